From an optimization exercise on the open Yosys and OpenROAD flow, aimed at small area and a short achievable clock period; shortcuts taken in it are not production practice.
Function was checked by simulation only, so behaviour that the tests miss may differ from the original.
Order is by start time. A run may have started before the one above it ended, and the first run may already hold edits.
The series may have gaps, and a smaller design here may also do less where the tests do not look.

## flow/run.sh

```bash
#!/bin/bash
# synth_recipe.tcl (not shown) runs the flow's synth.tcl, then flattens the netlist and writes it again
# the make line also repeats each setting of config.mk as NAME=value (left out here)
make -C /OpenROAD-flow-scripts/flow DESIGN_CONFIG=/design/flow/config.mk WORK_HOME=/design/flow/orfs CLKGATE_MAP_FILE= SYNTH_SCRIPT=/design/flow/synth_recipe.tcl finish
```

## flow/config.mk

```make
export PLATFORM = sky130hd
export DESIGN_NAME = conv_filter
export DESIGN_NICKNAME = conv_filter
export VERILOG_FILES = /design/flow/design.v
export SDC_FILE = /design/flow/constraint.sdc
export NUM_CORES = 4
export LEC_CHECK = 0
export CAP_MARGIN = 20
export CORE_MARGIN = 2
export CORE_UTILIZATION = 40
export SLEW_MARGIN = 20
```

## flow/constraint.sdc

```tcl
create_clock -name core_clock -period 85.0 [get_ports {clk}]
set_input_delay 17.0000 -clock core_clock [delete_from_list [all_inputs] [get_ports {clk}]]
set_output_delay 17.0000 -clock core_clock [all_outputs]
set_load 0.01 [all_outputs]
```

## flow/design.v

```verilog
module kernel_lut(kernel, divisor, select);
	output reg [49 * 8 - 1:0] kernel;	 
	output reg [7:0] divisor;			 
	input [3:0] select;				 
	always @(*) begin
		case (select)
			0: begin   
					kernel = {	{8'h00, 8'h00, 8'h00, 8'h00, 8'h00, 8'h00, 8'h00},
								{8'h00, 8'h00, 8'h00, 8'h00, 8'h00, 8'h00, 8'h00},
								{8'h00, 8'h00, 8'h00, 8'h00, 8'h00, 8'h00, 8'h00},
								{8'h00, 8'h00, 8'h00, 8'h01, 8'h00, 8'h00, 8'h00},
								{8'h00, 8'h00, 8'h00, 8'h00, 8'h00, 8'h00, 8'h00},
								{8'h00, 8'h00, 8'h00, 8'h00, 8'h00, 8'h00, 8'h00},
								{8'h00, 8'h00, 8'h00, 8'h00, 8'h00, 8'h00, 8'h00}};
					divisor = 1;
				end
			1: begin   
					kernel = {	{8'h00, 8'h00, 8'h00, 8'h00, 8'h00, 8'h00, 8'h00},
								{8'h00, 8'h00, 8'h00, 8'h00, 8'h00, 8'h00, 8'h00},
								{8'h00, 8'h00, 8'h01, 8'h01, 8'h01, 8'h00, 8'h00},
								{8'h00, 8'h00, 8'h01, 8'h01, 8'h01, 8'h00, 8'h00},
								{8'h00, 8'h00, 8'h01, 8'h01, 8'h01, 8'h00, 8'h00},
								{8'h00, 8'h00, 8'h00, 8'h00, 8'h00, 8'h00, 8'h00},
								{8'h00, 8'h00, 8'h00, 8'h00, 8'h00, 8'h00, 8'h00}};
					divisor = 9;
				end
			2: begin   
					kernel = {{8'h00, 8'h00, 8'h00, 8'h00, 8'h00, 8'h00, 8'h00},
								{8'h00, 8'h01, 8'h01, 8'h01, 8'h01, 8'h01, 8'h00},
								{8'h00, 8'h01, 8'h01, 8'h01, 8'h01, 8'h01, 8'h00},
								{8'h00, 8'h01, 8'h01, 8'h01, 8'h01, 8'h01, 8'h00},
								{8'h00, 8'h01, 8'h01, 8'h01, 8'h01, 8'h01, 8'h00},
								{8'h00, 8'h01, 8'h01, 8'h01, 8'h01, 8'h01, 8'h00},
								{8'h00, 8'h00, 8'h00, 8'h00, 8'h00, 8'h00, 8'h00}};
					divisor = 25;
				end
			3: begin   
					kernel = {	{8'h01, 8'h01, 8'h01, 8'h01, 8'h01, 8'h01, 8'h01},
								{8'h01, 8'h01, 8'h01, 8'h01, 8'h01, 8'h01, 8'h01},
								{8'h01, 8'h01, 8'h01, 8'h01, 8'h01, 8'h01, 8'h01},
								{8'h01, 8'h01, 8'h01, 8'h01, 8'h01, 8'h01, 8'h01},
								{8'h01, 8'h01, 8'h01, 8'h01, 8'h01, 8'h01, 8'h01},
								{8'h01, 8'h01, 8'h01, 8'h01, 8'h01, 8'h01, 8'h01},
								{8'h01, 8'h01, 8'h01, 8'h01, 8'h01, 8'h01, 8'h01}};
					divisor = 49;
				end
			4: begin   
					kernel = {	{8'h00, 8'h00, 8'h00, 8'h00, 8'h00, 8'h00, 8'h00},
								{8'h00, 8'h00, 8'h00, 8'h00, 8'h00, 8'h00, 8'h00},
								{8'h00, 8'h00, 8'h01, 8'h02, 8'h01, 8'h00, 8'h00},
								{8'h00, 8'h00, 8'h02, 8'h04, 8'h02, 8'h00, 8'h00},
								{8'h00, 8'h00, 8'h01, 8'h02, 8'h01, 8'h00, 8'h00},
								{8'h00, 8'h00, 8'h00, 8'h00, 8'h00, 8'h00, 8'h00},
								{8'h00, 8'h00, 8'h00, 8'h00, 8'h00, 8'h00, 8'h00}};
					divisor = 16;
				end
			5: begin   
					kernel = {	{8'h00, 8'h00, 8'h00, 8'h00, 8'h00, 8'h00, 8'h00},
								{8'h00, 8'h01, 8'h04, 8'h06, 8'h04, 8'h01, 8'h00},
								{8'h00, 8'h04, 8'h10, 8'h18, 8'h10, 8'h04, 8'h00},
								{8'h00, 8'h06, 8'h18, 8'h23, 8'h18, 8'h06, 8'h00},
								{8'h00, 8'h04, 8'h10, 8'h18, 8'h10, 8'h04, 8'h00},
								{8'h00, 8'h01, 8'h04, 8'h06, 8'h04, 8'h01, 8'h00},
								{8'h00, 8'h00, 8'h00, 8'h00, 8'h00, 8'h00, 8'h00}};
					divisor = 255;
				end
			6: begin   
					kernel = {	{8'h01, 8'h01, 8'h02, 8'h02, 8'h02, 8'h01, 8'h01},
								{8'h01, 8'h03, 8'h04, 8'h05, 8'h04, 8'h03, 8'h01},
								{8'h02, 8'h04, 8'h07, 8'h08, 8'h07, 8'h04, 8'h02},
								{8'h02, 8'h05, 8'h08, 8'h0A, 8'h08, 8'h05, 8'h02},
								{8'h02, 8'h04, 8'h07, 8'h08, 8'h07, 8'h04, 8'h02},
								{8'h01, 8'h03, 8'h04, 8'h05, 8'h04, 8'h03, 8'h01},
								{8'h01, 8'h01, 8'h02, 8'h02, 8'h02, 8'h01, 8'h01}};
					divisor = 176;
				end
			7: begin   
					kernel = {	{8'h00, 8'h00, 8'h00, 8'h00, 8'h00, 8'h00, 8'h00},
								{8'h00, 8'h00, 8'h00, 8'h00, 8'h00, 8'h00, 8'h00},
								{8'h00, 8'h00, 8'hFF, 8'h00, 8'h01, 8'h00, 8'h00},
								{8'h00, 8'h00, 8'hFE, 8'h00, 8'h02, 8'h00, 8'h00},
								{8'h00, 8'h00, 8'hFF, 8'h00, 8'h01, 8'h00, 8'h00},
								{8'h00, 8'h00, 8'h00, 8'h00, 8'h00, 8'h00, 8'h00},
								{8'h00, 8'h00, 8'h00, 8'h00, 8'h00, 8'h00, 8'h00}};
					divisor = 1;
				end
			8: begin   
					kernel = {	{8'h00, 8'h00, 8'h00, 8'h00, 8'h00, 8'h00, 8'h00},
								{8'h00, 8'h00, 8'h00, 8'h00, 8'h00, 8'h00, 8'h00},
								{8'h00, 8'h00, 8'h01, 8'h02, 8'h01, 8'h00, 8'h00},
								{8'h00, 8'h00, 8'h00, 8'h00, 8'h00, 8'h00, 8'h00},
								{8'h00, 8'h00, 8'hFF, 8'hFE, 8'hFF, 8'h00, 8'h00},
								{8'h00, 8'h00, 8'h00, 8'h00, 8'h00, 8'h00, 8'h00},
								{8'h00, 8'h00, 8'h00, 8'h00, 8'h00, 8'h00, 8'h00}};
					divisor = 1;
				end
			9: begin   
					kernel = {	{8'h00, 8'h00, 8'h00, 8'h00, 8'h00, 8'h00, 8'h00},
								{8'h00, 8'h00, 8'h00, 8'h00, 8'h00, 8'h00, 8'h00},
								{8'h00, 8'h00, 8'hFF, 8'hFF, 8'hFF, 8'h00, 8'h00},
								{8'h00, 8'h00, 8'hFF, 8'h09, 8'hFF, 8'h00, 8'h00},
								{8'h00, 8'h00, 8'hFF, 8'hFF, 8'hFF, 8'h00, 8'h00},
								{8'h00, 8'h00, 8'h00, 8'h00, 8'h00, 8'h00, 8'h00},
								{8'h00, 8'h00, 8'h00, 8'h00, 8'h00, 8'h00, 8'h00}};
					divisor = 1;
				end
			default: begin
					kernel = 0;
					divisor = 1;
				end
		endcase
	end
endmodule
module conv(red_out, green_out, blue_out, reset_n, enable, red_in, green_in, blue_in, kernel, divisor);
    input reset_n, enable;
    input [391:0] red_in, green_in, blue_in;   
    input [391:0] kernel;                      
    input [7:0] divisor;
    output reg [7:0] red_out, green_out, blue_out;
    reg signed [17:0] result_red, result_green, result_blue;
    reg signed [17:0] quot_red, quot_green, quot_blue;
    wire signed [17:0] div_s = {10'b0, divisor};
    wire signed [16:0] prod_red [0:48];
    wire signed [16:0] prod_green [0:48];
    wire signed [16:0] prod_blue [0:48];
    genvar g;
    generate
      for (g = 0; g < 49; g = g + 1) begin : tap
        assign prod_red[g]   = $signed(kernel[8 * g +: 8]) * $signed({1'b0, red_in[8 * g +: 8]});
        assign prod_green[g] = $signed(kernel[8 * g +: 8]) * $signed({1'b0, green_in[8 * g +: 8]});
        assign prod_blue[g]  = $signed(kernel[8 * g +: 8]) * $signed({1'b0, blue_in[8 * g +: 8]});
      end
    endgenerate
    integer i;
    always @(*) begin
      result_red = 0;
      result_green = 0;
      result_blue = 0;
      if (reset_n == 1 && enable == 1) begin
        for (i = 0; i < 49; i = i + 1) begin
          result_red = result_red + prod_red[i];
          result_green = result_green + prod_green[i];
          result_blue = result_blue + prod_blue[i];
        end
      end
    end
    always @(*) begin
      quot_red = result_red / div_s;
      quot_green = result_green / div_s;
      quot_blue = result_blue / div_s;
      red_out = quot_red < 0 ? 8'd0 : (quot_red > 255 ? 8'd255 : quot_red[7:0]);
      green_out = quot_green < 0 ? 8'd0 : (quot_green > 255 ? 8'd255 : quot_green[7:0]);
      blue_out = quot_blue < 0 ? 8'd0 : (quot_blue > 255 ? 8'd255 : quot_blue[7:0]);
    end
endmodule
module conv_filter(
    input clk,
    input reset_n,
    input in_valid,
    input [3:0] select,
    input [391:0] red_in,
    input [391:0] green_in,
    input [391:0] blue_in,
    output reg out_valid,
    output reg [7:0] red_out,
    output reg [7:0] green_out,
    output reg [7:0] blue_out
    );
    wire [391:0] kernel;
    wire [7:0] divisor;
    wire [7:0] red_c, green_c, blue_c;
    kernel_lut lut(
        .kernel(kernel),
        .divisor(divisor),
        .select(select)
    );
    conv c0(
        .red_out(red_c),
        .green_out(green_c),
        .blue_out(blue_c),
        .reset_n(reset_n),
        .enable(in_valid),
        .red_in(red_in),
        .green_in(green_in),
        .blue_in(blue_in),
        .kernel(kernel),
        .divisor(divisor)
    );
    always @(posedge clk) begin
        if (!reset_n)
            out_valid <= 1'b0;
        else
            out_valid <= in_valid;
        red_out <= red_c;
        green_out <= green_c;
        blue_out <= blue_c;
    end
endmodule
```

==> impl_metrics.ini, run 1 <==
[logic_synthesis]
synthXorXnorAreaFrac = 0.0142
yosys.area.top_type = fa_1
synthAdderAreaFrac = 0.655
async_flop_share = 0
yosysTopAreaCellShare = 0.400
syn_nets = 25979
yosysWarnings = 3
synth.area.top_cells = fa_1 40%, ha_1 25%, inv_1 11%
muxShareOfSynthArea = 0.00760
synth-simple-area-share = 0.143
yosysSeqAreaShare = 0.00302
synthFlopType = dfxtp_1
synth_edf_count = 0
netlist_instances = 18120
synth_commonest_cells = 4,882 x inv_1, 3,370 x ha_1, 3,306 x fa_1
ys_ff_latch = 25
syn_area_per_cell_um2 = 9.14
synthDistinctLibCells = 130
yosysMostFrequentCell = inv_1
synth_top_family_by_area = adder cells
syn-cell-area_um2 = 166000
synth_compound_area_frac = 0.0540

[run_status]
outcome = finished clean

[placed_design]
post_dp_cell_area_um2 = 184000
dp_hpwl_mm = 594
io_buffer_count = 1207
gp_congestion = 1.03

[global_route]
grt_max_degree = 102
antenna_found_initial = 298
grt_pass1_wl_mm = 957
track_usage = 0.319
gr-total-overflow = 0
grt_pass1_vias = 132625

[detailed_routing]
via_count = 127549
routed_wl_mm = 667
antenna_left = 0
drt-wirelength-per-cell_um = 27.1
avgViaCountPerCell = 5.19
drt-initial-drc-count = 11009
drc = 0
drt_pass1_iterations = 5

[cts]
ctsHoldBuffers = 0
htreeDepth = 1
clock_tree.buffer_depth = 2
cts_root_buf = clkbuf_16
clkTransAtPathRegs_ns = 0.07
cts_sinks = 25
cts_resized = 0
cts_setup_buffers = 0
cts_tree = yes
cts_made_buffers = 3

[worst_setup_path]
cp_slowest_cell = clkdlybuf4s50_1
max_stage_delay_ns = 0.95
required_ns = 85.14
path_common_cell = o21a_1
cp-start-kind = input port
path_class = in2reg
cp-end-kind = flip-flop
arrival_ns = 79.24
worstPathMaxFanout = 48

[hold_path]
hold_path_depth = 1
hp-class = reg2out

[floorplan]
core_area_um2 = 413000
floorplan.initialDensity = 0.401
die_area_um2 = 419000
core.rowCount = 236
dieWidth_um = 647
fp.dieH_um = 647
ios = 1208

[timing]
fin_tns_setup_ns = 0
slew-limit-headroom = 0.201
setup_viol = 0
period_minus_slack_ns = 79.10
worst_pin_slew_ns = 1.20
timing.final.crit_share = 0.931
final_max_slew_viol_count = 0
max_freq_mhz = 12.6
rsz0062_at_grt = false
hold_violations = 0

[finish]
final_area_um2 = 184000
num-fill-cells = 40556
syn_to_final_growth_pct = 11.4
regArea_um2 = 500
multi_input_area_um2 = 145000
layout-drive-gt1-share = 0.0220
final_nets = 26790

[job]
cap_violations = 0
[area by class of cell]
| class | count | area share |
|---|---|---|
| repair buffers | 1356 | 0.0717 |
| flip-flops and latches | 25 | 0.00271 |
| diodes | 185 | 0.00251 |
| well taps | 5474 | 0.0371 |
| multi-input cells | 12655 | 0.786 |
| inverters | 4890 | 0.0996 |
| clock buffers | 3 | 0.000407 |
| clock inverters | 1 | 0.0000407 |
[critical path, delay by kind of cell]
| kind | cells | cell delay [ns] |
|---|---|---|
| AO/OA/AOI/OAI | 126 | 28.36 |
| AND/OR/NAND/NOR | 63 | 13.27 |
| buffers and inverters | 27 | 6.10 |
| XOR/XNOR | 1 | 0.65 |
| adder cells (fa/ha/maj) | 34 | 13.04 |
| multiplexers | 2 | 0.52 |
[final timing paths]
| check | startpoint | endpoint | slack (ns) |
|---|---|---|---|
| worst min-delay path | red_out[1] | red_out[1] | 18.07 |
| worst max-delay path | select[3] | green_out[3] | 5.90 |
[registers in the layout (all words and copies together), names as in the netlist]
signal / count
red_out: 8
blue_out: 8
out_valid: 1
green_out: 8
[through the flow]
stage          hold slack, ns  std cells  worst slack, ns   util
6_report                18.07      24589             5.90  0.447
5_1_grt                 18.09      24545            0.865  0.447
4_1_cts                 18.08      24404             6.28  0.446
3_5_place_dp            17.74      24400             5.98  0.446
3_3_place_gp            17.75      24400             6.15  0.446
2_1_floorplan           17.30      18120            12.61      -
[cell families after synthesis]
kind of cell	Yosys count
compound gates	1269
buf+inv	5440
xor+xnor	260
flops	25
simple gates	4333
fa+ha+maj	6679
mux	114
[placed cells by master, fill, tap and decap left out, drive strengths merged, types with 33 or more instances in the layout]
cell | synthesis | routed
a211oi | 46 | 46
a21o | 84 | 84
a21oi | 228 | 228
a31oi | 38 | 38
and2 | 992 | 992
and3 | 1278 | 1278
buf | 40 | 150
clkdlybuf4s50 | 0 | 1206
diode | 0 | 185
fa | 3306 | 3306
ha | 3370 | 3370
inv | 4888 | 4889
mux2 | 65 | 65
mux2i | 49 | 49
nand2 | 803 | 803
nand2b | 109 | 109
nand3 | 71 | 71
nand4 | 33 | 33
nor2 | 533 | 533
nor2b | 73 | 73
nor3 | 254 | 254
o211ai | 35 | 35
o21a | 260 | 260
o21ai | 235 | 235
o31ai | 109 | 109
or2 | 55 | 55
or3 | 46 | 46
xnor2 | 183 | 183
xor2 | 74 | 74
[routing by layer]
metal | vias up | wire, µm | GRT usage
li1 | 58125 | - | -
met1 | 63800 | 291000 | 0.442
met2 | 4714 | 277000 | 0.463
met3 | 812 | 60600 | 0.0784
met4 | 98 | 37000 | 0.154
met5 | - | 625 | 0
Power of run 1 is not shown: default switching activity piles up to over one toggle a cycle in this logic, so the estimate is an artifact.
## Run 2: large edit since run 1, in outline
flow/design.v: 198 -> 3551 lines; modules unchanged: 0
  FA: new, 4 lines
  HA: new, 4 lines
  conv_filter: edited, 43 -> 3543 lines, shown in part
  removed: kernel_lut, conv
==> module FA as of run 2 <==
module FA(input a, input b, input c, output s, output co);
  assign s = a ^ b ^ c;
  assign co = (a & b) | (a & c) | (b & c);
endmodule
==> module HA as of run 2 <==
module HA(input a, input b, output s, output co);
  assign s = a ^ b;
  assign co = a & b;
endmodule
==> module conv_filter, changes in run 2, first 51 of 3586 lines <==
@@ -1,43 +1,3543 @@
-module conv_filter(
-    input clk,
-    input reset_n,
-    input in_valid,
-    input [3:0] select,
-    input [391:0] red_in,
-    input [391:0] green_in,
-    input [391:0] blue_in,
-    output reg out_valid,
-    output reg [7:0] red_out,
-    output reg [7:0] green_out,
-    output reg [7:0] blue_out
-    );
-    wire [391:0] kernel;
-    wire [7:0] divisor;
-    wire [7:0] red_c, green_c, blue_c;
-    kernel_lut lut(
-        .kernel(kernel),
-        .divisor(divisor),
-        .select(select)
-    );
-    conv c0(
-        .red_out(red_c),
-        .green_out(green_c),
-        .blue_out(blue_c),
-        .reset_n(reset_n),
-        .enable(in_valid),
-        .red_in(red_in),
-        .green_in(green_in),
-        .blue_in(blue_in),
-        .kernel(kernel),
-        .divisor(divisor)
-    );
-    always @(posedge clk) begin
-        if (!reset_n)
-            out_valid <= 1'b0;
-        else
-            out_valid <= in_valid;
-        red_out <= red_c;
-        green_out <= green_c;
-        blue_out <= blue_c;
-    end
+module conv_filter(input clk, input reset_n, input in_valid, input [3:0] select,
+  input [391:0] red_in, input [391:0] green_in, input [391:0] blue_in,
+  output reg out_valid, output reg [7:0] red_out, output reg [7:0] green_out, output reg [7:0] blue_out);
+wire w0,w1,w2,w3,w4,w5,w6,w7,w8,w9,w10,w11,w12,w13,w14,w15,w16,w17,w18,w19;
+wire w20,w21,w22,w23,w24,w25,w26,w27,w28,w29,w30,w31,w32,w33,w34,w35,w36,w37,w38,w39;
+wire w40,w41,w42,w43,w44,w45,w46,w47,w48,w49,w50,w51,w52,w53,w54,w55,w56,w57,w58,w59;
+wire w60,w61,w62,w63,w64,w65,w66,w67,w68,w69,w70,w71,w72,w73,w74,w75,w76,w77,w78,w79;
+wire w80,w81,w82,w83,w84,w85,w86,w87,w88,w89,w90,w91,w92,w93,w94,w95,w96,w97,w98,w99;
==> impl_metrics.ini, run 2 <==
[run_status]
outcome = finished clean

[timing]
setup_viol = 0
worst_pin_slew_ns = 1.00
period_minus_slack_ns = 23.41
rsz0062_at_grt = false
fin_tns_setup_ns = 0
timing.final.crit_share = 0.275
max_freq_mhz = 42.7
finClkSkew_ns = 0.0442
slew-limit-headroom = 0.315
hold_violations = 0
final_max_slew_viol_count = 0

[placed_design]
dp_hpwl_mm = 222
gp_congestion = 1.01
io_buffer_count = 1207
placedCellCount = 9004
post_dp_cell_area_um2 = 75000

[logic_synthesis]
synthFlopType = dfxtp_1
syn_nets = 9018
netlist_instances = 5954
yosysWarnings = 1
synthDistinctLibCells = 73
async_flop_share = 0
yosysMostFrequentCell = inv_1
syn-cell-area_um2 = 60800
syn_area_per_cell_um2 = 10.2
synth.area.top_cells = fa_1 58%, inv_1 11%, dfxtp_1 10%
ys_ff_latch = 312
synth_edf_count = 0
yosys.area.top_type = fa_1
yosysTopAreaCellShare = 0.579
yosysSeqAreaShare = 0.103
synth_commonest_cells = 1,816 x inv_1, 1,758 x fa_1, 349 x nand2_1

[detailed_routing]
via_count = 46439
drc = 0
avgViaCountPerCell = 5.10
drt-wirelength-per-cell_um = 27.4
routed_wl_mm = 250
drt_pass1_iterations = 10
drt-initial-drc-count = 3751
antenna_left = 0

[worst_setup_path]
arrival_ns = 23.96
cp_slowest_cell = or4b_2
cp-start-kind = input port
max_stage_delay_ns = 0.69
crit_cells = 20
endpoint = w2453
path_class = in2reg
reg2reg_from = w2643
worstPathMaxFanout = 76
critPathLaunch = select[1]
cp_num_buf_inv = 8
required_ns = 85.55
r2r-end = green_out[7]
path_delay_family = adder cells
path_common_cell = fa_1
reg2reg_depth = 54
crit_chain = clkdlybuf4s50_1, or4b_2, buf_4, nand2_1, inv_1, fa_1, fa_1, fa_1, inv_1, fa_1, inv_1, fa_1, inv_1, fa_1, fa_1, fa_1, fa_1, inv_1, fa_1, inv_1
r2r_slack_ns = 67.11
cp-end-kind = flip-flop

[floorplan]
die_area_um2 = 155000
ios = 1208
fp.dieH_um = 394
dieWidth_um = 394
core.rowCount = 143
floorplan.initialDensity = 0.402
core_area_um2 = 151000

[finish]
final_area_um2 = 76400
final_nets = 10079
final_common_cell = inv_1
final_cells = 9108
layout_common_cells = 1,814 x inv_1, 1,758 x fa_1, 1,207 x clkdlybuf4s50_1, 347 x nand2_1, 311 x dfxtp_1
fin_util = 0.505
syn_to_final_growth_pct = 25.6
reg.largest.list = blue_out (8), green_out (8), red_out (8)
layout-drive-gt1-share = 0.0223

[cts]
cts_root_buf = clkbuf_16
cts_made_buffers = 39
ctsHoldBuffers = 0
htreeDepth = 2
cts_tree = yes
cts_setup_buffers = 0
clock_tree.buffer_depth = 3
clkTransAtPathRegs_ns = 0.06
clock_latency_ns = 0.63
cts_resized = 0
cts_sinks = 312

[job]
cap_violations = 0

[global_route]
grt_pass1_vias = 52005
antenna_found_initial = 73
track_usage = 0.328
grt_pass1_wl_mm = 364
grt_max_degree = 108
gr-total-overflow = 0

[hold_path]
hp-class = reg2reg
[run 2: per-stage QoR]
| step | setup slack [ns] | hold WS, ns |
|---|---|---|
| 3_5_place_dp | 61.02 | 0.427 |
| 4_1_cts | 61.65 | 0.440 |
| 6_report | 61.59 | 0.439 |
| 5_1_grt | 61.30 | 0.458 |
| 2_1_floorplan | 61.86 | 0.412 |
| 3_3_place_gp | 61.06 | 0.419 |
[run 2: worst min-delay path by stage]
stage                           end  startpoint  cells past startpoint
after floorplan           out_valid          v1                      1
after detailed placement  out_valid          v1                      1
after global routing      out_valid          v1                      1
after CTS                 out_valid          v1                      1
after global placement    out_valid          v1                      1
final                     out_valid          v1                      1
[run 2: area by class of cell]
type,instances,area [µm²]
well taps,2030,2540
clock inverters,16,236
multi-input cells,3571,46700
flip-flops and latches,312,6250
clock buffers,55,1110
diodes,33,82.6
inverters,1821,6840
repair buffers,1270,12600
fillers,14062,75000
[run 2: cell families (layout without fill, tap and decap cells)]
group                    count (synthesis)  count (layout)  share of synthesized area
multiplexers                            11              11                    0.00183
AND/OR/NAND/NOR                        862             862                     0.0647
buffers and inverters                 2071            3162                      0.129
flip-flops                             312             312                      0.103
XOR/XNOR                                34              34                    0.00490
adder cells (fa/ha/maj)               1888            1888                      0.605
AO/OA/AOI/OAI                          776             776                     0.0911
other                                    0              33                          0
[run 2: per-layer routing]
metal / GRT usage / wire (µm) / share of wire
met5: 0 / 159 / 0.00064
met4: 0.118 / 11100 / 0.044
met3: 0.0580 / 19900 / 0.080
met2: 0.567 / 125000 / 0.50
met1: 0.413 / 93800 / 0.38
Power of run 2 is left out for the same reason.
--- run 3: outline of the changes from run 2 ---
flow/design.v: 3551 -> 3557 lines; modules unchanged: 2
  conv_filter: edited, 3543 -> 3549 lines, shown in part
==> module conv_filter as of run 3, first 16 of 3549 lines <==
module conv_filter(input clk, input reset_n, input in_valid, input [3:0] select,
  input [391:0] red_in, input [391:0] green_in, input [391:0] blue_in,
  output reg out_valid, output reg [7:0] red_out, output reg [7:0] green_out, output reg [7:0] blue_out);
wire w0,w1,w2,w3,w4,w5,w6,w7,w8,w9,w10,w11,w12,w13,w14,w15,w16,w17,w18,w19,w20,w21,w22,w23;
wire w24,w25,w26,w27,w28,w29,w30,w31,w32,w33,w34,w35,w36,w37,w38,w39,w40,w41,w42,w43,w44,w45,w46,w47;
wire w48,w49,w50,w51,w52,w53,w54,w55,w56,w57,w58,w59,w60,w61,w62,w63,w64,w65,w66,w67,w68,w69,w70,w71;
wire w72,w73,w74,w75,w76,w77,w78,w79,w80,w81,w82,w83,w84,w85,w86,w87,w88,w89,w90,w91,w92,w93,w94,w95;
wire w96,w97,w98,w99,w100,w101,w102,w103,w104,w105,w106,w107,w108,w109,w110,w111,w112,w113,w114,w115,w116,w117,w118,w119;
wire w120,w121,w122,w123,w124,w125,w126,w127,w128,w129,w130,w131,w132,w133,w134,w135,w136,w137,w138,w139,w140,w141,w142,w143;
wire w144,w145,w146,w147,w148,w149,w150,w151,w152,w153,w154,w155,w156,w157,w158,w159,w160,w161,w162,w163,w164,w165,w166,w167;
wire w168,w169,w170,w171,w172,w173,w174,w175,w176,w177,w178,w179,w180,w181,w182,w183,w184,w185,w186,w187,w188,w189,w190,w191;
wire w192,w193,w194,w195,w196,w197,w198,w199,w200,w201,w202,w203,w204,w205,w206,w207,w208,w209,w210,w211,w212,w213,w214,w215;
wire w216,w217,w218,w219,w220,w221,w222,w223,w224,w225,w226,w227,w228,w229,w230,w231,w232,w233,w234,w235,w236,w237,w238,w239;
wire w240,w241,w242,w243,w244,w245,w246,w247,w248,w249,w250,w251,w252,w253,w254,w255,w256,w257,w258,w259,w260,w261,w262,w263;
wire w264,w265,w266,w267,w268,w269,w270,w271,w272,w273,w274,w275,w276,w277,w278,w279,w280,w281,w282,w283,w284,w285,w286,w287;
wire w288,w289,w290,w291,w292,w293,w294,w295,w296,w297,w298,w299,w300,w301,w302,w303,w304,w305,w306,w307,w308,w309,w310,w311;
--- a/flow/config.mk
+++ b/flow/config.mk
@@ -10,2 +10,4 @@
 export CORE_UTILIZATION = 40
 export SLEW_MARGIN = 20
+export SYNTH_HIERARCHICAL = 1
+export SYNTH_MINIMUM_KEEP_SIZE = 0
==> impl_metrics.ini, run 3 <==
[run_status]
outcome = finished clean

[timing]
period_minus_slack_ns = 20.92
timing.final.crit_share = 0.246
finClkSkew_ns = 0.0325
fin_tns_setup_ns = 0
hold_violations = 0
slew-limit-headroom = 0.229
max_freq_mhz = 47.8
worst_pin_slew_ns = 1.15
setup_viol = 0
rsz0062_at_grt = false
final_max_slew_viol_count = 0

[cts]
clock_latency_ns = 0.69
clkTransAtPathRegs_ns = 0.07
clock_tree.buffer_depth = 3
cts_setup_buffers = 0
cts_root_buf = clkbuf_16
cts_sinks = 483
htreeDepth = 2
ctsHoldBuffers = 0
cts_made_buffers = 60
cts_resized = 0
cts_tree = yes

[worst_setup_path]
required_ns = 85.54
reg2reg_from = sel2[2]
arrival_ns = 21.46
r2r_slack_ns = 71.01
r2r-end = green_out[7]
path_class = in2reg
worstPathMaxFanout = 36
reg2reg_depth = 35
cp-start-kind = input port
cp-end-kind = flip-flop

[logic_synthesis]
synth-simple-area-share = 0.0602
synthAdderAreaFrac = 0.637
synthXorXnorAreaFrac = 0.000629
yosysWarnings = 7
syn_area_per_cell_um2 = 13.8
yosysMostFrequentCell = fa_1
syn-cell-area_um2 = 55700
async_flop_share = 0
ys_ff_latch = 483
netlist_instances = 4033
synth_edf_count = 0
synth.area.top_cells = fa_1 61%, dfxtp_1 17%, ha_1 3.0%
yosysSeqAreaShare = 0.174
yosys.area.top_type = fa_1
yosysTopAreaCellShare = 0.606
synth_top_family_by_area = adder cells
synthFlopType = dfxtp_1
synth_compound_area_frac = 0.0916
synth_commonest_cells = 1,686 x fa_1, 483 x dfxtp_1, 233 x and2_1
muxShareOfSynthArea = 0.0150
synthDistinctLibCells = 66
syn_nets = 7037

[finish]
reg.largest.list = blue_out (8), green_out (8), red_out (8)
layout_common_cells = 1,686 x fa_1, 1,207 x clkdlybuf4s50_1, 478 x dfxtp_1, 233 x and2_1, 191 x a22o_1
num-fill-cells = 11794
regArea_um2 = 9680
final_nets = 8132
multi_input_area_um2 = 44900
syn_to_final_growth_pct = 28.7
layout-drive-gt1-share = 0.0431
final_common_cell = fa_1

[global_route]
grt_max_degree = 67
grt_pass1_wl_mm = 315
antenna_found_initial = 41
track_usage = 0.315
grt_pass1_vias = 43402
gr-total-overflow = 0

[floorplan]
dieWidth_um = 377
floorplan.initialDensity = 0.404
core.rowCount = 136
core_area_um2 = 138000
ios = 1208
fp.dieH_um = 377
die_area_um2 = 142000

[job]
cap_violations = 0

[detailed_routing]
drt-wirelength-per-cell_um = 31.8
drt-initial-drc-count = 3349
antenna_left = 0
via_count = 38729
routed_wl_mm = 222
avgViaCountPerCell = 5.54
drt_pass1_iterations = 8
drc = 0

[hold_path]
hp-class = reg2reg
hold_path_depth = 1
holdCritStartpoint = v
min_to = out_valid

[placed_design]
io_buffer_count = 1207
dp_hpwl_mm = 194
gp_congestion = 0.996
-- run 3: cell type report --
cell class                 count  share of cell area
multi-input combinational   3268               0.626
timing repair buffer        1258               0.174
sequential                   483               0.135
tap                         1794              0.0313
clock buffer                  81              0.0235
clock inverter                32             0.00656
inverter                      57             0.00298
antenna                       15            0.000524
-- run 3: worst max path at each step --
stage / end / start / cells after the start
global route: r2_w2600 / select[3] / 10
floorplan: r2_w1254 / green_in[360] / 8
detailed placement: r2_w2600 / select[3] / 10
global placement: r2_w3343 / select[3] / 10
CTS: r2_w2600 / select[3] / 10
finish: r2_w2600 / select[3] / 10
-- run 3: cells by family after synthesis --
kind of cell / count (synthesis)
buffers and inverters: 282
AND/OR/NAND/NOR: 660
multiplexers: 77
AO/OA/AOI/OAI: 705
flip-flops: 483
XOR/XNOR: 4
adder cells (fa/ha/maj): 1822
-- run 3: routing by layer --
layer,vias up,wire (µm),track usage,part of all wire
met3,317,18500,0.0621,0.083
met5,-,253,0,0.0011
met1,20626,88600,0.430,0.40
li1,15713,-,-,-
met2,2045,108000,0.517,0.49
met4,28,6320,0.0813,0.028
-- run 3: per-module statistics from Yosys (local to each module, per instance) --
module       cell area (µm²)  flip-flops and latches  copies in the design
HA                      12.5                       0                   126
FA                      20.0                       0                  1686
conv_filter            20400                     483                     1
-- run 3: critical path, stage by stage --
cell and delay [ns]:
clkdlybuf4s50_1 0.82, nand2b_1 0.53, or2_1 0.35, inv_2 0.44
buf_4 0.56, a222oi_1 0.21, inv_1 0.12, fa_1 0.42
fa_1 0.56, fa_1 0.42
-- run 3: stage by stage --
step                      utilization  setup slack [ns]  hold slack, ns  std cells  cell area [µm²]
after floorplan                     -             64.86           0.412       4033            55700
after global placement          0.504             63.53           0.527       6860            69500
after detailed placement        0.504             63.45           0.525       6860            69500
after CTS                       0.520             64.15           0.543       6973            71700
after global routing            0.520             63.93           0.561       6978            71700
final                           0.520             64.08           0.530       6988            71700
Power of run 3 is left out for the same reason.
==> inputs of run 4 (changes only) <==
==> flow/flow/run.sh (new file) <==
#!/bin/bash
# The standard layout (standard.sh: standard synthesis, floorplan, place, CTS, route),
# with one change: the buffers that buffer_ports puts on every input and output port are
# sky130_fd_sc_hd__buf_1 instead of the flow's default delay-buffer cell.
set -uo pipefail
export BUFFER_PORTS_ARGS="-buffer_cell sky130_fd_sc_hd__buf_1"
bash standard.sh > standard_flow.log 2>&1
status=$?
# each ORFS step's own log is under orfs/logs; copy them next to this flow's log
mkdir -p step_logs
cp -r orfs/logs/. step_logs/ 2>/dev/null || true
exit $status
==> flow/standard.sh (new file) <==
#!/bin/bash
# synth_recipe.tcl (not shown) runs the flow's synth.tcl, then flattens the netlist and writes it again
# the make line also repeats each setting of config.mk as NAME=value (left out here)
make -C /OpenROAD-flow-scripts/flow DESIGN_CONFIG=/design/flow/config.mk WORK_HOME=/design/flow/orfs CLKGATE_MAP_FILE= SYNTH_SCRIPT=/design/flow/synth_recipe.tcl "${@:-finish}"
removed: flow/run.sh
==> impl_metrics.ini, run 4 <==
[run_status]
outcome = finished clean

[detailed_routing]
via_count = 38798
wl_met2_mm = 106
avgViaCountPerCell = 5.55
drc = 0
drt_pass1_iterations = 8
wl_met1_mm = 88.3
dr.max_layer_used = met5
drt-wirelength-per-cell_um = 31.4
antenna_left = 0
wl_met3_mm = 18.1
routed_wl_mm = 220
drt-initial-drc-count = 3335

[floorplan]
fp.dieH_um = 377
ios = 1208
die_area_um2 = 142000
floorplan.initialDensity = 0.404
core_area_um2 = 138000
dieWidth_um = 377
core.rowCount = 136

[finish]
syn_to_final_growth_pct = 15.2
final_nets = 8127
num-fill-cells = 12638
final_common_cell = fa_1
layout_common_cells = 1,686 x fa_1, 1,206 x buf_1, 478 x dfxtp_1, 233 x and2_1, 191 x a22o_1
layout-drive-gt1-share = 0.0437
reg.largest.list = blue_out (8), green_out (8), red_out (8)
regArea_um2 = 9680
multi_input_area_um2 = 44900

[worst_setup_path]
worstPathMaxFanout = 25
cp-end-kind = flip-flop
path_class = in2reg
required_ns = 85.54
critPathLaunch = select[3]
cp-start-kind = input port
reg2reg_from = sel2[2]
arrival_ns = 21.11

[placed_design]
dp_hpwl_mm = 192
io_buffer_count = 1207
gp_congestion = 1.01

[timing]
timing.final.crit_share = 0.242
rsz0062_at_grt = false
period_minus_slack_ns = 20.57
finClkSkew_ns = 0.0348
worst_pin_slew_ns = 1.17
setup_viol = 0
slew-limit-headroom = 0.218
final_max_slew_viol_count = 0
max_freq_mhz = 48.6
hold_violations = 0
fin_tns_setup_ns = 0

[logic_synthesis]
syn_nets = 7037
synthDistinctLibCells = 66
synth.area.top_cells = fa_1 61%, dfxtp_1 17%, ha_1 3.0%
yosysTopAreaCellShare = 0.606
yosysWarnings = 7
syn_area_per_cell_um2 = 13.8
yosys.area.top_type = fa_1
synth_commonest_cells = 1,686 x fa_1, 483 x dfxtp_1, 233 x and2_1
async_flop_share = 0
synthFlopType = dfxtp_1
ys_ff_latch = 483
syn-cell-area_um2 = 55700
synth_edf_count = 0
yosysMostFrequentCell = fa_1
yosysSeqAreaShare = 0.174
netlist_instances = 4033

[hold_path]
hp-class = reg2reg
holdCritStartpoint = v

[global_route]
grt_max_degree = 74
track_usage = 0.310
grt_pass1_vias = 43493
antenna_found_initial = 50
grt_pass1_wl_mm = 310
gr-total-overflow = 0

[cts]
cts_made_buffers = 59
cts_tree = yes
clock_latency_ns = 0.70
cts_sinks = 483
htreeDepth = 2
cts_resized = 0
cts_root_buf = clkbuf_16
ctsHoldBuffers = 0
clkTransAtPathRegs_ns = 0.06
cts_setup_buffers = 0
clock_tree.buffer_depth = 3

[job]
cap_violations = 0
-- run 4: cell types whose count changed in the layout (fill, tap and decap cells not counted), moves of 2 or more --
| cell | change |
|---|---|
| clkbuf_16 | -2 |
| buf_4 | -4 |
| diode_2 | +7 |
| clkinvlp_4 | +3 |
| clkinv_4 | -4 |
| buf_1 | +1206 |
| clkbuf_1 | -9 |
| clkdlybuf4s50_1 | -1207 |
| inv_6 | +2 |
-- run 4: critical path, stage by stage --
cell and delay [ns]:
buf_1 0.70, nand2b_1 0.48, or2_1 0.20, buf_4 0.28, nand2_2 0.41, and2_1 0.34
fa_1 0.40, fa_1 0.41, fa_1 0.40, fa_1 0.47
-- run 4: final timing paths --
kind	slack, ns	endpoint	depth (start not counted)
setup reg to reg	71.17	green_out[7]	33
hold / removal	0.45	out_valid	1
setup / recovery	64.43	r2_w3543	10
hold reg to reg	0.45	out_valid	1
-- run 4: cells by family (layout without fill, tap and decap cells) --
| family | count (synthesis) | in the layout | synth area share |
|---|---|---|---|
| simple gates | 660 | 660 | 0.0602 |
| xor+xnor | 4 | 4 | 0.000629 |
| mux | 77 | 77 | 0.0150 |
| fa+ha+maj | 1822 | 1822 | 0.637 |
| flops | 483 | 483 | 0.174 |
| other cells | 0 | 22 | 0 |
| compound gates | 705 | 705 | 0.0916 |
| buf+inv | 282 | 1420 | 0.0224 |
-- run 4: cell type report --
cell class	count	share of cell area
clock inverter	38	0.00870
inverter	57	0.00333
sequential	483	0.151
antenna	22	0.000858
tap	1794	0.0350
timing repair buffer	1254	0.0761
clock buffer	71	0.0251
multi-input combinational	3268	0.700
-- run 4: metrics by stage --
stage | cell area [µm²] | setup WS, ns | utilization | std cells | hold WS (ns)
6_report | 64200 | 64.43 | 0.465 | 6987 | 0.449
5_1_grt | 64100 | 64.32 | 0.465 | 6973 | 0.460
4_1_cts | 64100 | 64.55 | 0.465 | 6965 | 0.452
3_5_place_dp | 61900 | 63.86 | 0.449 | 6856 | 0.431
3_3_place_gp | 61900 | 63.99 | 0.449 | 6856 | 0.424
2_1_floorplan | 55700 | 64.86 | - | 4033 | 0.412
-- run 4: routing by layer --
layer	up-vias	GRT usage
met5	-	0
met4	32	0.0939
met3	328	0.0680
li1	15710	-
met2	1916	0.501
met1	20812	0.420
-- run 4: modules after synthesis, one instance, submodules excluded --
module       flip-flops and latches  cell area (µm²)  cells  times used
HA                                0             12.5      1         126
conv_filter                     483            20400   2221           1
FA                                0             20.0      1        1686
Power of run 4 is left out for the same reason.
==> inputs of run 5 (changes only) <==
--- a/flow/config.mk
+++ b/flow/config.mk
@@ -8,5 +8,6 @@
 export CAP_MARGIN = 20
 export CORE_MARGIN = 2
-export CORE_UTILIZATION = 40
+export CORE_UTILIZATION = 60
+export PLACE_DENSITY = 0.68
 export SLEW_MARGIN = 20
 export SYNTH_HIERARCHICAL = 1
==> impl_metrics.ini, run 5 <==
[run_status]
outcome = did not finish
haltStage = I/O pin placement (3_2_place_iop)
error_line = [ERROR PPL-0024] Number of IO pins (1208) exceeds maximum number of available positions (1114). Increase the die perimeter from 1234.66um to 1642.88um.

[logic_synthesis]
yosysTopAreaCellShare = 0.606
synth_commonest_cells = 1,686 x fa_1, 483 x dfxtp_1, 233 x and2_1
synthDistinctLibCells = 66
ys_ff_latch = 483
synth_edf_count = 0
muxShareOfSynthArea = 0.0150
synth.area.top_cells = fa_1 61%, dfxtp_1 17%, ha_1 3.0%
yosys.area.top_type = fa_1
yosysWarnings = 7
synth_compound_area_frac = 0.0916
synthAdderAreaFrac = 0.637
synth-simple-area-share = 0.0602
synthXorXnorAreaFrac = 0.000629
synthFlopType = dfxtp_1
yosysMostFrequentCell = fa_1
async_flop_share = 0
synth_top_family_by_area = adder cells
yosysSeqAreaShare = 0.174
syn_nets = 7037
syn-cell-area_um2 = 55700
netlist_instances = 4033
syn_area_per_cell_um2 = 13.8

[floorplan]
fp.dieH_um = 309
core.rowCount = 111
floorplan.initialDensity = 0.607
dieWidth_um = 309
## run 5: cells by family after synthesis
group	count (synthesis)
and+or+nand+nor	660
DFF	483
AOI/OAI and AO/OA	705
xor gates and xnor gates	4
adders and majority gates	1822
muxes	77
buffers and inverters	282
## run 5: per-module statistics from Yosys (local to each module, per instance)
module	copies in the design	area, µm²	flops+latches
conv_filter	1	20400	483
FA	1686	20.0	0
HA	126	12.5	0
## Run 6: large edit since run 5, in outline
flow/design.v: 3557 -> 3660 lines; modules unchanged: 2
  conv_filter: edited, 3549 -> 3652 lines, shown in part
==> module conv_filter as of run 6, first 16 of 3652 lines <==
module conv_filter(input clk, input reset_n, input in_valid, input [3:0] select,
  input [391:0] red_in, input [391:0] green_in, input [391:0] blue_in,
  output reg out_valid, output reg [7:0] red_out, output reg [7:0] green_out, output reg [7:0] blue_out);
wire w0,w1,w2,w3,w4,w5,w6,w7,w8,w9,w10,w11,w12,w13,w14,w15,w16,w17,w18,w19,w20,w21,w22,w23;
wire w24,w25,w26,w27,w28,w29,w30,w31,w32,w33,w34,w35,w36,w37,w38,w39,w40,w41,w42,w43,w44,w45,w46,w47;
wire w48,w49,w50,w51,w52,w53,w54,w55,w56,w57,w58,w59,w60,w61,w62,w63,w64,w65,w66,w67,w68,w69,w70,w71;
wire w72,w73,w74,w75,w76,w77,w78,w79,w80,w81,w82,w83,w84,w85,w86,w87,w88,w89,w90,w91,w92,w93,w94,w95;
wire w96,w97,w98,w99,w100,w101,w102,w103,w104,w105,w106,w107,w108,w109,w110,w111,w112,w113,w114,w115,w116,w117,w118,w119;
wire w120,w121,w122,w123,w124,w125,w126,w127,w128,w129,w130,w131,w132,w133,w134,w135,w136,w137,w138,w139,w140,w141,w142,w143;
wire w144,w145,w146,w147,w148,w149,w150,w151,w152,w153,w154,w155,w156,w157,w158,w159,w160,w161,w162,w163,w164,w165,w166,w167;
wire w168,w169,w170,w171,w172,w173,w174,w175,w176,w177,w178,w179,w180,w181,w182,w183,w184,w185,w186,w187,w188,w189,w190,w191;
wire w192,w193,w194,w195,w196,w197,w198,w199,w200,w201,w202,w203,w204,w205,w206,w207,w208,w209,w210,w211,w212,w213,w214,w215;
wire w216,w217,w218,w219,w220,w221,w222,w223,w224,w225,w226,w227,w228,w229,w230,w231,w232,w233,w234,w235,w236,w237,w238,w239;
wire w240,w241,w242,w243,w244,w245,w246,w247,w248,w249,w250,w251,w252,w253,w254,w255,w256,w257,w258,w259,w260,w261,w262,w263;
wire w264,w265,w266,w267,w268,w269,w270,w271,w272,w273,w274,w275,w276,w277,w278,w279,w280,w281,w282,w283,w284,w285,w286,w287;
wire w288,w289,w290,w291,w292,w293,w294,w295,w296,w297,w298,w299,w300,w301,w302,w303,w304,w305,w306,w307,w308,w309,w310,w311;
--- a/flow/config.mk
+++ b/flow/config.mk
@@ -8,6 +8,5 @@
 export CAP_MARGIN = 20
 export CORE_MARGIN = 2
-export CORE_UTILIZATION = 60
-export PLACE_DENSITY = 0.68
+export CORE_UTILIZATION = 40
 export SLEW_MARGIN = 20
 export SYNTH_HIERARCHICAL = 1
==> impl_metrics.ini, run 6 <==
[detailed_routing]
avgViaCountPerCell = 5.61
routed_wl_mm = 255
drt_pass1_iterations = 10
antenna_left = 0
drt-wirelength-per-cell_um = 35.3
drt-initial-drc-count = 5072
via_count = 40525
drc = 0

[cts]
cts_setup_buffers = 0
clkTransAtPathRegs_ns = 0.07
clock_tree.buffer_depth = 3
cts_sinks = 477
clock_latency_ns = 0.72
ctsHoldBuffers = 0
cts_made_buffers = 57
htreeDepth = 2
cts_tree = yes
cts_root_buf = clkbuf_16
cts_resized = 0

[timing]
rsz0062_at_grt = false
period_minus_slack_ns = 19.69
worst_pin_slew_ns = 1.16
max_freq_mhz = 50.8
setup_viol = 0
hold_violations = 0
holdWs_ns = 0.438
timing.final.crit_share = 0.232
fin_tns_setup_ns = 0
final.setup.worst_slack_ns = 65.31
slew-limit-headroom = 0.228
final_max_slew_viol_count = 0
finClkSkew_ns = 0.0579

[floorplan]
dieWidth_um = 381
core.rowCount = 138
ios = 1208
floorplan.initialDensity = 0.402
fp.dieH_um = 381
die_area_um2 = 145000
core_area_um2 = 141000

[run_status]
outcome = finished clean

[logic_synthesis]
netlist_instances = 4125
syn_area_per_cell_um2 = 13.8
syn_nets = 7258
synthDistinctLibCells = 71
async_flop_share = 0
synth_commonest_cells = 1,794 x fa_1, 477 x dfxtp_1, 379 x nand2_1
syn-cell-area_um2 = 56900
yosysTopAreaCellShare = 0.631
synthFlopType = dfxtp_1
yosysMostFrequentCell = fa_1
synth.area.top_cells = fa_1 63%, dfxtp_1 17%, ha_1 3.4%
ys_ff_latch = 477
yosys.area.top_type = fa_1
yosysSeqAreaShare = 0.168
synth_edf_count = 0
yosysWarnings = 7

[placed_design]
gp_congestion = 1.06
io_buffer_count = 1207
place_worst_setup_slack_ns = 64.66
dp_hpwl_mm = 226

[global_route]
grt_pass1_vias = 45082
gr-total-overflow = 0
grt_pass1_wl_mm = 354
grt_max_degree = 88
antenna_found_initial = 93
track_usage = 0.355

[job]
cap_violations = 0

[worst_setup_path]
r2r_slack_ns = 70.01
path_class = in2reg
arrival_ns = 20.23
required_ns = 85.54
worstPathMaxFanout = 1
cp-end-kind = flip-flop
cp-start-kind = input port

[finish]
final_common_cell = fa_1
syn_to_final_growth_pct = 15.1
reg.largest.list = blue_out (8), green_out (8), red_out (8)
final_nets = 8382
layout-drive-gt1-share = 0.0451
layout_common_cells = 1,794 x fa_1, 1,207 x buf_1, 473 x dfxtp_1, 379 x nand2_1, 224 x inv_1

[hold_path]
hp-class = reg2reg
run 6: changes by cell type after synthesis, moves of 44 or more:
cell | previous run | this run
nor2_1 | 143 | 83
a22oi_1 | 70 | 169
a22o_1 | 191 | 20
o22ai_1 | 86 | 34
inv_1 | 53 | 225
nand2_1 | 166 | 379
clkbuf_1 | 118 | 74
fa_1 | 1686 | 1794
o21ai_1 | 1 | 46
and2_1 | 233 | 8
o21ai_0 | 123 | 67
run 6: kinds of logic (layout without fill, tap and decap cells):
logic type,after synthesis,after routing,share of synthesized area
adder cells (fa/ha/maj),1950,1950,0.665
AO/OA/AOI/OAI,615,615,0.0778
AND/OR/NAND/NOR,603,603,0.0475
flip-flops,477,477,0.168
buffers and inverters,433,1605,0.0328
multiplexers,42,42,0.00813
XOR/XNOR,5,5,0.000769
other,0,42,0
run 6: final cells by class:
class                      instances  area, µm²
clock inverter                    40        524
clock buffer                      67       1500
timing repair buffer            1267       4990
multi-input combinational       3215      45600
fill                           12962      75900
sequential                       477       9560
inverter                         231        870
antenna                           42        105
tap                             1890       2360
run 6: worst paths after layout:
check | endpoint | depth (start not counted) | from
min | out_valid | 1 | v
max reg2reg | green_out[7] | 44 | sel2[1]
min reg2reg | out_valid | 1 | v
max | r2_w630 | 6 | red_in[63]
run 6: per-stage QoR:
step | instance area [µm²] | instances | utilization
3_5_place_dp | 63400 | 7080 | 0.448
2_1_floorplan | 56900 | 4125 | -
5_1_grt | 65400 | 7204 | 0.463
3_3_place_gp | 63400 | 7080 | 0.448
4_1_cts | 65400 | 7187 | 0.463
6_report | 65500 | 7229 | 0.463
run 6: modules after synthesis (local to each module, per instance):
module | copies in the design | cells inside | cell area (µm²)
HA | 120 | 1 | 12.5
FA | 1794 | 1 | 20.0
conv_filter | 1 | 2211 | 19500
run 6: worst max-delay path, stage by stage:
cell	delay, ns
buf_1	0.62
fa_1	0.73
fa_1	0.47
fa_1	0.46
fa_1	0.51
fa_1	0.42
run 6: layer usage:
layer | wire length, µm | up-vias | global-route usage | part of all wire
met5 | 287 | - | 0 | 0.0011
met4 | 14000 | 48 | 0.153 | 0.055
met3 | 27000 | 449 | 0.101 | 0.11
met2 | 118000 | 2594 | 0.554 | 0.46
met1 | 96200 | 21614 | 0.463 | 0.38
li1 | - | 15820 | - | -
Power of run 6 is left out for the same reason.
==> inputs of run 7 (changes only) <==
--- a/flow/config.mk
+++ b/flow/config.mk
@@ -7,6 +7,7 @@
 export LEC_CHECK = 0
 export CAP_MARGIN = 20
-export CORE_MARGIN = 2
-export CORE_UTILIZATION = 40
+export CORE_AREA = 2 2.72 458 222.72
+export DIE_AREA = 0 0 460 225
+export PLACE_DENSITY = 0.7
 export SLEW_MARGIN = 20
 export SYNTH_HIERARCHICAL = 1
==> impl_metrics.ini, run 7 <==
[run_status]
outcome = finished clean

[worst_setup_path]
path_class = in2reg
cp_slowest_cell = buf_1
max_stage_delay_ns = 0.69
required_ns = 85.52
r2r-end = red_out[7]
reg2reg_depth = 44
cp-end-kind = flip-flop
r2r_slack_ns = 69.52
worstPathMaxFanout = 1
critPathLaunch = red_in[329]
crit_chain = buf_1, fa_1, fa_1, fa_1, fa_1, fa_1
path_common_cell = fa_1
arrival_ns = 20.18
reg2reg_from = sel2[3]
cp-start-kind = input port

[cts]
htreeDepth = 2
clock_latency_ns = 0.64
cts_made_buffers = 45
clkTransAtPathRegs_ns = 0.07
cts_tree = yes
cts_setup_buffers = 0
ctsHoldBuffers = 0
cts_root_buf = clkbuf_16
clock_tree.buffer_depth = 3
cts_resized = 0
cts_sinks = 477

[detailed_routing]
via_count = 42139
routed_wl_mm = 250
drt_pass1_iterations = 12
drt-initial-drc-count = 6330
antenna_left = 0
drc = 0
drt-wirelength-per-cell_um = 37.3
avgViaCountPerCell = 6.29

[finish]
final_common_cell = fa_1
syn_to_final_growth_pct = 13.1
reg.largest.list = blue_out (8), green_out (8), red_out (8)
layout_common_cells = 1,794 x fa_1, 1,207 x buf_1, 473 x dfxtp_1, 379 x nand2_1, 224 x inv_1
layout-drive-gt1-share = 0.0378
num-fill-cells = 7507
fin_util = 0.650
final_nets = 8360

[logic_synthesis]
async_flop_share = 0
synthFlopType = dfxtp_1
yosysMostFrequentCell = fa_1
synthDistinctLibCells = 71
yosysWarnings = 7
yosysTopAreaCellShare = 0.631
yosysSeqAreaShare = 0.168
ys_ff_latch = 477
syn_nets = 7258
syn_area_per_cell_um2 = 13.8
yosys.area.top_type = fa_1
synth_commonest_cells = 1,794 x fa_1, 477 x dfxtp_1, 379 x nand2_1
synth_edf_count = 0
netlist_instances = 4125
synth.area.top_cells = fa_1 63%, dfxtp_1 17%, ha_1 3.4%
syn-cell-area_um2 = 56900

[timing]
timing.final.crit_share = 0.231
max_freq_mhz = 50.9
setup_viol = 0
finClkSkew_ns = 0.0264
period_minus_slack_ns = 19.66
fin_tns_setup_ns = 0
hold_violations = 0
slew-limit-headroom = 0.298
holdWs_ns = 0.440
final_max_slew_viol_count = 0
final.setup.worst_slack_ns = 65.34
worst_pin_slew_ns = 1.05
rsz0062_at_grt = false

[job]
cap_violations = 0

[hold_path]
hp-class = reg2reg
holdCritStartpoint = v
hold_path_depth = 1
min_to = out_valid

[floorplan]
die_area_um2 = 104000
floorplan.initialDensity = 0.574
core.rowCount = 80
fp.dieH_um = 225
core_area_um2 = 99100
ios = 1208
dieWidth_um = 460

[global_route]
grt_max_degree = 145
antenna_found_initial = 100
grt_pass1_vias = 46572
track_usage = 0.497
grt_pass1_wl_mm = 346
gr-total-overflow = 0

[placed_design]
dp_hpwl_mm = 216
place_worst_setup_slack_ns = 64.82
gp_congestion = 1.17
io_buffer_count = 1207
==> run 7: cell counts after synthesis <==
No cell type changed its count.
==> run 7: worst max-delay path by stage <==
stage                    end  slack (ns)  cells past startpoint
floorplan           r2_w1614       65.32                      6
global placement     r2_w462       64.85                      7
detailed placement   r2_w462       64.82                      7
CTS                  r2_w462       65.47                      7
global route         r2_w462       65.27                      6
finish               r2_w638       65.34                      6
==> run 7: per-module statistics from Yosys (local to each module, per instance) <==
| module | flip-flops and latches | copies in the design | cell area (µm²) |
|---|---|---|---|
| HA | 0 | 120 | 12.5 |
| conv_filter | 477 | 1 | 19500 |
| FA | 0 | 1794 | 20.0 |
==> run 7: metal layers <==
layer | part of all wire | track usage
met5 | 0.0011 | 0.0709
met3 | 0.16 | 0.270
met1 | 0.33 | 0.591
met4 | 0.085 | 0.328
met2 | 0.42 | 0.692
==> run 7: worst max-delay path: cells and delay by family <==
kind | cells | cell delay, ns
adders and majority gates | 5 | 2.47
buffers and inverters | 1 | 0.69
==> run 7: cell type report <==
cell class	count	area, µm²	share of cell area
Clock inverter	28	340	0.00528
Inverter	231	868	0.0135
Multi-Input combinational cell	3215	45600	0.708
Tap cell	1312	1640	0.0255
Timing Repair Buffer	1257	4920	0.0764
Antenna cell	121	303	0.00470
Sequential cell	477	9560	0.148
Clock buffer	56	1210	0.0187
==> run 7: cells by family after synthesis <==
| family | share of synthesized area |
|---|---|
| muxes | 0.00813 |
| buffers and inverters | 0.0328 |
| AOI/OAI and AO/OA | 0.0778 |
| DFF | 0.168 |
| adders and majority gates | 0.665 |
| and+or+nand+nor | 0.0475 |
| xor gates and xnor gates | 0.000769 |
==> run 7: metrics by stage <==
step,instances,instance area (µm²)
after floorplan,4125,56900
after global placement,6492,62600
after detailed placement,6492,62600
after CTS,6576,64100
after global routing,6675,64300
final,6697,64400
Power of run 7 is left out for the same reason.
--- run 8: outline of the changes from run 7 ---
flow/design.v: 3660 -> 3509 lines; modules unchanged: 2
  conv_filter: edited, 3652 -> 3501 lines, shown in part
==> module conv_filter as of run 8, first 16 of 3501 lines <==
module conv_filter(input clk, input reset_n, input in_valid, input [3:0] select,
  input [391:0] red_in, input [391:0] green_in, input [391:0] blue_in,
  output reg out_valid, output reg [7:0] red_out, output reg [7:0] green_out, output reg [7:0] blue_out);
wire w0,w1,w2,w3,w4,w5,w6,w7,w8,w9,w10,w11,w12,w13,w14,w15,w16,w17,w18,w19,w20,w21,w22,w23;
wire w24,w25,w26,w27,w28,w29,w30,w31,w32,w33,w34,w35,w36,w37,w38,w39,w40,w41,w42,w43,w44,w45,w46,w47;
wire w48,w49,w50,w51,w52,w53,w54,w55,w56,w57,w58,w59,w60,w61,w62,w63,w64,w65,w66,w67,w68,w69,w70,w71;
wire w72,w73,w74,w75,w76,w77,w78,w79,w80,w81,w82,w83,w84,w85,w86,w87,w88,w89,w90,w91,w92,w93,w94,w95;
wire w96,w97,w98,w99,w100,w101,w102,w103,w104,w105,w106,w107,w108,w109,w110,w111,w112,w113,w114,w115,w116,w117,w118,w119;
wire w120,w121,w122,w123,w124,w125,w126,w127,w128,w129,w130,w131,w132,w133,w134,w135,w136,w137,w138,w139,w140,w141,w142,w143;
wire w144,w145,w146,w147,w148,w149,w150,w151,w152,w153,w154,w155,w156,w157,w158,w159,w160,w161,w162,w163,w164,w165,w166,w167;
wire w168,w169,w170,w171,w172,w173,w174,w175,w176,w177,w178,w179,w180,w181,w182,w183,w184,w185,w186,w187,w188,w189,w190,w191;
wire w192,w193,w194,w195,w196,w197,w198,w199,w200,w201,w202,w203,w204,w205,w206,w207,w208,w209,w210,w211,w212,w213,w214,w215;
wire w216,w217,w218,w219,w220,w221,w222,w223,w224,w225,w226,w227,w228,w229,w230,w231,w232,w233,w234,w235,w236,w237,w238,w239;
wire w240,w241,w242,w243,w244,w245,w246,w247,w248,w249,w250,w251,w252,w253,w254,w255,w256,w257,w258,w259,w260,w261,w262,w263;
wire w264,w265,w266,w267,w268,w269,w270,w271,w272,w273,w274,w275,w276,w277,w278,w279,w280,w281,w282,w283,w284,w285,w286,w287;
wire w288,w289,w290,w291,w292,w293,w294,w295,w296,w297,w298,w299,w300,w301,w302,w303,w304,w305,w306,w307,w308,w309,w310,w311;
--- a/flow/config.mk
+++ b/flow/config.mk
@@ -7,7 +7,6 @@
 export LEC_CHECK = 0
 export CAP_MARGIN = 20
-export CORE_AREA = 2 2.72 458 222.72
-export DIE_AREA = 0 0 460 225
-export PLACE_DENSITY = 0.7
+export CORE_MARGIN = 2
+export CORE_UTILIZATION = 40
 export SLEW_MARGIN = 20
 export SYNTH_HIERARCHICAL = 1
==> impl_metrics.ini, run 8 <==
[detailed_routing]
antenna_left = 0
drc = 0
avgViaCountPerCell = 5.64
routed_wl_mm = 222
drt-initial-drc-count = 4374
via_count = 39407
drt-wirelength-per-cell_um = 31.8
drt_pass1_iterations = 9

[global_route]
track_usage = 0.317
antenna_found_initial = 90
grt_pass1_wl_mm = 314
grt_max_degree = 77
grt_pass1_vias = 43058
gr-total-overflow = 0

[timing]
max_freq_mhz = 51.7
slew-limit-headroom = 0.237
fin_tns_setup_ns = 0
hold_violations = 0
final_max_slew_viol_count = 0
finClkSkew_ns = 0.0612
timing.final.crit_share = 0.228
setup_viol = 0
worst_pin_slew_ns = 1.14
rsz0062_at_grt = false
period_minus_slack_ns = 19.35

[finish]
layout-drive-gt1-share = 0.0434
syn_to_final_growth_pct = 15.0
reg.largest.list = blue_out (8), green_out (8), red_out (8)
final_nets = 8125
final_area_um2 = 63600
final_common_cell = fa_1
num-fill-cells = 12604
layout_common_cells = 1,686 x fa_1, 1,207 x buf_1, 479 x dfxtp_1, 362 x nand2_1, 205 x a22oi_1

[logic_synthesis]
synthXorXnorAreaFrac = 0.00158
syn_nets = 7030
synth_edf_count = 0
yosysWarnings = 7
yosysTopAreaCellShare = 0.611
synth_commonest_cells = 1,686 x fa_1, 483 x dfxtp_1, 362 x nand2_1
synthAdderAreaFrac = 0.643
netlist_instances = 4020
synthFlopType = dfxtp_1
synth_compound_area_frac = 0.0986
synth_top_family_by_area = adder cells
syn-cell-area_um2 = 55300
yosys.area.top_type = fa_1
synth.area.top_cells = fa_1 61%, dfxtp_1 17%, ha_1 3.2%
synth-simple-area-share = 0.0479
yosysSeqAreaShare = 0.175
synthDistinctLibCells = 69
syn_area_per_cell_um2 = 13.7
async_flop_share = 0
muxShareOfSynthArea = 0.00709
ys_ff_latch = 483
yosysMostFrequentCell = fa_1

[floorplan]
fp.dieH_um = 376
ios = 1208
dieWidth_um = 376
core_area_um2 = 137000
core.rowCount = 136
floorplan.initialDensity = 0.402
die_area_um2 = 141000

[worst_setup_path]
path_class = in2reg
arrival_ns = 19.90
required_ns = 85.55
worstPathMaxFanout = 1
cp-end-kind = flip-flop
cp-start-kind = input port

[placed_design]
io_buffer_count = 1207
dp_hpwl_mm = 194
post_dp_cell_area_um2 = 61500
gp_congestion = 1.03

[run_status]
outcome = finished clean

[cts]
clkTransAtPathRegs_ns = 0.06
clock_tree.buffer_depth = 3
cts_root_buf = clkbuf_16
ctsHoldBuffers = 0
clock_latency_ns = 0.69
cts_made_buffers = 59
htreeDepth = 2
cts_tree = yes
cts_setup_buffers = 0
cts_resized = 0
cts_sinks = 483

[job]
cap_violations = 0

[hold_path]
hp-class = reg2reg
run 8: cell types whose count changed after synthesis, moves of 10 or more:
| cell | previous run | this run |
|---|---|---|
| nand2_1 | 379 | 362 |
| clkbuf_1 | 74 | 102 |
| o22a_1 | 3 | 92 |
| ha_1 | 156 | 141 |
| o21ai_0 | 67 | 81 |
| fa_1 | 1794 | 1686 |
| a22oi_1 | 169 | 205 |
| a21boi_1 | 13 | 3 |
| inv_1 | 225 | 100 |
| a21boi_0 | 6 | 17 |
| a21oi_1 | 61 | 78 |
| a221o_1 | 9 | 21 |
| o21ai_1 | 46 | 5 |
| nor3b_1 | 10 | 20 |
run 8: per-stage QoR:
stage | hold WS, ns | setup WS, ns | utilization | std cells
floorplan | 0.412 | 65.39 | - | 4020
global placement | 0.435 | 64.93 | 0.448 | 6848
detailed placement | 0.423 | 64.96 | 0.448 | 6848
CTS | 0.446 | 65.71 | 0.462 | 6956
global route | 0.477 | 65.62 | 0.462 | 6964
finish | 0.444 | 65.65 | 0.463 | 6989
run 8: worst max-delay path, stage by stage:
cell	delay [ns]
buf_1	0.26
fa_1	0.51
fa_1	0.52
fa_1	0.54
fa_1	0.41
ha_1	0.23
fa_1	0.42
run 8: cell type report:
cell class              count  area (µm²)  share of cell area
multi-input cells        3196       44200               0.695
flip-flops and latches    483        9670               0.152
repair buffers           1267        4980              0.0784
well taps                1794        2240              0.0353
clock buffers              82        1700              0.0268
inverters                 108         408             0.00642
clock inverters            26         283             0.00445
diodes                     33        82.6             0.00130
run 8: kinds of logic (layout without fill, tap and decap cells):
family / after synthesis / after routing
flops: 483 / 483
simple gates: 590 / 590
fa+ha+maj: 1827 / 1827
buf+inv: 341 / 1483
xor+xnor: 10 / 10
other cells: 0 / 33
mux: 36 / 36
compound gates: 733 / 733
run 8: modules after synthesis (local to each module, per instance):
module       copies in the design  cells  cell area, µm²  flip-flops and latches
FA                           1686      1            20.0                       0
HA                            108      1            12.5                       0
conv_filter                     1   2226           20200                     483
run 8: worst paths after layout:
kind	from	to	slack (ns)	depth (start not counted)
max	green_in[24]	r2_w1250	65.65	7
min	v	out_valid	0.44	1
max reg2reg	sel2[1]	green_out[7]	69.58	41
min reg2reg	v	out_valid	0.44	1
run 8: per-layer routing:
metal  vias to the layer above  wire [µm]  part of all wire  track usage
met5                         -        504            0.0023      0.00995
met3                       356      24900              0.11       0.0958
met1                     20876      91200              0.41        0.450
li1                      15757          -                 -            -
met4                        54       5380             0.024       0.0666
met2                      2364     100000              0.45        0.482
Power of run 8 is left out for the same reason.
==> inputs of run 9 (changes only) <==
--- a/flow/config.mk
+++ b/flow/config.mk
@@ -7,6 +7,8 @@
 export LEC_CHECK = 0
 export CAP_MARGIN = 20
-export CORE_MARGIN = 2
-export CORE_UTILIZATION = 40
+export CORE_AREA = 2 2.72 458 222.72
+export CTS_BUF_LIST = sky130_fd_sc_hd__clkbuf_4 sky130_fd_sc_hd__clkbuf_8
+export DIE_AREA = 0 0 460 225
+export PLACE_DENSITY = 0.7
 export SLEW_MARGIN = 20
 export SYNTH_HIERARCHICAL = 1
==> impl_metrics.ini, run 9 <==
[worst_setup_path]
cp-end-kind = flip-flop
cp-start-kind = input port
worstPathMaxFanout = 1
reg2reg_depth = 48
required_ns = 85.63
arrival_ns = 20.08
path_class = in2reg

[logic_synthesis]
yosysSeqAreaShare = 0.175
yosysTopAreaCellShare = 0.611
async_flop_share = 0
syn_nets = 7030
syn_area_per_cell_um2 = 13.7
synth_top_family_by_area = adder cells
muxShareOfSynthArea = 0.00709
synthXorXnorAreaFrac = 0.00158
synth-simple-area-share = 0.0479
yosysWarnings = 7
synth_commonest_cells = 1,686 x fa_1, 483 x dfxtp_1, 362 x nand2_1
synthAdderAreaFrac = 0.643
synth_edf_count = 0
yosysMostFrequentCell = fa_1
synth_compound_area_frac = 0.0986
netlist_instances = 4020
synth.area.top_cells = fa_1 61%, dfxtp_1 17%, ha_1 3.2%
ys_ff_latch = 483
syn-cell-area_um2 = 55300
synthFlopType = dfxtp_1
yosys.area.top_type = fa_1
synthDistinctLibCells = 69

[placed_design]
io_buffer_count = 1207
dp_hpwl_mm = 213
gp_congestion = 1.16

[cts]
clock_latency_ns = 0.80
htreeDepth = 3
cts_setup_buffers = 0
clkTransAtPathRegs_ns = 0.07
ctsHoldBuffers = 0
cts_resized = 0
clock_tree.buffer_depth = 3
cts_sinks = 483
cts_tree = yes
cts_root_buf = clkbuf_8
cts_made_buffers = 75

[detailed_routing]
drc = 0
avgViaCountPerCell = 6.45
antenna_left = 0
drt_pass1_iterations = 17
routed_wl_mm = 244
via_count = 42312
drt-wirelength-per-cell_um = 37.2
drt-initial-drc-count = 6691

[timing]
final_max_slew_viol_count = 0
slew-limit-headroom = 0.257
hold_violations = 0
finClkSkew_ns = 0.0365
worst_pin_slew_ns = 1.11
fin_tns_setup_ns = 0
max_freq_mhz = 51.4
setup_viol = 0
rsz0062_at_grt = false
timing.final.crit_share = 0.229
period_minus_slack_ns = 19.44

[floorplan]
ios = 1208
die_area_um2 = 104000
fp.dieH_um = 225
core.rowCount = 80
dieWidth_um = 460
core_area_um2 = 99100
floorplan.initialDensity = 0.558

[global_route]
grt_max_degree = 94
track_usage = 0.480
gr-total-overflow = 0
grt_pass1_vias = 45878
grt_pass1_wl_mm = 337
antenna_found_initial = 82

[finish]
syn_to_final_growth_pct = 13.5
layout_common_cells = 1,686 x fa_1, 1,207 x buf_1, 479 x dfxtp_1, 362 x nand2_1, 205 x a22oi_1
layout-drive-gt1-share = 0.0506
num-fill-cells = 7529
final_nets = 8144
reg.largest.list = blue_out (8), green_out (8), red_out (8)
final_common_cell = fa_1

[run_status]
outcome = finished clean

[hold_path]
hold_path_depth = 1
hp-class = reg2reg

[job]
cap_violations = 0
==> run 9: cell types whose count changed in the layout (fill, tap and decap cells not counted), moves of 2 or more <==
| cell | previous run | this run |
|---|---|---|
| inv_6 | 6 | 2 |
| clkinv_8 | 0 | 2 |
| buf_4 | 60 | 62 |
| clkbuf_1 | 9 | 0 |
| clkbuf_4 | 0 | 17 |
| inv_8 | 0 | 3 |
| clkbuf_16 | 59 | 0 |
| clkbuf_8 | 14 | 90 |
| diode_2 | 33 | 53 |
==> run 9: modules after synthesis, one instance, submodules excluded <==
module / area, µm² / cells inside
HA: 12.5 / 1
conv_filter: 20200 / 2226
FA: 20.0 / 1
==> run 9: per-layer routing <==
metal / routed length [µm] / global-route usage / vias up
met3: 43400 / 0.287 / 761
met5: 1010 / 0.0490 / -
li1: - / - / 15821
met4: 10600 / 0.170 / 40
met2: 102000 / 0.657 / 3735
met1: 87200 / 0.622 / 21955
==> run 9: cells by family after synthesis <==
kind of cell    after synthesis
fa+ha+maj                  1827
simple gates                590
mux                          36
compound gates              733
xor+xnor                     10
flops                       483
buf+inv                     341
==> run 9: final timing paths <==
kind                            slack (ns)            to        start
worst max-delay path                 65.56       r2_w446  red_in[221]
worst min-delay path                  0.54     out_valid            v
worst max register to register       68.53  green_out[7]      sel2[0]
worst min register to register        0.54     out_valid            v
==> run 9: worst max-delay path, stage by stage <==
cell   delay (ns)
buf_1        0.63
fa_1         0.58
fa_1         0.45
fa_1         0.46
fa_1         0.53
fa_1         0.42
==> run 9: final cells by class <==
type                    instances  area [µm²]  area share
inverters                     108         408     0.00650
multi-input cells            3196       44200       0.704
well taps                    1312        1640      0.0262
diodes                         53         133     0.00211
flip-flops and latches        483        9680       0.154
clock inverters                30         332     0.00528
clock buffers                 107        1370      0.0218
repair buffers               1270        5020      0.0799
==> run 9: per-stage QoR <==
stage                     std cells  hold slack [ns]  cell area (µm²)  worst slack (ns)  utilization
after floorplan                4020            0.412            55300             65.39            -
after global placement         6369            0.423            60900             64.88        0.615
after detailed placement       6369            0.466            60900             64.82        0.615
after CTS                      6506            0.533            62600             65.61        0.632
after global routing           6539            0.522            62700             65.60        0.633
final                          6559            0.540            62700             65.56        0.633
Power of run 9 is left out for the same reason.
==> inputs of run 10 (changes only) <==
--- a/flow/design.v
+++ b/flow/design.v
@@ -240,7 +240,9 @@
 wire g2_3=(sel2[0]&sel2[1]&~sel2[2]&~sel2[3]);
 wire g2_3_6=(sel2[0]&sel2[1]&~sel2[2]&~sel2[3])|(~sel2[0]&sel2[1]&sel2[2]&~sel2[3]);
+wire g2_3_5=(sel2[0]&sel2[1]&~sel2[2]&~sel2[3])|(sel2[0]&~sel2[1]&sel2[2]&~sel2[3]);
 wire g2_2=(~sel2[0]&sel2[1]&~sel2[2]&~sel2[3]);
+wire g2_1_6=(sel2[0]&~sel2[1]&~sel2[2]&~sel2[3])|(~sel2[0]&sel2[1]&sel2[2]&~sel2[3]);
 wire g2_1=(sel2[0]&~sel2[1]&~sel2[2]&~sel2[3]);
-wire g2_3_5=(sel2[0]&sel2[1]&~sel2[2]&~sel2[3])|(sel2[0]&~sel2[1]&sel2[2]&~sel2[3]);
+wire g2_2_6=(~sel2[0]&sel2[1]&~sel2[2]&~sel2[3])|(~sel2[0]&sel2[1]&sel2[2]&~sel2[3]);
 wire g2_1_2=(sel2[0]&~sel2[1]&~sel2[2]&~sel2[3])|(~sel2[0]&sel2[1]&~sel2[2]&~sel2[3]);
 wire g2_1_2_3_6=(sel2[0]&~sel2[1]&~sel2[2]&~sel2[3])|(~sel2[0]&sel2[1]&~sel2[2]&~sel2[3])|(sel2[0]&sel2[1]&~sel2[2]&~sel2[3])|(~sel2[0]&sel2[1]&sel2[2]&~sel2[3]);
@@ -1859,64 +1861,64 @@
 assign w2869=w2836|w2867;
 FA f1196(w2837,w2838,w2869,w2870,w2871);
-assign w2872=(g2_3&w2856)|(g2_5&~w2854);
-assign w2873=(g2_3&~w2852)|(g2_5&~w2536);
-assign w2874=(g2_3&w2848);
-assign w2875=(g2_3&~w2842);
-assign w2876=(g2_3&~w2536);
+assign w2872=(g2_3_5&~w2536);
+assign w2873=(g2_3&w2856)|(g2_5&~w2854);
+assign w2874=(g2_3&~w2852);
+assign w2875=(g2_3&w2848);
+assign w2876=(g2_3&~w2842);
 assign w2877=(g2_2_3&w2858)|(g2_5&~w2856);
-assign w2878=(g2_2&w2854)|(g2_3&~w2854)|(g2_5&~w2840);
-assign w2879=(g2_2&~w2844)|(g2_3&w2850);
-assign w2880=(g2_2&~w2536)|(g2_3&~w2844);
-assign w2881=(g2_3&~w2840);
+assign w2878=(g2_2_3&~w2844);
+assign w2879=(g2_3_5&~w2840)|(g2_2&w2854);
+assign w2880=(g2_2&~w2536)|(g2_3&~w2854);
+assign w2881=(g2_3&w2850);
 assign w2882=(g2_2_3&w2860)|(g2_5&~w2858);
-assign w2883=(g2_2&w2856)|(g2_3&~w2856)|(g2_5&~w2842);
-assign w2884=(g2_2&~w2846)|(g2_3&w2852);
-assign w2885=(g2_2&~w2840)|(g2_3&~w2846);
-assign w2886=(g2_3&~w2842);
+assign w2883=(g2_2_3&~w2846);
+assign w2884=(g2_3_5&~w2842)|(g2_2&w2856);
+assign w2885=(g2_2&~w2840)|(g2_3&~w2856);
+assign w2886=(g2_3&w2852);
 assign w2887=(g2_3&~w2536);
-assign w2888=(g2_1&w2852)|(g2_2_3&w2862)|(g2_5&~w2860)|(g2_6&w2866);
-assign w2889=(g2_1&~w2846)|(g2_2&w2858)|(g2_3&~w2858)|(g2_5&~w2844)|(g2_6&~w2862);
-assign w2890=(g2_1&w2840)|(g2_2&~w2848)|(g2_3&w2854)|(g2_6&~w2856);
-assign w2891=(g2_2&~w2842)|(g2_3&~w2848)|(g2_6&w2852);
-assign w2892=(g2_2&~w2536)|(g2_3&~w2844)|(g2_6&w2846);
+assign w2888=(g2_1_6&w2852)|(g2_2_3&w2862)|(g2_5&~w2860);
+assign w2889=(g2_2_3&~w2848)|(g2_1&~w2846)|(g2_6&w2866);
+assign w2890=(g2_3_5&~w2844)|(g2_1&w2840)|(g2_2&w2858)|(g2_6&~w2862);
+assign w2891=(g2_2&~w2842)|(g2_3&~w2858)|(g2_6&~w2856);
+assign w2892=(g2_2&~w2536)|(g2_3&w2854)|(g2_6&w2846);
 assign w2893=(g2_3&~w2840);
-assign w2894=(g2_1&w2854)|(g2_2&w2860)|(g2_3&w2864)|(g2_5&~w2862)|(g2_6&w2868);
-assign w2895=(g2_1&~w2848)|(g2_2&~w2850)|(g2_3&~w2860)|(g2_5&~w2846)|(g2_6&~w2864);
-assign w2896=(g2_1&w2842)|(g2_2&~w2844)|(g2_3&w2856)|(g2_6&~w2858);
-assign w2897=(g2_2&~w2840)|(g2_3&~w2850)|(g2_6&w2854);
-assign w2898=(g2_3&~w2846)|(g2_6&w2848);
+assign w2894=(g2_1_6&w2854)|(g2_2_3&~w2850)|(g2_5&~w2862);
+assign w2895=(g2_3_5&~w2846)|(g2_1&~w2848)|(g2_2&w2860)|(g2_6&w2868);
+assign w2896=(g2_1&w2842)|(g2_2&~w2844)|(g2_3&w2864)|(g2_6&~w2864);
+assign w2897=(g2_2&~w2840)|(g2_3&~w2860)|(g2_6&~w2858);
+assign w2898=(g2_3&w2856)|(g2_6&w2848);
 assign w2899=(g2_3&~w2842);
-assign w2900=(g2_1&w2856)|(g2_2&w2862)|(g2_3&~w2862)|(g2_5&~w2864)|(g2_6&~w2866);
-assign w2901=(g2_1&~w2850)|(g2_2&~w2852)|(g2_3&w2858)|(g2_5&~w2848)|(g2_6&~w2860);
-assign w2902=(g2_1&w2844)|(g2_2&~w2846)|(g2_3&~w2852)|(g2_6&w2856);
-assign w2903=(g2_1&~w2536)|(g2_2&~w2842)|(g2_3&~w2848)|(g2_6&w2850);
-assign w2904=(g2_3&~w2844)|(g2_6&~w2846);
-assign w2905=(g2_1&w2858)|(g2_2&~w2854)|(g2_3&~w2864)|(g2_5&~w2866)|(g2_6&~w2868);
-assign w2906=(g2_1&~w2852)|(g2_2&~w2848)|(g2_3&w2860)|(g2_5&~w2850)|(g2_6&~w2862);
-assign w2907=(g2_1&w2846)|(g2_2&~w2844)|(g2_3&~w2854)|(g2_6&w2858);
-assign w2908=(g2_1&~w2840)|(g2_3&~w2850)|(g2_6&w2852);
-assign w2909=(g2_3&~w2846)|(g2_6&~w2848);
-assign w2910=(g2_1&w2860)|(g2_2&~w2856)|(g2_3&w2862)|(g2_5&~w2868)|(g2_6&~w2864);
-assign w2911=(g2_1&~w2854)|(g2_2&~w2850)|(g2_3&~w2856)|(g2_5&~w2852)|(g2_6&w2860);
-assign w2912=(g2_1&w2848)|(g2_2&~w2846)|(g2_3&~w2852)|(g2_6&w2854);
-assign w2913=(g2_1&~w2842)|(g2_3&~w2848)|(g2_6&~w2850);
-assign w2914=(g2_1&~w2856)|(g2_2&~w2858)|(g2_3&w2864)|(g2_5&~w2854)|(g2_6&~w2866)|(g2_4&~w2846);
-assign w2915=(g2_1&w2850)|(g2_2&~w2852)|(g2_3&~w2858)|(g2_6&w2862);
-assign w2916=(g2_1&~w2844)|(g2_2&~w2848)|(g2_3&~w2854)|(g2_6&w2856);
-assign w2917=(g2_3&~w2850)|(g2_6&~w2852);
-assign w2918=(g2_1&~w2858)|(g2_2_3&~w2860)|(g2_5&~w2856)|(g2_6&~w2868)|(g2_4&~w2848);
-assign w2919=(g2_1&w2852)|(g2_2&~w2854)|(g2_3&~w2856)|(g2_6&w2864);
-assign w2920=(g2_1&~w2846)|(g2_2&~w2850)|(g2_3&~w2852)|(g2_6&w2858);
-assign w2921=(g2_6&~w2854);
-assign w2922=(g2_1&~w2860)|(g2_2_3&~w2862)|(g2_5&~w2858)|(g2_6&w2866)|(g2_4&~w2850);
-assign w2923=(g2_1&w2854)|(g2_2&~w2856)|(g2_3&~w2858)|(g2_6&w2860);
-assign w2924=(g2_1&~w2848)|(g2_2&~w2852)|(g2_3&~w2854)|(g2_6&~w2856);
-assign w2925=(g2_1&w2856)|(g2_2&~w2858)|(g2_3&~w2864)|(g2_5&~w2860)|(g2_6&w2868)|(g2_4&~w2852);
-assign w2926=(g2_1&~w2850)|(g2_2&~w2854)|(g2_3&~w2860)|(g2_6&w2862);
-assign w2927=(g2_3&~w2856)|(g2_6&~w2858);
-assign w2928=(g2_1&w2858)|(g2_2&~w2860)|(g2_3_5&~w2862)|(g2_6&w2864)|(g2_4&~w2854);
-assign w2929=(g2_1&~w2852)|(g2_2&~w2856)|(g2_3&~w2858)|(g2_6&~w2860);
-assign w2930=(g2_1&w2860)|(g2_2&~w2862)|(g2_3_5&~w2864)|(g2_6&w2866)|(g2_4&~w2856);
-assign w2931=(g2_1&~w2854)|(g2_2&~w2858)|(g2_3&~w2860)|(g2_6&~w2862);
+assign w2900=(g2_1_6&w2856)|(g2_2_3&~w2852)|(g2_5&~w2864);
+assign w2901=(g2_2_6&~w2846)|(g2_3_5&~w2848)|(g2_1&~w2850);
+assign w2902=(g2_1&w2844)|(g2_2&w2862)|(g2_3&~w2862)|(g2_6&~w2866);
+assign w2903=(g2_1&~w2536)|(g2_2&~w2842)|(g2_3&w2858)|(g2_6&~w2860);
+assign w2904=(g2_3&~w2844)|(g2_6&w2850);
+assign w2905=(g2_1_6&w2858)|(g2_2_3&~w2854)|(g2_5&~w2866);
+assign w2906=(g2_2_6&~w2848)|(g2_3_5&~w2850)|(g2_1&~w2852);
+assign w2907=(g2_1&w2846)|(g2_2&~w2844)|(g2_3&~w2864)|(g2_6&~w2868);
+assign w2908=(g2_1&~w2840)|(g2_3&w2860)|(g2_6&~w2862);
+assign w2909=(g2_3&~w2846)|(g2_6&w2852);
+assign w2910=(g2_1_6&w2860)|(g2_2_3&~w2856)|(g2_5&~w2868);
+assign w2911=(g2_2_6&~w2850)|(g2_3_5&~w2852)|(g2_1&~w2854);
+assign w2912=(g2_1&w2848)|(g2_2&~w2846)|(g2_3&w2862)|(g2_6&~w2864);
+assign w2913=(g2_1&~w2842)|(g2_3&~w2848)|(g2_6&w2854);
+assign w2914=(g2_2_3&~w2858)|(g2_1&~w2856)|(g2_6&~w2866)|(g2_4&~w2846);
+assign w2915=(g2_2_6&~w2852)|(g2_3_5&~w2854)|(g2_1&w2850);
+assign w2916=(g2_1&~w2844)|(g2_2&~w2848)|(g2_3&w2864)|(g2_6&w2862);
+assign w2917=(g2_3&~w2850)|(g2_6&w2856);
+assign w2918=(g2_2_3&~w2860)|(g2_1&~w2858)|(g2_6&~w2868)|(g2_4&~w2848);
+assign w2919=(g2_2_6&~w2854)|(g2_3_5&~w2856)|(g2_1&w2852);
+assign w2920=(g2_1&~w2846)|(g2_2&~w2850)|(g2_3&~w2852)|(g2_6&w2864);
+assign w2921=(g2_6&w2858);
+assign w2922=(g2_2_3&~w2862)|(g2_1&~w2860)|(g2_6&w2866)|(g2_4&~w2850);
+assign w2923=(g2_2_6&~w2856)|(g2_3_5&~w2858)|(g2_1&w2854);
+assign w2924=(g2_1&~w2848)|(g2_2&~w2852)|(g2_3&~w2854)|(g2_6&w2860);
+assign w2925=(g2_2_6&~w2858)|(g2_3_5&~w2860)|(g2_1&w2856)|(g2_4&~w2852);
+assign w2926=(g2_1&~w2850)|(g2_2&~w2854)|(g2_3&~w2864)|(g2_6&w2868);
+assign w2927=(g2_3&~w2856)|(g2_6&w2862);
+assign w2928=(g2_2_6&~w2860)|(g2_3_5&~w2862)|(g2_1&w2858)|(g2_4&~w2854);
+assign w2929=(g2_1&~w2852)|(g2_2&~w2856)|(g2_3&~w2858)|(g2_6&w2864);
+assign w2930=(g2_2_6&~w2862)|(g2_3_5&~w2864)|(g2_1&w2860)|(g2_4&~w2856);
+assign w2931=(g2_1&~w2854)|(g2_2&~w2858)|(g2_3&~w2860)|(g2_6&w2866);
 assign w2932=(g2_1&~w2856)|(g2_2&~w2860)|(g2_3&~w2862)|(g2_5&~w2866)|(g2_6&w2868)|(g2_4&~w2858);
 assign w2933=(g2_6&~w2864);
@@ -1937,59 +1939,59 @@
 assign w2948=(g2_2_3_6&1'b1);
 assign w2949=(g2_1_2_3&1'b1);
-FA f1197(w2935,w2876,w2875,w2950,w2951);
-FA f1198(w2950,w2874,w2873,w2952,w2953);
-FA f1199(w2881,w2951,w2880,w2954,w2955);
-FA f1200(w2954,w2879,w2878,w2956,w2957);
+FA f1197(w2935,w2872,w2876,w2950,w2951);
+FA f1198(w2950,w2875,w2874,w2952,w2953);
+FA f1199(w2951,w2878,w2881,w2954,w2955);
+FA f1200(w2954,w2879,w2880,w2956,w2957);
 FA f1201(w2953,w2956,w2877,w2958,w2959);
-FA f1202(w2936,w2887,w2886,w2960,w2961);
-FA f1203(w2960,w2885,w2955,w2962,w2963);
-FA f1204(w2962,w2884,w2883,w2964,w2965);
+FA f1202(w2936,w2887,w2883,w2960,w2961);
+FA f1203(w2960,w2886,w2955,w2962,w2963);
+FA f1204(w2962,w2884,w2885,w2964,w2965);
 FA f1205(w2957,w2882,w2964,w2966,w2967);
 FA f1206(w2937,w2893,w2961,w2968,w2969);
-FA f1207(w2892,w2968,w2963,w2970,w2971);
-FA f1208(w2970,w2891,w2890,w2972,w2973);
-FA f1209(w2965,w2972,w2889,w2974,w2975);
-FA f1210(w2967,w2974,w2888,w2976,w2977);
+FA f1207(w2968,w2892,w2963,w2970,w2971);
+FA f1208(w2970,w2891,w2965,w2972,w2973);
+FA f1209(w2888,w2890,w2967,w2974,w2975);
+FA f1210(w2972,w2889,w2974,w2976,w2977);
 FA f1211(w2938,w2899,w2969,w2978,w2979);
-FA f1212(w2898,w2978,w2971,w2980,w2981);
-FA f1213(w2980,w2897,w2896,w2982,w2983);
-FA f1214(w2973,w2982,w2895,w2984,w2985);
-FA f1215(w2975,w2984,w2894,w2986,w2987);
-FA f1216(w2939,w2904,w2979,w2988,w2989);
-FA f1217(w2903,w2988,w2981,w2990,w2991);
-FA f1218(w2990,w2902,w2901,w2992,w2993);
-FA f1219(w2983,w2992,w2900,w2994,w2995);
+FA f1212(w2978,w2898,w2971,w2980,w2981);
+FA f1213(w2897,w2980,w2894,w2982,w2983);
+FA f1214(w2973,w2896,w2982,w2984,w2985);
+FA f1215(w2975,w2895,w2984,w2986,w2987);
+FA f1216(w2939,w2901,w2904,w2988,w2989);
+FA f1217(w2979,w2988,w2981,w2990,w2991);
+FA f1218(w2903,w2990,w2900,w2992,w2993);
+FA f1219(w2983,w2902,w2992,w2994,w2995);
 FA f1220(w2985,w2994,w2987,w2996,w2997);
-FA f1221(w2940,w2909,w2989,w2998,w2999);
-FA f1222(w2908,w2998,w2991,w3000,w3001);
-FA f1223(w3000,w2907,w2906,w3002,w3003);
-FA f1224(w2993,w3002,w2905,w3004,w3005);
-FA f1225(w2995,w3004,w2997,w3006,w3007);
-FA f1226(w2941,w2913,w2999,w3008,w3009);
-FA f1227(w2912,w3008,w3001,w3010,w3011);
-FA f1228(w2911,w3010,w3003,w3012,w3013);
-FA f1229(w2910,w3012,w3005,w3014,w3015);
-FA f1230(w2942,w2917,w3009,w3016,w3017);
-FA f1231(w2916,w3016,w3011,w3018,w3019);
-FA f1232(w2915,w3018,w2914,w3020,w3021);
-FA f1233(w3013,w3020,w3015,w3022,w3023);
-FA f1234(w2943,w2921,w3017,w3024,w3025);
-FA f1235(w2920,w3024,w3019,w3026,w3027);
-FA f1236(w2919,w3026,w2918,w3028,w3029);
+FA f1221(w2940,w2906,w2909,w2998,w2999);
+FA f1222(w2989,w2998,w2908,w3000,w3001);
+FA f1223(w2991,w3000,w2905,w3002,w3003);
+FA f1224(w2993,w2907,w2995,w3004,w3005);
+FA f1225(w3002,w3004,w2997,w3006,w3007);
+FA f1226(w2941,w2911,w2913,w3008,w3009);
+FA f1227(w2999,w3008,w2912,w3010,w3011);
+FA f1228(w3001,w3010,w2910,w3012,w3013);
+FA f1229(w3003,w3012,w3005,w3014,w3015);
+FA f1230(w2942,w2915,w2917,w3016,w3017);
+FA f1231(w3009,w3016,w2916,w3018,w3019);
+FA f1232(w2914,w3011,w3018,w3020,w3021);
+FA f1233(w3020,w3013,w3015,w3022,w3023);
+FA f1234(w2943,w2919,w2921,w3024,w3025);
+FA f1235(w3017,w3024,w2920,w3026,w3027);
+FA f1236(w3019,w3026,w2918,w3028,w3029);
 FA f1237(w3021,w3028,w3023,w3030,w3031);
-FA f1238(w2944,w2924,w3025,w3032,w3033);
-FA f1239(w2923,w3032,w3027,w3034,w3035);
-FA f1240(w2922,w3034,w3029,w3036,w3037);
-FA f1241(w2945,w2927,w2926,w3038,w3039);
-FA f1242(w3033,w3038,w2925,w3040,w3041);
+FA f1238(w2944,w2923,w2924,w3032,w3033);
+FA f1239(w3025,w3032,w2922,w3034,w3035);
+FA f1240(w3027,w3034,w3029,w3036,w3037);
+FA f1241(w2945,w2925,w2927,w3038,w3039);
+FA f1242(w3033,w3038,w2926,w3040,w3041);
 FA f1243(w3035,w3040,w3037,w3042,w3043);
-FA f1244(w2946,w2929,w2928,w3044,w3045);
+FA f1244(w2946,w2928,w2929,w3044,w3045);
 FA f1245(w3039,w3044,w3041,w3046,w3047);
-FA f1246(w2947,w2931,w2930,w3048,w3049);
+FA f1246(w2947,w2930,w2931,w3048,w3049);
 FA f1247(w3045,w3048,w3047,w3050,w3051);
 FA f1248(w2948,w2933,w2932,w3052,w3053);
 FA f1249(w3049,w3052,w3051,w3054,w3055);
 FA f1250(w2949,w2934,w3053,w3056,w3057);
-HA h65(w2872,w2952,w3058,w3059);
+HA h65(w2873,w2952,w3058,w3059);
 HA h66(w2958,w3059,w3060,w3061);
 FA f1251(w2959,w2966,w3061,w3062,w3063);
@@ -2370,64 +2372,64 @@
 assign w3612=w3579|w3610;
 FA f1411(w3580,w3581,w3612,w3613,w3614);
-assign w3615=(g2_3&w3599)|(g2_5&~w3597);
-assign w3616=(g2_3&~w3595)|(g2_5&~w3279);
-assign w3617=(g2_3&w3591);
-assign w3618=(g2_3&~w3585);
-assign w3619=(g2_3&~w3279);
+assign w3615=(g2_3_5&~w3279);
+assign w3616=(g2_3&w3599)|(g2_5&~w3597);
+assign w3617=(g2_3&~w3595);
+assign w3618=(g2_3&w3591);
+assign w3619=(g2_3&~w3585);
 assign w3620=(g2_2_3&w3601)|(g2_5&~w3599);
-assign w3621=(g2_2&w3597)|(g2_3&~w3597)|(g2_5&~w3583);
-assign w3622=(g2_2&~w3587)|(g2_3&w3593);
-assign w3623=(g2_2&~w3279)|(g2_3&~w3587);
-assign w3624=(g2_3&~w3583);
+assign w3621=(g2_2_3&~w3587);
+assign w3622=(g2_3_5&~w3583)|(g2_2&w3597);
+assign w3623=(g2_2&~w3279)|(g2_3&~w3597);
+assign w3624=(g2_3&w3593);
 assign w3625=(g2_2_3&w3603)|(g2_5&~w3601);
-assign w3626=(g2_2&w3599)|(g2_3&~w3599)|(g2_5&~w3585);
-assign w3627=(g2_2&~w3589)|(g2_3&w3595);
-assign w3628=(g2_2&~w3583)|(g2_3&~w3589);
-assign w3629=(g2_3&~w3585);
+assign w3626=(g2_2_3&~w3589);
+assign w3627=(g2_3_5&~w3585)|(g2_2&w3599);
+assign w3628=(g2_2&~w3583)|(g2_3&~w3599);
+assign w3629=(g2_3&w3595);
 assign w3630=(g2_3&~w3279);
-assign w3631=(g2_1&w3595)|(g2_2_3&w3605)|(g2_5&~w3603)|(g2_6&w3609);
-assign w3632=(g2_1&~w3589)|(g2_2&w3601)|(g2_3&~w3601)|(g2_5&~w3587)|(g2_6&~w3605);
-assign w3633=(g2_1&w3583)|(g2_2&~w3591)|(g2_3&w3597)|(g2_6&~w3599);
-assign w3634=(g2_2&~w3585)|(g2_3&~w3591)|(g2_6&w3595);
-assign w3635=(g2_2&~w3279)|(g2_3&~w3587)|(g2_6&w3589);
+assign w3631=(g2_1_6&w3595)|(g2_2_3&w3605)|(g2_5&~w3603);
+assign w3632=(g2_2_3&~w3591)|(g2_1&~w3589)|(g2_6&w3609);
+assign w3633=(g2_3_5&~w3587)|(g2_1&w3583)|(g2_2&w3601)|(g2_6&~w3605);
+assign w3634=(g2_2&~w3585)|(g2_3&~w3601)|(g2_6&~w3599);
+assign w3635=(g2_2&~w3279)|(g2_3&w3597)|(g2_6&w3589);
 assign w3636=(g2_3&~w3583);
-assign w3637=(g2_1&w3597)|(g2_2&w3603)|(g2_3&w3607)|(g2_5&~w3605)|(g2_6&w3611);
-assign w3638=(g2_1&~w3591)|(g2_2&~w3593)|(g2_3&~w3603)|(g2_5&~w3589)|(g2_6&~w3607);
-assign w3639=(g2_1&w3585)|(g2_2&~w3587)|(g2_3&w3599)|(g2_6&~w3601);
-assign w3640=(g2_2&~w3583)|(g2_3&~w3593)|(g2_6&w3597);
-assign w3641=(g2_3&~w3589)|(g2_6&w3591);
+assign w3637=(g2_1_6&w3597)|(g2_2_3&~w3593)|(g2_5&~w3605);
+assign w3638=(g2_3_5&~w3589)|(g2_1&~w3591)|(g2_2&w3603)|(g2_6&w3611);
+assign w3639=(g2_1&w3585)|(g2_2&~w3587)|(g2_3&w3607)|(g2_6&~w3607);
+assign w3640=(g2_2&~w3583)|(g2_3&~w3603)|(g2_6&~w3601);
+assign w3641=(g2_3&w3599)|(g2_6&w3591);
 assign w3642=(g2_3&~w3585);
-assign w3643=(g2_1&w3599)|(g2_2&w3605)|(g2_3&~w3605)|(g2_5&~w3607)|(g2_6&~w3609);
-assign w3644=(g2_1&~w3593)|(g2_2&~w3595)|(g2_3&w3601)|(g2_5&~w3591)|(g2_6&~w3603);
-assign w3645=(g2_1&w3587)|(g2_2&~w3589)|(g2_3&~w3595)|(g2_6&w3599);
-assign w3646=(g2_1&~w3279)|(g2_2&~w3585)|(g2_3&~w3591)|(g2_6&w3593);
-assign w3647=(g2_3&~w3587)|(g2_6&~w3589);
-assign w3648=(g2_1&w3601)|(g2_2&~w3597)|(g2_3&~w3607)|(g2_5&~w3609)|(g2_6&~w3611);
-assign w3649=(g2_1&~w3595)|(g2_2&~w3591)|(g2_3&w3603)|(g2_5&~w3593)|(g2_6&~w3605);
-assign w3650=(g2_1&w3589)|(g2_2&~w3587)|(g2_3&~w3597)|(g2_6&w3601);
-assign w3651=(g2_1&~w3583)|(g2_3&~w3593)|(g2_6&w3595);
-assign w3652=(g2_3&~w3589)|(g2_6&~w3591);
-assign w3653=(g2_1&w3603)|(g2_2&~w3599)|(g2_3&w3605)|(g2_5&~w3611)|(g2_6&~w3607);
-assign w3654=(g2_1&~w3597)|(g2_2&~w3593)|(g2_3&~w3599)|(g2_5&~w3595)|(g2_6&w3603);
-assign w3655=(g2_1&w3591)|(g2_2&~w3589)|(g2_3&~w3595)|(g2_6&w3597);
-assign w3656=(g2_1&~w3585)|(g2_3&~w3591)|(g2_6&~w3593);
-assign w3657=(g2_1&~w3599)|(g2_2&~w3601)|(g2_3&w3607)|(g2_5&~w3597)|(g2_6&~w3609)|(g2_4&~w3589);
-assign w3658=(g2_1&w3593)|(g2_2&~w3595)|(g2_3&~w3601)|(g2_6&w3605);
-assign w3659=(g2_1&~w3587)|(g2_2&~w3591)|(g2_3&~w3597)|(g2_6&w3599);
-assign w3660=(g2_3&~w3593)|(g2_6&~w3595);
-assign w3661=(g2_1&~w3601)|(g2_2_3&~w3603)|(g2_5&~w3599)|(g2_6&~w3611)|(g2_4&~w3591);
-assign w3662=(g2_1&w3595)|(g2_2&~w3597)|(g2_3&~w3599)|(g2_6&w3607);
-assign w3663=(g2_1&~w3589)|(g2_2&~w3593)|(g2_3&~w3595)|(g2_6&w3601);
-assign w3664=(g2_6&~w3597);
-assign w3665=(g2_1&~w3603)|(g2_2_3&~w3605)|(g2_5&~w3601)|(g2_6&w3609)|(g2_4&~w3593);
-assign w3666=(g2_1&w3597)|(g2_2&~w3599)|(g2_3&~w3601)|(g2_6&w3603);
-assign w3667=(g2_1&~w3591)|(g2_2&~w3595)|(g2_3&~w3597)|(g2_6&~w3599);
-assign w3668=(g2_1&w3599)|(g2_2&~w3601)|(g2_3&~w3607)|(g2_5&~w3603)|(g2_6&w3611)|(g2_4&~w3595);
-assign w3669=(g2_1&~w3593)|(g2_2&~w3597)|(g2_3&~w3603)|(g2_6&w3605);
-assign w3670=(g2_3&~w3599)|(g2_6&~w3601);
-assign w3671=(g2_1&w3601)|(g2_2&~w3603)|(g2_3_5&~w3605)|(g2_6&w3607)|(g2_4&~w3597);
-assign w3672=(g2_1&~w3595)|(g2_2&~w3599)|(g2_3&~w3601)|(g2_6&~w3603);
-assign w3673=(g2_1&w3603)|(g2_2&~w3605)|(g2_3_5&~w3607)|(g2_6&w3609)|(g2_4&~w3599);
-assign w3674=(g2_1&~w3597)|(g2_2&~w3601)|(g2_3&~w3603)|(g2_6&~w3605);
+assign w3643=(g2_1_6&w3599)|(g2_2_3&~w3595)|(g2_5&~w3607);
+assign w3644=(g2_2_6&~w3589)|(g2_3_5&~w3591)|(g2_1&~w3593);
+assign w3645=(g2_1&w3587)|(g2_2&w3605)|(g2_3&~w3605)|(g2_6&~w3609);
+assign w3646=(g2_1&~w3279)|(g2_2&~w3585)|(g2_3&w3601)|(g2_6&~w3603);
+assign w3647=(g2_3&~w3587)|(g2_6&w3593);
+assign w3648=(g2_1_6&w3601)|(g2_2_3&~w3597)|(g2_5&~w3609);
+assign w3649=(g2_2_6&~w3591)|(g2_3_5&~w3593)|(g2_1&~w3595);
+assign w3650=(g2_1&w3589)|(g2_2&~w3587)|(g2_3&~w3607)|(g2_6&~w3611);
+assign w3651=(g2_1&~w3583)|(g2_3&w3603)|(g2_6&~w3605);
+assign w3652=(g2_3&~w3589)|(g2_6&w3595);
+assign w3653=(g2_1_6&w3603)|(g2_2_3&~w3599)|(g2_5&~w3611);
+assign w3654=(g2_2_6&~w3593)|(g2_3_5&~w3595)|(g2_1&~w3597);
+assign w3655=(g2_1&w3591)|(g2_2&~w3589)|(g2_3&w3605)|(g2_6&~w3607);
+assign w3656=(g2_1&~w3585)|(g2_3&~w3591)|(g2_6&w3597);
+assign w3657=(g2_2_3&~w3601)|(g2_1&~w3599)|(g2_6&~w3609)|(g2_4&~w3589);
+assign w3658=(g2_2_6&~w3595)|(g2_3_5&~w3597)|(g2_1&w3593);
+assign w3659=(g2_1&~w3587)|(g2_2&~w3591)|(g2_3&w3607)|(g2_6&w3605);
+assign w3660=(g2_3&~w3593)|(g2_6&w3599);
+assign w3661=(g2_2_3&~w3603)|(g2_1&~w3601)|(g2_6&~w3611)|(g2_4&~w3591);
+assign w3662=(g2_2_6&~w3597)|(g2_3_5&~w3599)|(g2_1&w3595);
+assign w3663=(g2_1&~w3589)|(g2_2&~w3593)|(g2_3&~w3595)|(g2_6&w3607);
+assign w3664=(g2_6&w3601);
+assign w3665=(g2_2_3&~w3605)|(g2_1&~w3603)|(g2_6&w3609)|(g2_4&~w3593);
+assign w3666=(g2_2_6&~w3599)|(g2_3_5&~w3601)|(g2_1&w3597);
+assign w3667=(g2_1&~w3591)|(g2_2&~w3595)|(g2_3&~w3597)|(g2_6&w3603);
+assign w3668=(g2_2_6&~w3601)|(g2_3_5&~w3603)|(g2_1&w3599)|(g2_4&~w3595);
+assign w3669=(g2_1&~w3593)|(g2_2&~w3597)|(g2_3&~w3607)|(g2_6&w3611);
+assign w3670=(g2_3&~w3599)|(g2_6&w3605);
+assign w3671=(g2_2_6&~w3603)|(g2_3_5&~w3605)|(g2_1&w3601)|(g2_4&~w3597);
+assign w3672=(g2_1&~w3595)|(g2_2&~w3599)|(g2_3&~w3601)|(g2_6&w3607);
+assign w3673=(g2_2_6&~w3605)|(g2_3_5&~w3607)|(g2_1&w3603)|(g2_4&~w3599);
+assign w3674=(g2_1&~w3597)|(g2_2&~w3601)|(g2_3&~w3603)|(g2_6&w3609);
 assign w3675=(g2_1&~w3599)|(g2_2&~w3603)|(g2_3&~w3605)|(g2_5&~w3609)|(g2_6&w3611)|(g2_4&~w3601);
 assign w3676=(g2_6&~w3607);
@@ -2448,59 +2450,59 @@
 assign w3691=(g2_2_3_6&1'b1);
 assign w3692=(g2_1_2_3&1'b1);
-FA f1412(w3678,w3619,w3618,w3693,w3694);
-FA f1413(w3693,w3617,w3616,w3695,w3696);
-FA f1414(w3624,w3694,w3623,w3697,w3698);
-FA f1415(w3697,w3622,w3621,w3699,w3700);
+FA f1412(w3678,w3615,w3619,w3693,w3694);
+FA f1413(w3693,w3618,w3617,w3695,w3696);
+FA f1414(w3694,w3621,w3624,w3697,w3698);
+FA f1415(w3697,w3622,w3623,w3699,w3700);
 FA f1416(w3696,w3699,w3620,w3701,w3702);
-FA f1417(w3679,w3630,w3629,w3703,w3704);
-FA f1418(w3703,w3628,w3698,w3705,w3706);
-FA f1419(w3705,w3627,w3626,w3707,w3708);
+FA f1417(w3679,w3630,w3626,w3703,w3704);
+FA f1418(w3703,w3629,w3698,w3705,w3706);
+FA f1419(w3705,w3627,w3628,w3707,w3708);
 FA f1420(w3700,w3625,w3707,w3709,w3710);
 FA f1421(w3680,w3636,w3704,w3711,w3712);
-FA f1422(w3635,w3711,w3706,w3713,w3714);
-FA f1423(w3713,w3634,w3633,w3715,w3716);
-FA f1424(w3708,w3715,w3632,w3717,w3718);
-FA f1425(w3710,w3717,w3631,w3719,w3720);
+FA f1422(w3711,w3635,w3706,w3713,w3714);
+FA f1423(w3713,w3634,w3708,w3715,w3716);
+FA f1424(w3631,w3633,w3710,w3717,w3718);
+FA f1425(w3715,w3632,w3717,w3719,w3720);
 FA f1426(w3681,w3642,w3712,w3721,w3722);
-FA f1427(w3641,w3721,w3714,w3723,w3724);
-FA f1428(w3723,w3640,w3639,w3725,w3726);
-FA f1429(w3716,w3725,w3638,w3727,w3728);
-FA f1430(w3718,w3727,w3637,w3729,w3730);
-FA f1431(w3682,w3647,w3722,w3731,w3732);
-FA f1432(w3646,w3731,w3724,w3733,w3734);
-FA f1433(w3733,w3645,w3644,w3735,w3736);
-FA f1434(w3726,w3735,w3643,w3737,w3738);
+FA f1427(w3721,w3641,w3714,w3723,w3724);
+FA f1428(w3640,w3723,w3637,w3725,w3726);
+FA f1429(w3716,w3639,w3725,w3727,w3728);
+FA f1430(w3718,w3638,w3727,w3729,w3730);
+FA f1431(w3682,w3644,w3647,w3731,w3732);
+FA f1432(w3722,w3731,w3724,w3733,w3734);
+FA f1433(w3646,w3733,w3643,w3735,w3736);
+FA f1434(w3726,w3645,w3735,w3737,w3738);
 FA f1435(w3728,w3737,w3730,w3739,w3740);
-FA f1436(w3683,w3652,w3732,w3741,w3742);
-FA f1437(w3651,w3741,w3734,w3743,w3744);
-FA f1438(w3743,w3650,w3649,w3745,w3746);
-FA f1439(w3736,w3745,w3648,w3747,w3748);
-FA f1440(w3738,w3747,w3740,w3749,w3750);
-FA f1441(w3684,w3656,w3742,w3751,w3752);
-FA f1442(w3655,w3751,w3744,w3753,w3754);
-FA f1443(w3654,w3753,w3746,w3755,w3756);
-FA f1444(w3653,w3755,w3748,w3757,w3758);
-FA f1445(w3685,w3660,w3752,w3759,w3760);
-FA f1446(w3659,w3759,w3754,w3761,w3762);
-FA f1447(w3658,w3761,w3657,w3763,w3764);
-FA f1448(w3756,w3763,w3758,w3765,w3766);
-FA f1449(w3686,w3664,w3760,w3767,w3768);
-FA f1450(w3663,w3767,w3762,w3769,w3770);
-FA f1451(w3662,w3769,w3661,w3771,w3772);
+FA f1436(w3683,w3649,w3652,w3741,w3742);
+FA f1437(w3732,w3741,w3651,w3743,w3744);
+FA f1438(w3734,w3743,w3648,w3745,w3746);
+FA f1439(w3736,w3650,w3738,w3747,w3748);
+FA f1440(w3745,w3747,w3740,w3749,w3750);
+FA f1441(w3684,w3654,w3656,w3751,w3752);
+FA f1442(w3742,w3751,w3655,w3753,w3754);
+FA f1443(w3744,w3753,w3653,w3755,w3756);
+FA f1444(w3746,w3755,w3748,w3757,w3758);
+FA f1445(w3685,w3658,w3660,w3759,w3760);
+FA f1446(w3752,w3759,w3659,w3761,w3762);
+FA f1447(w3657,w3754,w3761,w3763,w3764);
+FA f1448(w3763,w3756,w3758,w3765,w3766);
+FA f1449(w3686,w3662,w3664,w3767,w3768);
+FA f1450(w3760,w3767,w3663,w3769,w3770);
+FA f1451(w3762,w3769,w3661,w3771,w3772);
 FA f1452(w3764,w3771,w3766,w3773,w3774);
-FA f1453(w3687,w3667,w3768,w3775,w3776);
-FA f1454(w3666,w3775,w3770,w3777,w3778);
-FA f1455(w3665,w3777,w3772,w3779,w3780);
-FA f1456(w3688,w3670,w3669,w3781,w3782);
-FA f1457(w3776,w3781,w3668,w3783,w3784);
+FA f1453(w3687,w3666,w3667,w3775,w3776);
+FA f1454(w3768,w3775,w3665,w3777,w3778);
+FA f1455(w3770,w3777,w3772,w3779,w3780);
+FA f1456(w3688,w3668,w3670,w3781,w3782);
+FA f1457(w3776,w3781,w3669,w3783,w3784);
 FA f1458(w3778,w3783,w3780,w3785,w3786);
-FA f1459(w3689,w3672,w3671,w3787,w3788);
+FA f1459(w3689,w3671,w3672,w3787,w3788);
 FA f1460(w3782,w3787,w3784,w3789,w3790);
-FA f1461(w3690,w3674,w3673,w3791,w3792);
+FA f1461(w3690,w3673,w3674,w3791,w3792);
 FA f1462(w3788,w3791,w3790,w3793,w3794);
 FA f1463(w3691,w3676,w3675,w3795,w3796);
 FA f1464(w3792,w3795,w3794,w3797,w3798);
 FA f1465(w3692,w3677,w3796,w3799,w3800);
-HA h82(w3615,w3695,w3801,w3802);
+HA h82(w3616,w3695,w3801,w3802);
 HA h83(w3701,w3802,w3803,w3804);
 FA f1466(w3702,w3709,w3804,w3805,w3806);
@@ -2881,64 +2883,64 @@
 assign w4355=w4322|w4353;
 FA f1626(w4323,w4324,w4355,w4356,w4357);
-assign w4358=(g2_3&w4342)|(g2_5&~w4340);
-assign w4359=(g2_3&~w4338)|(g2_5&~w4022);
-assign w4360=(g2_3&w4334);
-assign w4361=(g2_3&~w4328);
-assign w4362=(g2_3&~w4022);
+assign w4358=(g2_3_5&~w4022);
+assign w4359=(g2_3&w4342)|(g2_5&~w4340);
+assign w4360=(g2_3&~w4338);
+assign w4361=(g2_3&w4334);
+assign w4362=(g2_3&~w4328);
 assign w4363=(g2_2_3&w4344)|(g2_5&~w4342);
-assign w4364=(g2_2&w4340)|(g2_3&~w4340)|(g2_5&~w4326);
-assign w4365=(g2_2&~w4330)|(g2_3&w4336);
-assign w4366=(g2_2&~w4022)|(g2_3&~w4330);
-assign w4367=(g2_3&~w4326);
+assign w4364=(g2_2_3&~w4330);
+assign w4365=(g2_3_5&~w4326)|(g2_2&w4340);
+assign w4366=(g2_2&~w4022)|(g2_3&~w4340);
+assign w4367=(g2_3&w4336);
 assign w4368=(g2_2_3&w4346)|(g2_5&~w4344);
-assign w4369=(g2_2&w4342)|(g2_3&~w4342)|(g2_5&~w4328);
-assign w4370=(g2_2&~w4332)|(g2_3&w4338);
-assign w4371=(g2_2&~w4326)|(g2_3&~w4332);
-assign w4372=(g2_3&~w4328);
+assign w4369=(g2_2_3&~w4332);
+assign w4370=(g2_3_5&~w4328)|(g2_2&w4342);
+assign w4371=(g2_2&~w4326)|(g2_3&~w4342);
+assign w4372=(g2_3&w4338);
 assign w4373=(g2_3&~w4022);
-assign w4374=(g2_1&w4338)|(g2_2_3&w4348)|(g2_5&~w4346)|(g2_6&w4352);
-assign w4375=(g2_1&~w4332)|(g2_2&w4344)|(g2_3&~w4344)|(g2_5&~w4330)|(g2_6&~w4348);
-assign w4376=(g2_1&w4326)|(g2_2&~w4334)|(g2_3&w4340)|(g2_6&~w4342);
-assign w4377=(g2_2&~w4328)|(g2_3&~w4334)|(g2_6&w4338);
-assign w4378=(g2_2&~w4022)|(g2_3&~w4330)|(g2_6&w4332);
+assign w4374=(g2_1_6&w4338)|(g2_2_3&w4348)|(g2_5&~w4346);
+assign w4375=(g2_2_3&~w4334)|(g2_1&~w4332)|(g2_6&w4352);
+assign w4376=(g2_3_5&~w4330)|(g2_1&w4326)|(g2_2&w4344)|(g2_6&~w4348);
+assign w4377=(g2_2&~w4328)|(g2_3&~w4344)|(g2_6&~w4342);
+assign w4378=(g2_2&~w4022)|(g2_3&w4340)|(g2_6&w4332);
 assign w4379=(g2_3&~w4326);
-assign w4380=(g2_1&w4340)|(g2_2&w4346)|(g2_3&w4350)|(g2_5&~w4348)|(g2_6&w4354);
-assign w4381=(g2_1&~w4334)|(g2_2&~w4336)|(g2_3&~w4346)|(g2_5&~w4332)|(g2_6&~w4350);
-assign w4382=(g2_1&w4328)|(g2_2&~w4330)|(g2_3&w4342)|(g2_6&~w4344);
-assign w4383=(g2_2&~w4326)|(g2_3&~w4336)|(g2_6&w4340);
-assign w4384=(g2_3&~w4332)|(g2_6&w4334);
+assign w4380=(g2_1_6&w4340)|(g2_2_3&~w4336)|(g2_5&~w4348);
+assign w4381=(g2_3_5&~w4332)|(g2_1&~w4334)|(g2_2&w4346)|(g2_6&w4354);
+assign w4382=(g2_1&w4328)|(g2_2&~w4330)|(g2_3&w4350)|(g2_6&~w4350);
+assign w4383=(g2_2&~w4326)|(g2_3&~w4346)|(g2_6&~w4344);
+assign w4384=(g2_3&w4342)|(g2_6&w4334);
 assign w4385=(g2_3&~w4328);
-assign w4386=(g2_1&w4342)|(g2_2&w4348)|(g2_3&~w4348)|(g2_5&~w4350)|(g2_6&~w4352);
-assign w4387=(g2_1&~w4336)|(g2_2&~w4338)|(g2_3&w4344)|(g2_5&~w4334)|(g2_6&~w4346);
-assign w4388=(g2_1&w4330)|(g2_2&~w4332)|(g2_3&~w4338)|(g2_6&w4342);
-assign w4389=(g2_1&~w4022)|(g2_2&~w4328)|(g2_3&~w4334)|(g2_6&w4336);
-assign w4390=(g2_3&~w4330)|(g2_6&~w4332);
-assign w4391=(g2_1&w4344)|(g2_2&~w4340)|(g2_3&~w4350)|(g2_5&~w4352)|(g2_6&~w4354);
-assign w4392=(g2_1&~w4338)|(g2_2&~w4334)|(g2_3&w4346)|(g2_5&~w4336)|(g2_6&~w4348);
-assign w4393=(g2_1&w4332)|(g2_2&~w4330)|(g2_3&~w4340)|(g2_6&w4344);
-assign w4394=(g2_1&~w4326)|(g2_3&~w4336)|(g2_6&w4338);
-assign w4395=(g2_3&~w4332)|(g2_6&~w4334);
-assign w4396=(g2_1&w4346)|(g2_2&~w4342)|(g2_3&w4348)|(g2_5&~w4354)|(g2_6&~w4350);
-assign w4397=(g2_1&~w4340)|(g2_2&~w4336)|(g2_3&~w4342)|(g2_5&~w4338)|(g2_6&w4346);
-assign w4398=(g2_1&w4334)|(g2_2&~w4332)|(g2_3&~w4338)|(g2_6&w4340);
-assign w4399=(g2_1&~w4328)|(g2_3&~w4334)|(g2_6&~w4336);
-assign w4400=(g2_1&~w4342)|(g2_2&~w4344)|(g2_3&w4350)|(g2_5&~w4340)|(g2_6&~w4352)|(g2_4&~w4332);
-assign w4401=(g2_1&w4336)|(g2_2&~w4338)|(g2_3&~w4344)|(g2_6&w4348);
-assign w4402=(g2_1&~w4330)|(g2_2&~w4334)|(g2_3&~w4340)|(g2_6&w4342);
-assign w4403=(g2_3&~w4336)|(g2_6&~w4338);
-assign w4404=(g2_1&~w4344)|(g2_2_3&~w4346)|(g2_5&~w4342)|(g2_6&~w4354)|(g2_4&~w4334);
-assign w4405=(g2_1&w4338)|(g2_2&~w4340)|(g2_3&~w4342)|(g2_6&w4350);
-assign w4406=(g2_1&~w4332)|(g2_2&~w4336)|(g2_3&~w4338)|(g2_6&w4344);
-assign w4407=(g2_6&~w4340);
-assign w4408=(g2_1&~w4346)|(g2_2_3&~w4348)|(g2_5&~w4344)|(g2_6&w4352)|(g2_4&~w4336);
-assign w4409=(g2_1&w4340)|(g2_2&~w4342)|(g2_3&~w4344)|(g2_6&w4346);
-assign w4410=(g2_1&~w4334)|(g2_2&~w4338)|(g2_3&~w4340)|(g2_6&~w4342);
-assign w4411=(g2_1&w4342)|(g2_2&~w4344)|(g2_3&~w4350)|(g2_5&~w4346)|(g2_6&w4354)|(g2_4&~w4338);
-assign w4412=(g2_1&~w4336)|(g2_2&~w4340)|(g2_3&~w4346)|(g2_6&w4348);
-assign w4413=(g2_3&~w4342)|(g2_6&~w4344);
-assign w4414=(g2_1&w4344)|(g2_2&~w4346)|(g2_3_5&~w4348)|(g2_6&w4350)|(g2_4&~w4340);
-assign w4415=(g2_1&~w4338)|(g2_2&~w4342)|(g2_3&~w4344)|(g2_6&~w4346);
-assign w4416=(g2_1&w4346)|(g2_2&~w4348)|(g2_3_5&~w4350)|(g2_6&w4352)|(g2_4&~w4342);
-assign w4417=(g2_1&~w4340)|(g2_2&~w4344)|(g2_3&~w4346)|(g2_6&~w4348);
+assign w4386=(g2_1_6&w4342)|(g2_2_3&~w4338)|(g2_5&~w4350);
+assign w4387=(g2_2_6&~w4332)|(g2_3_5&~w4334)|(g2_1&~w4336);
+assign w4388=(g2_1&w4330)|(g2_2&w4348)|(g2_3&~w4348)|(g2_6&~w4352);
+assign w4389=(g2_1&~w4022)|(g2_2&~w4328)|(g2_3&w4344)|(g2_6&~w4346);
+assign w4390=(g2_3&~w4330)|(g2_6&w4336);
+assign w4391=(g2_1_6&w4344)|(g2_2_3&~w4340)|(g2_5&~w4352);
+assign w4392=(g2_2_6&~w4334)|(g2_3_5&~w4336)|(g2_1&~w4338);
+assign w4393=(g2_1&w4332)|(g2_2&~w4330)|(g2_3&~w4350)|(g2_6&~w4354);
+assign w4394=(g2_1&~w4326)|(g2_3&w4346)|(g2_6&~w4348);
+assign w4395=(g2_3&~w4332)|(g2_6&w4338);
+assign w4396=(g2_1_6&w4346)|(g2_2_3&~w4342)|(g2_5&~w4354);
+assign w4397=(g2_2_6&~w4336)|(g2_3_5&~w4338)|(g2_1&~w4340);
+assign w4398=(g2_1&w4334)|(g2_2&~w4332)|(g2_3&w4348)|(g2_6&~w4350);
+assign w4399=(g2_1&~w4328)|(g2_3&~w4334)|(g2_6&w4340);
+assign w4400=(g2_2_3&~w4344)|(g2_1&~w4342)|(g2_6&~w4352)|(g2_4&~w4332);
+assign w4401=(g2_2_6&~w4338)|(g2_3_5&~w4340)|(g2_1&w4336);
+assign w4402=(g2_1&~w4330)|(g2_2&~w4334)|(g2_3&w4350)|(g2_6&w4348);
+assign w4403=(g2_3&~w4336)|(g2_6&w4342);
+assign w4404=(g2_2_3&~w4346)|(g2_1&~w4344)|(g2_6&~w4354)|(g2_4&~w4334);
+assign w4405=(g2_2_6&~w4340)|(g2_3_5&~w4342)|(g2_1&w4338);
+assign w4406=(g2_1&~w4332)|(g2_2&~w4336)|(g2_3&~w4338)|(g2_6&w4350);
+assign w4407=(g2_6&w4344);
+assign w4408=(g2_2_3&~w4348)|(g2_1&~w4346)|(g2_6&w4352)|(g2_4&~w4336);
+assign w4409=(g2_2_6&~w4342)|(g2_3_5&~w4344)|(g2_1&w4340);
+assign w4410=(g2_1&~w4334)|(g2_2&~w4338)|(g2_3&~w4340)|(g2_6&w4346);
+assign w4411=(g2_2_6&~w4344)|(g2_3_5&~w4346)|(g2_1&w4342)|(g2_4&~w4338);
+assign w4412=(g2_1&~w4336)|(g2_2&~w4340)|(g2_3&~w4350)|(g2_6&w4354);
+assign w4413=(g2_3&~w4342)|(g2_6&w4348);
+assign w4414=(g2_2_6&~w4346)|(g2_3_5&~w4348)|(g2_1&w4344)|(g2_4&~w4340);
+assign w4415=(g2_1&~w4338)|(g2_2&~w4342)|(g2_3&~w4344)|(g2_6&w4350);
+assign w4416=(g2_2_6&~w4348)|(g2_3_5&~w4350)|(g2_1&w4346)|(g2_4&~w4342);
+assign w4417=(g2_1&~w4340)|(g2_2&~w4344)|(g2_3&~w4346)|(g2_6&w4352);
 assign w4418=(g2_1&~w4342)|(g2_2&~w4346)|(g2_3&~w4348)|(g2_5&~w4352)|(g2_6&w4354)|(g2_4&~w4344);
 assign w4419=(g2_6&~w4350);
@@ -2959,59 +2961,59 @@
 assign w4434=(g2_2_3_6&1'b1);
 assign w4435=(g2_1_2_3&1'b1);
-FA f1627(w4421,w4362,w4361,w4436,w4437);
-FA f1628(w4436,w4360,w4359,w4438,w4439);
-FA f1629(w4367,w4437,w4366,w4440,w4441);
-FA f1630(w4440,w4365,w4364,w4442,w4443);
+FA f1627(w4421,w4358,w4362,w4436,w4437);
+FA f1628(w4436,w4361,w4360,w4438,w4439);
+FA f1629(w4437,w4364,w4367,w4440,w4441);
+FA f1630(w4440,w4365,w4366,w4442,w4443);
 FA f1631(w4439,w4442,w4363,w4444,w4445);
-FA f1632(w4422,w4373,w4372,w4446,w4447);
-FA f1633(w4446,w4371,w4441,w4448,w4449);
-FA f1634(w4448,w4370,w4369,w4450,w4451);
+FA f1632(w4422,w4373,w4369,w4446,w4447);
+FA f1633(w4446,w4372,w4441,w4448,w4449);
+FA f1634(w4448,w4370,w4371,w4450,w4451);
 FA f1635(w4443,w4368,w4450,w4452,w4453);
 FA f1636(w4423,w4379,w4447,w4454,w4455);
-FA f1637(w4378,w4454,w4449,w4456,w4457);
-FA f1638(w4456,w4377,w4376,w4458,w4459);
-FA f1639(w4451,w4458,w4375,w4460,w4461);
-FA f1640(w4453,w4460,w4374,w4462,w4463);
+FA f1637(w4454,w4378,w4449,w4456,w4457);
+FA f1638(w4456,w4377,w4451,w4458,w4459);
+FA f1639(w4374,w4376,w4453,w4460,w4461);
+FA f1640(w4458,w4375,w4460,w4462,w4463);
 FA f1641(w4424,w4385,w4455,w4464,w4465);
-FA f1642(w4384,w4464,w4457,w4466,w4467);
-FA f1643(w4466,w4383,w4382,w4468,w4469);
-FA f1644(w4459,w4468,w4381,w4470,w4471);
-FA f1645(w4461,w4470,w4380,w4472,w4473);
-FA f1646(w4425,w4390,w4465,w4474,w4475);
-FA f1647(w4389,w4474,w4467,w4476,w4477);
-FA f1648(w4476,w4388,w4387,w4478,w4479);
-FA f1649(w4469,w4478,w4386,w4480,w4481);
+FA f1642(w4464,w4384,w4457,w4466,w4467);
+FA f1643(w4383,w4466,w4380,w4468,w4469);
+FA f1644(w4459,w4382,w4468,w4470,w4471);
+FA f1645(w4461,w4381,w4470,w4472,w4473);
+FA f1646(w4425,w4387,w4390,w4474,w4475);
+FA f1647(w4465,w4474,w4467,w4476,w4477);
+FA f1648(w4389,w4476,w4386,w4478,w4479);
+FA f1649(w4469,w4388,w4478,w4480,w4481);
 FA f1650(w4471,w4480,w4473,w4482,w4483);
-FA f1651(w4426,w4395,w4475,w4484,w4485);
-FA f1652(w4394,w4484,w4477,w4486,w4487);
-FA f1653(w4486,w4393,w4392,w4488,w4489);
-FA f1654(w4479,w4488,w4391,w4490,w4491);
-FA f1655(w4481,w4490,w4483,w4492,w4493);
-FA f1656(w4427,w4399,w4485,w4494,w4495);
-FA f1657(w4398,w4494,w4487,w4496,w4497);
-FA f1658(w4397,w4496,w4489,w4498,w4499);
-FA f1659(w4396,w4498,w4491,w4500,w4501);
-FA f1660(w4428,w4403,w4495,w4502,w4503);
-FA f1661(w4402,w4502,w4497,w4504,w4505);
-FA f1662(w4401,w4504,w4400,w4506,w4507);
-FA f1663(w4499,w4506,w4501,w4508,w4509);
-FA f1664(w4429,w4407,w4503,w4510,w4511);
-FA f1665(w4406,w4510,w4505,w4512,w4513);
-FA f1666(w4405,w4512,w4404,w4514,w4515);
+FA f1651(w4426,w4392,w4395,w4484,w4485);
+FA f1652(w4475,w4484,w4394,w4486,w4487);
+FA f1653(w4477,w4486,w4391,w4488,w4489);
+FA f1654(w4479,w4393,w4481,w4490,w4491);
+FA f1655(w4488,w4490,w4483,w4492,w4493);
+FA f1656(w4427,w4397,w4399,w4494,w4495);
+FA f1657(w4485,w4494,w4398,w4496,w4497);
+FA f1658(w4487,w4496,w4396,w4498,w4499);
+FA f1659(w4489,w4498,w4491,w4500,w4501);
+FA f1660(w4428,w4401,w4403,w4502,w4503);
+FA f1661(w4495,w4502,w4402,w4504,w4505);
+FA f1662(w4400,w4497,w4504,w4506,w4507);
+FA f1663(w4506,w4499,w4501,w4508,w4509);
+FA f1664(w4429,w4405,w4407,w4510,w4511);
+FA f1665(w4503,w4510,w4406,w4512,w4513);
+FA f1666(w4505,w4512,w4404,w4514,w4515);
 FA f1667(w4507,w4514,w4509,w4516,w4517);
-FA f1668(w4430,w4410,w4511,w4518,w4519);
-FA f1669(w4409,w4518,w4513,w4520,w4521);
-FA f1670(w4408,w4520,w4515,w4522,w4523);
-FA f1671(w4431,w4413,w4412,w4524,w4525);
-FA f1672(w4519,w4524,w4411,w4526,w4527);
+FA f1668(w4430,w4409,w4410,w4518,w4519);
+FA f1669(w4511,w4518,w4408,w4520,w4521);
+FA f1670(w4513,w4520,w4515,w4522,w4523);
+FA f1671(w4431,w4411,w4413,w4524,w4525);
+FA f1672(w4519,w4524,w4412,w4526,w4527);
 FA f1673(w4521,w4526,w4523,w4528,w4529);
-FA f1674(w4432,w4415,w4414,w4530,w4531);
+FA f1674(w4432,w4414,w4415,w4530,w4531);
 FA f1675(w4525,w4530,w4527,w4532,w4533);
-FA f1676(w4433,w4417,w4416,w4534,w4535);
+FA f1676(w4433,w4416,w4417,w4534,w4535);
 FA f1677(w4531,w4534,w4533,w4536,w4537);
 FA f1678(w4434,w4419,w4418,w4538,w4539);
 FA f1679(w4535,w4538,w4537,w4540,w4541);
 FA f1680(w4435,w4420,w4539,w4542,w4543);
-HA h99(w4358,w4438,w4544,w4545);
+HA h99(w4359,w4438,w4544,w4545);
 HA h100(w4444,w4545,w4546,w4547);
 FA f1681(w4445,w4452,w4547,w4548,w4549);
==> impl_metrics.ini, run 10 <==
[logic_synthesis]
synth_commonest_cells = 1,686 x fa_1, 483 x dfxtp_1, 306 x nand2_1
synthFlopType = dfxtp_1
ys_ff_latch = 483
netlist_instances = 3957
yosysTopAreaCellShare = 0.613
yosys.area.top_type = fa_1
yosysSeqAreaShare = 0.176
synth.area.top_cells = fa_1 61%, dfxtp_1 18%, ha_1 3.2%
yosysMostFrequentCell = fa_1
synth_edf_count = 0
synthDistinctLibCells = 73
async_flop_share = 0
yosysWarnings = 7
syn_area_per_cell_um2 = 13.9
syn_nets = 6967
syn-cell-area_um2 = 55000

[global_route]
gr-total-overflow = 0
antenna_found_initial = 80
top_usage_layer = met2
grt_pass1_wl_mm = 310
grt_max_degree = 73
grtUsageMet1 = 0.553
grt_pass1_vias = 44432
track_usage = 0.434
grtUsageMet3 = 0.176
met2_usage = 0.643

[placed_design]
dp_hpwl_mm = 190
io_buffer_count = 1207
gp_congestion = 1.03

[timing]
finClkSkew_ns = 0.0534
period_minus_slack_ns = 19.59
worst_pin_slew_ns = 1.05
rsz0062_at_grt = false
final_max_slew_viol_count = 0
timing.final.crit_share = 0.230
fin_tns_setup_ns = 0
max_freq_mhz = 51.0
setup_viol = 0
slew-limit-headroom = 0.301
hold_violations = 0

[finish]
final_nets = 8086
reg.largest.list = blue_out (8), green_out (8), red_out (8)
final_common_cell = fa_1
layout_common_cells = 1,686 x fa_1, 1,207 x buf_1, 479 x dfxtp_1, 306 x nand2_1, 218 x a22oi_1
layout-drive-gt1-share = 0.0540
syn_to_final_growth_pct = 13.3

[detailed_routing]
antenna_left = 0
via_count = 40234
drt-wirelength-per-cell_um = 33.9
drt-initial-drc-count = 5349
drt_pass1_iterations = 11
avgViaCountPerCell = 6.20
drc = 0
routed_wl_mm = 220

[floorplan]
core_area_um2 = 99100
dieWidth_um = 460
fp.dieH_um = 225
ios = 1208
core.rowCount = 80
floorplan.initialDensity = 0.555
die_area_um2 = 104000

[cts]
htreeDepth = 3
cts_setup_buffers = 0
clock_latency_ns = 0.80
clock_tree.buffer_depth = 3
cts_resized = 0
cts_made_buffers = 73
cts_root_buf = clkbuf_8
clkTransAtPathRegs_ns = 0.06
cts_tree = yes
ctsHoldBuffers = 0
cts_sinks = 483

[worst_setup_path]
required_ns = 85.66
worstPathMaxFanout = 2
arrival_ns = 20.25
cp-start-kind = input port
path_class = in2reg
cp-end-kind = flip-flop

[run_status]
outcome = finished clean

[job]
cap_violations = 0

[hold_path]
hp-class = reg2reg
run 10: changes by cell type after synthesis, moves of 12 or more:
| cell | previous run | this run |
|---|---|---|
| a22oi_1 | 205 | 218 |
| and3_1 | 6 | 18 |
| clkbuf_1 | 102 | 85 |
| nand2_1 | 362 | 306 |
| nor2_1 | 82 | 121 |
| o211ai_1 | 56 | 28 |
| or2_2 | 1 | 21 |
| or3_1 | 30 | 1 |
run 10: Yosys stat by module (local to each module, per instance):
module,flip-flops and latches,times used
conv_filter,483,1
HA,0,108
FA,0,1686
run 10: logic make-up (layout without fill, tap and decap cells):
group           after synthesis  in the layout  share of synthesized area
simple gates                566            566                     0.0468
fa+ha+maj                  1827           1827                      0.645
other cells                   0             52                          0
mux                          43             43                    0.00837
xor+xnor                      7              7                    0.00111
compound gates              704            704                     0.0952
buf+inv                     327           1500                     0.0275
flops                       483            483                      0.176
run 10: worst max-delay path, stage by stage:
cell,delay [ns]
buf_1,0.10
fa_1,0.70
fa_1,0.81
fa_1,0.51
fa_1,0.47
ha_1,0.22
fa_1,0.43
run 10: layout make-up:
cell class / instances / area, µm²
Inverter: 105 / 398
Clock inverter: 29 / 350
Antenna cell: 52 / 130
Clock buffer: 100 / 1290
Multi-Input combinational cell: 3147 / 43900
Sequential cell: 483 / 9670
Timing Repair Buffer: 1266 / 4970
Tap cell: 1312 / 1640
Fill cell: 7780 / 36700
run 10: layer usage:
| metal | vias to the layer above | part of all wire |
|---|---|---|
| met3 | 696 | 0.14 |
| li1 | 15532 | - |
| met4 | 34 | 0.061 |
| met1 | 20989 | 0.36 |
| met2 | 2983 | 0.44 |
| met5 | - | 0.0010 |
run 10: through the flow:
stage | worst slack (ns) | std cells | instance area [µm²] | util | hold WS [ns]
4_1_cts | 65.46 | 6442 | 62200 | 0.628 | 0.468
3_3_place_gp | 64.62 | 6313 | 60600 | 0.612 | 0.421
3_5_place_dp | 64.61 | 6313 | 60600 | 0.612 | 0.444
2_1_floorplan | 65.39 | 3957 | 55000 | - | 0.412
5_1_grt | 65.35 | 6484 | 62300 | 0.629 | 0.492
6_report | 65.41 | 6494 | 62400 | 0.629 | 0.470
run 10: worst paths after layout:
kind / from / cells after the start / slack, ns / end
worst min register to register: v / 1 / 0.47 / out_valid
worst min-delay path: v / 1 / 0.47 / out_valid
worst max register to register: sel2[0] / 40 / 68.74 / green_out[7]
worst max-delay path: green_in[313] / 7 / 65.41 / r2_w1030
Power of run 10 is left out for the same reason.
==> inputs of run 11 (changes only) <==
--- a/flow/design.v
+++ b/flow/design.v
@@ -202,23 +202,24 @@
 wire w4560,w4561,w4562,w4563,w4564,w4565,w4566,w4567,w4568,w4569,w4570,w4571,w4572,w4573,w4574,w4575,w4576,w4577,w4578,w4579,w4580,w4581,w4582,w4583;
 wire w4584,w4585,w4586,w4587,w4588,w4589,w4590,w4591,w4592;
-reg r2_w17,r2_w20,r2_w39,r2_w21,r2_w24,r2_w25,r2_w28,r2_w27,r2_w29,r2_w65,r2_w68,r2_w87,r2_w69,r2_w72,r2_w73,r2_w76,r2_w75,r2_w77,r2_w113,r2_w116,r2_w135,r2_w117,r2_w120,r2_w121;
-reg r2_w124,r2_w123,r2_w125,r2_w183,r2_w194,r2_w243,r2_w195,r2_w206,r2_w207,r2_w218,r2_w219,r2_w230,r2_w231,r2_w234,r2_w233,r2_w235,r2_w273,r2_w276,r2_w295,r2_w277,r2_w280,r2_w281,r2_w284,r2_w283;
-reg r2_w285,r2_w366,r2_w463,r2_w367,r2_w386,r2_w387,r2_w406,r2_w407,r2_w426,r2_w427,r2_w446,r2_w447,r2_w454,r2_w455,r2_w456,r2_w457,r2_w542,r2_w639,r2_w543,r2_w562,r2_w563,r2_w582,r2_w583,r2_w602;
-reg r2_w603,r2_w622,r2_w623,r2_w630,r2_w631,r2_w632,r2_w633,r2_w707,r2_w708,r2_w710,r2_w709,r2_w711,r2_w714,r2_w716,r2_w715,r2_w717,r2_w722,r2_w724,r2_w723,r2_w725,r2_w730,r2_w732,r2_w731,r2_w733;
-reg r2_w738,r2_w740,r2_w739,r2_w741,r2_w746,r2_w748,r2_w747,r2_w749,r2_w754,r2_w756,r2_w671,r2_w695,r2_w755,r2_w757,r2_w696,r2_w706,r2_w767,r2_w805,r2_w808,r2_w827,r2_w809,r2_w812,r2_w813,r2_w816;
-reg r2_w815,r2_w817,r2_w853,r2_w856,r2_w875,r2_w857,r2_w860,r2_w861,r2_w864,r2_w863,r2_w865,r2_w901,r2_w904,r2_w923,r2_w905,r2_w908,r2_w909,r2_w912,r2_w911,r2_w913,r2_w971,r2_w982,r2_w1031,r2_w983;
-reg r2_w994,r2_w995,r2_w1006,r2_w1007,r2_w1018,r2_w1019,r2_w1022,r2_w1021,r2_w1023,r2_w1061,r2_w1064,r2_w1083,r2_w1065,r2_w1068,r2_w1069,r2_w1072,r2_w1071,r2_w1073,r2_w1154,r2_w1251,r2_w1155,r2_w1174,r2_w1175,r2_w1194;
-reg r2_w1195,r2_w1214,r2_w1215,r2_w1234,r2_w1235,r2_w1242,r2_w1243,r2_w1244,r2_w1245,r2_w1330,r2_w1427,r2_w1331,r2_w1350,r2_w1351,r2_w1370,r2_w1371,r2_w1390,r2_w1391,r2_w1410,r2_w1411,r2_w1418,r2_w1419,r2_w1420,r2_w1421;
-reg r2_w1495,r2_w1496,r2_w1498,r2_w1497,r2_w1499,r2_w1502,r2_w1504,r2_w1503,r2_w1505,r2_w1510,r2_w1512,r2_w1511,r2_w1513,r2_w1518,r2_w1520,r2_w1519,r2_w1521,r2_w1526,r2_w1528,r2_w1527,r2_w1529,r2_w1534,r2_w1536,r2_w1535;
-reg r2_w1537,r2_w1542,r2_w1544,r2_w1459,r2_w1483,r2_w1543,r2_w1545,r2_w1484,r2_w1494,r2_w1555,r2_w1593,r2_w1596,r2_w1615,r2_w1597,r2_w1600,r2_w1601,r2_w1604,r2_w1603,r2_w1605,r2_w1641,r2_w1644,r2_w1663,r2_w1645,r2_w1648;
-reg r2_w1649,r2_w1652,r2_w1651,r2_w1653,r2_w1689,r2_w1692,r2_w1711,r2_w1693,r2_w1696,r2_w1697,r2_w1700,r2_w1699,r2_w1701,r2_w1759,r2_w1770,r2_w1819,r2_w1771,r2_w1782,r2_w1783,r2_w1794,r2_w1795,r2_w1806,r2_w1807,r2_w1810;
-reg r2_w1809,r2_w1811,r2_w1849,r2_w1852,r2_w1871,r2_w1853,r2_w1856,r2_w1857,r2_w1860,r2_w1859,r2_w1861,r2_w1942,r2_w2039,r2_w1943,r2_w1962,r2_w1963,r2_w1982,r2_w1983,r2_w2002,r2_w2003,r2_w2022,r2_w2023,r2_w2030,r2_w2031;
-reg r2_w2032,r2_w2033,r2_w2118,r2_w2215,r2_w2119,r2_w2138,r2_w2139,r2_w2158,r2_w2159,r2_w2178,r2_w2179,r2_w2198,r2_w2199,r2_w2206,r2_w2207,r2_w2208,r2_w2209,r2_w2283,r2_w2284,r2_w2286,r2_w2285,r2_w2287,r2_w2290,r2_w2292;
-reg r2_w2291,r2_w2293,r2_w2298,r2_w2300,r2_w2299,r2_w2301,r2_w2306,r2_w2308,r2_w2307,r2_w2309,r2_w2314,r2_w2316,r2_w2315,r2_w2317,r2_w2322,r2_w2324,r2_w2323,r2_w2325,r2_w2330,r2_w2332,r2_w2247,r2_w2271,r2_w2331,r2_w2333;
-reg r2_w2272,r2_w2282,r2_w2343,r2_red_in_192,r2_red_in_193,r2_red_in_194,r2_red_in_195,r2_red_in_196,r2_red_in_197,r2_red_in_198,r2_red_in_199,r2_w30,r2_w32,r2_w34,r2_w36,r2_w38,r2_w78,r2_w80,r2_w82,r2_w84,r2_w86,r2_w126,r2_w128,r2_w130;
-reg r2_w132,r2_w134,r2_w236,r2_w238,r2_w240,r2_w242,r2_w286,r2_w288,r2_w290,r2_w292,r2_w294,r2_w458,r2_w460,r2_w462,r2_w634,r2_w636,r2_w638,r2_green_in_192,r2_green_in_193,r2_green_in_194,r2_green_in_195,r2_green_in_196,r2_green_in_197,r2_green_in_198;
-reg r2_green_in_199,r2_w818,r2_w820,r2_w822,r2_w824,r2_w826,r2_w866,r2_w868,r2_w870,r2_w872,r2_w874,r2_w914,r2_w916,r2_w918,r2_w920,r2_w922,r2_w1024,r2_w1026,r2_w1028,r2_w1030,r2_w1074,r2_w1076,r2_w1078,r2_w1080;
-reg r2_w1082,r2_w1246,r2_w1248,r2_w1250,r2_w1422,r2_w1424,r2_w1426,r2_blue_in_192,r2_blue_in_193,r2_blue_in_194,r2_blue_in_195,r2_blue_in_196,r2_blue_in_197,r2_blue_in_198,r2_blue_in_199,r2_w1606,r2_w1608,r2_w1610,r2_w1612,r2_w1614,r2_w1654,r2_w1656,r2_w1658,r2_w1660;
-reg r2_w1662,r2_w1702,r2_w1704,r2_w1706,r2_w1708,r2_w1710,r2_w1812,r2_w1814,r2_w1816,r2_w1818,r2_w1862,r2_w1864,r2_w1866,r2_w1868,r2_w1870,r2_w2034,r2_w2036,r2_w2038,r2_w2210,r2_w2212,r2_w2214;
+reg r2_w13,r2_w16,r2_w37,r2_w17,r2_w20,r2_w21,r2_w24,r2_w25,r2_w28,r2_w27,r2_w29,r2_w61,r2_w64,r2_w85,r2_w65,r2_w68,r2_w69,r2_w72,r2_w73,r2_w76,r2_w75,r2_w77,r2_w109,r2_w112;
+reg r2_w133,r2_w113,r2_w116,r2_w117,r2_w120,r2_w121,r2_w124,r2_w123,r2_w125,r2_w171,r2_w182,r2_w241,r2_w183,r2_w194,r2_w195,r2_w206,r2_w207,r2_w218,r2_w219,r2_w230,r2_w231,r2_w234,r2_w233,r2_w235;
+reg r2_w269,r2_w272,r2_w293,r2_w273,r2_w276,r2_w277,r2_w280,r2_w281,r2_w284,r2_w283,r2_w285,r2_w329,r2_w346,r2_w461,r2_w366,r2_w367,r2_w386,r2_w387,r2_w406,r2_w407,r2_w426,r2_w427,r2_w446,r2_w447;
+reg r2_w454,r2_w455,r2_w456,r2_w457,r2_w505,r2_w522,r2_w637,r2_w542,r2_w543,r2_w562,r2_w563,r2_w582,r2_w583,r2_w602,r2_w603,r2_w622,r2_w623,r2_w630,r2_w631,r2_w632,r2_w633,r2_w707,r2_w708,r2_w710;
+reg r2_w709,r2_w711,r2_w714,r2_w716,r2_w715,r2_w717,r2_w722,r2_w724,r2_w723,r2_w725,r2_w730,r2_w732,r2_w731,r2_w733,r2_w738,r2_w740,r2_w739,r2_w741,r2_w746,r2_w748,r2_w747,r2_w749,r2_w754,r2_w756;
+reg r2_w671,r2_w695,r2_w755,r2_w757,r2_w696,r2_w706,r2_w801,r2_w804,r2_w825,r2_w805,r2_w808,r2_w809,r2_w812,r2_w813,r2_w816,r2_w815,r2_w817,r2_w849,r2_w852,r2_w873,r2_w853,r2_w856,r2_w857,r2_w860;
+reg r2_w861,r2_w864,r2_w863,r2_w865,r2_w897,r2_w900,r2_w921,r2_w901,r2_w904,r2_w905,r2_w908,r2_w909,r2_w912,r2_w911,r2_w913,r2_w959,r2_w970,r2_w1029,r2_w971,r2_w982,r2_w983,r2_w994,r2_w995,r2_w1006;
+reg r2_w1007,r2_w1018,r2_w1019,r2_w1022,r2_w1021,r2_w1023,r2_w1057,r2_w1060,r2_w1081,r2_w1061,r2_w1064,r2_w1065,r2_w1068,r2_w1069,r2_w1072,r2_w1071,r2_w1073,r2_w1117,r2_w1134,r2_w1249,r2_w1154,r2_w1155,r2_w1174,r2_w1175;
+reg r2_w1194,r2_w1195,r2_w1214,r2_w1215,r2_w1234,r2_w1235,r2_w1242,r2_w1243,r2_w1244,r2_w1245,r2_w1293,r2_w1310,r2_w1425,r2_w1330,r2_w1331,r2_w1350,r2_w1351,r2_w1370,r2_w1371,r2_w1390,r2_w1391,r2_w1410,r2_w1411,r2_w1418;
+reg r2_w1419,r2_w1420,r2_w1421,r2_w1495,r2_w1496,r2_w1498,r2_w1497,r2_w1499,r2_w1502,r2_w1504,r2_w1503,r2_w1505,r2_w1510,r2_w1512,r2_w1511,r2_w1513,r2_w1518,r2_w1520,r2_w1519,r2_w1521,r2_w1526,r2_w1528,r2_w1527,r2_w1529;
+reg r2_w1534,r2_w1536,r2_w1535,r2_w1537,r2_w1542,r2_w1544,r2_w1459,r2_w1483,r2_w1543,r2_w1545,r2_w1484,r2_w1494,r2_w1589,r2_w1592,r2_w1613,r2_w1593,r2_w1596,r2_w1597,r2_w1600,r2_w1601,r2_w1604,r2_w1603,r2_w1605,r2_w1637;
+reg r2_w1640,r2_w1661,r2_w1641,r2_w1644,r2_w1645,r2_w1648,r2_w1649,r2_w1652,r2_w1651,r2_w1653,r2_w1685,r2_w1688,r2_w1709,r2_w1689,r2_w1692,r2_w1693,r2_w1696,r2_w1697,r2_w1700,r2_w1699,r2_w1701,r2_w1747,r2_w1758,r2_w1817;
+reg r2_w1759,r2_w1770,r2_w1771,r2_w1782,r2_w1783,r2_w1794,r2_w1795,r2_w1806,r2_w1807,r2_w1810,r2_w1809,r2_w1811,r2_w1845,r2_w1848,r2_w1869,r2_w1849,r2_w1852,r2_w1853,r2_w1856,r2_w1857,r2_w1860,r2_w1859,r2_w1861,r2_w1905;
+reg r2_w1922,r2_w2037,r2_w1942,r2_w1943,r2_w1962,r2_w1963,r2_w1982,r2_w1983,r2_w2002,r2_w2003,r2_w2022,r2_w2023,r2_w2030,r2_w2031,r2_w2032,r2_w2033,r2_w2081,r2_w2098,r2_w2213,r2_w2118,r2_w2119,r2_w2138,r2_w2139,r2_w2158;
+reg r2_w2159,r2_w2178,r2_w2179,r2_w2198,r2_w2199,r2_w2206,r2_w2207,r2_w2208,r2_w2209,r2_w2283,r2_w2284,r2_w2286,r2_w2285,r2_w2287,r2_w2290,r2_w2292,r2_w2291,r2_w2293,r2_w2298,r2_w2300,r2_w2299,r2_w2301,r2_w2306,r2_w2308;
+reg r2_w2307,r2_w2309,r2_w2314,r2_w2316,r2_w2315,r2_w2317,r2_w2322,r2_w2324,r2_w2323,r2_w2325,r2_w2330,r2_w2332,r2_w2247,r2_w2271,r2_w2331,r2_w2333,r2_w2272,r2_w2282,r2_red_in_192,r2_red_in_193,r2_red_in_194,r2_red_in_195,r2_red_in_196,r2_red_in_197;
+reg r2_red_in_198,r2_red_in_199,r2_w30,r2_w32,r2_w34,r2_w36,r2_w78,r2_w80,r2_w82,r2_w84,r2_w126,r2_w128,r2_w130,r2_w132,r2_w236,r2_w238,r2_w240,r2_w286,r2_w288,r2_w290,r2_w292,r2_w458,r2_w460,r2_w634;
+reg r2_w636,r2_green_in_192,r2_green_in_193,r2_green_in_194,r2_green_in_195,r2_green_in_196,r2_green_in_197,r2_green_in_198,r2_green_in_199,r2_w818,r2_w820,r2_w822,r2_w824,r2_w866,r2_w868,r2_w870,r2_w872,r2_w914,r2_w916,r2_w918,r2_w920,r2_w1024,r2_w1026,r2_w1028;
+reg r2_w1074,r2_w1076,r2_w1078,r2_w1080,r2_w1246,r2_w1248,r2_w1422,r2_w1424,r2_blue_in_192,r2_blue_in_193,r2_blue_in_194,r2_blue_in_195,r2_blue_in_196,r2_blue_in_197,r2_blue_in_198,r2_blue_in_199,r2_w1606,r2_w1608,r2_w1610,r2_w1612,r2_w1654,r2_w1656,r2_w1658,r2_w1660;
+reg r2_w1702,r2_w1704,r2_w1706,r2_w1708,r2_w1812,r2_w1814,r2_w1816,r2_w1862,r2_w1864,r2_w1866,r2_w1868,r2_w2034,r2_w2036,r2_w2210,r2_w2212;
 reg [3:0] sel2;
 reg [1:1] v;
@@ -268,6 +269,6 @@
 FA f16(w5,w8,w33,w34,w35);
 FA f17(w9,w12,w35,w36,w37);
-FA f18(w13,w16,w37,w38,w39);
-FA f19(r2_w17,r2_w20,r2_w39,w40,w41);
+FA f18(r2_w13,r2_w16,r2_w37,w38,w39);
+FA f19(r2_w17,r2_w20,w39,w40,w41);
 FA f20(r2_w21,r2_w24,w41,w42,w43);
 FA f21(r2_w25,r2_w28,w43,w44,w45);
@@ -292,6 +293,6 @@
 FA f38(w53,w56,w81,w82,w83);
 FA f39(w57,w60,w83,w84,w85);
-FA f40(w61,w64,w85,w86,w87);
-FA f41(r2_w65,r2_w68,r2_w87,w88,w89);
+FA f40(r2_w61,r2_w64,r2_w85,w86,w87);
+FA f41(r2_w65,r2_w68,w87,w88,w89);
 FA f42(r2_w69,r2_w72,w89,w90,w91);
 FA f43(r2_w73,r2_w76,w91,w92,w93);
@@ -316,6 +317,6 @@
 FA f60(w101,w104,w129,w130,w131);
 FA f61(w105,w108,w131,w132,w133);
-FA f62(w109,w112,w133,w134,w135);
-FA f63(r2_w113,r2_w116,r2_w135,w136,w137);
+FA f62(r2_w109,r2_w112,r2_w133,w134,w135);
+FA f63(r2_w113,r2_w116,w135,w136,w137);
 FA f64(r2_w117,r2_w120,w137,w138,w139);
 FA f65(r2_w121,r2_w124,w139,w140,w141);
@@ -370,6 +371,6 @@
 HA h8(w158,w237,w238,w239);
 HA h9(w170,w239,w240,w241);
-FA f113(w171,w182,w241,w242,w243);
-FA f114(r2_w183,r2_w194,r2_w243,w244,w245);
+FA f113(r2_w171,r2_w182,r2_w241,w242,w243);
+FA f114(r2_w183,r2_w194,w243,w244,w245);
 FA f115(r2_w195,r2_w206,w245,w246,w247);
 FA f116(r2_w207,r2_w218,w247,w248,w249);
@@ -396,6 +397,6 @@
 FA f135(w261,w264,w289,w290,w291);
 FA f136(w265,w268,w291,w292,w293);
-FA f137(w269,w272,w293,w294,w295);
-FA f138(r2_w273,r2_w276,r2_w295,w296,w297);
+FA f137(r2_w269,r2_w272,r2_w293,w294,w295);
+FA f138(r2_w273,r2_w276,w295,w296,w297);
 FA f139(r2_w277,r2_w280,w297,w298,w299);
 FA f140(r2_w281,r2_w284,w299,w300,w301);
@@ -480,6 +481,6 @@
 HA h12(w310,w312,w458,w459);
 HA h13(w328,w459,w460,w461);
-FA f219(w329,w346,w461,w462,w463);
-HA h14(r2_w366,r2_w463,w464,w465);
+FA f219(r2_w329,r2_w346,r2_w461,w462,w463);
+HA h14(r2_w366,w463,w464,w465);
 FA f220(r2_w367,r2_w386,w465,w466,w467);
 FA f221(r2_w387,r2_w406,w467,w468,w469);
@@ -568,6 +569,6 @@
 HA h16(w486,w488,w634,w635);
 HA h17(w504,w635,w636,w637);
-FA f303(w505,w522,w637,w638,w639);
-HA h18(r2_w542,r2_w639,w640,w641);
+FA f303(r2_w505,r2_w522,r2_w637,w638,w639);
+HA h18(r2_w542,w639,w640,w641);
 FA f304(r2_w543,r2_w562,w641,w642,w643);
 FA f305(r2_w563,r2_w582,w643,w644,w645);
@@ -658,7 +659,7 @@
 FA f339(r2_w757,w759,w762,w764,w765);
 assign w766=~(r2_w696^r2_w706);
-assign w767=w696|w706;
-assign w768=~(w712^r2_w767);
-assign w769=w712|r2_w767;
+assign w767=r2_w696|r2_w706;
+assign w768=~(w712^w767);
+assign w769=w712|w767;
 FA f340(w704,w720,w769,w770,w771);
 FA f341(w721,w728,w771,w772,w773);
@@ -690,6 +691,6 @@
 FA f363(w793,w796,w821,w822,w823);
 FA f364(w797,w800,w823,w824,w825);
-FA f365(w801,w804,w825,w826,w827);
-FA f366(r2_w805,r2_w808,r2_w827,w828,w829);
+FA f365(r2_w801,r2_w804,r2_w825,w826,w827);
+FA f366(r2_w805,r2_w808,w827,w828,w829);
 FA f367(r2_w809,r2_w812,w829,w830,w831);
 FA f368(r2_w813,r2_w816,w831,w832,w833);
@@ -714,6 +715,6 @@
 FA f385(w841,w844,w869,w870,w871);
 FA f386(w845,w848,w871,w872,w873);
-FA f387(w849,w852,w873,w874,w875);
-FA f388(r2_w853,r2_w856,r2_w875,w876,w877);
+FA f387(r2_w849,r2_w852,r2_w873,w874,w875);
+FA f388(r2_w853,r2_w856,w875,w876,w877);
 FA f389(r2_w857,r2_w860,w877,w878,w879);
 FA f390(r2_w861,r2_w864,w879,w880,w881);
@@ -738,6 +739,6 @@
 FA f407(w889,w892,w917,w918,w919);
 FA f408(w893,w896,w919,w920,w921);
-FA f409(w897,w900,w921,w922,w923);
-FA f410(r2_w901,r2_w904,r2_w923,w924,w925);
+FA f409(r2_w897,r2_w900,r2_w921,w922,w923);
+FA f410(r2_w901,r2_w904,w923,w924,w925);
 FA f411(r2_w905,r2_w908,w925,w926,w927);
 FA f412(r2_w909,r2_w912,w927,w928,w929);
@@ -792,6 +793,6 @@
 HA h27(w946,w1025,w1026,w1027);
 HA h28(w958,w1027,w1028,w1029);
-FA f460(w959,w970,w1029,w1030,w1031);
-FA f461(r2_w971,r2_w982,r2_w1031,w1032,w1033);
+FA f460(r2_w959,r2_w970,r2_w1029,w1030,w1031);
+FA f461(r2_w971,r2_w982,w1031,w1032,w1033);
 FA f462(r2_w983,r2_w994,w1033,w1034,w1035);
 FA f463(r2_w995,r2_w1006,w1035,w1036,w1037);
@@ -818,6 +819,6 @@
 FA f482(w1049,w1052,w1077,w1078,w1079);
 FA f483(w1053,w1056,w1079,w1080,w1081);
-FA f484(w1057,w1060,w1081,w1082,w1083);
-FA f485(r2_w1061,r2_w1064,r2_w1083,w1084,w1085);
+FA f484(r2_w1057,r2_w1060,r2_w1081,w1082,w1083);
+FA f485(r2_w1061,r2_w1064,w1083,w1084,w1085);
 FA f486(r2_w1065,r2_w1068,w1085,w1086,w1087);
 FA f487(r2_w1069,r2_w1072,w1087,w1088,w1089);
@@ -902,6 +903,6 @@
 HA h31(w1098,w1100,w1246,w1247);
 HA h32(w1116,w1247,w1248,w1249);
-FA f566(w1117,w1134,w1249,w1250,w1251);
-HA h33(r2_w1154,r2_w1251,w1252,w1253);
+FA f566(r2_w1117,r2_w1134,r2_w1249,w1250,w1251);
+HA h33(r2_w1154,w1251,w1252,w1253);
 FA f567(r2_w1155,r2_w1174,w1253,w1254,w1255);
 FA f568(r2_w1175,r2_w1194,w1255,w1256,w1257);
@@ -990,6 +991,6 @@
 HA h35(w1274,w1276,w1422,w1423);
 HA h36(w1292,w1423,w1424,w1425);
-FA f650(w1293,w1310,w1425,w1426,w1427);
-HA h37(r2_w1330,r2_w1427,w1428,w1429);
+FA f650(r2_w1293,r2_w1310,r2_w1425,w1426,w1427);
+HA h37(r2_w1330,w1427,w1428,w1429);
 FA f651(r2_w1331,r2_w1350,w1429,w1430,w1431);
 FA f652(r2_w1351,r2_w1370,w1431,w1432,w1433);
@@ -1080,7 +1081,7 @@
 FA f686(r2_w1545,w1547,w1550,w1552,w1553);
 assign w1554=~(r2_w1484^r2_w1494);
-assign w1555=w1484|w1494;
-assign w1556=~(w1500^r2_w1555);
-assign w1557=w1500|r2_w1555;
+assign w1555=r2_w1484|r2_w1494;
+assign w1556=~(w1500^w1555);
+assign w1557=w1500|w1555;
 FA f687(w1492,w1508,w1557,w1558,w1559);
 FA f688(w1509,w1516,w1559,w1560,w1561);
@@ -1112,6 +1113,6 @@
 FA f710(w1581,w1584,w1609,w1610,w1611);
 FA f711(w1585,w1588,w1611,w1612,w1613);
-FA f712(w1589,w1592,w1613,w1614,w1615);
-FA f713(r2_w1593,r2_w1596,r2_w1615,w1616,w1617);
+FA f712(r2_w1589,r2_w1592,r2_w1613,w1614,w1615);
+FA f713(r2_w1593,r2_w1596,w1615,w1616,w1617);
 FA f714(r2_w1597,r2_w1600,w1617,w1618,w1619);
 FA f715(r2_w1601,r2_w1604,w1619,w1620,w1621);
@@ -1136,6 +1137,6 @@
 FA f732(w1629,w1632,w1657,w1658,w1659);
 FA f733(w1633,w1636,w1659,w1660,w1661);
-FA f734(w1637,w1640,w1661,w1662,w1663);
-FA f735(r2_w1641,r2_w1644,r2_w1663,w1664,w1665);
+FA f734(r2_w1637,r2_w1640,r2_w1661,w1662,w1663);
+FA f735(r2_w1641,r2_w1644,w1663,w1664,w1665);
 FA f736(r2_w1645,r2_w1648,w1665,w1666,w1667);
 FA f737(r2_w1649,r2_w1652,w1667,w1668,w1669);
@@ -1160,6 +1161,6 @@
 FA f754(w1677,w1680,w1705,w1706,w1707);
 FA f755(w1681,w1684,w1707,w1708,w1709);
-FA f756(w1685,w1688,w1709,w1710,w1711);
-FA f757(r2_w1689,r2_w1692,r2_w1711,w1712,w1713);
+FA f756(r2_w1685,r2_w1688,r2_w1709,w1710,w1711);
+FA f757(r2_w1689,r2_w1692,w1711,w1712,w1713);
 FA f758(r2_w1693,r2_w1696,w1713,w1714,w1715);
 FA f759(r2_w1697,r2_w1700,w1715,w1716,w1717);
@@ -1214,6 +1215,6 @@
 HA h46(w1734,w1813,w1814,w1815);
 HA h47(w1746,w1815,w1816,w1817);
-FA f807(w1747,w1758,w1817,w1818,w1819);
-FA f808(r2_w1759,r2_w1770,r2_w1819,w1820,w1821);
+FA f807(r2_w1747,r2_w1758,r2_w1817,w1818,w1819);
+FA f808(r2_w1759,r2_w1770,w1819,w1820,w1821);
 FA f809(r2_w1771,r2_w1782,w1821,w1822,w1823);
 FA f810(r2_w1783,r2_w1794,w1823,w1824,w1825);
@@ -1240,6 +1241,6 @@
 FA f829(w1837,w1840,w1865,w1866,w1867);
 FA f830(w1841,w1844,w1867,w1868,w1869);
-FA f831(w1845,w1848,w1869,w1870,w1871);
-FA f832(r2_w1849,r2_w1852,r2_w1871,w1872,w1873);
+FA f831(r2_w1845,r2_w1848,r2_w1869,w1870,w1871);
+FA f832(r2_w1849,r2_w1852,w1871,w1872,w1873);
 FA f833(r2_w1853,r2_w1856,w1873,w1874,w1875);
 FA f834(r2_w1857,r2_w1860,w1875,w1876,w1877);
@@ -1324,6 +1325,6 @@
 HA h50(w1886,w1888,w2034,w2035);
 HA h51(w1904,w2035,w2036,w2037);
-FA f913(w1905,w1922,w2037,w2038,w2039);
-HA h52(r2_w1942,r2_w2039,w2040,w2041);
+FA f913(r2_w1905,r2_w1922,r2_w2037,w2038,w2039);
+HA h52(r2_w1942,w2039,w2040,w2041);
 FA f914(r2_w1943,r2_w1962,w2041,w2042,w2043);
 FA f915(r2_w1963,r2_w1982,w2043,w2044,w2045);
@@ -1412,6 +1413,6 @@
 HA h54(w2062,w2064,w2210,w2211);
 HA h55(w2080,w2211,w2212,w2213);
-FA f997(w2081,w2098,w2213,w2214,w2215);
-HA h56(r2_w2118,r2_w2215,w2216,w2217);
+FA f997(r2_w2081,r2_w2098,r2_w2213,w2214,w2215);
+HA h56(r2_w2118,w2215,w2216,w2217);
 FA f998(r2_w2119,r2_w2138,w2217,w2218,w2219);
 FA f999(r2_w2139,r2_w2158,w2219,w2220,w2221);
@@ -1502,7 +1503,7 @@
 FA f1033(r2_w2333,w2335,w2338,w2340,w2341);
 assign w2342=~(r2_w2272^r2_w2282);
-assign w2343=w2272|w2282;
-assign w2344=~(w2288^r2_w2343);
-assign w2345=w2288|r2_w2343;
+assign w2343=r2_w2272|r2_w2282;
+assign w2344=~(w2288^w2343);
+assign w2345=w2288|w2343;
 FA f1034(w2280,w2296,w2345,w2346,w2347);
 FA f1035(w2297,w2304,w2347,w2348,w2349);
@@ -1547,8 +1548,8 @@
 assign w2394=~((g2_1_2_3&r2_w34)|(g2_4&r2_w32)|(g2_9&~r2_w34));
 assign w2395=~((g2_1_2_3&r2_w36)|(g2_4&r2_w34)|(g2_5_6&r2_w30)|(g2_9&~r2_w36));
-assign w2396=~((g2_1_2_3&r2_w38)|(g2_4&r2_w36)|(g2_5_6&r2_w32)|(g2_9&~r2_w38));
-assign w2397=~((g2_1_2_3&w40)|(g2_4&r2_w38)|(g2_5_6&r2_w34)|(g2_9&~w40));
+assign w2396=~((g2_1_2_3&w38)|(g2_4&r2_w36)|(g2_5_6&r2_w32)|(g2_9&~w38));
+assign w2397=~((g2_1_2_3&w40)|(g2_4&w38)|(g2_5_6&r2_w34)|(g2_9&~w40));
 assign w2398=~((g2_1_2_3&w42)|(g2_4&w40)|(g2_5_6&r2_w36)|(g2_9&~w42));
-assign w2399=~((g2_1_2_3&w44)|(g2_4&w42)|(g2_5_6&r2_w38)|(g2_9&~w44));
+assign w2399=~((g2_1_2_3&w44)|(g2_4&w42)|(g2_5_6&w38)|(g2_9&~w44));
 assign w2400=~((g2_1_2_3&w46)|(g2_4&w44)|(g2_5_6&w40)|(g2_9&~w46));
 assign w2401=~((g2_1_2_3&w47)|(g2_4&w46)|(g2_5_6&w42)|(g2_9&~w47));
@@ -1560,5 +1561,5 @@
 assign w2407=~((g2_5&r2_w34));
 assign w2408=~((g2_5&r2_w36));
-assign w2409=~((g2_5&r2_w38));
+assign w2409=~((g2_5&w38));
 assign w2410=~((g2_5&w40));
 assign w2411=~((g2_5&w42));
@@ -1570,9 +1571,9 @@
 assign w2417=~((g2_1_2_3_4&r2_w82)|(g2_9&~r2_w82));
 assign w2418=~((g2_1_2_3_4&r2_w84)|(g2_6&r2_w78)|(g2_9&~r2_w84));
-assign w2419=~((g2_1_2_3_4&r2_w86)|(g2_5&r2_w78)|(g2_6&r2_w80)|(g2_9&~r2_w86));
+assign w2419=~((g2_1_2_3_4&w86)|(g2_5&r2_w78)|(g2_6&r2_w80)|(g2_9&~w86));
 assign w2420=~((g2_1_2_3_4&w88)|(g2_5&r2_w80)|(g2_6&r2_w82)|(g2_9&~w88));
 assign w2421=~((g2_1_2_3_4&w90)|(g2_5&r2_w82)|(g2_6&r2_w84)|(g2_9&~w90));
-assign w2422=~((g2_1_2_3_4&w92)|(g2_5&r2_w84)|(g2_6&r2_w86)|(g2_9&~w92));
-assign w2423=~((g2_1_2_3_4&w94)|(g2_5&r2_w86)|(g2_6&w88)|(g2_9&~w94));
+assign w2422=~((g2_1_2_3_4&w92)|(g2_5&r2_w84)|(g2_6&w86)|(g2_9&~w92));
+assign w2423=~((g2_1_2_3_4&w94)|(g2_5&w86)|(g2_6&w88)|(g2_9&~w94));
 assign w2424=~((g2_1_2_3_4&w95)|(g2_5&w88)|(g2_6&w90)|(g2_9&~w95));
 assign w2425=~((g2_5&w90)|(g2_6&w92));
@@ -1584,5 +1585,5 @@
 assign w2431=~((g2_6&~r2_w82));
 assign w2432=~((g2_6&~r2_w84));
-assign w2433=~((g2_6&~r2_w86));
+assign w2433=~((g2_6&~w86));
 assign w2434=~((g2_6&~w88));
 assign w2435=~((g2_6&~w90));
@@ -1594,6 +1595,6 @@
 assign w2441=~((g2_2_3_6&r2_w130)|(g2_5&r2_w128));
 assign w2442=~((g2_2_3_6&r2_w132)|(g2_5&r2_w130));
-assign w2443=~((g2_2_3_6&r2_w134)|(g2_5&r2_w132));
-assign w2444=~((g2_2_3_6&w136)|(g2_5&r2_w134));
+assign w2443=~((g2_2_3_6&w134)|(g2_5&r2_w132));
+assign w2444=~((g2_2_3_6&w136)|(g2_5&w134));
 assign w2445=~((g2_2_3_6&w138)|(g2_5&w136));
 assign w2446=~((g2_2_3_6&w140)|(g2_5&w138));
@@ -1605,5 +1606,5 @@
 assign w2452=~((g2_5_6&r2_w130));
 assign w2453=~((g2_5_6&r2_w132));
-assign w2454=~((g2_5_6&r2_w134));
+assign w2454=~((g2_5_6&w134));
 assign w2455=~((g2_5_6&w136));
 assign w2456=~((g2_5_6&w138));
@@ -1614,7 +1615,7 @@
 assign w2461=~((g2_2_3&r2_w238));
 assign w2462=~((g2_2_3&r2_w240)|(g2_5_6&r2_w236));
-assign w2463=~((g2_2_3&r2_w242)|(g2_5_6&r2_w238));
+assign w2463=~((g2_2_3&w242)|(g2_5_6&r2_w238));
 assign w2464=~((g2_2_3&w244)|(g2_5_6&r2_w240));
-assign w2465=~((g2_2_3&w246)|(g2_5_6&r2_w242));
+assign w2465=~((g2_2_3&w246)|(g2_5_6&w242));
 assign w2466=~((g2_2_3&w248)|(g2_5_6&w244));
 assign w2467=~((g2_2_3&w250)|(g2_5_6&w246));
@@ -1628,5 +1629,5 @@
 assign w2475=~((g2_2_3_5_6&r2_w290));
 assign w2476=~((g2_2_3_5_6&r2_w292));
-assign w2477=~((g2_2_3_5_6&r2_w294));
+assign w2477=~((g2_2_3_5_6&w294));
 assign w2478=~((g2_2_3_5_6&w296));
 assign w2479=~((g2_2_3_5_6&w298));
@@ -1638,5 +1639,5 @@
 assign w2485=~((g2_6&r2_w290));
 assign w2486=~((g2_6&r2_w292));
-assign w2487=~((g2_6&r2_w294));
+assign w2487=~((g2_6&w294));
 assign w2488=~((g2_6&w296));
 assign w2489=~((g2_6&w298));
@@ -1646,6 +1647,6 @@
 assign w2493=~((g2_3&r2_w458));
 assign w2494=~((g2_3&r2_w460)|(g2_6&r2_w458));
-assign w2495=~((g2_3&r2_w462)|(g2_6&r2_w460));
-assign w2496=~((g2_3&w464)|(g2_6&r2_w462));
+assign w2495=~((g2_3&w462)|(g2_6&r2_w460));
+assign w2496=~((g2_3&w464)|(g2_6&w462));
 assign w2497=~((g2_3&w466)|(g2_6&w464));
 assign w2498=~((g2_3&w468)|(g2_6&w466));
@@ -1659,5 +1660,5 @@
 assign w2506=~((g2_3_6&r2_w634));
 assign w2507=~((g2_3_6&r2_w636));
-assign w2508=~((g2_3_6&r2_w638));
+assign w2508=~((g2_3_6&w638));
 assign w2509=~((g2_3_6&w640));
 assign w2510=~((g2_3_6&w642));
@@ -1755,7 +1756,7 @@
 FA f1116(w2436,w2446,w2455,w2676,w2677);
 FA f1117(w2480,w2489,w2467,w2678,w2679);
-FA f1118(w2500,w2513,w2647,w2680,w2681);
-FA f1119(w2649,w2651,w2653,w2682,w2683);
-FA f1120(w2672,w2674,w2676,w2684,w2685);
+FA f1118(w2647,w2649,w2651,w2680,w2681);
+FA f1119(w2653,w2672,w2674,w2682,w2683);
+FA f1120(w2676,w2500,w2513,w2684,w2685);
 FA f1121(w2678,w2655,w2657,w2686,w2687);
 FA f1122(w2659,w2680,w2682,w2688,w2689);
@@ -1770,32 +1771,32 @@
 FA f1131(w2675,w2677,w2698,w2706,w2707);
 FA f1132(w2700,w2468,w2679,w2708,w2709);
-FA f1133(w2702,w2501,w2514,w2710,w2711);
-FA f1134(w2681,w2683,w2685,w2712,w2713);
-FA f1135(w2704,w2706,w2708,w2714,w2715);
-FA f1136(w2710,w2687,w2689,w2716,w2717);
+FA f1133(w2702,w2681,w2683,w2710,w2711);
+FA f1134(w2704,w2706,w2501,w2712,w2713);
+FA f1135(w2514,w2685,w2708,w2714,w2715);
+FA f1136(w2687,w2689,w2710,w2716,w2717);
 FA f1137(w2712,w2714,w2691,w2718,w2719);
 FA f1138(w2716,w2693,w2718,w2720,w2721);
 FA f1139(w2695,w2720,w782,w2722,w2723);
 FA f1140(w2373,w2382,w2388,w2724,w2725);
-FA f1141(w2410,w2424,w2438,w2726,w2727);
-FA f1142(w2457,w2482,w2401,w2728,w2729);
+FA f1141(w2410,w2457,w2424,w2726,w2727);
+FA f1142(w2438,w2482,w2401,w2728,w2729);
 FA f1143(w2448,w2491,w2699,w2730,w2731);
-FA f1144(w2701,w2703,w2724,w2732,w2733);
+FA f1144(w2701,w2724,w2703,w2732,w2733);
 FA f1145(w2726,w2728,w2705,w2734,w2735);
 FA f1146(w2707,w2730,w2469,w2736,w2737);
-FA f1147(w2709,w2732,w2502,w2738,w2739);
-FA f1148(w2515,w2711,w2713,w2740,w2741);
-FA f1149(w2734,w2715,w2736,w2742,w2743);
-FA f1150(w2738,w2717,w2740,w2744,w2745);
+FA f1147(w2709,w2732,w2711,w2738,w2739);
+FA f1148(w2734,w2502,w2515,w2740,w2741);
+FA f1149(w2713,w2715,w2736,w2742,w2743);
+FA f1150(w2717,w2738,w2740,w2744,w2745);
 FA f1151(w2742,w2719,w2744,w2746,w2747);
 FA f1152(w2721,w2746,w784,w2748,w2749);
 HA h58(w2383,w2389,w2750,w2751);
-FA f1153(w2402,w2411,w2425,w2752,w2753);
-FA f1154(w2449,w2492,w2521,w2754,w2755);
+FA f1153(w2411,w2425,w2521,w2752,w2753);
+FA f1154(w2402,w2449,w2492,w2754,w2755);
 FA f1155(w2458,w2750,w2725,w2756,w2757);
-FA f1156(w2727,w2729,w2752,w2758,w2759);
-FA f1157(w2754,w2731,w2470,w2760,w2761);
-FA f1158(w2733,w2756,w2758,w2762,w2763);
-FA f1159(w2735,w2737,w2760,w2764,w2765);
+FA f1156(w2752,w2727,w2729,w2758,w2759);
+FA f1157(w2754,w2731,w2756,w2760,w2761);
+FA f1158(w2470,w2733,w2758,w2762,w2763);
+FA f1159(w2735,w2760,w2737,w2764,w2765);
 FA f1160(w2503,w2516,w2762,w2766,w2767);
 FA f1161(w2739,w2741,w2743,w2768,w2769);
@@ -1804,29 +1805,29 @@
 FA f1164(w2772,w2518,w2749,w2774,w2775);
 HA h59(w2390,w2412,w2776,w2777);
-FA f1165(w2459,w2522,w2403,w2778,w2779);
-FA f1166(w2426,w2751,w2776,w2780,w2781);
+FA f1165(w2522,w2459,w2751,w2778,w2779);
+FA f1166(w2403,w2426,w2776,w2780,w2781);
 FA f1167(w2753,w2755,w2778,w2782,w2783);
 FA f1168(w2780,w2757,w2759,w2784,w2785);
 FA f1169(w2471,w2782,w2761,w2786,w2787);
 FA f1170(w2517,w2763,w2784,w2788,w2789);
-FA f1171(w2504,w2765,w2786,w2790,w2791);
+FA f1171(w2504,w2786,w2765,w2790,w2791);
 FA f1172(w2767,w2788,w2769,w2792,w2793);
 FA f1173(w2790,w2771,w2792,w2794,w2795);
 FA f1174(w2773,w2794,w2775,w2796,w2797);
-HA h60(w2391,w2404,w2798,w2799);
-FA f1175(w2523,w2413,w2427,w2800,w2801);
-FA f1176(w2777,w2798,w2779,w2802,w2803);
-FA f1177(w2800,w2781,w2472,w2804,w2805);
+HA h60(w2391,w2523,w2798,w2799);
+FA f1175(w2404,w2777,w2413,w2800,w2801);
+FA f1176(w2427,w2798,w2779,w2802,w2803);
+FA f1177(w2781,w2800,w2472,w2804,w2805);
 FA f1178(w2783,w2802,w2785,w2806,w2807);
 FA f1179(w2505,w2804,w2787,w2808,w2809);
-FA f1180(w2789,w2806,w2791,w2810,w2811);
-FA f1181(w2808,w2793,w2810,w2812,w2813);
+FA f1180(w2789,w2806,w2808,w2810,w2811);
+FA f1181(w2791,w2810,w2793,w2812,w2813);
 FA f1182(w2795,w2812,w2797,w2814,w2815);
-HA h61(w2414,w2428,w2816,w2817);
-FA f1183(w2524,w2799,w2816,w2818,w2819);
+HA h61(w2524,w2414,w2816,w2817);
+FA f1183(w2428,w2799,w2816,w2818,w2819);
 FA f1184(w2801,w2818,w2803,w2820,w2821);
 FA f1185(w2805,w2820,w2807,w2822,w2823);
 FA f1186(w2809,w2822,w2811,w2824,w2825);
-FA f1187(w2813,w2824,w2815,w2826,w2827);
+FA f1187(w2824,w2813,w2815,w2826,w2827);
 HA h62(w2525,w2817,w2828,w2829);
 FA f1188(w2828,w2819,w2821,w2830,w2831);
@@ -2058,8 +2059,8 @@
 assign w3137=~((g2_1_2_3&r2_w822)|(g2_4&r2_w820)|(g2_9&~r2_w822));
 assign w3138=~((g2_1_2_3&r2_w824)|(g2_4&r2_w822)|(g2_5_6&r2_w818)|(g2_9&~r2_w824));
-assign w3139=~((g2_1_2_3&r2_w826)|(g2_4&r2_w824)|(g2_5_6&r2_w820)|(g2_9&~r2_w826));
-assign w3140=~((g2_1_2_3&w828)|(g2_4&r2_w826)|(g2_5_6&r2_w822)|(g2_9&~w828));
+assign w3139=~((g2_1_2_3&w826)|(g2_4&r2_w824)|(g2_5_6&r2_w820)|(g2_9&~w826));
+assign w3140=~((g2_1_2_3&w828)|(g2_4&w826)|(g2_5_6&r2_w822)|(g2_9&~w828));
 assign w3141=~((g2_1_2_3&w830)|(g2_4&w828)|(g2_5_6&r2_w824)|(g2_9&~w830));
-assign w3142=~((g2_1_2_3&w832)|(g2_4&w830)|(g2_5_6&r2_w826)|(g2_9&~w832));
+assign w3142=~((g2_1_2_3&w832)|(g2_4&w830)|(g2_5_6&w826)|(g2_9&~w832));
 assign w3143=~((g2_1_2_3&w834)|(g2_4&w832)|(g2_5_6&w828)|(g2_9&~w834));
 assign w3144=~((g2_1_2_3&w835)|(g2_4&w834)|(g2_5_6&w830)|(g2_9&~w835));
@@ -2071,5 +2072,5 @@
 assign w3150=~((g2_5&r2_w822));
 assign w3151=~((g2_5&r2_w824));
-assign w3152=~((g2_5&r2_w826));
+assign w3152=~((g2_5&w826));
 assign w3153=~((g2_5&w828));
 assign w3154=~((g2_5&w830));
@@ -2081,9 +2082,9 @@
 assign w3160=~((g2_1_2_3_4&r2_w870)|(g2_9&~r2_w870));
 assign w3161=~((g2_1_2_3_4&r2_w872)|(g2_6&r2_w866)|(g2_9&~r2_w872));
-assign w3162=~((g2_1_2_3_4&r2_w874)|(g2_5&r2_w866)|(g2_6&r2_w868)|(g2_9&~r2_w874));
+assign w3162=~((g2_1_2_3_4&w874)|(g2_5&r2_w866)|(g2_6&r2_w868)|(g2_9&~w874));
 assign w3163=~((g2_1_2_3_4&w876)|(g2_5&r2_w868)|(g2_6&r2_w870)|(g2_9&~w876));
 assign w3164=~((g2_1_2_3_4&w878)|(g2_5&r2_w870)|(g2_6&r2_w872)|(g2_9&~w878));
-assign w3165=~((g2_1_2_3_4&w880)|(g2_5&r2_w872)|(g2_6&r2_w874)|(g2_9&~w880));
-assign w3166=~((g2_1_2_3_4&w882)|(g2_5&r2_w874)|(g2_6&w876)|(g2_9&~w882));
+assign w3165=~((g2_1_2_3_4&w880)|(g2_5&r2_w872)|(g2_6&w874)|(g2_9&~w880));
+assign w3166=~((g2_1_2_3_4&w882)|(g2_5&w874)|(g2_6&w876)|(g2_9&~w882));
 assign w3167=~((g2_1_2_3_4&w883)|(g2_5&w876)|(g2_6&w878)|(g2_9&~w883));
 assign w3168=~((g2_5&w878)|(g2_6&w880));
@@ -2095,5 +2096,5 @@
 assign w3174=~((g2_6&~r2_w870));
 assign w3175=~((g2_6&~r2_w872));
-assign w3176=~((g2_6&~r2_w874));
+assign w3176=~((g2_6&~w874));
 assign w3177=~((g2_6&~w876));
 assign w3178=~((g2_6&~w878));
@@ -2105,6 +2106,6 @@
 assign w3184=~((g2_2_3_6&r2_w918)|(g2_5&r2_w916));
 assign w3185=~((g2_2_3_6&r2_w920)|(g2_5&r2_w918));
-assign w3186=~((g2_2_3_6&r2_w922)|(g2_5&r2_w920));
-assign w3187=~((g2_2_3_6&w924)|(g2_5&r2_w922));
+assign w3186=~((g2_2_3_6&w922)|(g2_5&r2_w920));
+assign w3187=~((g2_2_3_6&w924)|(g2_5&w922));
 assign w3188=~((g2_2_3_6&w926)|(g2_5&w924));
 assign w3189=~((g2_2_3_6&w928)|(g2_5&w926));
@@ -2116,5 +2117,5 @@
 assign w3195=~((g2_5_6&r2_w918));
 assign w3196=~((g2_5_6&r2_w920));
-assign w3197=~((g2_5_6&r2_w922));
+assign w3197=~((g2_5_6&w922));
 assign w3198=~((g2_5_6&w924));
 assign w3199=~((g2_5_6&w926));
@@ -2125,7 +2126,7 @@
 assign w3204=~((g2_2_3&r2_w1026));
 assign w3205=~((g2_2_3&r2_w1028)|(g2_5_6&r2_w1024));
-assign w3206=~((g2_2_3&r2_w1030)|(g2_5_6&r2_w1026));
+assign w3206=~((g2_2_3&w1030)|(g2_5_6&r2_w1026));
 assign w3207=~((g2_2_3&w1032)|(g2_5_6&r2_w1028));
-assign w3208=~((g2_2_3&w1034)|(g2_5_6&r2_w1030));
+assign w3208=~((g2_2_3&w1034)|(g2_5_6&w1030));
 assign w3209=~((g2_2_3&w1036)|(g2_5_6&w1032));
 assign w3210=~((g2_2_3&w1038)|(g2_5_6&w1034));
@@ -2139,5 +2140,5 @@
 assign w3218=~((g2_2_3_5_6&r2_w1078));
 assign w3219=~((g2_2_3_5_6&r2_w1080));
-assign w3220=~((g2_2_3_5_6&r2_w1082));
+assign w3220=~((g2_2_3_5_6&w1082));
 assign w3221=~((g2_2_3_5_6&w1084));
 assign w3222=~((g2_2_3_5_6&w1086));
@@ -2149,5 +2150,5 @@
 assign w3228=~((g2_6&r2_w1078));
 assign w3229=~((g2_6&r2_w1080));
-assign w3230=~((g2_6&r2_w1082));
+assign w3230=~((g2_6&w1082));
 assign w3231=~((g2_6&w1084));
 assign w3232=~((g2_6&w1086));
@@ -2157,6 +2158,6 @@
 assign w3236=~((g2_3&r2_w1246));
 assign w3237=~((g2_3&r2_w1248)|(g2_6&r2_w1246));
-assign w3238=~((g2_3&r2_w1250)|(g2_6&r2_w1248));
-assign w3239=~((g2_3&w1252)|(g2_6&r2_w1250));
+assign w3238=~((g2_3&w1250)|(g2_6&r2_w1248));
+assign w3239=~((g2_3&w1252)|(g2_6&w1250));
 assign w3240=~((g2_3&w1254)|(g2_6&w1252));
 assign w3241=~((g2_3&w1256)|(g2_6&w1254));
@@ -2170,5 +2171,5 @@
 assign w3249=~((g2_3_6&r2_w1422));
 assign w3250=~((g2_3_6&r2_w1424));
-assign w3251=~((g2_3_6&r2_w1426));
+assign w3251=~((g2_3_6&w1426));
 assign w3252=~((g2_3_6&w1428));
 assign w3253=~((g2_3_6&w1430));
@@ -2266,7 +2267,7 @@
 FA f1331(w3179,w3189,w3198,w3419,w3420);
 FA f1332(w3223,w3232,w3210,w3421,w3422);
-FA f1333(w3243,w3256,w3390,w3423,w3424);
-FA f1334(w3392,w3394,w3396,w3425,w3426);
-FA f1335(w3415,w3417,w3419,w3427,w3428);
+FA f1333(w3390,w3392,w3394,w3423,w3424);
+FA f1334(w3396,w3415,w3417,w3425,w3426);
+FA f1335(w3419,w3243,w3256,w3427,w3428);
 FA f1336(w3421,w3398,w3400,w3429,w3430);
 FA f1337(w3402,w3423,w3425,w3431,w3432);
@@ -2281,32 +2282,32 @@
 FA f1346(w3418,w3420,w3441,w3449,w3450);
 FA f1347(w3443,w3211,w3422,w3451,w3452);
-FA f1348(w3445,w3244,w3257,w3453,w3454);
-FA f1349(w3424,w3426,w3428,w3455,w3456);
-FA f1350(w3447,w3449,w3451,w3457,w3458);
-FA f1351(w3453,w3430,w3432,w3459,w3460);
+FA f1348(w3445,w3424,w3426,w3453,w3454);
+FA f1349(w3447,w3449,w3244,w3455,w3456);
+FA f1350(w3257,w3428,w3451,w3457,w3458);
+FA f1351(w3430,w3432,w3453,w3459,w3460);
 FA f1352(w3455,w3457,w3434,w3461,w3462);
 FA f1353(w3459,w3436,w3461,w3463,w3464);
 FA f1354(w3438,w3463,w1570,w3465,w3466);
 FA f1355(w3116,w3125,w3131,w3467,w3468);
-FA f1356(w3153,w3167,w3181,w3469,w3470);
-FA f1357(w3200,w3225,w3144,w3471,w3472);
+FA f1356(w3153,w3200,w3167,w3469,w3470);
+FA f1357(w3181,w3225,w3144,w3471,w3472);
 FA f1358(w3191,w3234,w3442,w3473,w3474);
-FA f1359(w3444,w3446,w3467,w3475,w3476);
+FA f1359(w3444,w3467,w3446,w3475,w3476);
 FA f1360(w3469,w3471,w3448,w3477,w3478);
 FA f1361(w3450,w3473,w3212,w3479,w3480);
-FA f1362(w3452,w3475,w3245,w3481,w3482);
-FA f1363(w3258,w3454,w3456,w3483,w3484);
-FA f1364(w3477,w3458,w3479,w3485,w3486);
-FA f1365(w3481,w3460,w3483,w3487,w3488);
+FA f1362(w3452,w3475,w3454,w3481,w3482);
+FA f1363(w3477,w3245,w3258,w3483,w3484);
+FA f1364(w3456,w3458,w3479,w3485,w3486);
+FA f1365(w3460,w3481,w3483,w3487,w3488);
 FA f1366(w3485,w3462,w3487,w3489,w3490);
 FA f1367(w3464,w3489,w1572,w3491,w3492);
 HA h75(w3126,w3132,w3493,w3494);
-FA f1368(w3145,w3154,w3168,w3495,w3496);
-FA f1369(w3192,w3235,w3264,w3497,w3498);
+FA f1368(w3154,w3168,w3264,w3495,w3496);
+FA f1369(w3145,w3192,w3235,w3497,w3498);
 FA f1370(w3201,w3493,w3468,w3499,w3500);
-FA f1371(w3470,w3472,w3495,w3501,w3502);
-FA f1372(w3497,w3474,w3213,w3503,w3504);
-FA f1373(w3476,w3499,w3501,w3505,w3506);
-FA f1374(w3478,w3480,w3503,w3507,w3508);
+FA f1371(w3495,w3470,w3472,w3501,w3502);
+FA f1372(w3497,w3474,w3499,w3503,w3504);
+FA f1373(w3213,w3476,w3501,w3505,w3506);
+FA f1374(w3478,w3503,w3480,w3507,w3508);
 FA f1375(w3246,w3259,w3505,w3509,w3510);
 FA f1376(w3482,w3484,w3486,w3511,w3512);
@@ -2315,29 +2316,29 @@
 FA f1379(w3515,w3261,w3492,w3517,w3518);
 HA h76(w3133,w3155,w3519,w3520);
-FA f1380(w3202,w3265,w3146,w3521,w3522);
-FA f1381(w3169,w3494,w3519,w3523,w3524);
+FA f1380(w3265,w3202,w3494,w3521,w3522);
+FA f1381(w3146,w3169,w3519,w3523,w3524);
 FA f1382(w3496,w3498,w3521,w3525,w3526);
 FA f1383(w3523,w3500,w3502,w3527,w3528);
 FA f1384(w3214,w3525,w3504,w3529,w3530);
 FA f1385(w3260,w3506,w3527,w3531,w3532);
-FA f1386(w3247,w3508,w3529,w3533,w3534);
+FA f1386(w3247,w3529,w3508,w3533,w3534);
 FA f1387(w3510,w3531,w3512,w3535,w3536);
 FA f1388(w3533,w3514,w3535,w3537,w3538);
 FA f1389(w3516,w3537,w3518,w3539,w3540);
-HA h77(w3134,w3147,w3541,w3542);
-FA f1390(w3266,w3156,w3170,w3543,w3544);
-FA f1391(w3520,w3541,w3522,w3545,w3546);
-FA f1392(w3543,w3524,w3215,w3547,w3548);
+HA h77(w3134,w3266,w3541,w3542);
+FA f1390(w3147,w3520,w3156,w3543,w3544);
+FA f1391(w3170,w3541,w3522,w3545,w3546);
+FA f1392(w3524,w3543,w3215,w3547,w3548);
 FA f1393(w3526,w3545,w3528,w3549,w3550);
 FA f1394(w3248,w3547,w3530,w3551,w3552);
-FA f1395(w3532,w3549,w3534,w3553,w3554);
-FA f1396(w3551,w3536,w3553,w3555,w3556);
+FA f1395(w3532,w3549,w3551,w3553,w3554);
+FA f1396(w3534,w3553,w3536,w3555,w3556);
 FA f1397(w3538,w3555,w3540,w3557,w3558);
-HA h78(w3157,w3171,w3559,w3560);
-FA f1398(w3267,w3542,w3559,w3561,w3562);
+HA h78(w3267,w3157,w3559,w3560);
+FA f1398(w3171,w3542,w3559,w3561,w3562);
 FA f1399(w3544,w3561,w3546,w3563,w3564);
 FA f1400(w3548,w3563,w3550,w3565,w3566);
 FA f1401(w3552,w3565,w3554,w3567,w3568);
-FA f1402(w3556,w3567,w3558,w3569,w3570);
+FA f1402(w3567,w3556,w3558,w3569,w3570);
 HA h79(w3268,w3560,w3571,w3572);
 FA f1403(w3571,w3562,w3564,w3573,w3574);
@@ -2569,8 +2570,8 @@
 assign w3880=~((g2_1_2_3&r2_w1610)|(g2_4&r2_w1608)|(g2_9&~r2_w1610));
 assign w3881=~((g2_1_2_3&r2_w1612)|(g2_4&r2_w1610)|(g2_5_6&r2_w1606)|(g2_9&~r2_w1612));
-assign w3882=~((g2_1_2_3&r2_w1614)|(g2_4&r2_w1612)|(g2_5_6&r2_w1608)|(g2_9&~r2_w1614));
-assign w3883=~((g2_1_2_3&w1616)|(g2_4&r2_w1614)|(g2_5_6&r2_w1610)|(g2_9&~w1616));
+assign w3882=~((g2_1_2_3&w1614)|(g2_4&r2_w1612)|(g2_5_6&r2_w1608)|(g2_9&~w1614));
+assign w3883=~((g2_1_2_3&w1616)|(g2_4&w1614)|(g2_5_6&r2_w1610)|(g2_9&~w1616));
 assign w3884=~((g2_1_2_3&w1618)|(g2_4&w1616)|(g2_5_6&r2_w1612)|(g2_9&~w1618));
-assign w3885=~((g2_1_2_3&w1620)|(g2_4&w1618)|(g2_5_6&r2_w1614)|(g2_9&~w1620));
+assign w3885=~((g2_1_2_3&w1620)|(g2_4&w1618)|(g2_5_6&w1614)|(g2_9&~w1620));
 assign w3886=~((g2_1_2_3&w1622)|(g2_4&w1620)|(g2_5_6&w1616)|(g2_9&~w1622));
 assign w3887=~((g2_1_2_3&w1623)|(g2_4&w1622)|(g2_5_6&w1618)|(g2_9&~w1623));
@@ -2582,5 +2583,5 @@
 assign w3893=~((g2_5&r2_w1610));
 assign w3894=~((g2_5&r2_w1612));
-assign w3895=~((g2_5&r2_w1614));
+assign w3895=~((g2_5&w1614));
 assign w3896=~((g2_5&w1616));
 assign w3897=~((g2_5&w1618));
@@ -2592,9 +2593,9 @@
 assign w3903=~((g2_1_2_3_4&r2_w1658)|(g2_9&~r2_w1658));
 assign w3904=~((g2_1_2_3_4&r2_w1660)|(g2_6&r2_w1654)|(g2_9&~r2_w1660));
-assign w3905=~((g2_1_2_3_4&r2_w1662)|(g2_5&r2_w1654)|(g2_6&r2_w1656)|(g2_9&~r2_w1662));
+assign w3905=~((g2_1_2_3_4&w1662)|(g2_5&r2_w1654)|(g2_6&r2_w1656)|(g2_9&~w1662));
 assign w3906=~((g2_1_2_3_4&w1664)|(g2_5&r2_w1656)|(g2_6&r2_w1658)|(g2_9&~w1664));
 assign w3907=~((g2_1_2_3_4&w1666)|(g2_5&r2_w1658)|(g2_6&r2_w1660)|(g2_9&~w1666));
-assign w3908=~((g2_1_2_3_4&w1668)|(g2_5&r2_w1660)|(g2_6&r2_w1662)|(g2_9&~w1668));
-assign w3909=~((g2_1_2_3_4&w1670)|(g2_5&r2_w1662)|(g2_6&w1664)|(g2_9&~w1670));
+assign w3908=~((g2_1_2_3_4&w1668)|(g2_5&r2_w1660)|(g2_6&w1662)|(g2_9&~w1668));
+assign w3909=~((g2_1_2_3_4&w1670)|(g2_5&w1662)|(g2_6&w1664)|(g2_9&~w1670));
 assign w3910=~((g2_1_2_3_4&w1671)|(g2_5&w1664)|(g2_6&w1666)|(g2_9&~w1671));
 assign w3911=~((g2_5&w1666)|(g2_6&w1668));
@@ -2606,5 +2607,5 @@
 assign w3917=~((g2_6&~r2_w1658));
 assign w3918=~((g2_6&~r2_w1660));
-assign w3919=~((g2_6&~r2_w1662));
+assign w3919=~((g2_6&~w1662));
 assign w3920=~((g2_6&~w1664));
 assign w3921=~((g2_6&~w1666));
@@ -2616,6 +2617,6 @@
 assign w3927=~((g2_2_3_6&r2_w1706)|(g2_5&r2_w1704));
 assign w3928=~((g2_2_3_6&r2_w1708)|(g2_5&r2_w1706));
-assign w3929=~((g2_2_3_6&r2_w1710)|(g2_5&r2_w1708));
-assign w3930=~((g2_2_3_6&w1712)|(g2_5&r2_w1710));
+assign w3929=~((g2_2_3_6&w1710)|(g2_5&r2_w1708));
+assign w3930=~((g2_2_3_6&w1712)|(g2_5&w1710));
 assign w3931=~((g2_2_3_6&w1714)|(g2_5&w1712));
 assign w3932=~((g2_2_3_6&w1716)|(g2_5&w1714));
@@ -2627,5 +2628,5 @@
 assign w3938=~((g2_5_6&r2_w1706));
 assign w3939=~((g2_5_6&r2_w1708));
-assign w3940=~((g2_5_6&r2_w1710));
+assign w3940=~((g2_5_6&w1710));
 assign w3941=~((g2_5_6&w1712));
 assign w3942=~((g2_5_6&w1714));
@@ -2636,7 +2637,7 @@
 assign w3947=~((g2_2_3&r2_w1814));
 assign w3948=~((g2_2_3&r2_w1816)|(g2_5_6&r2_w1812));
-assign w3949=~((g2_2_3&r2_w1818)|(g2_5_6&r2_w1814));
+assign w3949=~((g2_2_3&w1818)|(g2_5_6&r2_w1814));
 assign w3950=~((g2_2_3&w1820)|(g2_5_6&r2_w1816));
-assign w3951=~((g2_2_3&w1822)|(g2_5_6&r2_w1818));
+assign w3951=~((g2_2_3&w1822)|(g2_5_6&w1818));
 assign w3952=~((g2_2_3&w1824)|(g2_5_6&w1820));
 assign w3953=~((g2_2_3&w1826)|(g2_5_6&w1822));
@@ -2650,5 +2651,5 @@
 assign w3961=~((g2_2_3_5_6&r2_w1866));
 assign w3962=~((g2_2_3_5_6&r2_w1868));
-assign w3963=~((g2_2_3_5_6&r2_w1870));
+assign w3963=~((g2_2_3_5_6&w1870));
 assign w3964=~((g2_2_3_5_6&w1872));
 assign w3965=~((g2_2_3_5_6&w1874));
@@ -2660,5 +2661,5 @@
 assign w3971=~((g2_6&r2_w1866));
 assign w3972=~((g2_6&r2_w1868));
-assign w3973=~((g2_6&r2_w1870));
+assign w3973=~((g2_6&w1870));
 assign w3974=~((g2_6&w1872));
 assign w3975=~((g2_6&w1874));
@@ -2668,6 +2669,6 @@
 assign w3979=~((g2_3&r2_w2034));
 assign w3980=~((g2_3&r2_w2036)|(g2_6&r2_w2034));
-assign w3981=~((g2_3&r2_w2038)|(g2_6&r2_w2036));
-assign w3982=~((g2_3&w2040)|(g2_6&r2_w2038));
+assign w3981=~((g2_3&w2038)|(g2_6&r2_w2036));
+assign w3982=~((g2_3&w2040)|(g2_6&w2038));
 assign w3983=~((g2_3&w2042)|(g2_6&w2040));
 assign w3984=~((g2_3&w2044)|(g2_6&w2042));
@@ -2681,5 +2682,5 @@
 assign w3992=~((g2_3_6&r2_w2210));
 assign w3993=~((g2_3_6&r2_w2212));
-assign w3994=~((g2_3_6&r2_w2214));
+assign w3994=~((g2_3_6&w2214));
 assign w3995=~((g2_3_6&w2216));
 assign w3996=~((g2_3_6&w2218));
@@ -2777,7 +2778,7 @@
 FA f1546(w3922,w3932,w3941,w4162,w4163);
 FA f1547(w3966,w3975,w3953,w4164,w4165);
-FA f1548(w3986,w3999,w4133,w4166,w4167);
-FA f1549(w4135,w4137,w4139,w4168,w4169);
-FA f1550(w4158,w4160,w4162,w4170,w4171);
+FA f1548(w4133,w4135,w4137,w4166,w4167);
+FA f1549(w4139,w4158,w4160,w4168,w4169);
+FA f1550(w4162,w3986,w3999,w4170,w4171);
 FA f1551(w4164,w4141,w4143,w4172,w4173);
 FA f1552(w4145,w4166,w4168,w4174,w4175);
@@ -2792,32 +2793,32 @@
 FA f1561(w4161,w4163,w4184,w4192,w4193);
 FA f1562(w4186,w3954,w4165,w4194,w4195);
-FA f1563(w4188,w3987,w4000,w4196,w4197);
-FA f1564(w4167,w4169,w4171,w4198,w4199);
-FA f1565(w4190,w4192,w4194,w4200,w4201);
-FA f1566(w4196,w4173,w4175,w4202,w4203);
+FA f1563(w4188,w4167,w4169,w4196,w4197);
+FA f1564(w4190,w4192,w3987,w4198,w4199);
+FA f1565(w4000,w4171,w4194,w4200,w4201);
+FA f1566(w4173,w4175,w4196,w4202,w4203);
 FA f1567(w4198,w4200,w4177,w4204,w4205);
 FA f1568(w4202,w4179,w4204,w4206,w4207);
 FA f1569(w4181,w4206,w2358,w4208,w4209);
 FA f1570(w3859,w3868,w3874,w4210,w4211);
-FA f1571(w3896,w3910,w3924,w4212,w4213);
-FA f1572(w3943,w3968,w3887,w4214,w4215);
+FA f1571(w3896,w3943,w3910,w4212,w4213);
+FA f1572(w3924,w3968,w3887,w4214,w4215);
 FA f1573(w3934,w3977,w4185,w4216,w4217);
-FA f1574(w4187,w4189,w4210,w4218,w4219);
+FA f1574(w4187,w4210,w4189,w4218,w4219);
 FA f1575(w4212,w4214,w4191,w4220,w4221);
 FA f1576(w4193,w4216,w3955,w4222,w4223);
-FA f1577(w4195,w4218,w3988,w4224,w4225);
-FA f1578(w4001,w4197,w4199,w4226,w4227);
-FA f1579(w4220,w4201,w4222,w4228,w4229);
-FA f1580(w4224,w4203,w4226,w4230,w4231);
+FA f1577(w4195,w4218,w4197,w4224,w4225);
+FA f1578(w4220,w3988,w4001,w4226,w4227);
+FA f1579(w4199,w4201,w4222,w4228,w4229);
+FA f1580(w4203,w4224,w4226,w4230,w4231);
 FA f1581(w4228,w4205,w4230,w4232,w4233);
 FA f1582(w4207,w4232,w2360,w4234,w4235);
 HA h92(w3869,w3875,w4236,w4237);
-FA f1583(w3888,w3897,w3911,w4238,w4239);
-FA f1584(w3935,w3978,w4007,w4240,w4241);
+FA f1583(w3897,w3911,w4007,w4238,w4239);
+FA f1584(w3888,w3935,w3978,w4240,w4241);
 FA f1585(w3944,w4236,w4211,w4242,w4243);
-FA f1586(w4213,w4215,w4238,w4244,w4245);
-FA f1587(w4240,w4217,w3956,w4246,w4247);
-FA f1588(w4219,w4242,w4244,w4248,w4249);
-FA f1589(w4221,w4223,w4246,w4250,w4251);
+FA f1586(w4238,w4213,w4215,w4244,w4245);
+FA f1587(w4240,w4217,w4242,w4246,w4247);
+FA f1588(w3956,w4219,w4244,w4248,w4249);
+FA f1589(w4221,w4246,w4223,w4250,w4251);
 FA f1590(w3989,w4002,w4248,w4252,w4253);
 FA f1591(w4225,w4227,w4229,w4254,w4255);
@@ -2826,29 +2827,29 @@
 FA f1594(w4258,w4004,w4235,w4260,w4261);
 HA h93(w3876,w3898,w4262,w4263);
-FA f1595(w3945,w4008,w3889,w4264,w4265);
-FA f1596(w3912,w4237,w4262,w4266,w4267);
+FA f1595(w4008,w3945,w4237,w4264,w4265);
+FA f1596(w3889,w3912,w4262,w4266,w4267);
 FA f1597(w4239,w4241,w4264,w4268,w4269);
 FA f1598(w4266,w4243,w4245,w4270,w4271);
 FA f1599(w3957,w4268,w4247,w4272,w4273);
 FA f1600(w4003,w4249,w4270,w4274,w4275);
-FA f1601(w3990,w4251,w4272,w4276,w4277);
+FA f1601(w3990,w4272,w4251,w4276,w4277);
 FA f1602(w4253,w4274,w4255,w4278,w4279);
 FA f1603(w4276,w4257,w4278,w4280,w4281);
 FA f1604(w4259,w4280,w4261,w4282,w4283);
-HA h94(w3877,w3890,w4284,w4285);
-FA f1605(w4009,w3899,w3913,w4286,w4287);
-FA f1606(w4263,w4284,w4265,w4288,w4289);
-FA f1607(w4286,w4267,w3958,w4290,w4291);
+HA h94(w3877,w4009,w4284,w4285);
+FA f1605(w3890,w4263,w3899,w4286,w4287);
+FA f1606(w3913,w4284,w4265,w4288,w4289);
+FA f1607(w4267,w4286,w3958,w4290,w4291);
 FA f1608(w4269,w4288,w4271,w4292,w4293);
 FA f1609(w3991,w4290,w4273,w4294,w4295);
-FA f1610(w4275,w4292,w4277,w4296,w4297);
-FA f1611(w4294,w4279,w4296,w4298,w4299);
+FA f1610(w4275,w4292,w4294,w4296,w4297);
+FA f1611(w4277,w4296,w4279,w4298,w4299);
 FA f1612(w4281,w4298,w4283,w4300,w4301);
-HA h95(w3900,w3914,w4302,w4303);
-FA f1613(w4010,w4285,w4302,w4304,w4305);
+HA h95(w4010,w3900,w4302,w4303);
+FA f1613(w3914,w4285,w4302,w4304,w4305);
 FA f1614(w4287,w4304,w4289,w4306,w4307);
 FA f1615(w4291,w4306,w4293,w4308,w4309);
 FA f1616(w4295,w4308,w4297,w4310,w4311);
-FA f1617(w4299,w4310,w4301,w4312,w4313);
+FA f1617(w4310,w4299,w4301,w4312,w4313);
 HA h96(w4011,w4303,w4314,w4315);
 FA f1618(w4314,w4305,w4307,w4316,w4317);
@@ -3049,7 +3050,9 @@
 assign w4592=(g2_0_7_8_9_10_11_12_13_14_15&w4591)|(g2_1_2_3_4_5_6&w4574);
 always @(posedge clk) begin
+ r2_w13<=w13;
+ r2_w16<=w16;
+ r2_w37<=w37;
  r2_w17<=w17;
  r2_w20<=w20;
- r2_w39<=w39;
  r2_w21<=w21;
  r2_w24<=w24;
@@ -3058,7 +3061,9 @@
  r2_w27<=w27;
  r2_w29<=w29;
+ r2_w61<=w61;
+ r2_w64<=w64;
+ r2_w85<=w85;
  r2_w65<=w65;
  r2_w68<=w68;
- r2_w87<=w87;
  r2_w69<=w69;
  r2_w72<=w72;
@@ -3067,7 +3072,9 @@
  r2_w75<=w75;
  r2_w77<=w77;
+ r2_w109<=w109;
+ r2_w112<=w112;
+ r2_w133<=w133;
  r2_w113<=w113;
  r2_w116<=w116;
- r2_w135<=w135;
  r2_w117<=w117;
  r2_w120<=w120;
@@ -3076,7 +3083,9 @@
  r2_w123<=w123;
  r2_w125<=w125;
+ r2_w171<=w171;
+ r2_w182<=w182;
+ r2_w241<=w241;
  r2_w183<=w183;
  r2_w194<=w194;
- r2_w243<=w243;
  r2_w195<=w195;
  r2_w206<=w206;
@@ -3089,7 +3098,9 @@
  r2_w233<=w233;
  r2_w235<=w235;
+ r2_w269<=w269;
+ r2_w272<=w272;
+ r2_w293<=w293;
  r2_w273<=w273;
  r2_w276<=w276;
- r2_w295<=w295;
  r2_w277<=w277;
  r2_w280<=w280;
@@ -3098,6 +3109,8 @@
  r2_w283<=w283;
  r2_w285<=w285;
+ r2_w329<=w329;
+ r2_w346<=w346;
+ r2_w461<=w461;
  r2_w366<=w366;
- r2_w463<=w463;
  r2_w367<=w367;
  r2_w386<=w386;
@@ -3113,6 +3126,8 @@
  r2_w456<=w456;
  r2_w457<=w457;
+ r2_w505<=w505;
+ r2_w522<=w522;
+ r2_w637<=w637;
  r2_w542<=w542;
- r2_w639<=w639;
  r2_w543<=w543;
  r2_w562<=w562;
@@ -3161,8 +3176,9 @@
  r2_w696<=w696;
  r2_w706<=w706;
- r2_w767<=w767;
+ r2_w801<=w801;
+ r2_w804<=w804;
+ r2_w825<=w825;
  r2_w805<=w805;
  r2_w808<=w808;
- r2_w827<=w827;
  r2_w809<=w809;
  r2_w812<=w812;
@@ -3171,7 +3187,9 @@
  r2_w815<=w815;
  r2_w817<=w817;
+ r2_w849<=w849;
+ r2_w852<=w852;
+ r2_w873<=w873;
  r2_w853<=w853;
  r2_w856<=w856;
- r2_w875<=w875;
  r2_w857<=w857;
  r2_w860<=w860;
@@ -3180,7 +3198,9 @@
  r2_w863<=w863;
  r2_w865<=w865;
+ r2_w897<=w897;
+ r2_w900<=w900;
+ r2_w921<=w921;
  r2_w901<=w901;
  r2_w904<=w904;
- r2_w923<=w923;
  r2_w905<=w905;
  r2_w908<=w908;
@@ -3189,7 +3209,9 @@
  r2_w911<=w911;
  r2_w913<=w913;
+ r2_w959<=w959;
+ r2_w970<=w970;
+ r2_w1029<=w1029;
  r2_w971<=w971;
  r2_w982<=w982;
- r2_w1031<=w1031;
  r2_w983<=w983;
  r2_w994<=w994;
@@ -3202,7 +3224,9 @@
  r2_w1021<=w1021;
  r2_w1023<=w1023;
+ r2_w1057<=w1057;
+ r2_w1060<=w1060;
+ r2_w1081<=w1081;
  r2_w1061<=w1061;
  r2_w1064<=w1064;
- r2_w1083<=w1083;
  r2_w1065<=w1065;
  r2_w1068<=w1068;
@@ -3211,6 +3235,8 @@
  r2_w1071<=w1071;
  r2_w1073<=w1073;
+ r2_w1117<=w1117;
+ r2_w1134<=w1134;
+ r2_w1249<=w1249;
  r2_w1154<=w1154;
- r2_w1251<=w1251;
  r2_w1155<=w1155;
  r2_w1174<=w1174;
@@ -3226,6 +3252,8 @@
  r2_w1244<=w1244;
  r2_w1245<=w1245;
+ r2_w1293<=w1293;
+ r2_w1310<=w1310;
+ r2_w1425<=w1425;
  r2_w1330<=w1330;
- r2_w1427<=w1427;
  r2_w1331<=w1331;
  r2_w1350<=w1350;
@@ -3274,8 +3302,9 @@
  r2_w1484<=w1484;
  r2_w1494<=w1494;
- r2_w1555<=w1555;
+ r2_w1589<=w1589;
+ r2_w1592<=w1592;
+ r2_w1613<=w1613;
  r2_w1593<=w1593;
  r2_w1596<=w1596;
- r2_w1615<=w1615;
  r2_w1597<=w1597;
  r2_w1600<=w1600;
@@ -3284,7 +3313,9 @@
  r2_w1603<=w1603;
  r2_w1605<=w1605;
+ r2_w1637<=w1637;
+ r2_w1640<=w1640;
+ r2_w1661<=w1661;
  r2_w1641<=w1641;
  r2_w1644<=w1644;
- r2_w1663<=w1663;
  r2_w1645<=w1645;
  r2_w1648<=w1648;
@@ -3293,7 +3324,9 @@
  r2_w1651<=w1651;
  r2_w1653<=w1653;
+ r2_w1685<=w1685;
+ r2_w1688<=w1688;
+ r2_w1709<=w1709;
  r2_w1689<=w1689;
  r2_w1692<=w1692;
- r2_w1711<=w1711;
  r2_w1693<=w1693;
  r2_w1696<=w1696;
@@ -3302,7 +3335,9 @@
  r2_w1699<=w1699;
  r2_w1701<=w1701;
+ r2_w1747<=w1747;
+ r2_w1758<=w1758;
+ r2_w1817<=w1817;
  r2_w1759<=w1759;
  r2_w1770<=w1770;
- r2_w1819<=w1819;
  r2_w1771<=w1771;
  r2_w1782<=w1782;
@@ -3315,7 +3350,9 @@
  r2_w1809<=w1809;
  r2_w1811<=w1811;
+ r2_w1845<=w1845;
+ r2_w1848<=w1848;
+ r2_w1869<=w1869;
  r2_w1849<=w1849;
  r2_w1852<=w1852;
- r2_w1871<=w1871;
  r2_w1853<=w1853;
  r2_w1856<=w1856;
@@ -3324,6 +3361,8 @@
  r2_w1859<=w1859;
  r2_w1861<=w1861;
+ r2_w1905<=w1905;
+ r2_w1922<=w1922;
+ r2_w2037<=w2037;
  r2_w1942<=w1942;
- r2_w2039<=w2039;
  r2_w1943<=w1943;
  r2_w1962<=w1962;
@@ -3339,6 +3378,8 @@
  r2_w2032<=w2032;
  r2_w2033<=w2033;
+ r2_w2081<=w2081;
+ r2_w2098<=w2098;
+ r2_w2213<=w2213;
  r2_w2118<=w2118;
- r2_w2215<=w2215;
  r2_w2119<=w2119;
  r2_w2138<=w2138;
@@ -3387,5 +3428,4 @@
  r2_w2272<=w2272;
  r2_w2282<=w2282;
- r2_w2343<=w2343;
  r2_red_in_192<=red_in[192];
  r2_red_in_193<=red_in[193];
@@ -3400,30 +3440,23 @@
  r2_w34<=w34;
  r2_w36<=w36;
- r2_w38<=w38;
  r2_w78<=w78;
  r2_w80<=w80;
  r2_w82<=w82;
  r2_w84<=w84;
- r2_w86<=w86;
  r2_w126<=w126;
  r2_w128<=w128;
  r2_w130<=w130;
  r2_w132<=w132;
- r2_w134<=w134;
  r2_w236<=w236;
  r2_w238<=w238;
  r2_w240<=w240;
- r2_w242<=w242;
  r2_w286<=w286;
  r2_w288<=w288;
  r2_w290<=w290;
  r2_w292<=w292;
- r2_w294<=w294;
  r2_w458<=w458;
  r2_w460<=w460;
- r2_w462<=w462;
  r2_w634<=w634;
  r2_w636<=w636;
- r2_w638<=w638;
  r2_green_in_192<=green_in[192];
  r2_green_in_193<=green_in[193];
@@ -3438,30 +3471,23 @@
  r2_w822<=w822;
  r2_w824<=w824;
- r2_w826<=w826;
  r2_w866<=w866;
  r2_w868<=w868;
  r2_w870<=w870;
  r2_w872<=w872;
- r2_w874<=w874;
  r2_w914<=w914;
  r2_w916<=w916;
  r2_w918<=w918;
  r2_w920<=w920;
- r2_w922<=w922;
  r2_w1024<=w1024;
  r2_w1026<=w1026;
  r2_w1028<=w1028;
- r2_w1030<=w1030;
  r2_w1074<=w1074;
  r2_w1076<=w1076;
  r2_w1078<=w1078;
  r2_w1080<=w1080;
- r2_w1082<=w1082;
  r2_w1246<=w1246;
  r2_w1248<=w1248;
- r2_w1250<=w1250;
  r2_w1422<=w1422;
  r2_w1424<=w1424;
- r2_w1426<=w1426;
  r2_blue_in_192<=blue_in[192];
  r2_blue_in_193<=blue_in[193];
@@ -3476,30 +3502,23 @@
  r2_w1610<=w1610;
  r2_w1612<=w1612;
- r2_w1614<=w1614;
  r2_w1654<=w1654;
  r2_w1656<=w1656;
  r2_w1658<=w1658;
  r2_w1660<=w1660;
- r2_w1662<=w1662;
  r2_w1702<=w1702;
  r2_w1704<=w1704;
  r2_w1706<=w1706;
  r2_w1708<=w1708;
- r2_w1710<=w1710;
  r2_w1812<=w1812;
  r2_w1814<=w1814;
  r2_w1816<=w1816;
- r2_w1818<=w1818;
  r2_w1862<=w1862;
  r2_w1864<=w1864;
  r2_w1866<=w1866;
  r2_w1868<=w1868;
- r2_w1870<=w1870;
  r2_w2034<=w2034;
  r2_w2036<=w2036;
- r2_w2038<=w2038;
  r2_w2210<=w2210;
  r2_w2212<=w2212;
- r2_w2214<=w2214;
  sel2<=select;
  red_out<={w3106,w3104,w3102,w3100,w3098,w3096,w3094,w3092};
==> impl_metrics.ini, run 11 <==
[run_status]
outcome = finished clean

[finish]
reg.largest.list = blue_out (8), green_out (8), red_out (8)
layout_common_cells = 1,686 x fa_1, 1,207 x buf_1, 498 x dfxtp_1, 319 x nand2_1, 223 x a22oi_1
fin_util = 0.633
final_nets = 8097
num-fill-cells = 7785
layout-drive-gt1-share = 0.0521
final_cells = 6497
final_common_cell = fa_1
syn_to_final_growth_pct = 13.8

[placed_design]
gp_congestion = 1.06
dp_hpwl_mm = 185
io_buffer_count = 1207
place_worst_setup_slack_ns = 65.16
placedCellCount = 6317

[worst_setup_path]
r2r-end = green_out[7]
reg2reg_depth = 46
required_ns = 85.65
worstPathMaxFanout = 1
cp-end-kind = flip-flop
r2r_slack_ns = 69.00
path_class = in2reg
reg2reg_from = sel2[2]
arrival_ns = 19.76
cp-start-kind = input port

[logic_synthesis]
netlist_instances = 3966
syn_area_per_cell_um2 = 13.9
synth_compound_area_frac = 0.0959
synthXorXnorAreaFrac = 0.000635
yosysWarnings = 7
yosys.area.top_type = fa_1
yosysSeqAreaShare = 0.182
synth.area.top_cells = fa_1 61%, dfxtp_1 18%, ha_1 3.3%
muxShareOfSynthArea = 0.00844
ys_ff_latch = 501
synth_edf_count = 0
yosysMostFrequentCell = fa_1
syn-cell-area_um2 = 55200
synth_commonest_cells = 1,686 x fa_1, 501 x dfxtp_1, 320 x nand2_1
synthDistinctLibCells = 64
synth_top_family_by_area = adder cells
syn_nets = 6979
yosysTopAreaCellShare = 0.612
synthFlopType = dfxtp_1
async_flop_share = 0
synth-simple-area-share = 0.0432
synthAdderAreaFrac = 0.644

[floorplan]
core_area_um2 = 99100
dieWidth_um = 460
die_area_um2 = 104000
fp.dieH_um = 225
core.rowCount = 80
floorplan.initialDensity = 0.557
ios = 1208

[timing]
fin_tns_setup_ns = 0
finClkSkew_ns = 0.0678
rsz0062_at_grt = false
max_freq_mhz = 52.3
hold_violations = 0
final.setup.worst_slack_ns = 65.89
worst_pin_slew_ns = 1.20
final_max_slew_viol_count = 0
period_minus_slack_ns = 19.11
setup_viol = 0
timing.final.crit_share = 0.225
slew-limit-headroom = 0.200

[cts]
cts_resized = 0
clock_latency_ns = 0.83
cts_tree = yes
htreeDepth = 3
cts_setup_buffers = 0
ctsHoldBuffers = 0
cts_sinks = 501
cts_root_buf = clkbuf_8
cts_made_buffers = 77
clock_tree.buffer_depth = 3
clkTransAtPathRegs_ns = 0.07

[detailed_routing]
drc = 0
antenna_left = 0
drt_pass1_iterations = 10
avgViaCountPerCell = 6.17
drt-initial-drc-count = 4940
via_count = 40112
routed_wl_mm = 216
drt-wirelength-per-cell_um = 33.2

[hold_path]
hold_path_depth = 1
hp-class = reg2reg
holdCritStartpoint = v
min_to = out_valid

[job]
cap_violations = 0

[global_route]
antenna_found_initial = 67
gr-total-overflow = 0
grt_pass1_wl_mm = 305
track_usage = 0.425
grt_pass1_vias = 44621
grt_max_degree = 102
-- run 11: cell count changes after synthesis, moves of 15 or more --
| cell | change |
|---|---|
| dfxtp_1 | +18 |
| or2_2 | -19 |
| clkbuf_1 | +35 |
| or3_1 | +30 |
| buf_4 | -15 |
| nor2_1 | -26 |
-- run 11: Yosys stat by module, one instance, submodules excluded --
module | area (µm²) | times used | cells inside | flops+latches
FA | 20.0 | 1686 | 1 | 0
conv_filter | 20100 | 1 | 2172 | 501
HA | 12.5 | 108 | 1 | 0
-- run 11: worst max-delay path, cell delays in order --
cell and delay [ns]:
buf_1 0.43, fa_1 0.53, fa_1 0.41, fa_1 0.46, fa_1 0.52, fa_1 0.40
-- run 11: worst max path at each step --
stage | slack [ns] | from | to
final | 65.89 | green_in[371] | r2_w1194
after global routing | 65.93 | green_in[5] | r2_w1410
after CTS | 65.99 | green_in[371] | r2_w1194
after detailed placement | 65.16 | green_in[371] | r2_w1194
after global placement | 65.15 | green_in[371] | r2_w1194
after floorplan | 65.60 | green_in[362] | r2_w1154
-- run 11: logic make-up after synthesis --
family	Yosys count
adder cells (fa/ha/maj)	1830
AO/OA/AOI/OAI	711
AND/OR/NAND/NOR	541
flip-flops	501
buffers and inverters	336
multiplexers	43
XOR/XNOR	4
-- run 11: area by class of cell --
type | instances | area (µm²) | share of cell area
clock buffer | 111 | 1380 | 0.0220
sequential | 501 | 10000 | 0.160
clock inverter | 30 | 344 | 0.00548
tap | 1312 | 1640 | 0.0262
multi-input combinational | 3129 | 43800 | 0.698
timing repair buffer | 1267 | 5020 | 0.0800
inverter | 108 | 407 | 0.00648
antenna | 39 | 97.6 | 0.00156
-- run 11: through the flow --
step | area, µm² | hold slack, ns
final | 62800 | 0.454
after global placement | 60900 | 0.426
after detailed placement | 60900 | 0.437
after CTS | 62700 | 0.454
after global routing | 62700 | 0.479
after floorplan | 55200 | 0.412
-- run 11: routing by layer --
layer / track usage / up-vias / share of wire
li1: - / 15592 / -
met1: 0.546 / 21005 / 0.36
met2: 0.632 / 2804 / 0.45
met3: 0.162 / 677 / 0.13
met4: 0.221 / 34 / 0.063
met5: 0 / - / 0.0017
Power of run 11 is left out for the same reason.
==> inputs of run 12 (changes only) <==
==> flow/flow/run.sh (replaced) <==
#!/bin/bash
# The standard layout (standard.sh: standard synthesis, floorplan, place, CTS, route),
# with two changes:
#  - the buffers that buffer_ports puts on every input and output port are
#    sky130_fd_sc_hd__buf_1 instead of the flow's default delay-buffer cell;
#  - clock tree synthesis runs without dummy loads (same arguments as the standard
#    cts.tcl, with the buffer list from config.mk, plus -dont_use_dummy_load).
set -uo pipefail
export BUFFER_PORTS_ARGS="-buffer_cell sky130_fd_sc_hd__buf_1"
export CTS_ARGS="-sink_clustering_enable -repair_clock_nets -buf_list {sky130_fd_sc_hd__clkbuf_4 sky130_fd_sc_hd__clkbuf_8} -dont_use_dummy_load"
bash standard.sh > standard_flow.log 2>&1
status=$?
# each ORFS step's own log is under orfs/logs; copy them next to this flow's log
mkdir -p step_logs
cp -r orfs/logs/. step_logs/ 2>/dev/null || true
exit $status
--- a/flow/config.mk
+++ b/flow/config.mk
@@ -7,8 +7,6 @@
 export LEC_CHECK = 0
 export CAP_MARGIN = 20
-export CORE_AREA = 2 2.72 458 222.72
-export CTS_BUF_LIST = sky130_fd_sc_hd__clkbuf_4 sky130_fd_sc_hd__clkbuf_8
-export DIE_AREA = 0 0 460 225
-export PLACE_DENSITY = 0.7
+export CORE_MARGIN = 2
+export CORE_UTILIZATION = 40
 export SLEW_MARGIN = 20
 export SYNTH_HIERARCHICAL = 1
==> impl_metrics.ini, run 12 <==
[hold_path]
holdCritStartpoint = v
hp-class = reg2reg

[floorplan]
die_area_um2 = 141000
core_area_um2 = 137000
fp.dieH_um = 375
ios = 1208
dieWidth_um = 375
core.rowCount = 136
floorplan.initialDensity = 0.402

[finish]
layout-drive-gt1-share = 0.0456
final_area_um2 = 63100
layout_common_cells = 1,686 x fa_1, 1,207 x buf_1, 497 x dfxtp_1, 319 x nand2_1, 223 x a22oi_1
reg.largest.list = blue_out (8), green_out (8), red_out (8)
regArea_um2 = 10000
num-fill-cells = 12876
final_nets = 8122
multi_input_area_um2 = 43800
final_common_cell = fa_1
syn_to_final_growth_pct = 14.4

[global_route]
grt_max_degree = 73
track_usage = 0.391
grt_pass1_vias = 44563
antenna_found_initial = 131
grt_pass1_wl_mm = 369
gr-total-overflow = 0

[cts]
cts_made_buffers = 93
cts_sinks = 501
cts_tree = yes
cts_setup_buffers = 0
clkTransAtPathRegs_ns = 0.06
ctsHoldBuffers = 0
htreeDepth = 3
cts_root_buf = clkbuf_8
clock_tree.buffer_depth = 3
clock_latency_ns = 0.76
cts_resized = 0

[logic_synthesis]
yosys.area.top_type = fa_1
synth.area.top_cells = fa_1 61%, dfxtp_1 18%, ha_1 3.3%
syn-cell-area_um2 = 55200
netlist_instances = 3966
syn_area_per_cell_um2 = 13.9
synth_commonest_cells = 1,686 x fa_1, 501 x dfxtp_1, 320 x nand2_1
yosysWarnings = 7
syn_nets = 6979
async_flop_share = 0
synthDistinctLibCells = 64
ys_ff_latch = 501
yosysSeqAreaShare = 0.182
yosysTopAreaCellShare = 0.612
yosysMostFrequentCell = fa_1
synthFlopType = dfxtp_1
synth_edf_count = 0

[worst_setup_path]
required_ns = 85.62
cp-start-kind = input port
critPathLaunch = green_in[367]
cp-end-kind = flip-flop
crit_chain = buf_1, fa_1, fa_1, fa_1, fa_1, fa_1
reg2reg_from = sel2[3]
endpoint = r2_w1242
r2r_slack_ns = 69.42
arrival_ns = 20.10
cp_slowest_cell = buf_1
reg2reg_depth = 41
worstPathMaxFanout = 1
max_stage_delay_ns = 0.71
r2r-end = green_out[7]
path_common_cell = fa_1
path_class = in2reg

[detailed_routing]
antenna_left = 0
via_count = 40784
avgViaCountPerCell = 5.85
drc = 0
drt-wirelength-per-cell_um = 39.1
routed_wl_mm = 272
drt_pass1_iterations = 10
drt-initial-drc-count = 4993

[timing]
fin_tns_setup_ns = 0
timing.final.crit_share = 0.229
rsz0062_at_grt = false
holdWs_ns = 0.436
slew-limit-headroom = 0.202
setup_viol = 0
hold_violations = 0
worst_pin_slew_ns = 1.20
max_freq_mhz = 51.3
period_minus_slack_ns = 19.49
final_max_slew_viol_count = 0
finClkSkew_ns = 0.0638

[placed_design]
gp_congestion = 1.11
post_dp_cell_area_um2 = 61600
dp_hpwl_mm = 238
io_buffer_count = 1207

[run_status]
outcome = finished clean

[job]
cap_violations = 0
[run 12: cell count changes in the layout (fill, tap and decap cells not counted), moves of 2 or more]
cell,before,now
buf_12,3,1
buf_4,57,67
bufinv_16,5,0
clkbuf_4,23,0
clkbuf_8,88,93
clkinv_2,14,0
clkinv_4,4,0
clkinv_8,2,0
clkinvlp_4,3,0
diode_2,39,75
inv_8,2,0
nand2b_1,7,5
nand2b_2,0,2
[run 12: stage by stage]
step / worst slack [ns] / instances / utilization
final: 65.51 / 6976 / 0.460
after global routing: 65.49 / 6961 / 0.460
after CTS: 65.55 / 6899 / 0.458
after detailed placement: 64.74 / 6806 / 0.449
after global placement: 64.69 / 6806 / 0.449
after floorplan: 65.60 / 3966 / -
[run 12: layout make-up]
class                      count  share of cell area
inverter                     108             0.00647
antenna                       75             0.00298
timing repair buffer        1276              0.0805
clock buffer                  93              0.0203
sequential                   501               0.159
tap                         1794              0.0356
multi-input combinational   3129               0.695
[run 12: layer usage]
| layer | up-vias | global-route usage | part of all wire |
|---|---|---|---|
| li1 | 15623 | - | - |
| met3 | 636 | 0.126 | 0.11 |
| met5 | - | 0.00789 | 0.0013 |
| met1 | 21780 | 0.471 | 0.35 |
| met2 | 2687 | 0.621 | 0.47 |
| met4 | 58 | 0.219 | 0.066 |
[run 12: worst min path at each step]
stage,endpoint,slack (ns),depth (start not counted)
6_report,out_valid,0.44,1
3_5_place_dp,out_valid,0.43,1
5_1_grt,out_valid,0.48,1
4_1_cts,out_valid,0.44,1
2_1_floorplan,out_valid,0.41,1
3_3_place_gp,out_valid,0.44,1
[run 12: cells by family after synthesis]
group	count (synthesis)	synth area share
fa+ha+maj	1830	0.644
compound gates	711	0.0959
buf+inv	336	0.0255
mux	43	0.00844
simple gates	541	0.0432
xor+xnor	4	0.000635
flops	501	0.182
[run 12: critical path: cells and delay by family]
family / cells / cell delay, ns
fa+ha+maj: 5 / 2.37
buf+inv: 1 / 0.71
[run 12: Yosys stat by module, one instance, submodules excluded]
module / copies in the design / area, µm² / cells inside / flip-flops and latches
HA: 108 / 12.5 / 1 / 0
FA: 1686 / 20.0 / 1 / 0
conv_filter: 1 / 20100 / 2172 / 501
Power of run 12 is left out for the same reason.
==> inputs of run 13 (changes only) <==
==> flow/flow/run.sh (replaced) <==
#!/bin/bash
# The standard layout (standard.sh: standard synthesis, floorplan, place, CTS, route),
# with one change: the buffers that buffer_ports puts on every input and output port are
# sky130_fd_sc_hd__buf_1 instead of the flow's default delay-buffer cell.
set -uo pipefail
export BUFFER_PORTS_ARGS="-buffer_cell sky130_fd_sc_hd__buf_1"
bash standard.sh > standard_flow.log 2>&1
status=$?
# each ORFS step's own log is under orfs/logs; copy them next to this flow's log
mkdir -p step_logs
cp -r orfs/logs/. step_logs/ 2>/dev/null || true
exit $status
==> impl_metrics.ini, run 13 <==
[logic_synthesis]
yosysSeqAreaShare = 0.182
synthFlopType = dfxtp_1
async_flop_share = 0
syn_area_per_cell_um2 = 13.9
yosysWarnings = 7
yosys.area.top_type = fa_1
syn_nets = 6979
synth_commonest_cells = 1,686 x fa_1, 501 x dfxtp_1, 320 x nand2_1
yosysMostFrequentCell = fa_1
yosysTopAreaCellShare = 0.612
netlist_instances = 3966
ys_ff_latch = 501
synthDistinctLibCells = 64
synth_edf_count = 0
synth.area.top_cells = fa_1 61%, dfxtp_1 18%, ha_1 3.3%
syn-cell-area_um2 = 55200

[timing]
fin_tns_setup_ns = 0
final_max_slew_viol_count = 0
timing.final.crit_share = 0.230
slew-limit-headroom = 0.199
period_minus_slack_ns = 19.55
finClkSkew_ns = 0.0333
hold_violations = 0
worst_pin_slew_ns = 1.20
setup_viol = 0
max_freq_mhz = 51.1
rsz0062_at_grt = false

[worst_setup_path]
worstPathMaxFanout = 1
arrival_ns = 20.09
required_ns = 85.54
cp-start-kind = input port
cp-end-kind = flip-flop
path_class = in2reg

[detailed_routing]
drt-initial-drc-count = 5026
drt-wirelength-per-cell_um = 39.0
routed_wl_mm = 272
drc = 0
avgViaCountPerCell = 5.85
antenna_left = 0
via_count = 40802
drt_pass1_iterations = 10

[finish]
layout-drive-gt1-share = 0.0468
final_nets = 8090
reg.largest.list = blue_out (8), green_out (8), red_out (8)
syn_to_final_growth_pct = 15.7
layout_common_cells = 1,686 x fa_1, 1,207 x buf_1, 497 x dfxtp_1, 319 x nand2_1, 223 x a22oi_1
num-fill-cells = 12813
final_common_cell = fa_1

[global_route]
top_usage_layer = met2
grt_max_degree = 73
gr-total-overflow = 0
grtUsageMet1 = 0.473
grt_pass1_vias = 44293
met2_usage = 0.630
grt_pass1_wl_mm = 369
antenna_found_initial = 127
track_usage = 0.390
grtUsageMet3 = 0.122

[placed_design]
io_buffer_count = 1207
dp_hpwl_mm = 238
gp_congestion = 1.11

[run_status]
outcome = finished clean

[cts]
cts_tree = yes
htreeDepth = 2
cts_sinks = 501
clock_tree.buffer_depth = 3
cts_resized = 0
cts_root_buf = clkbuf_16
cts_made_buffers = 61
ctsHoldBuffers = 0
clkTransAtPathRegs_ns = 0.07
cts_setup_buffers = 0
clock_latency_ns = 0.69

[hold_path]
hp-class = reg2reg

[job]
cap_violations = 0

[floorplan]
core.rowCount = 136
core_area_um2 = 137000
fp.dieH_um = 375
dieWidth_um = 375
floorplan.initialDensity = 0.402
die_area_um2 = 141000
ios = 1208
[run 13: final timing paths]
path                       from  slack (ns)  cells past startpoint           end
setup / recovery  green_in[366]       65.45                      6      r2_w1234
hold / removal                v        0.46                      1     out_valid
setup reg to reg        sel2[3]       69.32                     41  green_out[7]
hold reg to reg               v        0.46                      1     out_valid
[run 13: modules after synthesis, one instance, submodules excluded]
module,cells,area (µm²)
FA,1,20.0
conv_filter,2172,20100
HA,1,12.5
[run 13: worst max-delay path, stage by stage]
cell and delay [ns]:
buf_1 0.70, fa_1 0.57, fa_1 0.49, fa_1 0.40, fa_1 0.51, fa_1 0.41
[run 13: layout make-up]
type / count / area, µm² / area share
Sequential cell: 501 / 10000 / 0.157
Tap cell: 1794 / 2240 / 0.0352
Clock inverter: 26 / 329 / 0.00515
Timing Repair Buffer: 1276 / 5090 / 0.0797
Antenna cell: 60 / 150 / 0.00235
Multi-Input combinational cell: 3129 / 43800 / 0.687
Clock buffer: 83 / 1740 / 0.0272
Inverter: 108 / 408 / 0.00639
[run 13: kinds of logic after synthesis]
logic type,count (synthesis),share of synthesized area
AO/OA/AOI/OAI,711,0.0959
flip-flops,501,0.182
multiplexers,43,0.00844
buffers and inverters,336,0.0255
XOR/XNOR,4,0.000635
adder cells (fa/ha/maj),1830,0.644
AND/OR/NAND/NOR,541,0.0432
[run 13: per-layer routing]
metal	share of wire	routed length [µm]	up-vias
met5	0.0017	474	-
met1	0.36	97100	21983
met4	0.062	17000	78
met3	0.10	27700	581
met2	0.48	130000	2554
li1	-	-	15606
[run 13: through the flow]
step | worst slack [ns] | instance area, µm² | utilization | hold WS [ns] | std cells
2_1_floorplan | 65.60 | 55200 | - | 0.412 | 3966
3_3_place_gp | 64.69 | 61600 | 0.449 | 0.439 | 6806
3_5_place_dp | 64.74 | 61600 | 0.449 | 0.432 | 6806
4_1_cts | 65.45 | 63600 | 0.464 | 0.457 | 6915
5_1_grt | 65.37 | 63800 | 0.465 | 0.488 | 6965
6_report | 65.45 | 63800 | 0.465 | 0.456 | 6977
Power of run 13 is left out for the same reason.

[afterwards: timing with drivers on the ports]
How much do the figures lean on ideal ports? The routed layouts below were timed once more, with nothing changed but the port constraints.
Step 1: set_driving_cell puts a clkbuf_16 on clk and a buf_2 on each other input, an assumption about the parent block.
Step 2 moves the port delays by t, midway between the first and last clock arrival at a register: inputs arrive t later, outputs are due t later. That takes back most of the time a late clock gives input paths.
a / b / c = no drivers / after step 1 / after step 2; a / b = the first two.
run	shift t [ns]	setup slack, ns	worst setup path at the end	slew at the worst register clock pin (ns)
run 1	0.327	5.899 / 5.834 / 5.508	input to register	0.09 / 0.09
run 2	0.675	61.589 / 61.628 / 60.952	input to register	0.07 / 0.07
run 3	0.760	64.081 / 64.031 / 63.271	input to register	0.07 / 0.07
run 4	0.774	64.433 / 64.337 / 63.563	input to register	0.07 / 0.07
run 6	0.753	65.311 / 65.335 / 64.582	input to register	0.08 / 0.08
run 7	0.678	65.337 / 65.354 / 64.676	input to register	0.08 / 0.08
run 8	0.750	65.655 / 65.668 / 64.919	input to register	0.07 / 0.07
run 9	0.861	65.555 / 65.602 / 64.741	input to register	0.08 / 0.08
run 10	0.828	65.410 / 65.444 / 64.616	input to register	0.08 / 0.08
run 11	0.853	65.889 / 65.916 / 65.064	input to register	0.08 / 0.08
run 12	0.828	65.512 / 65.564 / 64.736	input to register	0.07 / 0.07
run 13	0.760	65.447 / 65.494 / 64.734	input to register	0.07 / 0.07
After both steps every run listed still meets setup and hold. The setup slack of run 4, which loses most, moves by -0.096 ns with the drivers and by -0.870 ns with both steps.
